Context: an optimization exercise on an open-source flow, tuned for small area and a short achievable clock period. The choices shown serve that exercise and are no tape-out recipe. Only simulation tests tie the RTL to the original design; equivalence was not proved. Runs are listed by start time; runs that overlapped did not see each other's results, and the first one shown may already differ from the original design. Some runs may be left out. An edit can pass the tests and still lose a function that they never use. Power and IR drop assume default switching activity.

$ cat flow/design.v
`timescale 1ns / 1ps
module gg_deblock_filter
   #(
     parameter int BIT_LEN               = 17,
     parameter int WORD_LEN              = 16
    )
    (
    input  logic clk,  
    input  logic [0:3][0:15][7:0]  blki,   
    output logic [0:3][0:15][7:0]  blko,  
    input  logic [0:2][0:1][2:0] bs,  
    input  logic [0:3][5:0] qpz,  
    input  logic [4:0] FilterOffsetA,  
    input  logic [4:0] FilterOffsetB,  
    input  logic ch_flag  
    );     
    logic [0:15][7:0] cur_blk;
    logic [0:15][7:0] lef_blk;
    logic [0:2][7:0] alpha;
    logic [0:2][7:0] beta;
    logic [0:2][0:1][4:0] tc0;
    logic [0:2][0:1][1:0] bsidx;
    logic [5:0] qpavg[2:0];
    logic [6:0] qpofsA[2:0];
    logic [6:0] qpofsB[2:0];
    logic [5:0] indexA[2:0];
    logic [5:0] indexB[2:0];
    logic xx0, xx1, xx2;  
    logic [0:51][5:0] qpc_table;
    logic [0:51][7:0] alpha_table;
    logic [0:51][7:0] beta_table;
    logic [0:2][0:51][4:0] tc0_table;
    assign qpc_table =  { 6'd0,  6'd1,  6'd2,  6'd3,  6'd4,  6'd5,  6'd6,  6'd7,  6'd8,  6'd9,  6'd10, 6'd11, 
                          6'd12, 6'd13, 6'd14, 6'd15, 6'd16, 6'd17, 6'd18, 6'd19, 6'd20, 6'd21, 6'd22, 6'd23, 
                          6'd24, 6'd25, 6'd26, 6'd27, 6'd28, 6'd29, 6'd29, 6'd30, 6'd31, 6'd32, 6'd32, 6'd33, 
                          6'd34, 6'd34, 6'd35, 6'd35, 6'd36, 6'd36, 6'd37, 6'd37, 6'd37, 6'd38, 6'd38, 6'd38, 
                          6'd39, 6'd39, 6'd39, 6'd39 };
    assign alpha_table = { 8'd0, 8'd0, 8'd0, 8'd0, 8'd0, 8'd0, 8'd0, 8'd0, 8'd0, 8'd0, 8'd0, 8'd0, 
                           8'd0, 8'd0, 8'd0, 8'd0, 8'd4, 8'd4, 8'd5, 8'd6, 8'd7, 8'd8, 8'd9, 8'd10, 
                           8'd12, 8'd13, 8'd15, 8'd17, 8'd20, 8'd22, 8'd25, 8'd28, 8'd32, 8'd36, 8'd40, 8'd45, 
                           8'd50, 8'd56, 8'd63, 8'd71, 8'd80, 8'd90, 8'd101, 8'd113, 8'd127, 8'd144, 8'd162, 8'd182, 
                           8'd203, 8'd226, 8'd255, 8'd255 };
    assign beta_table  = { 8'd0, 8'd0, 8'd0, 8'd0, 8'd0, 8'd0, 8'd0, 8'd0, 8'd0, 8'd0, 8'd0, 8'd0, 
                           8'd0, 8'd0, 8'd0, 8'd0, 8'd2, 8'd2, 8'd2, 8'd3, 8'd3, 8'd3, 8'd3, 8'd4, 
                           8'd4, 8'd4, 8'd6, 8'd6, 8'd7, 8'd7, 8'd8, 8'd8, 8'd9, 8'd9, 8'd10, 8'd10, 
                           8'd11, 8'd11, 8'd12, 8'd12, 8'd13, 8'd13, 8'd14, 8'd14, 8'd15, 8'd15, 8'd16, 8'd16, 
                           8'd17, 8'd17, 8'd18, 8'd18 };
    assign tc0_table =  {{ 5'd0, 5'd0, 5'd0, 5'd0, 5'd0, 5'd0, 5'd0, 5'd0, 5'd0, 5'd0, 5'd0, 5'd0, 
                           5'd0, 5'd0, 5'd0, 5'd0, 5'd0, 5'd0, 5'd0, 5'd0, 5'd0, 5'd0, 5'd0, 5'd1, 
                           5'd1, 5'd1, 5'd1, 5'd1, 5'd1, 5'd1, 5'd1, 5'd1, 5'd1, 5'd2, 5'd2, 5'd2, 
                           5'd2, 5'd3, 5'd3, 5'd3, 5'd4, 5'd4, 5'd4, 5'd5, 5'd6, 5'd6, 5'd7, 5'd8, 
                           5'd9, 5'd10, 5'd11, 5'd13  },
                         { 5'd0, 5'd0, 5'd0, 5'd0, 5'd0, 5'd0, 5'd0, 5'd0, 5'd0, 5'd0, 5'd0, 5'd0, 
                           5'd0, 5'd0, 5'd0, 5'd0, 5'd0, 5'd0, 5'd0, 5'd0, 5'd0, 5'd1, 5'd1, 5'd1, 
                           5'd1, 5'd1, 5'd1, 5'd1, 5'd1, 5'd1, 5'd1, 5'd2, 5'd2, 5'd2, 5'd2, 5'd3, 
                           5'd3, 5'd3, 5'd4, 5'd4, 5'd5, 5'd5, 5'd6, 5'd7, 5'd8, 5'd8, 5'd10, 5'd11, 
                           5'd12, 5'd13, 5'd15, 5'd17 },
                         { 5'd0, 5'd0, 5'd0, 5'd0, 5'd0, 5'd0, 5'd0, 5'd0, 5'd0, 5'd0, 5'd0, 5'd0, 
                           5'd0, 5'd0, 5'd0, 5'd0, 5'd0, 5'd1, 5'd1, 5'd1, 5'd1, 5'd1, 5'd1, 5'd1, 
                           5'd1, 5'd1, 5'd1, 5'd2, 5'd2, 5'd2, 5'd2, 5'd3, 5'd3, 5'd3, 5'd4, 5'd4, 
                           5'd4, 5'd5, 5'd6, 5'd6, 5'd7, 5'd8, 5'd9, 5'd10, 5'd11, 5'd13, 5'd14, 5'd16, 
                           5'd18, 5'd20, 5'd23, 5'd25 } };
    always_comb begin
        { qpavg[0][5:0], xx0 } = ch_flag ? (qpc_table[qpz[2]] + qpc_table[qpz[3]] + 1) : ( qpz[2] + qpz[3] + 1);  
        { qpavg[1][5:0], xx1 } = ch_flag ? (qpc_table[qpz[0]] + qpc_table[qpz[2]] + 1) : ( qpz[0] + qpz[2] + 1);  
        { qpavg[2][5:0], xx2 } = ch_flag ? (qpc_table[qpz[1]] + qpc_table[qpz[3]] + 1) : ( qpz[1] + qpz[3] + 1);  
        for( int ii = 0; ii < 3; ii++ ) begin
            qpofsA[ii][6:0] = { 1'b0, qpavg[ii][5:0] } + { {2{FilterOffsetA[4]}}, FilterOffsetA[4:0] };
            qpofsB[ii][6:0] = { 1'b0, qpavg[ii][5:0] } + { {2{FilterOffsetB[4]}}, FilterOffsetB[4:0] };
            indexA[ii][5:0] = ( qpofsA[ii][6] ) ? 6'd0 : ( qpofsA[ii][5:0] > 6'd51 ) ? 6'd51 : qpofsA[ii][5:0];
            indexB[ii][5:0] = ( qpofsB[ii][6] ) ? 6'd0 : ( qpofsB[ii][5:0] > 6'd51 ) ? 6'd51 : qpofsB[ii][5:0];
            alpha[ii][7:0] = alpha_table[indexA[ii]];
            beta[ii][7:0]  = beta_table[indexB[ii]];
            bsidx[ii][0][1:0] = (bs[ii]==2)?2'd1:(bs[ii][0]==3)?2'd2:2'd0;
            bsidx[ii][1][1:0] = (bs[ii]==2)?2'd1:(bs[ii][1]==3)?2'd2:2'd0;  
            tc0[ii][0][4:0]   = tc0_table[bsidx[ii][0]][indexA[ii]];
            tc0[ii][1][4:0]   = tc0_table[bsidx[ii][1]][indexA[ii]];
         end
    end
    genvar ii;
    generate
        for (ii=0; ii<4; ii=ii+1) begin
            gg_deblock_filter_1x8 _filt0 ( 
                .clk        ( clk      ),
                .ch_flag    ( ch_flag  ),
                .bs         ( ( ii < 2 ) ? bs[0][0] : bs[0][1] ),
                .alpha      ( alpha[0] ),
                .beta       ( beta[0]  ),
                .tc0        ( ( ii < 2 ) ? tc0[0][0] : tc0[0][1] ),
                .qi         ( { blki[3][0+4*ii], blki[3][1+4*ii], blki[3][2+4*ii], blki[3][3+4*ii] } ),
                .pi         ( { blki[2][3+4*ii], blki[2][2+4*ii], blki[2][1+4*ii], blki[2][0+4*ii] } ),
                .qo         ( { cur_blk[0+4*ii], cur_blk[1+4*ii], cur_blk[2+4*ii], cur_blk[3+4*ii] } ),
                .po         ( { lef_blk[3+4*ii], lef_blk[2+4*ii], lef_blk[1+4*ii], lef_blk[0+4*ii] } )
            );
        end
        for (ii=0; ii<4; ii=ii+1) begin
            gg_deblock_filter_1x8 _filt1 ( 
                .clk        ( clk      ),
                .ch_flag    ( ch_flag  ),
                .bs         ( ( ii < 2 ) ? bs[1][0] : bs[1][1] ),
                .alpha      ( alpha[1] ),
                .beta       ( beta[1]  ),
                .tc0        ( ( ii < 2 ) ? tc0[1][0] : tc0[1][1] ),
                .qi         ( { lef_blk[0*4+ii], lef_blk[1*4+ii], lef_blk[2*4+ii], lef_blk[3*4+ii] } ),
                .pi         ( { blki[0][3*4+ii], blki[0][2*4+ii], blki[0][1*4+ii], blki[0][0*4+ii] } ),
                .qo         ( { blko[2][0*4+ii], blko[2][1*4+ii], blko[2][2*4+ii], blko[2][3*4+ii] } ),
                .po         ( { blko[0][3*4+ii], blko[0][2*4+ii], blko[0][1*4+ii], blko[0][0*4+ii] } )
            );
        end
        for (ii=0; ii<4; ii=ii+1) begin
            gg_deblock_filter_1x8 _filt2 ( 
                .clk        ( clk      ),
                .ch_flag    ( ch_flag  ),
                .bs         ( ( ii < 2 ) ? bs[2][0] : bs[2][1] ),
                .alpha      ( alpha[2] ),
                .beta       ( beta[2]  ),
                .tc0        ( ( ii < 2 ) ? tc0[2][0] : tc0[2][1] ),
                .qi         ( { cur_blk[0*4+ii], cur_blk[1*4+ii], cur_blk[2*4+ii], cur_blk[3*4+ii] } ),
                .pi         ( { blki[1][3*4+ii], blki[1][2*4+ii], blki[1][1*4+ii], blki[1][0*4+ii] } ),
                .qo         ( { blko[3][0*4+ii], blko[3][1*4+ii], blko[3][2*4+ii], blko[3][3*4+ii] } ),
                .po         ( { blko[1][3*4+ii], blko[1][2*4+ii], blko[1][1*4+ii], blko[1][0*4+ii] } )
            );
        end
    endgenerate    
endmodule
module gg_deblock_filter_1x8
(
    input logic clk,
    input logic ch_flag,
    input logic [2:0] bs,
    input logic [7:0] alpha,
    input logic [7:0] beta,
    input logic [4:0] tc0,
    input logic [0:3][7:0] pi,
    input logic [0:3][7:0] qi,
    output logic [0:3][7:0] po,
    output logic [0:3][7:0] qo
 );
    logic filterSamplesFlag;
    logic aq1_lt_beta, ap1_lt_beta, aq2_lt_beta, ap2_lt_beta, pq_lt_alpha, pq_lt_alpha_d4;
    logic [4:0]  tc;
    logic [2:0]  dummy1;
    logic [5:0]  delta_clip;
    logic [11:0] delta;
    logic [9:0]  p0pd, q0md;
    logic [7:0]  p0pd_clip, q0md_clip;
    logic [10:0] p1d, q1d;
    logic [5:0]  p1d_clip, q1d_clip;
    logic [7:0]  p1pd, q1pd;
    logic [7:0]  alpha_d4;
    logic [10:0] p0f, p1f, p2f, p0cf;
    logic [10:0] q0f, q1f, q2f, q0cf;
    always_comb begin
        aq2_lt_beta =   ( { 1'b0, qi[2] } - { 1'b0, qi[0] } < { 1'b0, beta  } || 
                         { 1'b0, qi[0] } - { 1'b0, qi[2] } < { 1'b0, beta  } ) ? 1'b1 : 1'b0;
        ap2_lt_beta =   ( { 1'b0, pi[2] } - { 1'b0, pi[0] } < { 1'b0, beta  } || 
                         { 1'b0, pi[0] } - { 1'b0, pi[2] } < { 1'b0, beta  } ) ? 1'b1 : 1'b0;
        aq1_lt_beta =   ( { 1'b0, qi[1] } - { 1'b0, qi[0] } < { 1'b0, beta  } || 
                         { 1'b0, qi[0] } - { 1'b0, qi[1] } < { 1'b0, beta  } ) ? 1'b1 : 1'b0;
        ap1_lt_beta =   ( { 1'b0, pi[1] } - { 1'b0, pi[0] } < { 1'b0, beta  } || 
                         { 1'b0, pi[0] } - { 1'b0, pi[1] } < { 1'b0, beta  } ) ? 1'b1 : 1'b0;
        pq_lt_alpha =  ( { 1'b0, pi[0] } - { 1'b0, qi[0] } < { 1'b0, alpha } || 
                         { 1'b0, qi[0] } - { 1'b0, pi[0] } < { 1'b0, alpha } ) ? 1'b1 : 1'b0 ;
        alpha_d4      = alpha[7:2] + 2;
        pq_lt_alpha_d4 =  ( { 1'b0, pi[0] } - { 1'b0, qi[0] } < { 1'b0, alpha_d4 } || 
                          { 1'b0, qi[0] } - { 1'b0, pi[0] } < { 1'b0, alpha_d4 } ) ? 1'b1 : 1'b0 ;
        filterSamplesFlag = pq_lt_alpha & ap1_lt_beta & aq1_lt_beta;
        tc = tc0 + (( ch_flag ) ? 5'd1 : ({ 4'b0, ap2_lt_beta } + { 4'b0, aq2_lt_beta }));
        delta[11:0] = ( { 2'b00  , qi[0], 2'b00 } - { 2'b00  , pi[0], 2'b00 } ) +
                      ( { 4'b0000, pi[1]        } - { 4'b0000, qi[1]        } ) + 12'd4;
        delta_clip[5:0] = ( !delta[11] && delta[11:3] >  { 4'b0000,  tc[4:0] } ) ? { 1'b0,  tc[4:0] } :
                          (  delta[11] && delta[11:3] <= { 4'b1111, ~tc[4:0] } ) ? { 1'b1, ~tc[4:0] } + 6'd1 : delta[8:3];
        p0pd[9:0] = { 2'b00, pi[0][7:0] } + { {4{delta_clip[5]}}, delta_clip[5:0] } ;
        q0md[9:0] = { 2'b00, qi[0][7:0] } - { {4{delta_clip[5]}}, delta_clip[5:0] } ;
        p0pd_clip[7:0] = ( p0pd[9] ) ? 8'h00 : ( p0pd[8] ) ? 8'hFF : p0pd[7:0];  
        q0md_clip[7:0] = ( q0md[9] ) ? 8'h00 : ( q0md[8] ) ? 8'hFF : q0md[7:0];  
        p1d[10:0] = { 2'b00, pi[2], 1'b1 } + { 3'b000, pi[0] } + { 3'b000, qi[0] } - { 1'b0, pi[1], 2'b00 };
        q1d[10:0] = { 2'b00, qi[2], 1'b1 } + { 3'b000, pi[0] } + { 3'b000, qi[0] } - { 1'b0, qi[1], 2'b00 };
        p1d_clip = ( !p1d[10] && p1d[10:2] >  {5'b00000,  tc0[4:0]} ) ? { 1'b0,  tc0[4:0] } :
                   (  p1d[10] && p1d[10:2] <= {5'b11111, ~tc0[4:0]} ) ? { 1'b1, ~tc0[4:0] } + 6'd1 : p1d[7:2];
        q1d_clip = ( !q1d[10] && q1d[10:2] >  {5'b00000,  tc0[4:0]} ) ? { 1'b0,  tc0[4:0] } :
                   (  q1d[10] && q1d[10:2] <= {5'b11111, ~tc0[4:0]} ) ? { 1'b1, ~tc0[4:0] } + 6'd1 : q1d[7:2];
        p1pd = pi[1] + { {2{p1d_clip[5]}}, p1d_clip };
        q1pd = qi[1] + { {2{q1d_clip[5]}}, q1d_clip };
        p0f  = (pi[2] + {pi[1], 1'b0}) + ({pi[0],1'b0} + {qi[0],1'b0}) + (qi[1] + 4);
        p1f  = (pi[2] + pi[1]) + (pi[0] + qi[0]) + 2;
        p2f  = (({pi[3],1'b0} + {pi[2],1'b0}) + (pi[2] + pi[1])) + ((pi[0] + qi[0]) + 4);
        p0cf = ({pi[1],1'b0} + pi[0]) + (qi[1] + 2);      
        q0f  = (qi[2] + {qi[1], 1'b0}) + ({qi[0],1'b0} + {pi[0],1'b0}) + (pi[1] + 4);
        q1f  = (qi[2] + qi[1]) + (qi[0] + pi[0]) + 2;
        q2f  = (({qi[3],1'b0} + {qi[2],1'b0}) + (qi[2] + qi[1])) + ((qi[0] + pi[0]) + 4);
        q0cf = ({qi[1],1'b0} + qi[0]) + (pi[1] + 2);      
        po = pi;
        qo = qi;
        if( filterSamplesFlag && bs[2:0] == 3'd4 ) begin
            if( ap2_lt_beta && pq_lt_alpha_d4 && !ch_flag ) begin
                po[0] = p0f[10:3];
                po[1] = p1f[9:2];
                po[2] = p2f[10:3];
            end else begin
                po[0] = p0cf[9:2];
            end
            if( aq2_lt_beta && pq_lt_alpha_d4 && !ch_flag ) begin
                qo[0] = q0f[10:3];
                qo[1] = q1f[9:2];
                qo[2] = q2f[10:3];
            end else begin
                qo[0] = q0cf[9:2]; 
            end       
        end
        else if( filterSamplesFlag && bs[2:0] != 3'd0 ) begin
            po[0] = p0pd;
            qo[0] = q0md;
            if( ap2_lt_beta && !ch_flag )
                po[1] = p1pd;
            if( aq2_lt_beta && !ch_flag )
                qo[1] = q1pd;
        end
    end   
endmodule
`timescale 1ns / 1ps
module gg_deblock_filter_top (
    input  logic         clk,
    input  logic [511:0] blki_d,
    input  logic [17:0]  bs_d,
    input  logic [23:0]  qpz_d,
    input  logic [4:0]   FilterOffsetA_d,
    input  logic [4:0]   FilterOffsetB_d,
    input  logic         ch_flag_d,
    output logic [511:0] blko_q
);
    logic [0:3][0:15][7:0] blki;
    logic [0:3][0:15][7:0] blko;
    logic [0:2][0:1][2:0]  bs;
    logic [0:3][5:0]       qpz;
    logic [4:0]            FilterOffsetA;
    logic [4:0]            FilterOffsetB;
    logic                  ch_flag;
    always_ff @(posedge clk) begin
        blki          <= blki_d;
        bs            <= bs_d;
        qpz           <= qpz_d;
        FilterOffsetA <= FilterOffsetA_d;
        FilterOffsetB <= FilterOffsetB_d;
        ch_flag       <= ch_flag_d;
    end
    gg_deblock_filter _core_filter
    (
        .clk           ( clk           ),
        .blki          ( blki          ),
        .blko          ( blko          ),
        .bs            ( bs            ),
        .qpz           ( qpz           ),
        .FilterOffsetA ( FilterOffsetA ),
        .FilterOffsetB ( FilterOffsetB ),
        .ch_flag       ( ch_flag       )
    );
    always_ff @(posedge clk) begin
        blko_q <= blko;
    end
endmodule
$ cat flow/run.sh
#!/bin/bash
# synth_recipe.tcl (not shown) runs the flow's synth.tcl, then flattens the netlist and writes it again
# the make line also repeats each setting of config.mk as NAME=value (left out here)
make -C /OpenROAD-flow-scripts/flow DESIGN_CONFIG=/design/flow/config.mk WORK_HOME=/design/flow/orfs CLKGATE_MAP_FILE= SYNTH_SCRIPT=/design/flow/synth_recipe.tcl finish
$ cat flow/config.mk
export PLATFORM = sky130hd
export DESIGN_NAME = gg_deblock_filter_top
export DESIGN_NICKNAME = gg_deblock_filter_top
export VERILOG_FILES = /design/flow/design.v
export SDC_FILE = /design/flow/constraint.sdc
export NUM_CORES = 4
export LEC_CHECK = 0
export CAP_MARGIN = 20
export CORE_MARGIN = 2
export CORE_UTILIZATION = 30
export PLACE_DENSITY = 0.35
export SLEW_MARGIN = 20
$ cat flow/constraint.sdc
create_clock -name core_clock -period 27.0 [get_ports {clk}]
set_input_delay 5.4000 -clock core_clock [delete_from_list [all_inputs] [get_ports {clk}]]
set_output_delay 5.4000 -clock core_clock [all_outputs]
set_load 0.01 [all_outputs]
==> results of run 1 <==
repair_timing:
action                                  in CTS  in global routing
setup buffers                                0                  9
endpoints found under the setup margin      18                 56
gates cloned                                 0                  0
pin swaps                                    0                  4
gates resized for setup                     10                 42
registers in the layout (all words and copies together), names as in the netlist:
signal         count
blki             512
qpz               24
FilterOffsetA      5
blko_q           512
FilterOffsetB      5
ch_flag            1
bs                18
worst reg2reg max path, delay by kind of cell (launching register included):
family                   cells  cell delay, ns
AO/OA/AOI/OAI               39            8.55
AND/OR/NAND/NOR             26            6.42
adder cells (fa/ha/maj)     17            5.87
buffers and inverters       14            2.19
XOR/XNOR                     4            1.17
multiplexers                 3            0.70
flip-flops                   1            0.42
layer usage:
metal | share of wire, % | up-vias | track usage (%)
met5 | 0.015 | - | 0
met4 | 5.2 | 34 | 14.23
met3 | 5.6 | 1672 | 4.402
met2 | 45 | 7646 | 52.99
met1 | 44 | 112500 | 43.28
li1 | - | 104900 | -
final cells by class:
type	instances	area (um2)
antenna	131	327.8
clock buffer	196	4240
clock inverter	76	1051
fill	81710	504500
inverter	2993	11250
multi-input combinational	23680	197700
sequential	1077	21580
tap	10240	12810
timing repair buffer	2193	19220
worst max-delay path by stage:
stage / slack [ns] / startpoint / cells past startpoint / endpoint
6_report: 1.60 / qpz[2]$_DFF_P_ / 103 / blko_q[391]$_DFF_P_
5_1_grt: -0.04 / qpz[1]$_DFF_P_ / 115 / blko_q[127]$_DFF_P_
4_1_cts: 0.04 / qpz[2]$_DFF_P_ / 106 / blko_q[127]$_DFF_P_
3_5_place_dp: -0.88 / qpz[2]$_DFF_P_ / 99 / blko_q[127]$_DFF_P_
3_3_place_gp: -1.28 / qpz[8]$_DFF_P_ / 96 / blko_q[127]$_DFF_P_
2_1_floorplan: 1.99 / qpz[0]$_DFF_P_ / 107 / blko_q[391]$_DFF_P_
synthesized netlist by cell type, drive strengths merged, types with 63 or more instances:
| master | instances |
|---|---|
| nor2b | 463 |
| buf | 165 |
| and2 | 94 |
| fa | 1423 |
| o22ai | 198 |
| nor4 | 103 |
| o221ai | 101 |
| o21ai | 1657 |
| mux2 | 89 |
| nor3 | 583 |
| xor2 | 762 |
| o211ai | 227 |
| o2111ai | 65 |
| nor2 | 2197 |
| a211o | 69 |
| a31oi | 308 |
| o31ai | 124 |
| inv | 2972 |
| dfxtp | 1077 |
| ha | 4637 |
| nand3 | 405 |
| a211oi | 292 |
| o311ai | 63 |
| a21oi | 2530 |
| a311oi | 74 |
| a21o | 1105 |
| a2111oi | 104 |
| or2 | 110 |
| clkbuf | 790 |
| nand4 | 230 |
| or3 | 101 |
| nand2 | 1459 |
| a221oi | 125 |
| o21bai | 496 |
| mux2i | 252 |
| o21a | 303 |
| a22oi | 145 |
| and3 | 145 |
| nand2b | 358 |
| xnor2 | 1372 |
| a21boi | 83 |
stage by stage:
step                      setup TNS [ns]  setup slack [ns]  cell area (um2)  hold WS (ns)  util (%)
after floorplan                        0             1.987           232400        0.3308         -
after global placement            -13.71            -1.281           262100        0.3420     33.92
after detailed placement          -6.031           -0.8797           262200        0.3430     33.93
after CTS                              0           0.03977           267500        0.3523     34.62
after global routing            -0.05088          -0.04351           268100        0.3574     34.69
final                                  0             1.601           268200        0.3530     34.70
kinds of logic after synthesis:
family	Yosys count	share of synthesized area, %
multiplexers	348	1.587
flip-flops	1077	9.282
XOR/XNOR	2137	8.089
AND/OR/NAND/NOR	6440	13.08
AO/OA/AOI/OAI	8663	24.17
other	1	0.001614
buffers and inverters	3948	6.526
adder cells (fa/ha/maj)	6064	37.26
placed cells by master (no fill, tap or decap), types with 744 or more instances in the layout:
cell type,n
ha_1,4632
nor2_1,2176
inv_1,2959
nand2_1,1450
fa_1,1417
o21ai_0,1578
dfxtp_1,1066
xnor2_1,1329
buf_4,1110
a21oi_1,2479
xor2_1,744
clkdlybuf4s50_1,1077
a21o_1,1105
==> impl_metrics.csv, run 1 <==
group,metric,value,unit
run_status,status,"finished clean",
die,initial_core_util,30.06,%
routing,wl,1326000,um
sta,finalHoldViolations,0,
cells_and_area,drive_gt1_share,6.692,%
critical_path,worstPathRequired,27.85,ns
placement,place_congestion,0.9680,
synth,synth.ff_latch_count,1077,
critical_path,crit_fanout,24,
routing,viasPerCell,5.587,
synth,synth_edf_count,0,
cts,ctsHtreeMaxLevel,4,
sta,setup_viol,0,
critical_path,endpoint_kind,"flip-flop",
synth,synthFlopType,"dfxtp_1",
critical_path,r2r-start,"qpz[2]$_DFF_P_",
sta,maxSlewHeadroom,15.78,%
synth,synth_top_area_share,24.98,%
worst_hold_path,whs_path_depth,0,
cts,cts_tree,"yes",
cts,clk_pin_slew_worst_paths,0.07,ns
routing,dr.pass1.iters,7,
synth,synth_top_cells_by_area,"ha_1 (25%), fa_1 (12%), dfxtp_1 (9.3%)",
critical_path,cpLargestDelayFamily,"compound AO/OA/AOI/OAI gates",
cells_and_area,area_growth,15.45,%
die,rows,323,
critical_path,critical-path-slowest-cell,"a2111oi_0",
worst_hold_path,hp-class,"reg2reg",
synth,yosys.area.top_type,"ha_1",
routing,avgRoutedWirePerCell,32.68,um
die,die_w,883.9,um
global_route,grt_pass1_vias,223700,
synth,netlist_instances,28680,
critical_path,r2r-end,"blko_q[391]$_DFF_P_",
routing,drt_iter0_markers,19260,
critical_path,critPathBufInv,14,
job,drv_cap,0,
sta,fin_crit,25.40,ns
routing,drc_errors,0,
critical_path,crit_type,"reg2reg",
global_route,grt_max_degree,65,
synth,seq_area_frac_synth,9.282,%
critical_path,reg2reg_depth,103,
synth,syn_area,0.2323,mm2
synth,yosysUniqueCellTypes,136,
critical_path,slowest_delay,0.90,ns
sta,fmax,39.37,MHz
synth,synthArstFlopShare,0,%
die,die_area,0.7813,mm2
synth,synth-warning-count,8,
die,core,0.7727,mm2
worst_hold_path,hold-path-endpoint,"blko_q[1]$_DFF_P_",
die,fp.dieH,883.9,um
sta,worst_slew_pin_slew,1.250,ns
global_route,overflow,0,
cts,cts_buffer_depth,4,
global_route,grt_pass1_wl,1825000,um
worst_hold_path,hold_start,"blki[1]$_DFF_P_",
global_route,antenna_found_initial,152,
critical_path,crit_arrival,26.25,ns
cells_and_area,fin_nets,36730,
cells_and_area,fin_cells,40590,
cts,clk_latency,1.01,ns
sta,fin_skew,0.1498,ns
placement,detailed_place_hpwl,1098000,um
critical_path,critPathLaunchType,"flip-flop",
cts,root_buffer,"clkbuf_16",
cts,clkSinkCount,1077,
cts,cts_buffers,153,
synth,avgSynthCellArea,8.100,um2
sta,fin_crit_sh,94.07,%
critical_path,r2r_slack,1.60,ns
die,ioPinCount,1078,
sta,maxSlewViolCount,0,
routing,dr_total_vias,226700,
cts,holdBufCountCts,0,
global_route,grt.total_usage,32.64,%
routing,ant_nets,0,
placement,portBuffers,1077,
placement,dp_cells,40170,
Power of run 1 is not shown: default switching activity piles up to over one toggle a cycle in this logic, so the estimate is an artifact.
==> run 2: changes to the inputs <==
==> flow/design.v (replaced) <==
`timescale 1ns / 1ps
module gg_deblock_filter
(
    input  logic [0:3][0:15][7:0] blki,
    output logic [0:3][0:15][7:0] blko,
    input  logic [1:2][7:0]       alpha,
    input  logic [1:2][4:0]       beta,
    input  logic [0:2][0:1][4:0]  tc0,
    input  logic [1:2][0:1]       is4,
    input  logic [1:2][0:1]       is13,
    input  logic [0:3][4:0]       vflg,
    input  logic                  ch_flag
);
    logic [0:15][7:0] cur_blk;
    logic [0:15][7:0] lef_blk;
    logic [0:7][4:0]  hflg;
    genvar ii;
    generate
        for (ii = 0; ii < 4; ii++) begin : g_v
            gg_deblock_dp _dp (
                .ch_flag ( ch_flag ), .tc0 ( tc0[0][ii/2] ), .flags ( vflg[ii] ),
                .pi ( { blki[2][3+4*ii], blki[2][2+4*ii], blki[2][1+4*ii], blki[2][0+4*ii] } ),
                .qi ( { blki[3][0+4*ii], blki[3][1+4*ii], blki[3][2+4*ii], blki[3][3+4*ii] } ),
                .po ( { lef_blk[3+4*ii], lef_blk[2+4*ii], lef_blk[1+4*ii], lef_blk[0+4*ii] } ),
                .qo ( { cur_blk[0+4*ii], cur_blk[1+4*ii], cur_blk[2+4*ii], cur_blk[3+4*ii] } )
            );
        end
        for (ii = 0; ii < 4; ii++) begin : g_h1
            gg_deblock_dec _dec (
                .alpha ( alpha[1] ), .beta ( beta[1] ),
                .is4 ( is4[1][ii/2] ), .is13 ( is13[1][ii/2] ),
                .pi ( { blki[0][3*4+ii], blki[0][2*4+ii], blki[0][1*4+ii], blki[0][0*4+ii] } ),
                .qi ( { lef_blk[0*4+ii], lef_blk[1*4+ii], lef_blk[2*4+ii], lef_blk[3*4+ii] } ),
                .flags ( hflg[ii] )
            );
            gg_deblock_dp _dp (
                .ch_flag ( ch_flag ), .tc0 ( tc0[1][ii/2] ), .flags ( hflg[ii] ),
                .pi ( { blki[0][3*4+ii], blki[0][2*4+ii], blki[0][1*4+ii], blki[0][0*4+ii] } ),
                .qi ( { lef_blk[0*4+ii], lef_blk[1*4+ii], lef_blk[2*4+ii], lef_blk[3*4+ii] } ),
                .po ( { blko[0][3*4+ii], blko[0][2*4+ii], blko[0][1*4+ii], blko[0][0*4+ii] } ),
                .qo ( { blko[2][0*4+ii], blko[2][1*4+ii], blko[2][2*4+ii], blko[2][3*4+ii] } )
            );
        end
        for (ii = 0; ii < 4; ii++) begin : g_h2
            gg_deblock_dec _dec (
                .alpha ( alpha[2] ), .beta ( beta[2] ),
                .is4 ( is4[2][ii/2] ), .is13 ( is13[2][ii/2] ),
                .pi ( { blki[1][3*4+ii], blki[1][2*4+ii], blki[1][1*4+ii], blki[1][0*4+ii] } ),
                .qi ( { cur_blk[0*4+ii], cur_blk[1*4+ii], cur_blk[2*4+ii], cur_blk[3*4+ii] } ),
                .flags ( hflg[4+ii] )
            );
            gg_deblock_dp _dp (
                .ch_flag ( ch_flag ), .tc0 ( tc0[2][ii/2] ), .flags ( hflg[4+ii] ),
                .pi ( { blki[1][3*4+ii], blki[1][2*4+ii], blki[1][1*4+ii], blki[1][0*4+ii] } ),
                .qi ( { cur_blk[0*4+ii], cur_blk[1*4+ii], cur_blk[2*4+ii], cur_blk[3*4+ii] } ),
                .po ( { blko[1][3*4+ii], blko[1][2*4+ii], blko[1][1*4+ii], blko[1][0*4+ii] } ),
                .qo ( { blko[3][0*4+ii], blko[3][1*4+ii], blko[3][2*4+ii], blko[3][3*4+ii] } )
            );
        end
    endgenerate
endmodule
module gg_deblock_params
(
    input  logic [0:3][5:0] qpz,
    input  logic [4:0] FilterOffsetA,
    input  logic [4:0] FilterOffsetB,
    input  logic ch_flag,
    input  logic [0:2][0:1][2:0] bs,
    output logic [0:2][7:0]      alpha,
    output logic [0:2][4:0]      beta,
    output logic [0:2][0:1][4:0] tc0,
    output logic [0:2][0:1]      is4,
    output logic [0:2][0:1]      is13
);
    function automatic logic [5:0] qpc(input logic [5:0] q);
        case (q)
            6'd30: qpc = 6'd29; 6'd31: qpc = 6'd30; 6'd32: qpc = 6'd31; 6'd33: qpc = 6'd32;
            6'd34: qpc = 6'd32; 6'd35: qpc = 6'd33; 6'd36: qpc = 6'd34; 6'd37: qpc = 6'd34;
            6'd38: qpc = 6'd35; 6'd39: qpc = 6'd35; 6'd40: qpc = 6'd36; 6'd41: qpc = 6'd36;
            6'd42: qpc = 6'd37; 6'd43: qpc = 6'd37; 6'd44: qpc = 6'd37; 6'd45: qpc = 6'd38;
            6'd46: qpc = 6'd38; 6'd47: qpc = 6'd38; 6'd48: qpc = 6'd39; 6'd49: qpc = 6'd39;
            6'd50: qpc = 6'd39; 6'd51: qpc = 6'd39;
            default: qpc = q;
        endcase
    endfunction
    function automatic logic [7:0] alpha_f(input logic [5:0] i);
        case (i)
            16: alpha_f = 4;   17: alpha_f = 4;   18: alpha_f = 5;   19: alpha_f = 6;
            20: alpha_f = 7;   21: alpha_f = 8;   22: alpha_f = 9;   23: alpha_f = 10;
            24: alpha_f = 12;  25: alpha_f = 13;  26: alpha_f = 15;  27: alpha_f = 17;
            28: alpha_f = 20;  29: alpha_f = 22;  30: alpha_f = 25;  31: alpha_f = 28;
            32: alpha_f = 32;  33: alpha_f = 36;  34: alpha_f = 40;  35: alpha_f = 45;
            36: alpha_f = 50;  37: alpha_f = 56;  38: alpha_f = 63;  39: alpha_f = 71;
            40: alpha_f = 80;  41: alpha_f = 90;  42: alpha_f = 101; 43: alpha_f = 113;
            44: alpha_f = 127; 45: alpha_f = 144; 46: alpha_f = 162; 47: alpha_f = 182;
            48: alpha_f = 203; 49: alpha_f = 226; 50: alpha_f = 255; 51: alpha_f = 255;
            default: alpha_f = 0;
        endcase
    endfunction
    function automatic logic [4:0] beta_f(input logic [5:0] i);
        case (i)
            16: beta_f = 2;  17: beta_f = 2;  18: beta_f = 2;  19: beta_f = 3;
            20: beta_f = 3;  21: beta_f = 3;  22: beta_f = 3;  23: beta_f = 4;
            24: beta_f = 4;  25: beta_f = 4;  26: beta_f = 6;  27: beta_f = 6;
            28: beta_f = 7;  29: beta_f = 7;  30: beta_f = 8;  31: beta_f = 8;
            32: beta_f = 9;  33: beta_f = 9;  34: beta_f = 10; 35: beta_f = 10;
            36: beta_f = 11; 37: beta_f = 11; 38: beta_f = 12; 39: beta_f = 12;
            40: beta_f = 13; 41: beta_f = 13; 42: beta_f = 14; 43: beta_f = 14;
            44: beta_f = 15; 45: beta_f = 15; 46: beta_f = 16; 47: beta_f = 16;
            48: beta_f = 17; 49: beta_f = 17; 50: beta_f = 18; 51: beta_f = 18;
            default: beta_f = 0;
        endcase
    endfunction
    function automatic logic [4:0] tc0_f(input logic [1:0] r, input logic [5:0] i);
        logic [4:0] v0, v1, v2;
        case (i)
            23: begin v0 = 1;  v1 = 1;  v2 = 1;  end
            24: begin v0 = 1;  v1 = 1;  v2 = 1;  end
            25: begin v0 = 1;  v1 = 1;  v2 = 1;  end
            26: begin v0 = 1;  v1 = 1;  v2 = 1;  end
            27: begin v0 = 1;  v1 = 1;  v2 = 2;  end
            28: begin v0 = 1;  v1 = 1;  v2 = 2;  end
            29: begin v0 = 1;  v1 = 1;  v2 = 2;  end
            30: begin v0 = 1;  v1 = 1;  v2 = 2;  end
            31: begin v0 = 1;  v1 = 2;  v2 = 3;  end
            32: begin v0 = 1;  v1 = 2;  v2 = 3;  end
            33: begin v0 = 2;  v1 = 2;  v2 = 3;  end
            34: begin v0 = 2;  v1 = 2;  v2 = 4;  end
            35: begin v0 = 2;  v1 = 3;  v2 = 4;  end
            36: begin v0 = 2;  v1 = 3;  v2 = 4;  end
            37: begin v0 = 3;  v1 = 3;  v2 = 5;  end
            38: begin v0 = 3;  v1 = 4;  v2 = 6;  end
            39: begin v0 = 3;  v1 = 4;  v2 = 6;  end
            40: begin v0 = 4;  v1 = 5;  v2 = 7;  end
            41: begin v0 = 4;  v1 = 5;  v2 = 8;  end
            42: begin v0 = 4;  v1 = 6;  v2 = 9;  end
            43: begin v0 = 5;  v1 = 7;  v2 = 10; end
            44: begin v0 = 6;  v1 = 8;  v2 = 11; end
            45: begin v0 = 6;  v1 = 8;  v2 = 13; end
            46: begin v0 = 7;  v1 = 10; v2 = 14; end
            47: begin v0 = 8;  v1 = 11; v2 = 16; end
            48: begin v0 = 9;  v1 = 12; v2 = 18; end
            49: begin v0 = 10; v1 = 13; v2 = 20; end
            50: begin v0 = 11; v1 = 15; v2 = 23; end
            51: begin v0 = 13; v1 = 17; v2 = 25; end
            default: begin
                v0 = 0;
                v1 = (i >= 21) ? 5'd1 : 5'd0;
                v2 = (i >= 17) ? 5'd1 : 5'd0;
            end
        endcase
        tc0_f = (r == 2'd1) ? v1 : (r == 2'd2) ? v2 : v0;
    endfunction
    logic [5:0] qa [0:3];
    logic [6:0] qsum [0:2];
    logic [5:0] qavg [0:2];
    logic [6:0] ofsA, ofsB;
    logic [5:0] idxA, idxB;
    logic [1:0] r0, r1;
    always_comb begin
        for (int b = 0; b < 4; b++) qa[b] = ch_flag ? qpc(qpz[b]) : qpz[b];
        qsum[0] = qa[2] + qa[3] + 7'd1;
        qsum[1] = qa[0] + qa[2] + 7'd1;
        qsum[2] = qa[1] + qa[3] + 7'd1;
        for (int e = 0; e < 3; e++) begin
            qavg[e] = qsum[e][6:1];
            ofsA = { 1'b0, qavg[e] } + { {2{FilterOffsetA[4]}}, FilterOffsetA };
            ofsB = { 1'b0, qavg[e] } + { {2{FilterOffsetB[4]}}, FilterOffsetB };
            idxA = ofsA[6] ? 6'd0 : (ofsA[5:0] > 6'd51) ? 6'd51 : ofsA[5:0];
            idxB = ofsB[6] ? 6'd0 : (ofsB[5:0] > 6'd51) ? 6'd51 : ofsB[5:0];
            alpha[e] = alpha_f(idxA);
            beta[e]  = beta_f(idxB);
            r0 = (bs[e][0] == 3'd3) ? 2'd2 : 2'd0;
            r1 = (bs[e][0] == 3'd0 && bs[e][1] == 3'd2) ? 2'd1 : (bs[e][1] == 3'd3) ? 2'd2 : 2'd0;
            tc0[e][0] = tc0_f(r0, idxA);
            tc0[e][1] = tc0_f(r1, idxA);
            for (int h = 0; h < 2; h++) begin
                is4[e][h]  = bs[e][h] == 3'd4;
                is13[e][h] = bs[e][h] != 3'd4 && bs[e][h] != 3'd0;
            end
        end
    end
endmodule
module gg_deblock_dec
(
    input  logic [7:0] alpha,
    input  logic [4:0] beta,
    input  logic is4,
    input  logic is13,
    input  logic [0:3][7:0] pi,
    input  logic [0:3][7:0] qi,
    output logic [4:0] flags
);
    function automatic logic absd_lt(input logic [7:0] a, input logic [7:0] b, input logic [7:0] thr);
        logic [8:0] d;
        logic [7:0] m;
        d = {1'b0, a} - {1'b0, b};
        m = d[7:0] ^ {8{d[8]}};           
        absd_lt = d[8] ? ((thr != 8'd0) && (m < thr - 8'd1)) : (m < thr);
    endfunction
    logic [7:0] alpha4;
    logic f, ap1, aq1, ap2, aq2, pq_a, pq_a4;
    always_comb begin
        alpha4 = {2'b0, alpha[7:2]} + 8'd2;
        pq_a  = absd_lt(pi[0], qi[0], alpha);
        pq_a4 = absd_lt(pi[0], qi[0], alpha4);
        ap1   = absd_lt(pi[1], pi[0], {3'd0, beta});
        aq1   = absd_lt(qi[1], qi[0], {3'd0, beta});
        ap2   = absd_lt(pi[2], pi[0], {3'd0, beta});
        aq2   = absd_lt(qi[2], qi[0], {3'd0, beta});
        f = pq_a & ap1 & aq1;
        flags = { f & is4, f & is13, ap2, aq2, pq_a4 };
    end
endmodule
module gg_deblock_dp
(
    input  logic ch_flag,
    input  logic [4:0] tc0,
    input  logic [4:0] flags,
    input  logic [0:3][7:0] pi,
    input  logic [0:3][7:0] qi,
    output logic [0:3][7:0] po,
    output logic [0:3][7:0] qo
);
    logic [7:0] p0, p1, p2, p3, q0, q1, q2, q3;
    assign { p0, p1, p2, p3 } = pi;
    assign { q0, q1, q2, q3 } = qi;
    logic str_en, nrm_en, ap2, aq2, sm, pstr, qstr;
    logic [4:0] tc;
    logic [8:0] d0, e;
    logic [9:0] dl;
    logic [8:0] dsh;
    logic [5:0] dclip;
    logic [8:0] S1;
    logic [9:0] X, Xq, A1, Aq1, B1, C2, Cq2, p0cf, q0cf;
    logic [8:0] T, Tq, D1, D1q;
    logic [10:0] p0f, q0f, p2f, q2f;
    logic [5:0] c1, c1q;
    logic [7:0] p0n, q0n, p1n, q1n;
    always_comb begin
        { str_en, nrm_en, ap2, aq2, sm } = flags;
        pstr = ap2 & sm & !ch_flag;
        qstr = aq2 & sm & !ch_flag;
        tc = tc0 + (ch_flag ? 5'd1 : ({4'd0, ap2} + {4'd0, aq2}));
        d0 = {1'b0, q0} - {1'b0, p0};
        e  = {1'b0, p1} - {1'b0, q1};
        dl = {d0[8], d0} + {{3{e[8]}}, e[8:2]} + 10'd1;      
        dsh = dl[9:1];
        dclip = (!dsh[8] && dsh[7:0] > {3'd0, tc}) ? {1'b0, tc} :
                ( dsh[8] && ~dsh[7:0] >= {3'd0, tc}) ? (6'd0 - {1'b0, tc}) : dsh[5:0];
        p0n = p0 + {{2{dclip[5]}}, dclip};
        q0n = q0 - {{2{dclip[5]}}, dclip};
        S1 = {1'b0, p0} + {1'b0, q0} + 9'd1;
        X  = {1'b0, p2, 1'b0} + {1'b0, S1};                 
        Xq = {1'b0, q2, 1'b0} + {1'b0, S1};
        D1  = {1'b0, X[9:2]}  - {1'b0, p1};
        D1q = {1'b0, Xq[9:2]} - {1'b0, q1};
        c1  = D1[8]  ? (6'd0 - {1'b0, tc0}) : (D1[7:0]  > {3'd0, tc0}) ? {1'b0, tc0} : D1[5:0];
        c1q = D1q[8] ? (6'd0 - {1'b0, tc0}) : (D1q[7:0] > {3'd0, tc0}) ? {1'b0, tc0} : D1q[5:0];
        p1n = p1 + {{2{c1[5]}}, c1};
        q1n = q1 + {{2{c1q[5]}}, c1q};
        A1  = {1'b0, S1} + {2'd0, p1};                      
        Aq1 = {1'b0, S1} + {2'd0, q1};
        B1  = A1 + {2'd0, q1};                              
        C2  = A1 + {2'd0, p2} + 10'd1;                      
        Cq2 = Aq1 + {2'd0, q2} + 10'd1;
        T   = {1'b0, p3} + {1'b0, p2};
        Tq  = {1'b0, q3} + {1'b0, q2};
        p0f = {1'b0, C2} + {1'b0, B1} + 11'd1;              
        q0f = {1'b0, Cq2} + {1'b0, B1} + 11'd1;
        p2f = {1'b0, T, 1'b0} + {1'b0, C2} + 11'd2;         
        q2f = {1'b0, Tq, 1'b0} + {1'b0, Cq2} + 11'd2;
        p0cf = {1'b0, p1, 1'b0} + {2'd0, p0} + {2'd0, q1} + 10'd2;
        q0cf = {1'b0, q1, 1'b0} + {2'd0, q0} + {2'd0, p1} + 10'd2;
        po = pi;
        qo = qi;
        if (str_en) begin
            if (pstr) begin
                po[0] = p0f[10:3]; po[1] = C2[9:2]; po[2] = p2f[10:3];
            end else
                po[0] = p0cf[9:2];
            if (qstr) begin
                qo[0] = q0f[10:3]; qo[1] = Cq2[9:2]; qo[2] = q2f[10:3];
            end else
                qo[0] = q0cf[9:2];
        end else if (nrm_en) begin
            po[0] = p0n;
            qo[0] = q0n;
            if (ap2 && !ch_flag) po[1] = p1n;
            if (aq2 && !ch_flag) qo[1] = q1n;
        end
    end
endmodule
`timescale 1ns / 1ps
module gg_deblock_filter_top (
    input  logic         clk,
    input  logic [511:0] blki_d,
    input  logic [17:0]  bs_d,
    input  logic [23:0]  qpz_d,
    input  logic [4:0]   FilterOffsetA_d,
    input  logic [4:0]   FilterOffsetB_d,
    input  logic         ch_flag_d,
    output logic [511:0] blko_q
);
    logic [0:3][0:15][7:0] blki_w;
    logic [0:2][0:1][2:0]  bs_w;
    logic [0:3][5:0]       qpz_w;
    assign blki_w = blki_d;
    assign bs_w   = bs_d;
    assign qpz_w  = qpz_d;
    logic [0:2][7:0]      alpha_w;
    logic [0:2][4:0]      beta_w;
    logic [0:2][0:1][4:0] tc0_w;
    logic [0:2][0:1]      is4_w, is13_w;
    logic [0:3][4:0]      vflg_w;    
    gg_deblock_params _par (
        .qpz(qpz_w), .FilterOffsetA(FilterOffsetA_d), .FilterOffsetB(FilterOffsetB_d),
        .ch_flag(ch_flag_d), .bs(bs_w),
        .alpha(alpha_w), .beta(beta_w), .tc0(tc0_w), .is4(is4_w), .is13(is13_w)
    );
    genvar ii;
    generate
        for (ii = 0; ii < 4; ii++) begin : g_vdec
            gg_deblock_dec _dec (
                .alpha ( alpha_w[0] ), .beta ( beta_w[0] ),
                .is4   ( is4_w[0][ii/2] ), .is13 ( is13_w[0][ii/2] ),
                .pi    ( { blki_w[2][3+4*ii], blki_w[2][2+4*ii], blki_w[2][1+4*ii], blki_w[2][0+4*ii] } ),
                .qi    ( { blki_w[3][0+4*ii], blki_w[3][1+4*ii], blki_w[3][2+4*ii], blki_w[3][3+4*ii] } ),
                .flags ( vflg_w[ii] )
            );
        end
    endgenerate
    logic [0:3][0:15][7:0] blki;
    logic [1:2][7:0]       alpha;
    logic [1:2][4:0]       beta;
    logic [0:2][0:1][4:0]  tc0;
    logic [1:2][0:1]       is4, is13;
    logic [0:3][4:0]       vflg;
    logic                  ch_flag;
    always_ff @(posedge clk) begin
        blki    <= blki_w;
        alpha   <= alpha_w[1:2];
        beta    <= beta_w[1:2];
        tc0     <= tc0_w;
        is4     <= is4_w[1:2];
        is13    <= is13_w[1:2];
        vflg    <= vflg_w;
        ch_flag <= ch_flag_d;
    end
    logic [0:3][0:15][7:0] blko;
    gg_deblock_filter _core_filter (
        .blki ( blki ), .blko ( blko ),
        .alpha ( alpha ), .beta ( beta ), .tc0 ( tc0 ),
        .is4 ( is4 ), .is13 ( is13 ), .vflg ( vflg ), .ch_flag ( ch_flag )
    );
    always_ff @(posedge clk) begin
        blko_q <= blko;
    end
endmodule
==> impl_metrics.csv, run 2 <==
group,metric,value,unit
synth,synthXorXnorAreaFrac,11.35,%
synth,synth_fa_ha_area_share,34.16,%
critical_path,critical-path-slowest-cell,"a211oi_2",
synth,synth_compound_area_share,22.74,%
global_route,grt_pass1_wl,1257000,um
cts,clk_latency,0.95,ns
sta,fmax,56.67,MHz
cells_and_area,drive_gt1_share,5.015,%
routing,dr.pass1.iters,6,
synth,synthFlopType,"dfxtp_1",
critical_path,crit_fanout,12,
sta,setup_viol,0,
synth,synthMuxAreaShare,1.851,%
synth,synthArstFlopShare,0,%
placement,detailed_place_hpwl,761000,um
die,ioPinCount,1078,
synth,synth.most_common_cell,"ha_1",
synth,synth_top_family_by_area,"adder cells",
sta,rsz0062_at_grt,"false",
cts,clkSinkCount,1109,
critical_path,critPathLaunchType,"flip-flop",
cells_and_area,top_regs,"blki x512, blko_q x512, tc0 x30",
routing,avgRoutedWirePerCell,27.99,um
critical_path,endpoint_kind,"flip-flop",
synth,synth_top_area_share,28.36,%
sta,worst_slew_pin_slew,1.219,ns
critical_path,worst_path_most_repeated_cell,"ha_1",
die,initial_core_util,30.14,%
routing,dr_total_vias,170100,
global_route,overflow,0,
cells_and_area,final_cell_mix,"ha_1 (4,208), inv_1 (2,251), a21oi_1 (1,887)",
sta,finalHoldViolations,0,
sta,fin_crit_sh,65.35,%
critical_path,slowest_delay,0.74,ns
cts,ctsHtreeMaxLevel,4,
worst_hold_path,hp-class,"reg2reg",
cts,root_buffer,"clkbuf_16",
run_status,status,"finished clean",
synth,ys_top_cells_by_count,"ha_1 (4,208), inv_1 (2,254), a21oi_1 (1,906)",
synth,synth.ff_latch_count,1109,
synth,seq_area_frac_synth,11.96,%
routing,drt_iter0_markers,12920,
sta,maxSlewViolCount,0,
synth,yosys.area.top_type,"ha_1",
placement,portBuffers,1077,
cts,cts_buffers,159,
synth,synth_edf_count,0,
critical_path,crit_arrival,18.50,ns
placement,place_congestion,0.9246,
sta,tns,0,ns
synth,avgSynthCellArea,8.209,um2
cts,holdBufCountCts,0,
routing,wl,904500,um
sta,fin_skew,0.05484,ns
cts,cts_tree,"yes",
synth,netlist_instances,22610,
synth,yosysUniqueCellTypes,103,
sta,maxSlewHeadroom,18.13,%
cts,cts_buffer_depth,4,
cts,cts_resized,0,
cells_and_area,fin_nets,29320,
synth,synth_top_cells_by_area,"ha_1 (28%), dfxtp_1 (12%), xnor2_1 (7.9%)",
job,drv_cap,0,
critical_path,worstPathRequired,27.86,ns
cts,postCtsSetupBuffers,0,
global_route,antenna_found_initial,221,
synth,synth-warning-count,7,
cts,clk_pin_slew_worst_paths,0.06,ns
cells_and_area,layout_commonest_cell,"ha_1",
synth,yosys.area_share.simple,12.59,%
cells_and_area,area_growth,15.90,%
global_route,grt.total_usage,27.93,%
routing,ant_nets,0,
global_route,grt_max_degree,49,
global_route,grt_pass1_vias,164900,
die,die_w,790.6,um
die,core,0.6158,mm2
die,die_area,0.6251,mm2
die,fp.dieH,790.6,um
sta,fin_crit,17.65,ns
synth,syn_area,0.1856,mm2
critical_path,crit_type,"reg2reg",
routing,viasPerCell,5.265,
die,rows,288,
routing,drc_errors,0,
## run 2: cell types whose count changed in the layout (fill, tap and decap cells not counted), moves of 108 or more
cell / before / now
inv_1: 2959 / 2251
xnor2_1: 1329 / 1665
a211oi_1: 275 / 163
a21oi_1: 2479 / 1887
o21a_1: 302 / 440
a31oi_1: 295 / 115
nor2_1: 2176 / 1407
o21ai_0: 1578 / 1231
ha_1: 4632 / 4208
fa_1: 1417 / 537
o211ai_1: 227 / 119
nand3_1: 402 / 240
buf_4: 1110 / 526
nand2_1: 1450 / 1072
## run 2: routing by layer
layer	wire [um]	vias to the layer above	GRT usage, %	share of wire (%)
met3	46660	714	3.308	5.2
met5	405	-	0	0.045
met4	23000	60	6.485	2.5
li1	-	83330	-	-
met2	388200	4236	43.49	43
met1	446200	81800	40.82	49
## run 2: path summary, 6_finish.rpt
path	start	endpoint	slack (ns)	cells past startpoint
setup / recovery	blki[113]$_DFF_P_	blko_q[231]$_DFF_P_	9.35	74
hold / removal	blki[354]$_DFF_P_	blko_q[354]$_DFF_P_	0.36	0
hold reg to reg	blki[354]$_DFF_P_	blko_q[354]$_DFF_P_	0.36	0
setup reg to reg	blki[113]$_DFF_P_	blko_q[231]$_DFF_P_	9.35	74
## run 2: layout make-up
class / count / area, um2
fill: 64470 / 400700
multi-input combinational: 18870 / 154100
sequential: 1109 / 22210
timing repair buffer: 1604 / 14760
tap: 8120 / 10160
inverter: 2258 / 8476
clock buffer: 210 / 4433
clock inverter: 74 / 814.5
antenna: 67 / 167.7
## run 2: stage by stage
| stage | utilization, % | std cells | hold slack [ns] | setup slack, ns | area [um2] |
|---|---|---|---|---|---|
| floorplan | - | 22610 | 0.3345 | 12.12 | 185600 |
| global placement | 34.04 | 31960 | 0.3488 | 9.292 | 209700 |
| detailed placement | 34.05 | 31960 | 0.3542 | 9.336 | 209700 |
| CTS | 34.90 | 32250 | 0.3632 | 9.242 | 214900 |
| global route | 34.92 | 32280 | 0.3668 | 7.732 | 215100 |
| finish | 34.94 | 32310 | 0.3592 | 9.355 | 215200 |
## run 2: cells by family after synthesis
kind of cell    after synthesis
compound gates             6603
xor+xnor                   2405
fa+ha+maj                  4747
buf+inv                    2633
flops                      1109
mux                         326
simple gates               4791
## run 2: critical path: cells and delay by family, from the launching register on
| family | cells | cell delay (ns) |
|---|---|---|
| compound gates | 30 | 7.29 |
| fa+ha+maj | 11 | 3.34 |
| simple gates | 20 | 3.19 |
| xor+xnor | 7 | 1.51 |
| buf+inv | 4 | 0.82 |
| mux | 2 | 0.77 |
| flops | 1 | 0.62 |
Power of run 2 is not shown: the default activity estimate is doubtful for this run.
==> run 3: changes to the inputs <==
==> flow/design.v (replaced) <==
`timescale 1ns / 1ps
module gg_deblock_stage2
(
    input  logic [0:3][0:15][7:0] blki,
    output logic [0:3][0:15][7:0] blkm,    
    input  logic [0:2][41:0]      thr,
    input  logic [0:2][0:1][14:0] tcs,
    input  logic [0:2][0:1]       is4,
    input  logic [0:2][0:1]       is13,
    input  logic                  ch_flag,
    output logic [0:7][4:0]       hflg
);
    logic [0:15][7:0] cur_blk;
    logic [0:15][7:0] lef_blk;
    logic [0:3][4:0]  vflg;
    assign blkm[0] = blki[0];
    assign blkm[1] = blki[1];
    assign blkm[2] = lef_blk;
    assign blkm[3] = cur_blk;
    genvar ii;
    generate
        for (ii = 0; ii < 4; ii++) begin : g_v
            gg_deblock_dec _dec (
                .thr ( thr[0] ), .is4 ( is4[0][ii/2] ), .is13 ( is13[0][ii/2] ),
                .pi ( { blki[2][3+4*ii], blki[2][2+4*ii], blki[2][1+4*ii], blki[2][0+4*ii] } ),
                .qi ( { blki[3][0+4*ii], blki[3][1+4*ii], blki[3][2+4*ii], blki[3][3+4*ii] } ),
                .flags ( vflg[ii] )
            );
            gg_deblock_dp #(.PAR(0)) _dp (
                .ch_flag ( ch_flag ), .tcs ( tcs[0][ii/2] ), .flags ( vflg[ii] ),
                .pi ( { blki[2][3+4*ii], blki[2][2+4*ii], blki[2][1+4*ii], blki[2][0+4*ii] } ),
                .qi ( { blki[3][0+4*ii], blki[3][1+4*ii], blki[3][2+4*ii], blki[3][3+4*ii] } ),
                .po ( { lef_blk[3+4*ii], lef_blk[2+4*ii], lef_blk[1+4*ii], lef_blk[0+4*ii] } ),
                .qo ( { cur_blk[0+4*ii], cur_blk[1+4*ii], cur_blk[2+4*ii], cur_blk[3+4*ii] } )
            );
        end
        for (ii = 0; ii < 4; ii++) begin : g_h
            gg_deblock_dec _dec1 (
                .thr ( thr[1] ), .is4 ( is4[1][ii/2] ), .is13 ( is13[1][ii/2] ),
                .pi ( { blki[0][3*4+ii], blki[0][2*4+ii], blki[0][1*4+ii], blki[0][0*4+ii] } ),
                .qi ( { lef_blk[0*4+ii], lef_blk[1*4+ii], lef_blk[2*4+ii], lef_blk[3*4+ii] } ),
                .flags ( hflg[ii] )
            );
            gg_deblock_dec _dec2 (
                .thr ( thr[2] ), .is4 ( is4[2][ii/2] ), .is13 ( is13[2][ii/2] ),
                .pi ( { blki[1][3*4+ii], blki[1][2*4+ii], blki[1][1*4+ii], blki[1][0*4+ii] } ),
                .qi ( { cur_blk[0*4+ii], cur_blk[1*4+ii], cur_blk[2*4+ii], cur_blk[3*4+ii] } ),
                .flags ( hflg[4+ii] )
            );
        end
    endgenerate
endmodule
module gg_deblock_stage3
(
    input  logic [0:3][0:15][7:0] blkm,
    output logic [0:3][0:15][7:0] blko,
    input  logic [1:2][0:1][14:0] tcs,
    input  logic                  ch_flag,
    input  logic [0:7][4:0]       hflg
);
    genvar ii;
    generate
        for (ii = 0; ii < 4; ii++) begin : g_h
            gg_deblock_dp #(.PAR(1)) _dp1 (
                .ch_flag ( ch_flag ), .tcs ( tcs[1][ii/2] ), .flags ( hflg[ii] ),
                .pi ( { blkm[0][3*4+ii], blkm[0][2*4+ii], blkm[0][1*4+ii], blkm[0][0*4+ii] } ),
                .qi ( { blkm[2][0*4+ii], blkm[2][1*4+ii], blkm[2][2*4+ii], blkm[2][3*4+ii] } ),
                .po ( { blko[0][3*4+ii], blko[0][2*4+ii], blko[0][1*4+ii], blko[0][0*4+ii] } ),
                .qo ( { blko[2][0*4+ii], blko[2][1*4+ii], blko[2][2*4+ii], blko[2][3*4+ii] } )
            );
            gg_deblock_dp #(.PAR(1)) _dp2 (
                .ch_flag ( ch_flag ), .tcs ( tcs[2][ii/2] ), .flags ( hflg[4+ii] ),
                .pi ( { blkm[1][3*4+ii], blkm[1][2*4+ii], blkm[1][1*4+ii], blkm[1][0*4+ii] } ),
                .qi ( { blkm[3][0*4+ii], blkm[3][1*4+ii], blkm[3][2*4+ii], blkm[3][3*4+ii] } ),
                .po ( { blko[1][3*4+ii], blko[1][2*4+ii], blko[1][1*4+ii], blko[1][0*4+ii] } ),
                .qo ( { blko[3][0*4+ii], blko[3][1*4+ii], blko[3][2*4+ii], blko[3][3*4+ii] } )
            );
        end
    endgenerate
endmodule
module gg_deblock_index
(
    input  logic [0:3][5:0] qpz,
    input  logic [4:0] FilterOffsetA,
    input  logic [4:0] FilterOffsetB,
    input  logic ch_flag,
    output logic [0:2][6:0] tA,      
    output logic [0:2][6:0] tB
);
    function automatic logic [5:0] qpc(input logic [5:0] i);
        case (i)
            6'd0: qpc = 6'd0;
            6'd1: qpc = 6'd1;
            6'd2: qpc = 6'd2;
            6'd3: qpc = 6'd3;
            6'd4: qpc = 6'd4;
            6'd5: qpc = 6'd5;
            6'd6: qpc = 6'd6;
            6'd7: qpc = 6'd7;
            6'd8: qpc = 6'd8;
            6'd9: qpc = 6'd9;
            6'd10: qpc = 6'd10;
            6'd11: qpc = 6'd11;
            6'd12: qpc = 6'd12;
            6'd13: qpc = 6'd13;
            6'd14: qpc = 6'd14;
            6'd15: qpc = 6'd15;
            6'd16: qpc = 6'd16;
            6'd17: qpc = 6'd17;
            6'd18: qpc = 6'd18;
            6'd19: qpc = 6'd19;
            6'd20: qpc = 6'd20;
            6'd21: qpc = 6'd21;
            6'd22: qpc = 6'd22;
            6'd23: qpc = 6'd23;
            6'd24: qpc = 6'd24;
            6'd25: qpc = 6'd25;
            6'd26: qpc = 6'd26;
            6'd27: qpc = 6'd27;
            6'd28: qpc = 6'd28;
            6'd29: qpc = 6'd29;
            6'd30: qpc = 6'd29;
            6'd31: qpc = 6'd30;
            6'd32: qpc = 6'd31;
            6'd33: qpc = 6'd32;
            6'd34: qpc = 6'd32;
            6'd35: qpc = 6'd33;
            6'd36: qpc = 6'd34;
            6'd37: qpc = 6'd34;
            6'd38: qpc = 6'd35;
            6'd39: qpc = 6'd35;
            6'd40: qpc = 6'd36;
            6'd41: qpc = 6'd36;
            6'd42: qpc = 6'd37;
            6'd43: qpc = 6'd37;
            6'd44: qpc = 6'd37;
            6'd45: qpc = 6'd38;
            6'd46: qpc = 6'd38;
            6'd47: qpc = 6'd38;
            6'd48: qpc = 6'd39;
            6'd49: qpc = 6'd39;
            6'd50: qpc = 6'd39;
            6'd51: qpc = 6'd39;
            default: qpc = 6'd39;
        endcase
    endfunction
    function automatic logic [6:0] qsum(input logic [5:0] qa, input logic [5:0] qb, input logic [4:0] ofs);
        logic [7:0] a, b, c, s, cy, t;
        a = {2'b00, qa};
        b = {2'b00, qb};
        c = {ofs[4], ofs[4], ofs[4:0], 1'b1};         
        s  = a ^ b ^ c;
        cy = {(a[6:0] & b[6:0]) | (a[6:0] & c[6:0]) | (b[6:0] & c[6:0]), 1'b0};
        t = s + cy;
        qsum = t[7:1];
    endfunction
    logic [5:0] qa [0:3];
    always_comb begin
        for (int b = 0; b < 4; b++) qa[b] = ch_flag ? qpc(qpz[b]) : qpz[b];
        tA[0] = qsum(qa[2], qa[3], FilterOffsetA);  tB[0] = qsum(qa[2], qa[3], FilterOffsetB);
        tA[1] = qsum(qa[0], qa[2], FilterOffsetA);  tB[1] = qsum(qa[0], qa[2], FilterOffsetB);
        tA[2] = qsum(qa[1], qa[3], FilterOffsetA);  tB[2] = qsum(qa[1], qa[3], FilterOffsetB);
    end
endmodule
module gg_deblock_params
(
    input  logic [0:2][6:0] tA,
    input  logic [0:2][6:0] tB,
    input  logic [0:2][0:1][2:0] bs,
    output logic [0:2][41:0]      thr,
    output logic [0:2][0:1][14:0] tcs,
    output logic [0:2][0:1]       is4,
    output logic [0:2][0:1]       is13
);
    function automatic logic [7:0] alpha_f(input logic [5:0] i);
        case (i)
            6'd0: alpha_f = 8'd0;
            6'd1: alpha_f = 8'd0;
            6'd2: alpha_f = 8'd0;
            6'd3: alpha_f = 8'd0;
            6'd4: alpha_f = 8'd0;
            6'd5: alpha_f = 8'd0;
            6'd6: alpha_f = 8'd0;
            6'd7: alpha_f = 8'd0;
            6'd8: alpha_f = 8'd0;
            6'd9: alpha_f = 8'd0;
            6'd10: alpha_f = 8'd0;
            6'd11: alpha_f = 8'd0;
            6'd12: alpha_f = 8'd0;
            6'd13: alpha_f = 8'd0;
            6'd14: alpha_f = 8'd0;
            6'd15: alpha_f = 8'd0;
            6'd16: alpha_f = 8'd4;
            6'd17: alpha_f = 8'd4;
            6'd18: alpha_f = 8'd5;
            6'd19: alpha_f = 8'd6;
            6'd20: alpha_f = 8'd7;
            6'd21: alpha_f = 8'd8;
            6'd22: alpha_f = 8'd9;
            6'd23: alpha_f = 8'd10;
            6'd24: alpha_f = 8'd12;
            6'd25: alpha_f = 8'd13;
            6'd26: alpha_f = 8'd15;
            6'd27: alpha_f = 8'd17;
            6'd28: alpha_f = 8'd20;
            6'd29: alpha_f = 8'd22;
            6'd30: alpha_f = 8'd25;
            6'd31: alpha_f = 8'd28;
            6'd32: alpha_f = 8'd32;
            6'd33: alpha_f = 8'd36;
            6'd34: alpha_f = 8'd40;
            6'd35: alpha_f = 8'd45;
            6'd36: alpha_f = 8'd50;
            6'd37: alpha_f = 8'd56;
            6'd38: alpha_f = 8'd63;
            6'd39: alpha_f = 8'd71;
            6'd40: alpha_f = 8'd80;
            6'd41: alpha_f = 8'd90;
            6'd42: alpha_f = 8'd101;
            6'd43: alpha_f = 8'd113;
            6'd44: alpha_f = 8'd127;
            6'd45: alpha_f = 8'd144;
            6'd46: alpha_f = 8'd162;
            6'd47: alpha_f = 8'd182;
            6'd48: alpha_f = 8'd203;
            6'd49: alpha_f = 8'd226;
            6'd50: alpha_f = 8'd255;
            6'd51: alpha_f = 8'd255;
            default: alpha_f = 8'd255;
        endcase
    endfunction
    function automatic logic [7:0] alpha_m1_f(input logic [5:0] i);
        case (i)
            6'd0: alpha_m1_f = 8'd0;
            6'd1: alpha_m1_f = 8'd0;
            6'd2: alpha_m1_f = 8'd0;
            6'd3: alpha_m1_f = 8'd0;
            6'd4: alpha_m1_f = 8'd0;
            6'd5: alpha_m1_f = 8'd0;
            6'd6: alpha_m1_f = 8'd0;
            6'd7: alpha_m1_f = 8'd0;
            6'd8: alpha_m1_f = 8'd0;
            6'd9: alpha_m1_f = 8'd0;
            6'd10: alpha_m1_f = 8'd0;
            6'd11: alpha_m1_f = 8'd0;
            6'd12: alpha_m1_f = 8'd0;
            6'd13: alpha_m1_f = 8'd0;
            6'd14: alpha_m1_f = 8'd0;
            6'd15: alpha_m1_f = 8'd0;
            6'd16: alpha_m1_f = 8'd3;
            6'd17: alpha_m1_f = 8'd3;
            6'd18: alpha_m1_f = 8'd4;
            6'd19: alpha_m1_f = 8'd5;
            6'd20: alpha_m1_f = 8'd6;
            6'd21: alpha_m1_f = 8'd7;
            6'd22: alpha_m1_f = 8'd8;
            6'd23: alpha_m1_f = 8'd9;
            6'd24: alpha_m1_f = 8'd11;
            6'd25: alpha_m1_f = 8'd12;
            6'd26: alpha_m1_f = 8'd14;
            6'd27: alpha_m1_f = 8'd16;
            6'd28: alpha_m1_f = 8'd19;
            6'd29: alpha_m1_f = 8'd21;
            6'd30: alpha_m1_f = 8'd24;
            6'd31: alpha_m1_f = 8'd27;
            6'd32: alpha_m1_f = 8'd31;
            6'd33: alpha_m1_f = 8'd35;
            6'd34: alpha_m1_f = 8'd39;
            6'd35: alpha_m1_f = 8'd44;
            6'd36: alpha_m1_f = 8'd49;
            6'd37: alpha_m1_f = 8'd55;
            6'd38: alpha_m1_f = 8'd62;
            6'd39: alpha_m1_f = 8'd70;
            6'd40: alpha_m1_f = 8'd79;
            6'd41: alpha_m1_f = 8'd89;
            6'd42: alpha_m1_f = 8'd100;
            6'd43: alpha_m1_f = 8'd112;
            6'd44: alpha_m1_f = 8'd126;
            6'd45: alpha_m1_f = 8'd143;
            6'd46: alpha_m1_f = 8'd161;
            6'd47: alpha_m1_f = 8'd181;
            6'd48: alpha_m1_f = 8'd202;
            6'd49: alpha_m1_f = 8'd225;
            6'd50: alpha_m1_f = 8'd254;
            6'd51: alpha_m1_f = 8'd254;
            default: alpha_m1_f = 8'd254;
        endcase
    endfunction
    function automatic logic [6:0] alpha4_f(input logic [5:0] i);
        case (i)
            6'd0: alpha4_f = 7'd2;
            6'd1: alpha4_f = 7'd2;
            6'd2: alpha4_f = 7'd2;
            6'd3: alpha4_f = 7'd2;
            6'd4: alpha4_f = 7'd2;
            6'd5: alpha4_f = 7'd2;
            6'd6: alpha4_f = 7'd2;
            6'd7: alpha4_f = 7'd2;
            6'd8: alpha4_f = 7'd2;
            6'd9: alpha4_f = 7'd2;
            6'd10: alpha4_f = 7'd2;
            6'd11: alpha4_f = 7'd2;
            6'd12: alpha4_f = 7'd2;
            6'd13: alpha4_f = 7'd2;
            6'd14: alpha4_f = 7'd2;
            6'd15: alpha4_f = 7'd2;
            6'd16: alpha4_f = 7'd3;
            6'd17: alpha4_f = 7'd3;
            6'd18: alpha4_f = 7'd3;
            6'd19: alpha4_f = 7'd3;
            6'd20: alpha4_f = 7'd3;
            6'd21: alpha4_f = 7'd4;
            6'd22: alpha4_f = 7'd4;
            6'd23: alpha4_f = 7'd4;
            6'd24: alpha4_f = 7'd5;
            6'd25: alpha4_f = 7'd5;
            6'd26: alpha4_f = 7'd5;
            6'd27: alpha4_f = 7'd6;
            6'd28: alpha4_f = 7'd7;
            6'd29: alpha4_f = 7'd7;
            6'd30: alpha4_f = 7'd8;
            6'd31: alpha4_f = 7'd9;
            6'd32: alpha4_f = 7'd10;
            6'd33: alpha4_f = 7'd11;
            6'd34: alpha4_f = 7'd12;
            6'd35: alpha4_f = 7'd13;
            6'd36: alpha4_f = 7'd14;
            6'd37: alpha4_f = 7'd16;
            6'd38: alpha4_f = 7'd17;
            6'd39: alpha4_f = 7'd19;
            6'd40: alpha4_f = 7'd22;
            6'd41: alpha4_f = 7'd24;
            6'd42: alpha4_f = 7'd27;
            6'd43: alpha4_f = 7'd30;
            6'd44: alpha4_f = 7'd33;
            6'd45: alpha4_f = 7'd38;
            6'd46: alpha4_f = 7'd42;
            6'd47: alpha4_f = 7'd47;
            6'd48: alpha4_f = 7'd52;
            6'd49: alpha4_f = 7'd58;
            6'd50: alpha4_f = 7'd65;
            6'd51: alpha4_f = 7'd65;
            default: alpha4_f = 7'd65;
        endcase
    endfunction
    function automatic logic [6:0] alpha4_m1_f(input logic [5:0] i);
        case (i)
            6'd0: alpha4_m1_f = 7'd1;
            6'd1: alpha4_m1_f = 7'd1;
            6'd2: alpha4_m1_f = 7'd1;
            6'd3: alpha4_m1_f = 7'd1;
            6'd4: alpha4_m1_f = 7'd1;
            6'd5: alpha4_m1_f = 7'd1;
            6'd6: alpha4_m1_f = 7'd1;
            6'd7: alpha4_m1_f = 7'd1;
            6'd8: alpha4_m1_f = 7'd1;
            6'd9: alpha4_m1_f = 7'd1;
            6'd10: alpha4_m1_f = 7'd1;
            6'd11: alpha4_m1_f = 7'd1;
            6'd12: alpha4_m1_f = 7'd1;
            6'd13: alpha4_m1_f = 7'd1;
            6'd14: alpha4_m1_f = 7'd1;
            6'd15: alpha4_m1_f = 7'd1;
            6'd16: alpha4_m1_f = 7'd2;
            6'd17: alpha4_m1_f = 7'd2;
            6'd18: alpha4_m1_f = 7'd2;
            6'd19: alpha4_m1_f = 7'd2;
            6'd20: alpha4_m1_f = 7'd2;
            6'd21: alpha4_m1_f = 7'd3;
            6'd22: alpha4_m1_f = 7'd3;
            6'd23: alpha4_m1_f = 7'd3;
            6'd24: alpha4_m1_f = 7'd4;
            6'd25: alpha4_m1_f = 7'd4;
            6'd26: alpha4_m1_f = 7'd4;
            6'd27: alpha4_m1_f = 7'd5;
            6'd28: alpha4_m1_f = 7'd6;
            6'd29: alpha4_m1_f = 7'd6;
            6'd30: alpha4_m1_f = 7'd7;
            6'd31: alpha4_m1_f = 7'd8;
            6'd32: alpha4_m1_f = 7'd9;
            6'd33: alpha4_m1_f = 7'd10;
            6'd34: alpha4_m1_f = 7'd11;
            6'd35: alpha4_m1_f = 7'd12;
            6'd36: alpha4_m1_f = 7'd13;
            6'd37: alpha4_m1_f = 7'd15;
            6'd38: alpha4_m1_f = 7'd16;
            6'd39: alpha4_m1_f = 7'd18;
            6'd40: alpha4_m1_f = 7'd21;
            6'd41: alpha4_m1_f = 7'd23;
            6'd42: alpha4_m1_f = 7'd26;
            6'd43: alpha4_m1_f = 7'd29;
            6'd44: alpha4_m1_f = 7'd32;
            6'd45: alpha4_m1_f = 7'd37;
            6'd46: alpha4_m1_f = 7'd41;
            6'd47: alpha4_m1_f = 7'd46;
            6'd48: alpha4_m1_f = 7'd51;
            6'd49: alpha4_m1_f = 7'd57;
            6'd50: alpha4_m1_f = 7'd64;
            6'd51: alpha4_m1_f = 7'd64;
            default: alpha4_m1_f = 7'd64;
        endcase
    endfunction
    function automatic logic [4:0] beta_f(input logic [5:0] i);
        case (i)
            6'd0: beta_f = 5'd0;
            6'd1: beta_f = 5'd0;
            6'd2: beta_f = 5'd0;
            6'd3: beta_f = 5'd0;
            6'd4: beta_f = 5'd0;
            6'd5: beta_f = 5'd0;
            6'd6: beta_f = 5'd0;
            6'd7: beta_f = 5'd0;
            6'd8: beta_f = 5'd0;
            6'd9: beta_f = 5'd0;
            6'd10: beta_f = 5'd0;
            6'd11: beta_f = 5'd0;
            6'd12: beta_f = 5'd0;
            6'd13: beta_f = 5'd0;
            6'd14: beta_f = 5'd0;
            6'd15: beta_f = 5'd0;
            6'd16: beta_f = 5'd2;
            6'd17: beta_f = 5'd2;
            6'd18: beta_f = 5'd2;
            6'd19: beta_f = 5'd3;
            6'd20: beta_f = 5'd3;
            6'd21: beta_f = 5'd3;
            6'd22: beta_f = 5'd3;
            6'd23: beta_f = 5'd4;
            6'd24: beta_f = 5'd4;
            6'd25: beta_f = 5'd4;
            6'd26: beta_f = 5'd6;
            6'd27: beta_f = 5'd6;
            6'd28: beta_f = 5'd7;
            6'd29: beta_f = 5'd7;
            6'd30: beta_f = 5'd8;
            6'd31: beta_f = 5'd8;
            6'd32: beta_f = 5'd9;
            6'd33: beta_f = 5'd9;
            6'd34: beta_f = 5'd10;
            6'd35: beta_f = 5'd10;
            6'd36: beta_f = 5'd11;
            6'd37: beta_f = 5'd11;
            6'd38: beta_f = 5'd12;
            6'd39: beta_f = 5'd12;
            6'd40: beta_f = 5'd13;
            6'd41: beta_f = 5'd13;
            6'd42: beta_f = 5'd14;
            6'd43: beta_f = 5'd14;
            6'd44: beta_f = 5'd15;
            6'd45: beta_f = 5'd15;
            6'd46: beta_f = 5'd16;
            6'd47: beta_f = 5'd16;
            6'd48: beta_f = 5'd17;
            6'd49: beta_f = 5'd17;
            6'd50: beta_f = 5'd18;
            6'd51: beta_f = 5'd18;
            default: beta_f = 5'd18;
        endcase
    endfunction
    function automatic logic [4:0] beta_m1_f(input logic [5:0] i);
        case (i)
            6'd0: beta_m1_f = 5'd0;
            6'd1: beta_m1_f = 5'd0;
            6'd2: beta_m1_f = 5'd0;
            6'd3: beta_m1_f = 5'd0;
            6'd4: beta_m1_f = 5'd0;
            6'd5: beta_m1_f = 5'd0;
            6'd6: beta_m1_f = 5'd0;
            6'd7: beta_m1_f = 5'd0;
            6'd8: beta_m1_f = 5'd0;
            6'd9: beta_m1_f = 5'd0;
            6'd10: beta_m1_f = 5'd0;
            6'd11: beta_m1_f = 5'd0;
            6'd12: beta_m1_f = 5'd0;
            6'd13: beta_m1_f = 5'd0;
            6'd14: beta_m1_f = 5'd0;
            6'd15: beta_m1_f = 5'd0;
            6'd16: beta_m1_f = 5'd1;
            6'd17: beta_m1_f = 5'd1;
            6'd18: beta_m1_f = 5'd1;
            6'd19: beta_m1_f = 5'd2;
            6'd20: beta_m1_f = 5'd2;
            6'd21: beta_m1_f = 5'd2;
            6'd22: beta_m1_f = 5'd2;
            6'd23: beta_m1_f = 5'd3;
            6'd24: beta_m1_f = 5'd3;
            6'd25: beta_m1_f = 5'd3;
            6'd26: beta_m1_f = 5'd5;
            6'd27: beta_m1_f = 5'd5;
            6'd28: beta_m1_f = 5'd6;
            6'd29: beta_m1_f = 5'd6;
            6'd30: beta_m1_f = 5'd7;
            6'd31: beta_m1_f = 5'd7;
            6'd32: beta_m1_f = 5'd8;
            6'd33: beta_m1_f = 5'd8;
            6'd34: beta_m1_f = 5'd9;
            6'd35: beta_m1_f = 5'd9;
            6'd36: beta_m1_f = 5'd10;
            6'd37: beta_m1_f = 5'd10;
            6'd38: beta_m1_f = 5'd11;
            6'd39: beta_m1_f = 5'd11;
            6'd40: beta_m1_f = 5'd12;
            6'd41: beta_m1_f = 5'd12;
            6'd42: beta_m1_f = 5'd13;
            6'd43: beta_m1_f = 5'd13;
            6'd44: beta_m1_f = 5'd14;
            6'd45: beta_m1_f = 5'd14;
            6'd46: beta_m1_f = 5'd15;
            6'd47: beta_m1_f = 5'd15;
            6'd48: beta_m1_f = 5'd16;
            6'd49: beta_m1_f = 5'd16;
            6'd50: beta_m1_f = 5'd17;
            6'd51: beta_m1_f = 5'd17;
            default: beta_m1_f = 5'd17;
        endcase
    endfunction
    function automatic logic [4:0] tc0_r0_f(input logic [5:0] i);
        case (i)
            6'd0: tc0_r0_f = 5'd0;
            6'd1: tc0_r0_f = 5'd0;
            6'd2: tc0_r0_f = 5'd0;
            6'd3: tc0_r0_f = 5'd0;
            6'd4: tc0_r0_f = 5'd0;
            6'd5: tc0_r0_f = 5'd0;
            6'd6: tc0_r0_f = 5'd0;
            6'd7: tc0_r0_f = 5'd0;
            6'd8: tc0_r0_f = 5'd0;
            6'd9: tc0_r0_f = 5'd0;
            6'd10: tc0_r0_f = 5'd0;
            6'd11: tc0_r0_f = 5'd0;
            6'd12: tc0_r0_f = 5'd0;
            6'd13: tc0_r0_f = 5'd0;
            6'd14: tc0_r0_f = 5'd0;
            6'd15: tc0_r0_f = 5'd0;
            6'd16: tc0_r0_f = 5'd0;
            6'd17: tc0_r0_f = 5'd0;
            6'd18: tc0_r0_f = 5'd0;
            6'd19: tc0_r0_f = 5'd0;
            6'd20: tc0_r0_f = 5'd0;
            6'd21: tc0_r0_f = 5'd0;
            6'd22: tc0_r0_f = 5'd0;
            6'd23: tc0_r0_f = 5'd1;
            6'd24: tc0_r0_f = 5'd1;
            6'd25: tc0_r0_f = 5'd1;
            6'd26: tc0_r0_f = 5'd1;
            6'd27: tc0_r0_f = 5'd1;
            6'd28: tc0_r0_f = 5'd1;
            6'd29: tc0_r0_f = 5'd1;
            6'd30: tc0_r0_f = 5'd1;
            6'd31: tc0_r0_f = 5'd1;
            6'd32: tc0_r0_f = 5'd1;
            6'd33: tc0_r0_f = 5'd2;
            6'd34: tc0_r0_f = 5'd2;
            6'd35: tc0_r0_f = 5'd2;
            6'd36: tc0_r0_f = 5'd2;
            6'd37: tc0_r0_f = 5'd3;
            6'd38: tc0_r0_f = 5'd3;
            6'd39: tc0_r0_f = 5'd3;
            6'd40: tc0_r0_f = 5'd4;
            6'd41: tc0_r0_f = 5'd4;
            6'd42: tc0_r0_f = 5'd4;
            6'd43: tc0_r0_f = 5'd5;
            6'd44: tc0_r0_f = 5'd6;
            6'd45: tc0_r0_f = 5'd6;
            6'd46: tc0_r0_f = 5'd7;
            6'd47: tc0_r0_f = 5'd8;
            6'd48: tc0_r0_f = 5'd9;
            6'd49: tc0_r0_f = 5'd10;
            6'd50: tc0_r0_f = 5'd11;
            6'd51: tc0_r0_f = 5'd13;
            default: tc0_r0_f = 5'd13;
        endcase
    endfunction
    function automatic logic [4:0] tc0_r1_f(input logic [5:0] i);
        case (i)
            6'd0: tc0_r1_f = 5'd0;
            6'd1: tc0_r1_f = 5'd0;
            6'd2: tc0_r1_f = 5'd0;
            6'd3: tc0_r1_f = 5'd0;
            6'd4: tc0_r1_f = 5'd0;
            6'd5: tc0_r1_f = 5'd0;
            6'd6: tc0_r1_f = 5'd0;
            6'd7: tc0_r1_f = 5'd0;
            6'd8: tc0_r1_f = 5'd0;
            6'd9: tc0_r1_f = 5'd0;
            6'd10: tc0_r1_f = 5'd0;
            6'd11: tc0_r1_f = 5'd0;
            6'd12: tc0_r1_f = 5'd0;
            6'd13: tc0_r1_f = 5'd0;
            6'd14: tc0_r1_f = 5'd0;
            6'd15: tc0_r1_f = 5'd0;
            6'd16: tc0_r1_f = 5'd0;
            6'd17: tc0_r1_f = 5'd0;
            6'd18: tc0_r1_f = 5'd0;
            6'd19: tc0_r1_f = 5'd0;
            6'd20: tc0_r1_f = 5'd0;
            6'd21: tc0_r1_f = 5'd1;
            6'd22: tc0_r1_f = 5'd1;
            6'd23: tc0_r1_f = 5'd1;
            6'd24: tc0_r1_f = 5'd1;
            6'd25: tc0_r1_f = 5'd1;
            6'd26: tc0_r1_f = 5'd1;
            6'd27: tc0_r1_f = 5'd1;
            6'd28: tc0_r1_f = 5'd1;
            6'd29: tc0_r1_f = 5'd1;
            6'd30: tc0_r1_f = 5'd1;
            6'd31: tc0_r1_f = 5'd2;
            6'd32: tc0_r1_f = 5'd2;
            6'd33: tc0_r1_f = 5'd2;
            6'd34: tc0_r1_f = 5'd2;
            6'd35: tc0_r1_f = 5'd3;
            6'd36: tc0_r1_f = 5'd3;
            6'd37: tc0_r1_f = 5'd3;
            6'd38: tc0_r1_f = 5'd4;
            6'd39: tc0_r1_f = 5'd4;
            6'd40: tc0_r1_f = 5'd5;
            6'd41: tc0_r1_f = 5'd5;
            6'd42: tc0_r1_f = 5'd6;
            6'd43: tc0_r1_f = 5'd7;
            6'd44: tc0_r1_f = 5'd8;
            6'd45: tc0_r1_f = 5'd8;
            6'd46: tc0_r1_f = 5'd10;
            6'd47: tc0_r1_f = 5'd11;
            6'd48: tc0_r1_f = 5'd12;
            6'd49: tc0_r1_f = 5'd13;
            6'd50: tc0_r1_f = 5'd15;
            6'd51: tc0_r1_f = 5'd17;
            default: tc0_r1_f = 5'd17;
        endcase
    endfunction
    function automatic logic [4:0] tc0_r2_f(input logic [5:0] i);
        case (i)
            6'd0: tc0_r2_f = 5'd0;
            6'd1: tc0_r2_f = 5'd0;
            6'd2: tc0_r2_f = 5'd0;
            6'd3: tc0_r2_f = 5'd0;
            6'd4: tc0_r2_f = 5'd0;
            6'd5: tc0_r2_f = 5'd0;
            6'd6: tc0_r2_f = 5'd0;
            6'd7: tc0_r2_f = 5'd0;
            6'd8: tc0_r2_f = 5'd0;
            6'd9: tc0_r2_f = 5'd0;
            6'd10: tc0_r2_f = 5'd0;
            6'd11: tc0_r2_f = 5'd0;
            6'd12: tc0_r2_f = 5'd0;
            6'd13: tc0_r2_f = 5'd0;
            6'd14: tc0_r2_f = 5'd0;
            6'd15: tc0_r2_f = 5'd0;
            6'd16: tc0_r2_f = 5'd0;
            6'd17: tc0_r2_f = 5'd1;
            6'd18: tc0_r2_f = 5'd1;
            6'd19: tc0_r2_f = 5'd1;
            6'd20: tc0_r2_f = 5'd1;
            6'd21: tc0_r2_f = 5'd1;
            6'd22: tc0_r2_f = 5'd1;
            6'd23: tc0_r2_f = 5'd1;
            6'd24: tc0_r2_f = 5'd1;
            6'd25: tc0_r2_f = 5'd1;
            6'd26: tc0_r2_f = 5'd1;
            6'd27: tc0_r2_f = 5'd2;
            6'd28: tc0_r2_f = 5'd2;
            6'd29: tc0_r2_f = 5'd2;
            6'd30: tc0_r2_f = 5'd2;
            6'd31: tc0_r2_f = 5'd3;
            6'd32: tc0_r2_f = 5'd3;
            6'd33: tc0_r2_f = 5'd3;
            6'd34: tc0_r2_f = 5'd4;
            6'd35: tc0_r2_f = 5'd4;
            6'd36: tc0_r2_f = 5'd4;
            6'd37: tc0_r2_f = 5'd5;
            6'd38: tc0_r2_f = 5'd6;
            6'd39: tc0_r2_f = 5'd6;
            6'd40: tc0_r2_f = 5'd7;
            6'd41: tc0_r2_f = 5'd8;
            6'd42: tc0_r2_f = 5'd9;
            6'd43: tc0_r2_f = 5'd10;
            6'd44: tc0_r2_f = 5'd11;
            6'd45: tc0_r2_f = 5'd13;
            6'd46: tc0_r2_f = 5'd14;
            6'd47: tc0_r2_f = 5'd16;
            6'd48: tc0_r2_f = 5'd18;
            6'd49: tc0_r2_f = 5'd20;
            6'd50: tc0_r2_f = 5'd23;
            6'd51: tc0_r2_f = 5'd25;
            default: tc0_r2_f = 5'd25;
        endcase
    endfunction
    function automatic logic [5:0] clip_idx(input logic [6:0] t);
        clip_idx = t[6] ? 6'd0 : (t[5:0] > 6'd51) ? 6'd51 : t[5:0];
    endfunction
    function automatic logic [14:0] tcs_f(input logic [1:0] r, input logic [5:0] i);
        logic [4:0] v;
        v = (r == 2'd1) ? tc0_r1_f(i) : (r == 2'd2) ? tc0_r2_f(i) : tc0_r0_f(i);
        tcs_f = { v, v + 5'd1, v + 5'd2 };
    endfunction
    logic [5:0] idxA, idxB;
    logic [1:0] r0, r1;
    always_comb begin
        for (int e = 0; e < 3; e++) begin
            idxA = clip_idx(tA[e]);
            idxB = clip_idx(tB[e]);
            thr[e] = { alpha_f(idxA), alpha_m1_f(idxA), 1'b0, alpha4_f(idxA), 1'b0, alpha4_m1_f(idxA),
                       beta_f(idxB), beta_m1_f(idxB) };
            r0 = (bs[e][0] == 3'd3) ? 2'd2 : 2'd0;
            r1 = (bs[e][0] == 3'd0 && bs[e][1] == 3'd2) ? 2'd1 : (bs[e][1] == 3'd3) ? 2'd2 : 2'd0;
            tcs[e][0] = tcs_f(r0, idxA);
            tcs[e][1] = tcs_f(r1, idxA);
            for (int h = 0; h < 2; h++) begin
                is4[e][h]  = bs[e][h] == 3'd4;
                is13[e][h] = bs[e][h] != 3'd4 && bs[e][h] != 3'd0;
            end
        end
    end
endmodule
module gg_deblock_dec
(
    input  logic [41:0] thr,
    input  logic is4,
    input  logic is13,
    input  logic [0:3][7:0] pi,
    input  logic [0:3][7:0] qi,
    output logic [4:0] flags
);
    function automatic logic absd_lt5(input logic [7:0] a, input logic [7:0] b,
                                      input logic [4:0] t, input logic [4:0] t_m1);
        logic [8:0] d;
        logic [4:0] m;
        d = {1'b0, a} - {1'b0, b};
        m = d[4:0] ^ {5{d[8]}};
        absd_lt5 = (d[8:5] == {4{d[8]}}) && (d[8] ? (m < t_m1) : (m < t));
    endfunction
    logic [7:0] alpha, alpha_m1;
    logic [6:0] alpha4, alpha4_m1;
    logic [4:0] beta, beta_m1;
    logic [8:0] d0;
    logic [7:0] m8;
    logic [6:0] m7;
    logic f, ap1, aq1, ap2, aq2, pq_a, pq_a4;
    always_comb begin
        alpha     = thr[41:34];
        alpha_m1  = thr[33:26];
        alpha4    = thr[24:18];
        alpha4_m1 = thr[16:10];
        beta      = thr[9:5];
        beta_m1   = thr[4:0];
        d0  = {1'b0, qi[0]} - {1'b0, pi[0]};
        m8  = d0[7:0] ^ {8{d0[8]}};
        m7  = m8[6:0];
        pq_a  = d0[8] ? (m8 < alpha_m1) : (m8 < alpha);
        pq_a4 = (d0[8:7] == {2{d0[8]}}) && (d0[8] ? (m7 < alpha4_m1) : (m7 < alpha4));
        ap1   = absd_lt5(pi[1], pi[0], beta, beta_m1);
        aq1   = absd_lt5(qi[1], qi[0], beta, beta_m1);
        ap2   = absd_lt5(pi[2], pi[0], beta, beta_m1);
        aq2   = absd_lt5(qi[2], qi[0], beta, beta_m1);
        f = pq_a & ap1 & aq1;
        flags = { f & is4, f & is13, ap2, aq2, pq_a4 };
    end
endmodule
module gg_deblock_dp
#(
    parameter int PAR = 0
)
(
    input  logic ch_flag,
    input  logic [14:0] tcs,         
    input  logic [4:0] flags,
    input  logic [0:3][7:0] pi,
    input  logic [0:3][7:0] qi,
    output logic [0:3][7:0] po,
    output logic [0:3][7:0] qo
);
    function automatic logic [11:0] csa_s(input logic [11:0] a, input logic [11:0] b, input logic [11:0] c);
        csa_s = a ^ b ^ c;
    endfunction
    function automatic logic [11:0] csa_c(input logic [11:0] a, input logic [11:0] b, input logic [11:0] c);
        csa_c = ((a & b) | (a & c) | (b & c)) << 1;
    endfunction
    logic [11:0] p0, p1, p2, p3, q0, q1, q2, q3;
    assign p0 = {4'd0, pi[0]};  assign p1 = {4'd0, pi[1]};  assign p2 = {4'd0, pi[2]};  assign p3 = {4'd0, pi[3]};
    assign q0 = {4'd0, qi[0]};  assign q1 = {4'd0, qi[1]};  assign q2 = {4'd0, qi[2]};  assign q3 = {4'd0, qi[3]};
    logic str_en, nrm_en, ap2, aq2, sm, pstr, qstr;
    logic [4:0] tc0, tc;
    logic [11:0] d0, e, dl, S, X, Xq, D1, D1q, Y, Yq;
    logic [11:0] s1, c1, s2, c2, s3, c3;
    logic [11:0] C2, Cq2, p0f, q0f, p2f, q2f, p0cf, q0cf;
    logic [8:0] dsh;
    logic hi, lo;
    logic [5:0] dclip, k1, k1q;
    logic [7:0] p0n, q0n, p1n, q1n;
    always_comb begin
        { str_en, nrm_en, ap2, aq2, sm } = flags;
        pstr = ap2 & sm & !ch_flag;
        qstr = aq2 & sm & !ch_flag;
        tc0 = tcs[14:10];
        tc  = ch_flag ? tcs[9:5] : (ap2 & aq2) ? tcs[4:0] : (ap2 | aq2) ? tcs[9:5] : tcs[14:10];
        d0 = q0 - p0;
        e  = p1 - q1;
        S  = p0 + q0;
        dl = d0 + {{2{e[11]}}, e[11:2]} + 12'd1;           
        dsh = dl[9:1];
        hi = !dsh[8] && (dsh[7:0] > {3'd0, tc});
        lo =  dsh[8] && (~dsh[7:0] >= {3'd0, tc});
        if (PAR) begin
            Y  = S + {{2{e[11]}}, e[11:2]} + 12'd1;         
            Yq = S + {{2{~e[11]}}, ~e[11:2]} + 12'd1;       
            p0n = hi ? pi[0] + {3'd0, tc} : lo ? pi[0] - {3'd0, tc} : Y[8:1];
            q0n = hi ? qi[0] - {3'd0, tc} : lo ? qi[0] + {3'd0, tc} : Yq[8:1];
        end else begin
            dclip = hi ? {1'b0, tc} : lo ? (6'd0 - {1'b0, tc}) : dsh[5:0];
            p0n = pi[0] + {{2{dclip[5]}}, dclip};
            q0n = qi[0] - {{2{dclip[5]}}, dclip};
        end
        X   = {p2[10:0], 1'b1} + S;
        Xq  = {q2[10:0], 1'b1} + S;
        D1  = {2'd0, X[11:2]}  - p1;
        D1q = {2'd0, Xq[11:2]} - q1;
        if (PAR) begin
            p1n = D1[11]  ? pi[1] - {3'd0, tc0} : (D1[7:0]  > {3'd0, tc0}) ? pi[1] + {3'd0, tc0} : X[9:2];
            q1n = D1q[11] ? qi[1] - {3'd0, tc0} : (D1q[7:0] > {3'd0, tc0}) ? qi[1] + {3'd0, tc0} : Xq[9:2];
        end else begin
            k1  = D1[11]  ? (6'd0 - {1'b0, tc0}) : (D1[7:0]  > {3'd0, tc0}) ? {1'b0, tc0} : D1[5:0];
            k1q = D1q[11] ? (6'd0 - {1'b0, tc0}) : (D1q[7:0] > {3'd0, tc0}) ? {1'b0, tc0} : D1q[5:0];
            p1n = pi[1] + {{2{k1[5]}}, k1};
            q1n = qi[1] + {{2{k1q[5]}}, k1q};
        end
        s1 = csa_s(p2, p1, S);  c1 = csa_c(p2, p1, S);
        s2 = csa_s(s1, c1, 12'd2);  c2 = csa_c(s1, c1, 12'd2);
        C2 = s2 + c2;
        s1 = csa_s(q2, q1, S);  c1 = csa_c(q2, q1, S);
        s2 = csa_s(s1, c1, 12'd2);  c2 = csa_c(s1, c1, 12'd2);
        Cq2 = s2 + c2;
        s1 = csa_s(p2, p1 << 1, S << 1);  c1 = csa_c(p2, p1 << 1, S << 1);
        s2 = csa_s(s1, c1, q1);  c2 = csa_c(s1, c1, q1);
        s3 = csa_s(s2, c2, 12'd4);  c3 = csa_c(s2, c2, 12'd4);
        p0f = s3 + c3;
        s1 = csa_s(q2, q1 << 1, S << 1);  c1 = csa_c(q2, q1 << 1, S << 1);
        s2 = csa_s(s1, c1, p1);  c2 = csa_c(s1, c1, p1);
        s3 = csa_s(s2, c2, 12'd4);  c3 = csa_c(s2, c2, 12'd4);
        q0f = s3 + c3;
        s1 = csa_s(p3 << 1, p2 << 1, C2);  c1 = csa_c(p3 << 1, p2 << 1, C2);
        s2 = csa_s(s1, c1, 12'd2);  c2 = csa_c(s1, c1, 12'd2);
        p2f = s2 + c2;
        s1 = csa_s(q3 << 1, q2 << 1, Cq2);  c1 = csa_c(q3 << 1, q2 << 1, Cq2);
        s2 = csa_s(s1, c1, 12'd2);  c2 = csa_c(s1, c1, 12'd2);
        q2f = s2 + c2;
        s1 = csa_s(p1 << 1, p0, q1);  c1 = csa_c(p1 << 1, p0, q1);
        s2 = csa_s(s1, c1, 12'd2);  c2 = csa_c(s1, c1, 12'd2);
        p0cf = s2 + c2;
        s1 = csa_s(q1 << 1, q0, p1);  c1 = csa_c(q1 << 1, q0, p1);
        s2 = csa_s(s1, c1, 12'd2);  c2 = csa_c(s1, c1, 12'd2);
        q0cf = s2 + c2;
        po = pi;
        qo = qi;
        if (str_en) begin
            if (pstr) begin
                po[0] = p0f[10:3]; po[1] = C2[9:2]; po[2] = p2f[10:3];
            end else
                po[0] = p0cf[9:2];
            if (qstr) begin
                qo[0] = q0f[10:3]; qo[1] = Cq2[9:2]; qo[2] = q2f[10:3];
            end else
                qo[0] = q0cf[9:2];
        end else if (nrm_en) begin
            po[0] = p0n;
            qo[0] = q0n;
            if (ap2 && !ch_flag) po[1] = p1n;
            if (aq2 && !ch_flag) qo[1] = q1n;
        end
    end
endmodule
`timescale 1ns / 1ps
module gg_deblock_filter_top (
    input  logic         clk,
    input  logic [511:0] blki_d,
    input  logic [17:0]  bs_d,
    input  logic [23:0]  qpz_d,
    input  logic [4:0]   FilterOffsetA_d,
    input  logic [4:0]   FilterOffsetB_d,
    input  logic         ch_flag_d,
    output logic [511:0] blko_q
);
    logic [0:3][5:0]       qpz_w;
    logic [0:2][6:0]       tA_w, tB_w;
    assign qpz_w = qpz_d;
    gg_deblock_index _idx (
        .qpz(qpz_w), .FilterOffsetA(FilterOffsetA_d), .FilterOffsetB(FilterOffsetB_d),
        .ch_flag(ch_flag_d), .tA(tA_w), .tB(tB_w)
    );
    logic [0:3][0:15][7:0] blki;
    logic [0:2][6:0]       tA, tB;
    logic [0:2][0:1][2:0]  bs;
    logic                  ch_flag;
    always_ff @(posedge clk) begin
        blki    <= blki_d;
        tA      <= tA_w;
        tB      <= tB_w;
        bs      <= bs_d;
        ch_flag <= ch_flag_d;
    end
    logic [0:3][0:15][7:0] blkm_w;
    logic [0:7][4:0]       hflg_w;
    logic [0:2][41:0]      thr;
    logic [0:2][0:1][14:0] tcs;
    logic [0:2][0:1]       is4, is13;
    gg_deblock_params _par (
        .tA(tA), .tB(tB), .bs(bs),
        .thr(thr), .tcs(tcs), .is4(is4), .is13(is13)
    );
    gg_deblock_stage2 _st2 (
        .blki ( blki ), .blkm ( blkm_w ),
        .thr ( thr ), .tcs ( tcs ), .is4 ( is4 ), .is13 ( is13 ),
        .ch_flag ( ch_flag ), .hflg ( hflg_w )
    );
    logic [0:3][0:15][7:0] blkm;
    logic [0:7][4:0]       hflg;
    logic [1:2][0:1][14:0] tcs_h;
    logic                  ch_flag_h;
    always_ff @(posedge clk) begin
        blkm      <= blkm_w;
        hflg      <= hflg_w;
        tcs_h     <= tcs[1:2];
        ch_flag_h <= ch_flag;
    end
    logic [0:3][0:15][7:0] blko;
    gg_deblock_stage3 _st3 (
        .blkm ( blkm ), .blko ( blko ), .tcs ( tcs_h ), .ch_flag ( ch_flag_h ), .hflg ( hflg )
    );
    assign blko_q = blko;
endmodule
==> impl_metrics.csv, run 3 <==
group,metric,value,unit
die,ioPinCount,1078,
synth,avgSynthCellArea,8.275,um2
cells_and_area,drive_gt1_share,4.491,%
sta,fin_crit_sh,53.46,%
cells_and_area,utilization,34.73,%
cts,clkSinkCount,1182,
cts,holdBufCountCts,0,
cts,clk_pin_slew_worst_paths,0.06,ns
sta,fin_skew,0.07655,ns
routing,wl,962200,um
global_route,grt_pass1_wl,1333000,um
placement,place_ws,13.11,ns
synth,yosysUniqueCellTypes,110,
synth,synthArstFlopShare,0,%
sta,maxSlewHeadroom,9.919,%
global_route,antenna_found_initial,176,
synth,synth_edf_count,0,
cts,postCtsSetupBuffers,0,
routing,avgRoutedWirePerCell,27.82,um
critical_path,crit_fanout,24,
sta,finalHoldViolations,0,
synth,synth_top_area_share,26.58,%
cts,cts_tree,"yes",
job,drv_cap,0,
synth,syn_area,0.1998,mm2
cts,clk_latency,1.02,ns
routing,dr_total_vias,175900,
power_and_ir_drop,power,24.12,mW
power_and_ir_drop,powerDensity,104.7,mW/mm2
worst_hold_path,hp-class,"reg2reg",
synth,synth-warning-count,7,
critical_path,endpoint_kind,"primary output",
critical_path,crit_type,"reg2out",
run_status,status,"finished clean",
die,die_area,0.6726,mm2
global_route,grt.total_usage,27.70,%
global_route,grt_pass1_vias,174200,
die,die_w,820.1,um
critical_path,critPathLaunchType,"flip-flop",
critical_path,crit_arrival,9.03,ns
synth,ys_top_cells_by_count,"ha_1 (4,245), inv_1 (3,491), a21oi_1 (1,966)",
synth,yosys.area.top_type,"ha_1",
power_and_ir_drop,ir_drop,110.8,uV
cts,cts_buffer_depth,4,
placement,place_congestion,0.9333,
die,initial_core_util,30.13,%
sta,worst_hold_slack,0.3235,ns
sta,fin_crit,14.43,ns
global_route,grt_max_degree,47,
synth,synth.ff_latch_count,1182,
routing,drt_iter0_markers,12410,
synth,synth.most_common_cell,"ha_1",
cells_and_area,final_cell_mix,"ha_1 (4,245), inv_1 (3,491), a21oi_1 (1,952)",
synth,netlist_instances,24150,
placement,detailed_place_hpwl,821000,um
critical_path,worstPathRequired,21.60,ns
cts,ctsHtreeMaxLevel,4,
sta,worst_slew_pin_slew,1.351,ns
cells_and_area,fin_nets,31390,
die,fp.dieH,820.1,um
sta,maxSlewViolCount,0,
cells_and_area,layout_commonest_cell,"ha_1",
cells_and_area,area_growth,15.28,%
sta,fmax,69.28,MHz
cells_and_area,top_regs,"blki x512, blkm x512, tcs_h x56",
cts,cts_resized,0,
sta,tns,0,ns
routing,viasPerCell,5.085,
worst_hold_path,hold_start,"blki[357]$_DFF_P_",
cts,cts_buffers,179,
synth,seq_area_frac_synth,11.84,%
global_route,overflow,0,
placement,portBuffers,1077,
critical_path,critPathLaunch,"blkm[217]$_DFF_P_",
synth,synthFlopType,"dfxtp_1",
die,core,0.6633,mm2
power_and_ir_drop,leakage,110.4,nW
routing,dr.pass1.iters,6,
synth,synth_top_cells_by_area,"ha_1 (27%), fa_1 (12%), dfxtp_1 (12%)",
routing,drc_errors,0,
sta,setup_viol,0,
die,rows,299,
sta,fin_ws,12.57,ns
sta,rsz0062_at_grt,"false",
routing,ant_nets,0,
critical_path,r2r-start,"tA[19]$_DFF_P_",
cts,root_buffer,"clkbuf_16",
## run 3: changes by cell type after synthesis, sizes merged, moves of 73 or more
cell / previous run / this run
o21a: 440 / 322
buf: 68 / 178
dfxtp: 1109 / 1182
o21ai: 1309 / 1396
xor2: 727 / 569
clkbuf: 307 / 383
nor3: 507 / 341
fa: 537 / 1208
inv: 2257 / 3497
a21o: 1024 / 743
xnor2: 1678 / 1451
nor2: 1412 / 1585
nand2: 1074 / 1188
## run 3: worst paths after layout
check / to / slack [ns] / cells after the start
min: blkm[357]$_DFF_P_ / 0.32 / 0
max reg2reg: hflg[19]$_DFF_P_ / 12.84 / 48
max: blko_q[251] / 12.57 / 25
min reg2reg: blkm[357]$_DFF_P_ / 0.32 / 0
## run 3: final cells by class
class | instances | area, um2
inverter | 3505 | 13160
multi-input combinational | 18900 | 160800
fill | 69980 | 432900
clock buffer | 221 | 4898
tap | 8879 | 11110
sequential | 1182 | 23680
clock inverter | 106 | 1460
timing repair buffer | 1602 | 14720
antenna | 197 | 493.0
## run 3: cell families after synthesis
logic type | synth area share, %
AO/OA/AOI/OAI | 20.13
adder cells (fa/ha/maj) | 38.73
AND/OR/NAND/NOR | 11.35
buffers and inverters | 7.902
XOR/XNOR | 8.858
flip-flops | 11.84
multiplexers | 1.185
## run 3: where the power goes
group / total, mW / switching, mW / internal (mW)
Combinational: 19.3 / 11.3 / 7.99
Sequential: 2.21 / 0.309 / 1.90
Clock: 2.65 / 1.12 / 1.53
## run 3: routing by layer
metal	global-route usage (%)	share of wire [%]
met1	40.04	49
met5	0	0.012
met3	2.725	4.5
met4	6.974	2.8
met2	43.99	44
## run 3: worst max-delay path: stages, from the launching register on
cell and delay (ns):
dfxtp_1 0.52, inv_1 0.36, ha_1 0.40, a21oi_1 0.23, nor2b_1 0.10, o21a_1 0.19
nor2_1 0.16, o21bai_1 0.12, a21oi_1 0.23, nor2b_1 0.09, o21ai_0 0.12, nor2b_1 0.67
ha_1 0.40, or3_1 0.35, o21ai_0 0.08, a21oi_1 0.07, xor2_1 0.18, o2111ai_1 0.18
o21ai_0 0.20, a211o_1 0.71, inv_1 0.29, a22o_1 0.27, a2111oi_0 0.71, mux2i_1 0.31
o21ai_0 0.46, clkdlybuf4s50_1 0.63
## run 3: through the flow
| step | cells | instance area [um2] |
|---|---|---|
| after floorplan | 24150 | 199800 |
| after global placement | 34070 | 223400 |
| after detailed placement | 34070 | 223500 |
| after CTS | 34390 | 229800 |
| after global routing | 34530 | 230200 |
| final | 34590 | 230300 |
==> run 4: changes to the inputs <==
--- a/flow/design.v
+++ b/flow/design.v
@@ -1,4 +1,24 @@
 `timescale 1ns / 1ps
+module gg_deblock_stage1
+(
+    input  logic [0:3][0:15][7:0] blki,
+    input  logic [0:2][41:0]      thr,
+    input  logic [0:2][0:1]       is4,
+    input  logic [0:2][0:1]       is13,
+    output logic [0:3][4:0]       vflg
+);
+    genvar ii;
+    generate
+        for (ii = 0; ii < 4; ii++) begin : g_v
+            gg_deblock_dec _dec (
+                .thr ( thr[0] ), .is4 ( is4[0][ii/2] ), .is13 ( is13[0][ii/2] ),
+                .pi ( { blki[2][3+4*ii], blki[2][2+4*ii], blki[2][1+4*ii], blki[2][0+4*ii] } ),
+                .qi ( { blki[3][0+4*ii], blki[3][1+4*ii], blki[3][2+4*ii], blki[3][3+4*ii] } ),
+                .flags ( vflg[ii] )
+            );
+        end
+    endgenerate
+endmodule
 module gg_deblock_stage2
 (
     input  logic [0:3][0:15][7:0] blki,
@@ -8,11 +28,12 @@
     input  logic [0:2][0:1]       is4,
     input  logic [0:2][0:1]       is13,
     input  logic                  ch_flag,
-    output logic [0:7][4:0]       hflg
+    input  logic [0:3][4:0]       vflg,
+    output logic [0:7][4:0]       hflg,
+    output logic [0:7][17:0]      hclp
 );
     logic [0:15][7:0] cur_blk;
     logic [0:15][7:0] lef_blk;
-    logic [0:3][4:0]  vflg;
     assign blkm[0] = blki[0];
     assign blkm[1] = blki[1];
     assign blkm[2] = lef_blk;
@@ -20,14 +41,8 @@
     genvar ii;
     generate
         for (ii = 0; ii < 4; ii++) begin : g_v
-            gg_deblock_dec _dec (
-                .thr ( thr[0] ), .is4 ( is4[0][ii/2] ), .is13 ( is13[0][ii/2] ),
-                .pi ( { blki[2][3+4*ii], blki[2][2+4*ii], blki[2][1+4*ii], blki[2][0+4*ii] } ),
-                .qi ( { blki[3][0+4*ii], blki[3][1+4*ii], blki[3][2+4*ii], blki[3][3+4*ii] } ),
-                .flags ( vflg[ii] )
-            );
-            gg_deblock_dp #(.PAR(0)) _dp (
-                .ch_flag ( ch_flag ), .tcs ( tcs[0][ii/2] ), .flags ( vflg[ii] ),
+            gg_deblock_dp #(.MODE(0)) _dp (
+                .ch_flag ( ch_flag ), .tcs ( tcs[0][ii/2] ), .flags ( vflg[ii] ), .clp ( 18'd0 ),
                 .pi ( { blki[2][3+4*ii], blki[2][2+4*ii], blki[2][1+4*ii], blki[2][0+4*ii] } ),
                 .qi ( { blki[3][0+4*ii], blki[3][1+4*ii], blki[3][2+4*ii], blki[3][3+4*ii] } ),
                 .po ( { lef_blk[3+4*ii], lef_blk[2+4*ii], lef_blk[1+4*ii], lef_blk[0+4*ii] } ),
@@ -41,12 +56,24 @@
                 .qi ( { lef_blk[0*4+ii], lef_blk[1*4+ii], lef_blk[2*4+ii], lef_blk[3*4+ii] } ),
                 .flags ( hflg[ii] )
             );
+            gg_deblock_clip _clp1 (
+                .ch_flag ( ch_flag ), .tcs ( tcs[1][ii/2] ), .flags ( hflg[ii] ),
+                .pi ( { blki[0][3*4+ii], blki[0][2*4+ii], blki[0][1*4+ii], blki[0][0*4+ii] } ),
+                .qi ( { lef_blk[0*4+ii], lef_blk[1*4+ii], lef_blk[2*4+ii], lef_blk[3*4+ii] } ),
+                .clp ( hclp[ii] )
+            );
             gg_deblock_dec _dec2 (
                 .thr ( thr[2] ), .is4 ( is4[2][ii/2] ), .is13 ( is13[2][ii/2] ),
                 .pi ( { blki[1][3*4+ii], blki[1][2*4+ii], blki[1][1*4+ii], blki[1][0*4+ii] } ),
                 .qi ( { cur_blk[0*4+ii], cur_blk[1*4+ii], cur_blk[2*4+ii], cur_blk[3*4+ii] } ),
                 .flags ( hflg[4+ii] )
             );
+            gg_deblock_clip _clp2 (
+                .ch_flag ( ch_flag ), .tcs ( tcs[2][ii/2] ), .flags ( hflg[4+ii] ),
+                .pi ( { blki[1][3*4+ii], blki[1][2*4+ii], blki[1][1*4+ii], blki[1][0*4+ii] } ),
+                .qi ( { cur_blk[0*4+ii], cur_blk[1*4+ii], cur_blk[2*4+ii], cur_blk[3*4+ii] } ),
+                .clp ( hclp[4+ii] )
+            );
         end
     endgenerate
 endmodule
@@ -56,20 +83,21 @@
     output logic [0:3][0:15][7:0] blko,
     input  logic [1:2][0:1][14:0] tcs,
     input  logic                  ch_flag,
-    input  logic [0:7][4:0]       hflg
+    input  logic [0:7][4:0]       hflg,
+    input  logic [0:7][17:0]      hclp
 );
     genvar ii;
     generate
         for (ii = 0; ii < 4; ii++) begin : g_h
-            gg_deblock_dp #(.PAR(1)) _dp1 (
-                .ch_flag ( ch_flag ), .tcs ( tcs[1][ii/2] ), .flags ( hflg[ii] ),
+            gg_deblock_dp #(.MODE(2)) _dp1 (
+                .ch_flag ( ch_flag ), .tcs ( tcs[1][ii/2] ), .flags ( hflg[ii] ), .clp ( hclp[ii] ),
                 .pi ( { blkm[0][3*4+ii], blkm[0][2*4+ii], blkm[0][1*4+ii], blkm[0][0*4+ii] } ),
                 .qi ( { blkm[2][0*4+ii], blkm[2][1*4+ii], blkm[2][2*4+ii], blkm[2][3*4+ii] } ),
                 .po ( { blko[0][3*4+ii], blko[0][2*4+ii], blko[0][1*4+ii], blko[0][0*4+ii] } ),
                 .qo ( { blko[2][0*4+ii], blko[2][1*4+ii], blko[2][2*4+ii], blko[2][3*4+ii] } )
             );
-            gg_deblock_dp #(.PAR(1)) _dp2 (
-                .ch_flag ( ch_flag ), .tcs ( tcs[2][ii/2] ), .flags ( hflg[4+ii] ),
+            gg_deblock_dp #(.MODE(2)) _dp2 (
+                .ch_flag ( ch_flag ), .tcs ( tcs[2][ii/2] ), .flags ( hflg[4+ii] ), .clp ( hclp[4+ii] ),
                 .pi ( { blkm[1][3*4+ii], blkm[1][2*4+ii], blkm[1][1*4+ii], blkm[1][0*4+ii] } ),
                 .qi ( { blkm[3][0*4+ii], blkm[3][1*4+ii], blkm[3][2*4+ii], blkm[3][3*4+ii] } ),
                 .po ( { blko[1][3*4+ii], blko[1][2*4+ii], blko[1][1*4+ii], blko[1][0*4+ii] } ),
@@ -758,12 +786,13 @@
 endmodule
 module gg_deblock_dp
 #(
-    parameter int PAR = 0
+    parameter int MODE = 0
 )
 (
     input  logic ch_flag,
     input  logic [14:0] tcs,         
     input  logic [4:0] flags,
+    input  logic [17:0] clp,         
     input  logic [0:3][7:0] pi,
     input  logic [0:3][7:0] qi,
     output logic [0:3][7:0] po,
@@ -780,11 +809,12 @@
     assign q0 = {4'd0, qi[0]};  assign q1 = {4'd0, qi[1]};  assign q2 = {4'd0, qi[2]};  assign q3 = {4'd0, qi[3]};
     logic str_en, nrm_en, ap2, aq2, sm, pstr, qstr;
     logic [4:0] tc0, tc;
-    logic [11:0] d0, e, dl, S, X, Xq, D1, D1q, Y, Yq;
-    logic [11:0] s1, c1, s2, c2, s3, c3;
+    logic [11:0] ts, tcy, tqs, tqcy;                  
+    logic [11:0] a1, b1, a2, b2, a3, b3;
+    logic [11:0] dnum, ynum, yqnum, X, Xq, p1d, q1d;
     logic [11:0] C2, Cq2, p0f, q0f, p2f, q2f, p0cf, q0cf;
     logic [8:0] dsh;
-    logic hi, lo;
+    logic hi, lo, p1neg, q1neg, p1big, q1big;
     logic [5:0] dclip, k1, k1q;
     logic [7:0] p0n, q0n, p1n, q1n;
     always_comb begin
@@ -793,62 +823,69 @@
         qstr = aq2 & sm & !ch_flag;
         tc0 = tcs[14:10];
         tc  = ch_flag ? tcs[9:5] : (ap2 & aq2) ? tcs[4:0] : (ap2 | aq2) ? tcs[9:5] : tcs[14:10];
-        d0 = q0 - p0;
-        e  = p1 - q1;
-        S  = p0 + q0;
-        dl = d0 + {{2{e[11]}}, e[11:2]} + 12'd1;           
-        dsh = dl[9:1];
+        a1 = csa_s((q0 << 2) | 12'd3, (~p0 << 2) | 12'd3, p1);  b1 = csa_c((q0 << 2) | 12'd3, (~p0 << 2) | 12'd3, p1);
+        a2 = csa_s(a1, b1 | 12'd1, ~q1);  b2 = csa_c(a1, b1 | 12'd1, ~q1);
+        dnum = a2 + (b2 | 12'd1) + 12'd1;
+        dsh = dnum[11:3];
         hi = !dsh[8] && (dsh[7:0] > {3'd0, tc});
         lo =  dsh[8] && (~dsh[7:0] >= {3'd0, tc});
-        if (PAR) begin
-            Y  = S + {{2{e[11]}}, e[11:2]} + 12'd1;         
-            Yq = S + {{2{~e[11]}}, ~e[11:2]} + 12'd1;       
-            p0n = hi ? pi[0] + {3'd0, tc} : lo ? pi[0] - {3'd0, tc} : Y[8:1];
-            q0n = hi ? qi[0] - {3'd0, tc} : lo ? qi[0] + {3'd0, tc} : Yq[8:1];
+        if (MODE == 1) begin
+            a1 = csa_s((p0 << 2) | 12'd3, (q0 << 2) | 12'd1, p1);  b1 = csa_c((p0 << 2) | 12'd3, (q0 << 2) | 12'd1, p1);
+            a2 = csa_s(a1, b1 | 12'd1, ~q1);  b2 = csa_c(a1, b1 | 12'd1, ~q1);
+            ynum = a2 + b2;
+            a1 = csa_s((p0 << 2) | 12'd3, q0 << 2, q1);  b1 = csa_c((p0 << 2) | 12'd3, q0 << 2, q1);
+            a2 = csa_s(a1, b1 | 12'd1, ~p1);  b2 = csa_c(a1, b1 | 12'd1, ~p1);
+            yqnum = a2 + b2;
+            p0n = hi ? pi[0] + {3'd0, tc} : lo ? pi[0] - {3'd0, tc} : ynum[10:3];
+            q0n = hi ? qi[0] - {3'd0, tc} : lo ? qi[0] + {3'd0, tc} : yqnum[10:3];
         end else begin
-            dclip = hi ? {1'b0, tc} : lo ? (6'd0 - {1'b0, tc}) : dsh[5:0];
+            ynum = 12'd0;
+            yqnum = 12'd0;
+            dclip = (MODE == 2) ? clp[17:12] : hi ? {1'b0, tc} : lo ? (6'd0 - {1'b0, tc}) : dsh[5:0];
             p0n = pi[0] + {{2{dclip[5]}}, dclip};
             q0n = qi[0] - {{2{dclip[5]}}, dclip};
         end
-        X   = {p2[10:0], 1'b1} + S;
-        Xq  = {q2[10:0], 1'b1} + S;
-        D1  = {2'd0, X[11:2]}  - p1;
-        D1q = {2'd0, Xq[11:2]} - q1;
-        if (PAR) begin
-            p1n = D1[11]  ? pi[1] - {3'd0, tc0} : (D1[7:0]  > {3'd0, tc0}) ? pi[1] + {3'd0, tc0} : X[9:2];
-            q1n = D1q[11] ? qi[1] - {3'd0, tc0} : (D1q[7:0] > {3'd0, tc0}) ? qi[1] + {3'd0, tc0} : Xq[9:2];
+        X   = csa_s((p2 << 1) | 12'd1, p0, q0) + csa_c((p2 << 1) | 12'd1, p0, q0);
+        Xq  = csa_s((q2 << 1) | 12'd1, p0, q0) + csa_c((q2 << 1) | 12'd1, p0, q0);
+        a1 = csa_s((p2 << 1) | 12'd1, p0, q0);  b1 = csa_c((p2 << 1) | 12'd1, p0, q0);
+        a2 = csa_s(a1, b1 | 12'd1, (~p1 << 2) | 12'd3);  b2 = csa_c(a1, b1 | 12'd1, (~p1 << 2) | 12'd3);
+        p1d = a2 + b2;
+        a1 = csa_s((q2 << 1) | 12'd1, p0, q0);  b1 = csa_c((q2 << 1) | 12'd1, p0, q0);
+        a2 = csa_s(a1, b1 | 12'd1, (~q1 << 2) | 12'd3);  b2 = csa_c(a1, b1 | 12'd1, (~q1 << 2) | 12'd3);
+        q1d = a2 + b2;
+        p1neg = p1d[11];
+        q1neg = q1d[11];
+        p1big = p1d[10:2] > {4'd0, tc0};
+        q1big = q1d[10:2] > {4'd0, tc0};
+        if (MODE == 1) begin
+            p1n = p1neg ? pi[1] - {3'd0, tc0} : p1big ? pi[1] + {3'd0, tc0} : X[9:2];
+            q1n = q1neg ? qi[1] - {3'd0, tc0} : q1big ? qi[1] + {3'd0, tc0} : Xq[9:2];
         end else begin
-            k1  = D1[11]  ? (6'd0 - {1'b0, tc0}) : (D1[7:0]  > {3'd0, tc0}) ? {1'b0, tc0} : D1[5:0];
-            k1q = D1q[11] ? (6'd0 - {1'b0, tc0}) : (D1q[7:0] > {3'd0, tc0}) ? {1'b0, tc0} : D1q[5:0];
+            k1  = (MODE == 2) ? clp[11:6] : p1neg ? (6'd0 - {1'b0, tc0}) : p1big ? {1'b0, tc0} : p1d[7:2];
+            k1q = (MODE == 2) ? clp[5:0]  : q1neg ? (6'd0 - {1'b0, tc0}) : q1big ? {1'b0, tc0} : q1d[7:2];
             p1n = pi[1] + {{2{k1[5]}}, k1};
             q1n = qi[1] + {{2{k1q[5]}}, k1q};
         end
-        s1 = csa_s(p2, p1, S);  c1 = csa_c(p2, p1, S);
-        s2 = csa_s(s1, c1, 12'd2);  c2 = csa_c(s1, c1, 12'd2);
-        C2 = s2 + c2;
-        s1 = csa_s(q2, q1, S);  c1 = csa_c(q2, q1, S);
-        s2 = csa_s(s1, c1, 12'd2);  c2 = csa_c(s1, c1, 12'd2);
-        Cq2 = s2 + c2;
-        s1 = csa_s(p2, p1 << 1, S << 1);  c1 = csa_c(p2, p1 << 1, S << 1);
-        s2 = csa_s(s1, c1, q1);  c2 = csa_c(s1, c1, q1);
-        s3 = csa_s(s2, c2, 12'd4);  c3 = csa_c(s2, c2, 12'd4);
-        p0f = s3 + c3;
-        s1 = csa_s(q2, q1 << 1, S << 1);  c1 = csa_c(q2, q1 << 1, S << 1);
-        s2 = csa_s(s1, c1, p1);  c2 = csa_c(s1, c1, p1);
-        s3 = csa_s(s2, c2, 12'd4);  c3 = csa_c(s2, c2, 12'd4);
-        q0f = s3 + c3;
-        s1 = csa_s(p3 << 1, p2 << 1, C2);  c1 = csa_c(p3 << 1, p2 << 1, C2);
-        s2 = csa_s(s1, c1, 12'd2);  c2 = csa_c(s1, c1, 12'd2);
-        p2f = s2 + c2;
-        s1 = csa_s(q3 << 1, q2 << 1, Cq2);  c1 = csa_c(q3 << 1, q2 << 1, Cq2);
-        s2 = csa_s(s1, c1, 12'd2);  c2 = csa_c(s1, c1, 12'd2);
-        q2f = s2 + c2;
-        s1 = csa_s(p1 << 1, p0, q1);  c1 = csa_c(p1 << 1, p0, q1);
-        s2 = csa_s(s1, c1, 12'd2);  c2 = csa_c(s1, c1, 12'd2);
-        p0cf = s2 + c2;
-        s1 = csa_s(q1 << 1, q0, p1);  c1 = csa_c(q1 << 1, q0, p1);
-        s2 = csa_s(s1, c1, 12'd2);  c2 = csa_c(s1, c1, 12'd2);
-        q0cf = s2 + c2;
+        ts   = csa_s(p1, p0, q0);  tcy  = csa_c(p1, p0, q0);
+        tqs  = csa_s(q1, p0, q0);  tqcy = csa_c(q1, p0, q0);
+        C2  = csa_s(ts, tcy | 12'd1, p2) + (csa_c(ts, tcy | 12'd1, p2) | 12'd1);
+        Cq2 = csa_s(tqs, tqcy | 12'd1, q2) + (csa_c(tqs, tqcy | 12'd1, q2) | 12'd1);
+        a1 = csa_s(p2, q1, (ts << 1) | 12'd1);  b1 = csa_c(p2, q1, (ts << 1) | 12'd1);
+        a2 = csa_s(a1, b1 | 12'd1, (tcy << 1) | 12'd2);  b2 = csa_c(a1, b1 | 12'd1, (tcy << 1) | 12'd2);
+        p0f = a2 + b2;
+        a1 = csa_s(q2, p1, (tqs << 1) | 12'd1);  b1 = csa_c(q2, p1, (tqs << 1) | 12'd1);
+        a2 = csa_s(a1, b1 | 12'd1, (tqcy << 1) | 12'd2);  b2 = csa_c(a1, b1 | 12'd1, (tqcy << 1) | 12'd2);
+        q0f = a2 + b2;
+        a1 = csa_s((p3 << 1) | 12'd1, (p2 << 1) | 12'd1, p2);  b1 = csa_c((p3 << 1) | 12'd1, (p2 << 1) | 12'd1, p2);
+        a2 = csa_s(a1, b1 | 12'd1, ts);  b2 = csa_c(a1, b1 | 12'd1, ts);
+        a3 = csa_s(a2, b2 | 12'd1, tcy);  b3 = csa_c(a2, b2 | 12'd1, tcy);
+        p2f = a3 + b3;
+        a1 = csa_s((q3 << 1) | 12'd1, (q2 << 1) | 12'd1, q2);  b1 = csa_c((q3 << 1) | 12'd1, (q2 << 1) | 12'd1, q2);
+        a2 = csa_s(a1, b1 | 12'd1, tqs);  b2 = csa_c(a1, b1 | 12'd1, tqs);
+        a3 = csa_s(a2, b2 | 12'd1, tqcy);  b3 = csa_c(a2, b2 | 12'd1, tqcy);
+        q2f = a3 + b3;
+        p0cf = csa_s((p1 << 1) | 12'd1, p0, q1) + (csa_c((p1 << 1) | 12'd1, p0, q1) | 12'd1);
+        q0cf = csa_s((q1 << 1) | 12'd1, q0, p1) + (csa_c((q1 << 1) | 12'd1, q0, p1) | 12'd1);
         po = pi;
         qo = qi;
         if (str_en) begin
@@ -868,6 +905,51 @@
         end
     end
 endmodule
+module gg_deblock_clip
+(
+    input  logic ch_flag,
+    input  logic [14:0] tcs,         
+    input  logic [4:0] flags,
+    input  logic [0:3][7:0] pi,
+    input  logic [0:3][7:0] qi,
+    output logic [17:0] clp
+);
+    function automatic logic [11:0] csa_s(input logic [11:0] a, input logic [11:0] b, input logic [11:0] c);
+        csa_s = a ^ b ^ c;
+    endfunction
+    function automatic logic [11:0] csa_c(input logic [11:0] a, input logic [11:0] b, input logic [11:0] c);
+        csa_c = ((a & b) | (a & c) | (b & c)) << 1;
+    endfunction
+    logic [11:0] p0, p1, p2, q0, q1, q2;
+    assign p0 = {4'd0, pi[0]};  assign p1 = {4'd0, pi[1]};  assign p2 = {4'd0, pi[2]};
+    assign q0 = {4'd0, qi[0]};  assign q1 = {4'd0, qi[1]};  assign q2 = {4'd0, qi[2]};
+    logic ap2, aq2;
+    logic [4:0] tc0, tc;
+    logic [11:0] a1, b1, a2, b2, dnum, p1d, q1d;
+    logic [8:0] dsh;
+    logic hi, lo;
+    always_comb begin
+        ap2 = flags[2];
+        aq2 = flags[1];
+        tc0 = tcs[14:10];
+        tc  = ch_flag ? tcs[9:5] : (ap2 & aq2) ? tcs[4:0] : (ap2 | aq2) ? tcs[9:5] : tcs[14:10];
+        a1 = csa_s((q0 << 2) | 12'd3, (~p0 << 2) | 12'd3, p1);  b1 = csa_c((q0 << 2) | 12'd3, (~p0 << 2) | 12'd3, p1);
+        a2 = csa_s(a1, b1 | 12'd1, ~q1);  b2 = csa_c(a1, b1 | 12'd1, ~q1);
+        dnum = a2 + (b2 | 12'd1) + 12'd1;
+        dsh = dnum[11:3];
+        a1 = csa_s((p2 << 1) | 12'd1, p0, q0);  b1 = csa_c((p2 << 1) | 12'd1, p0, q0);
+        a2 = csa_s(a1, b1 | 12'd1, (~p1 << 2) | 12'd3);  b2 = csa_c(a1, b1 | 12'd1, (~p1 << 2) | 12'd3);
+        p1d = a2 + b2;
+        a1 = csa_s((q2 << 1) | 12'd1, p0, q0);  b1 = csa_c((q2 << 1) | 12'd1, p0, q0);
+        a2 = csa_s(a1, b1 | 12'd1, (~q1 << 2) | 12'd3);  b2 = csa_c(a1, b1 | 12'd1, (~q1 << 2) | 12'd3);
+        q1d = a2 + b2;
+        hi = !dsh[8] && (dsh[7:0] > {3'd0, tc});
+        lo =  dsh[8] && (~dsh[7:0] >= {3'd0, tc});
+        clp[17:12] = hi ? {1'b0, tc} : lo ? (6'd0 - {1'b0, tc}) : dsh[5:0];
+        clp[11:6]  = p1d[11] ? (6'd0 - {1'b0, tc0}) : (p1d[10:2] > {4'd0, tc0}) ? {1'b0, tc0} : p1d[7:2];
+        clp[5:0]   = q1d[11] ? (6'd0 - {1'b0, tc0}) : (q1d[10:2] > {4'd0, tc0}) ? {1'b0, tc0} : q1d[7:2];
+    end
+endmodule
 `timescale 1ns / 1ps
 module gg_deblock_filter_top (
     input  logic         clk,
@@ -879,51 +961,72 @@
     input  logic         ch_flag_d,
     output logic [511:0] blko_q
 );
+    logic [0:3][0:15][7:0] blki_w;
     logic [0:3][5:0]       qpz_w;
+    logic [0:2][0:1][2:0]  bs_w;
     logic [0:2][6:0]       tA_w, tB_w;
-    assign qpz_w = qpz_d;
+    logic [0:2][41:0]      thr_w;
+    logic [0:2][0:1][14:0] tcs_w;
+    logic [0:2][0:1]       is4_w, is13_w;
+    logic [0:3][4:0]       vflg_w;
+    assign blki_w = blki_d;
+    assign qpz_w  = qpz_d;
+    assign bs_w   = bs_d;
     gg_deblock_index _idx (
         .qpz(qpz_w), .FilterOffsetA(FilterOffsetA_d), .FilterOffsetB(FilterOffsetB_d),
         .ch_flag(ch_flag_d), .tA(tA_w), .tB(tB_w)
     );
+    gg_deblock_params _par1 (
+        .tA(tA_w), .tB(tB_w), .bs(bs_w),
+        .thr(thr_w), .tcs(tcs_w), .is4(is4_w), .is13(is13_w)
+    );
+    gg_deblock_stage1 _st1 (
+        .blki ( blki_w ), .thr ( thr_w ), .is4 ( is4_w ), .is13 ( is13_w ), .vflg ( vflg_w )
+    );
     logic [0:3][0:15][7:0] blki;
     logic [0:2][6:0]       tA, tB;
     logic [0:2][0:1][2:0]  bs;
     logic                  ch_flag;
+    logic [0:3][4:0]       vflg;
     always_ff @(posedge clk) begin
         blki    <= blki_d;
         tA      <= tA_w;
         tB      <= tB_w;
         bs      <= bs_d;
         ch_flag <= ch_flag_d;
+        vflg    <= vflg_w;
     end
-    logic [0:3][0:15][7:0] blkm_w;
-    logic [0:7][4:0]       hflg_w;
     logic [0:2][41:0]      thr;
     logic [0:2][0:1][14:0] tcs;
     logic [0:2][0:1]       is4, is13;
-    gg_deblock_params _par (
+    logic [0:3][0:15][7:0] blkm_w;
+    logic [0:7][4:0]       hflg_w;
+    logic [0:7][17:0]      hclp_w;
+    gg_deblock_params _par2 (
         .tA(tA), .tB(tB), .bs(bs),
         .thr(thr), .tcs(tcs), .is4(is4), .is13(is13)
     );
     gg_deblock_stage2 _st2 (
         .blki ( blki ), .blkm ( blkm_w ),
         .thr ( thr ), .tcs ( tcs ), .is4 ( is4 ), .is13 ( is13 ),
-        .ch_flag ( ch_flag ), .hflg ( hflg_w )
+        .ch_flag ( ch_flag ), .vflg ( vflg ), .hflg ( hflg_w ), .hclp ( hclp_w )
     );
     logic [0:3][0:15][7:0] blkm;
     logic [0:7][4:0]       hflg;
+    logic [0:7][17:0]      hclp;
     logic [1:2][0:1][14:0] tcs_h;
     logic                  ch_flag_h;
     always_ff @(posedge clk) begin
         blkm      <= blkm_w;
         hflg      <= hflg_w;
+        hclp      <= hclp_w;
         tcs_h     <= tcs[1:2];
         ch_flag_h <= ch_flag;
     end
     logic [0:3][0:15][7:0] blko;
     gg_deblock_stage3 _st3 (
-        .blkm ( blkm ), .blko ( blko ), .tcs ( tcs_h ), .ch_flag ( ch_flag_h ), .hflg ( hflg )
+        .blkm ( blkm ), .blko ( blko ), .tcs ( tcs_h ), .ch_flag ( ch_flag_h ),
+        .hflg ( hflg ), .hclp ( hclp )
     );
     assign blko_q = blko;
 endmodule
--- a/flow/config.mk
+++ b/flow/config.mk
@@ -5,6 +5,7 @@
 export SDC_FILE = /design/flow/constraint.sdc
 export NUM_CORES = 4
 export LEC_CHECK = 0
+export ABC_AREA = 1
 export CAP_MARGIN = 20
 export CORE_MARGIN = 2
 export CORE_UTILIZATION = 30
==> impl_metrics.csv, run 4 <==
group,metric,value,unit
run_status,status,"finished clean",
sta,fin_crit,13.25,ns
synth,yosys.area.top_type,"fa_1",
synth,netlist_instances,24300,
power_and_ir_drop,pwr-share-comb,70.2,%
routing,dr.pass1.iters,5,
sta,finalHoldViolations,0,
synth,ys_top_cells_by_count,"inv_1 (4,886), nand2_1 (3,248), ha_1 (3,216)",
synth,synth_top_area_share,21.21,%
sta,tns,0,ns
sta,maxSlewHeadroom,17.68,%
cells_and_area,seq_area,0.02570,mm2
cells_and_area,fillers,67560,
synth,syn_area,0.1919,mm2
synth,synth-warning-count,8,
cts,cts_resized,0,
routing,avgRoutedWirePerCell,26.04,um
cts,clk_pin_slew_worst_paths,0.06,ns
cts,root_buffer,"clkbuf_16",
critical_path,crit_arrival,14.08,ns
cts,ctsHtreeMaxLevel,4,
worst_hold_path,hp-class,"reg2reg",
die,initial_core_util,30.13,%
cts,cts_buffers,198,
cells_and_area,layout_commonest_cell,"inv_1",
sta,worst_slew_pin_slew,1.226,ns
synth,seq_area_frac_synth,13.38,%
die,rows,293,
power_and_ir_drop,intPower,8.503,mW
critical_path,worstPathRequired,27.83,ns
placement,detailed_place_hpwl,763700,um
critical_path,crit_type,"reg2reg",
routing,ant_nets,0,
die,die_w,803.9,um
power_and_ir_drop,power,18.16,mW
synth,synth_edf_count,0,
critical_path,slowest_delay,0.48,ns
routing,viasPerCell,4.849,
power_and_ir_drop,switchingPower,9.653,mW
cells_and_area,fin_cells,34190,
placement,dp_cells,33770,
global_route,overflow,0,
cells_and_area,final_cell_mix,"inv_1 (4,885), nand2_1 (3,248), ha_1 (3,216)",
power_and_ir_drop,powerDensity,81.98,mW/mm2
global_route,grt_pass1_vias,164900,
cells_and_area,drive_gt1_share,4.125,%
synth,synth.ff_latch_count,1283,
sta,fmax,75.48,MHz
critical_path,critPathBufInv,9,
die,die_area,0.6462,mm2
placement,portBuffers,1077,
synth,yosysUniqueCellTypes,98,
global_route,grt_max_degree,55,
power_and_ir_drop,power.share.clock,15.8,%
global_route,grt.total_usage,26.94,%
placement,place_area,0.2144,mm2
critical_path,critPathLaunchType,"flip-flop",
cells_and_area,top_regs,"blki x512, blkm x512, hclp x144",
critical_path,endpoint_kind,"flip-flop",
global_route,grt_pass1_wl,1246000,um
synth,avgSynthCellArea,7.900,um2
cts,holdBufCountCts,0,
cells_and_area,fin_nets,31380,
cells_and_area,finish.instance_area,0.2215,mm2
die,ioPinCount,1078,
cells_and_area,multiInputGateArea,0.1462,mm2
global_route,antenna_found_initial,212,
cts,cts_buffer_depth,4,
critical_path,crit_fanout,11,
synth,synthFlopType,"dfxtp_1",
sta,rsz0062_at_grt,"false",
routing,drt_iter0_markers,11550,
critical_path,critical-path-slowest-cell,"inv_1",
placement,place_congestion,0.9053,
cts,clkSinkCount,1283,
synth,synthArstFlopShare,0,%
sta,setup_viol,0,
power_and_ir_drop,ir_drop,58.05,uV
critical_path,cpLargestDelayFamily,"simple AND/OR/NAND/NOR gates",
synth,synth_top_cells_by_area,"fa_1 (21%), ha_1 (21%), dfxtp_1 (13%)",
cts,clk_latency,1.02,ns
cts,cts_tree,"yes",
routing,wl,890200,um
sta,fin_skew,0.07018,ns
die,fp.dieH,803.9,um
sta,fin_crit_sh,49.07,%
critical_path,worst_path_most_repeated_cell,"nand2_1",
power_and_ir_drop,leakage,109.9,nW
cells_and_area,area_growth,15.39,%
power_and_ir_drop,seqPwrFrac,14.0,%
job,drv_cap,0,
routing,drc_errors,0,
cts,postCtsSetupBuffers,0,
synth,synth.most_common_cell,"inv_1",
routing,dr_total_vias,165800,
die,core,0.6372,mm2
power_and_ir_drop,swShare,53.17,%
sta,maxSlewViolCount,0,
## run 4: routing by layer
metal / share of wire, % / GRT usage, % / vias to the layer above
li1: - / - / 80980
met1: 50 / 40.31 / 80230
met2: 43 / 41.85 / 3838
met4: 1.9 / 4.963 / 30
met5: 0.022 / 0 / -
met3: 4.5 / 2.995 / 684
## run 4: path summary, 6_finish.rpt
check / from / endpoint / slack (ns) / depth (start not counted)
worst max-delay path: tA[18]$_DFF_P_ / hclp[68]$_DFF_P_ / 13.75 / 78
worst min-delay path: blki[379]$_DFF_P_ / blkm[379]$_DFF_P_ / 0.30 / 0
worst min register to register: blki[379]$_DFF_P_ / blkm[379]$_DFF_P_ / 0.30 / 0
worst max register to register: tA[18]$_DFF_P_ / hclp[68]$_DFF_P_ / 13.75 / 78
## run 4: cell families (layout without fill, tap and decap cells)
group | after synthesis | after routing | share of synthesized area, %
XOR/XNOR | 1210 | 1210 | 5.537
other | 0 | 58 | 0
flip-flops | 1283 | 1283 | 13.38
AND/OR/NAND/NOR | 6471 | 6471 | 13.78
adder cells (fa/ha/maj) | 5250 | 5250 | 42.18
multiplexers | 19 | 19 | 0.09973
AO/OA/AOI/OAI | 4736 | 4736 | 14.31
buffers and inverters | 5327 | 6752 | 10.71
## run 4: cell type report
cell class | instances | share of cell area [%]
antenna | 58 | 0.06553
clock buffer | 254 | 2.514
clock inverter | 106 | 0.6000
inverter | 4968 | 8.423
multi-input combinational | 17690 | 66.00
sequential | 1283 | 11.60
tap | 8407 | 4.749
timing repair buffer | 1424 | 6.044
## run 4: power by group through the flow
stage | Combinational [mW] | Sequential [mW] | Clock (mW)
global placement | 12.6 | 2.60 | 0
detailed placement | 12.6 | 2.60 | 0
global route | 14.6 | 2.58 | 3.02
finish | 12.7 | 2.55 | 2.87
CTS | 12.7 | 2.56 | 2.97
floorplan | 8.91 | 2.36 | 0
## run 4: per-stage QoR
step           util (%)  hold WS (ns)  setup WS [ns]
2_1_floorplan         -        0.3096          15.79
6_report          34.76        0.2981          13.75
3_5_place_dp      33.65        0.3121          13.95
4_1_cts           34.74        0.3022          13.88
3_3_place_gp      33.65        0.3100          14.03
5_1_grt           34.75        0.3205          12.39
==> run 5: changes to the inputs <==
--- a/flow/design.v
+++ b/flow/design.v
@@ -988,6 +988,7 @@
     logic [0:2][0:1][2:0]  bs;
     logic                  ch_flag;
     logic [0:3][4:0]       vflg;
+    logic [0:1][14:0]      tcs0;
     always_ff @(posedge clk) begin
         blki    <= blki_d;
         tA      <= tA_w;
@@ -995,9 +996,10 @@
         bs      <= bs_d;
         ch_flag <= ch_flag_d;
         vflg    <= vflg_w;
+        tcs0    <= tcs_w[0];
     end
     logic [0:2][41:0]      thr;
-    logic [0:2][0:1][14:0] tcs;
+    logic [0:2][0:1][14:0] tcs, tcs_s2;
     logic [0:2][0:1]       is4, is13;
     logic [0:3][0:15][7:0] blkm_w;
     logic [0:7][4:0]       hflg_w;
@@ -1006,9 +1008,10 @@
         .tA(tA), .tB(tB), .bs(bs),
         .thr(thr), .tcs(tcs), .is4(is4), .is13(is13)
     );
+    assign tcs_s2 = { tcs0, tcs[1], tcs[2] };
     gg_deblock_stage2 _st2 (
         .blki ( blki ), .blkm ( blkm_w ),
-        .thr ( thr ), .tcs ( tcs ), .is4 ( is4 ), .is13 ( is13 ),
+        .thr ( thr ), .tcs ( tcs_s2 ), .is4 ( is4 ), .is13 ( is13 ),
         .ch_flag ( ch_flag ), .vflg ( vflg ), .hflg ( hflg_w ), .hclp ( hclp_w )
     );
     logic [0:3][0:15][7:0] blkm;
==> impl_metrics.csv, run 5 <==
group,metric,value,unit
run_status,status,"finished clean",
cts,clk_pin_slew_worst_paths,0.07,ns
die,die_area,0.6458,mm2
cts,postCtsSetupBuffers,0,
cts,clk_latency,1.00,ns
critical_path,worstPathRequired,27.83,ns
synth,synth_top_area_share,21.23,%
sta,rsz0062_at_grt,"false",
cells_and_area,fin_nets,31270,
synth,yosysUniqueCellTypes,95,
critical_path,crit_type,"reg2reg",
synth,ys_top_cells_by_count,"inv_1 (4,827), nand2_1 (3,274), ha_1 (3,217)",
critical_path,crit_fanout,8,
routing,dr_total_vias,164800,
routing,avgRoutedWirePerCell,26.15,um
routing,viasPerCell,4.827,
global_route,grt_max_degree,52,
cts,cts_buffers,193,
worst_hold_path,hp-class,"reg2reg",
global_route,grt.total_usage,27.03,%
routing,drc_errors,0,
sta,finalHoldViolations,0,
cells_and_area,area_growth,15.37,%
die,ioPinCount,1078,
cells_and_area,utilization,34.75,%
placement,place_congestion,0.9314,
synth,yosys.area.top_type,"fa_1",
synth,synth_edf_count,0,
cts,ctsHtreeMaxLevel,4,
synth,synth_compound_area_share,14.26,%
synth,syn_area,0.1918,mm2
sta,fmax,81.22,MHz
placement,detailed_place_hpwl,768200,um
synth,synth.ff_latch_count,1298,
global_route,grt_pass1_wl,1248000,um
cts,root_buffer,"clkbuf_16",
die,core,0.6368,mm2
cts,cts_resized,0,
sta,fin_crit,12.31,ns
synth,yosys.area_share.simple,13.68,%
sta,tns,0,ns
cts,holdBufCountCts,0,
cts,clkSinkCount,1298,
job,drv_cap,0,
sta,maxSlewHeadroom,17.18,%
critical_path,critPathLaunchType,"flip-flop",
power_and_ir_drop,ir_drop,48.40,uV
critical_path,crit_arrival,13.14,ns
critical_path,critical-path-slowest-cell,"o21ai_2",
placement,portBuffers,1077,
global_route,grt_pass1_vias,163500,
routing,wl,892700,um
die,rows,293,
sta,fin_crit_sh,45.60,%
synth,avgSynthCellArea,7.925,um2
synth,netlist_instances,24200,
synth,synth_top_cells_by_area,"fa_1 (21%), ha_1 (21%), dfxtp_1 (14%)",
synth,seq_area_frac_synth,13.55,%
synth,synth.most_common_cell,"inv_1",
die,fp.dieH,803.6,um
cells_and_area,drive_gt1_share,4.234,%
cells_and_area,final_cell_mix,"inv_1 (4,826), nand2_1 (3,273), ha_1 (3,217)",
die,die_w,803.6,um
synth,synth_top_family_by_area,"adder cells",
routing,ant_nets,0,
cells_and_area,layout_commonest_cell,"inv_1",
synth,synthFlopType,"dfxtp_1",
synth,synthXorXnorAreaFrac,5.541,%
global_route,overflow,0,
synth,synthArstFlopShare,0,%
sta,fin_skew,0.06497,ns
power_and_ir_drop,leakage,109.7,nW
power_and_ir_drop,powerDensity,80.84,mW/mm2
global_route,antenna_found_initial,194,
sta,maxSlewViolCount,0,
routing,drt_iter0_markers,11020,
synth,synth_fa_ha_area_share,42.21,%
cells_and_area,top_regs,"blki x512, blkm x512, hclp x144",
cts,cts_buffer_depth,4,
synth,synth-warning-count,8,
critical_path,endpoint_kind,"flip-flop",
critical_path,slowest_delay,0.75,ns
critical_path,worst_path_most_repeated_cell,"nand2_1",
die,initial_core_util,30.12,%
synth,synthMuxAreaShare,0.1213,%
sta,setup_viol,0,
sta,worst_slew_pin_slew,1.238,ns
cts,cts_tree,"yes",
routing,dr.pass1.iters,9,
-- run 5: cell types whose count changed after synthesis, sizes merged, moves of 10 or more --
cell	delta
a211oi	+11
a21boi	-14
a21oi	-16
dfxtp	+15
inv	-35
nand2	+40
nand3	-11
nor2	-68
o2111ai	-13
o21ai	+47
o22ai	-11
xnor2	-10
-- run 5: path summary, 6_finish.rpt --
path	from	endpoint	slack (ns)	depth (start not counted)
min	blki[358]$_DFF_P_	blkm[358]$_DFF_P_	0.31	0
min reg2reg	blki[358]$_DFF_P_	blkm[358]$_DFF_P_	0.31	0
max	blki[57]$_DFF_P_	hclp[86]$_DFF_P_	14.69	61
max reg2reg	blki[57]$_DFF_P_	hclp[86]$_DFF_P_	14.69	61
-- run 5: metrics by stage --
stage / setup WS (ns) / hold WS, ns / power (mW) / instances / area [um2]
6_report: 14.69 / 0.3138 / 17.89 / 34140 / 221300
5_1_grt: 13.55 / 0.3157 / 19.86 / 34100 / 221200
4_1_cts: 14.61 / 0.3040 / 18.02 / 34010 / 221000
3_5_place_dp: 13.96 / 0.3121 / 14.99 / 33660 / 214200
3_3_place_gp: 13.96 / 0.3104 / 14.99 / 33660 / 214200
2_1_floorplan: 15.85 / 0.3096 / 11.05 / 24200 / 191800
-- run 5: cells by family after synthesis --
kind of cell | after synthesis
compound gates | 4723
flops | 1298
xor+xnor | 1207
fa+ha+maj | 5251
simple gates | 6411
mux | 23
buf+inv | 5289
-- run 5: worst max-delay path: cells and delay by family, from the launching register on --
kind                       cells  cell delay (ns)
adders and majority gates      9             3.43
AOI/OAI and AO/OA             20             4.05
DFF                            1             0.55
buffers and inverters          8             1.07
and+or+nand+nor               22             2.60
xor gates and xnor gates       2             0.38
-- run 5: cell type report --
type                            instances  area, um2
Fill cell                           67290     415500
Multi-Input combinational cell      17620     145800
Sequential cell                      1298      26000
Inverter                             4926      18500
Timing Repair Buffer                 1415      13320
Tap cell                             8407      10520
Clock buffer                          232       5220
Clock inverter                        116       1568
Antenna cell                          131      327.8
-- run 5: power by group --
| group | internal [mW] | switching [mW] | total [mW] |
|---|---|---|---|
| logic | 4.58 | 7.86 | 12.4 |
| registers | 2.17 | 0.421 | 2.59 |
| clock network | 1.67 | 1.19 | 2.86 |
| total | 8.42 | 9.47 | 17.9 |
-- run 5: layer usage --
| layer | GRT usage (%) | part of all wire [%] |
|---|---|---|
| met5 | 0 | 0.028 |
| met4 | 6.253 | 2.5 |
| met3 | 2.891 | 4.3 |
| met2 | 42.53 | 44 |
| met1 | 39.59 | 49 |
==> run 6: changes to the inputs <==
--- a/flow/design.v
+++ b/flow/design.v
@@ -751,11 +751,15 @@
 );
     function automatic logic absd_lt5(input logic [7:0] a, input logic [7:0] b,
                                       input logic [4:0] t, input logic [4:0] t_m1);
-        logic [8:0] d;
-        logic [4:0] m;
-        d = {1'b0, a} - {1'b0, b};
-        m = d[4:0] ^ {5{d[8]}};
-        absd_lt5 = (d[8:5] == {4{d[8]}}) && (d[8] ? (m < t_m1) : (m < t));
+        logic [5:0] d;
+        logic eq, up, dn, pos, neg;
+        d  = {1'b0, a[4:0]} - {1'b0, b[4:0]};           
+        eq = a[7:5] == b[7:5];
+        up = {1'b0, a[7:5]} == {1'b0, b[7:5]} + 4'd1;
+        dn = {1'b0, a[7:5]} + 4'd1 == {1'b0, b[7:5]};
+        pos = d[5] ? up : eq;                           
+        neg = d[5] ? eq : dn;                           
+        absd_lt5 = (pos && (d[4:0] < t)) || (neg && (~d[4:0] < t_m1));
     endfunction
     logic [7:0] alpha, alpha_m1;
     logic [6:0] alpha4, alpha4_m1;
==> impl_metrics.csv, run 6 <==
group,metric,value,unit
die,die_area,0.6460,mm2
sta,maxSlewHeadroom,13.40,%
run_status,status,"finished clean",
synth,yosys.area.top_type,"fa_1",
critical_path,crit_fanout,13,
placement,detailed_place_hpwl,773000,um
synth,ys_top_cells_by_count,"inv_1 (5,087), nand2_1 (3,360), ha_1 (3,134)",
job,drv_cap,0,
synth,synth_top_cells_by_area,"fa_1 (21%), ha_1 (20%), dfxtp_1 (14%)",
synth,synth_top_area_share,21.24,%
synth,synth.ff_latch_count,1298,
cts,ctsHtreeMaxLevel,4,
cells_and_area,fin_nets,31550,
cells_and_area,final_cell_mix,"inv_1 (5,085), nand2_1 (3,359), ha_1 (3,134)",
synth,yosysUniqueCellTypes,83,
sta,maxSlewViolCount,0,
synth,seq_area_frac_synth,13.54,%
critical_path,crit_arrival,13.34,ns
critical_path,worstPathRequired,27.93,ns
power_and_ir_drop,power,18.50,mW
die,fp.dieH,803.7,um
global_route,overflow,0,
cts,clkSinkCount,1298,
sta,rsz0062_at_grt,"false",
die,rows,293,
global_route,grt_max_degree,54,
sta,finalHoldViolations,0,
routing,drc_errors,0,
cells_and_area,layout_commonest_cell,"inv_1",
worst_hold_path,hp-class,"reg2reg",
cells_and_area,top_regs,"blki x512, blkm x512, hclp x144",
power_and_ir_drop,powerDensity,83.56,mW/mm2
routing,viasPerCell,4.834,
synth,synth.most_common_cell,"inv_1",
critical_path,worst_path_most_repeated_cell,"inv_1",
synth,synthFlopType,"dfxtp_1",
critical_path,critical-path-slowest-cell,"clkdlybuf4s50_1",
routing,dr.pass1.iters,6,
cts,cts_tree,"yes",
global_route,grt_pass1_wl,1258000,um
critical_path,crit_type,"in2reg",
sta,fin_skew,0.04342,ns
die,die_w,803.7,um
sta,worst_slew_pin_slew,1.299,ns
cts,cts_buffers,197,
placement,place_area,0.2145,mm2
power_and_ir_drop,ir_drop,56.02,uV
cts,clk_latency,1.00,ns
global_route,antenna_found_initial,204,
cts,clk_pin_slew_worst_paths,0.07,ns
cells_and_area,area_growth,15.41,%
placement,portBuffers,1077,
sta,fin_crit,12.41,ns
synth,synth_edf_count,0,
die,core,0.6368,mm2
synth,avgSynthCellArea,7.815,um2
cells_and_area,fillers,67470,
routing,wl,898500,um
cts,cts_resized,0,
global_route,grt_pass1_vias,164800,
routing,drt_iter0_markers,11250,
die,initial_core_util,30.13,%
critical_path,slowest_delay,0.78,ns
sta,setup_viol,0,
cells_and_area,drive_gt1_share,4.158,%
routing,ant_nets,0,
synth,netlist_instances,24550,
placement,place_congestion,0.9131,
cts,holdBufCountCts,0,
cts,cts_buffer_depth,4,
cells_and_area,finish.instance_area,0.2214,mm2
synth,synthArstFlopShare,0,%
cells_and_area,utilization,34.77,%
power_and_ir_drop,leakage,110.1,nW
cts,root_buffer,"clkbuf_16",
routing,avgRoutedWirePerCell,26.07,um
routing,dr_total_vias,166600,
synth,syn_area,0.1919,mm2
global_route,grt.total_usage,27.20,%
die,ioPinCount,1078,
critical_path,endpoint_kind,"flip-flop",
critical_path,critPathLaunchType,"primary input",
sta,fmax,80.59,MHz
sta,tns,0,ns
sta,fin_crit_sh,45.96,%
synth,synth-warning-count,8,
cts,postCtsSetupBuffers,0,
run 6: cell types whose count changed after synthesis, sizes merged, moves of 51 or more:
| cell | before | now |
|---|---|---|
| nor2 | 2057 | 2296 |
| inv | 4898 | 5129 |
| a21oi | 1747 | 1598 |
| o21ai | 1718 | 1597 |
| nand2 | 3332 | 3417 |
| ha | 3217 | 3134 |
| xor2 | 795 | 734 |
| xnor2 | 412 | 359 |
| a211oi | 138 | 189 |
run 6: worst max-delay path: cells and delay by family:
kind	cells	cell delay, ns
and+or+nand+nor	5	0.70
AOI/OAI and AO/OA	11	3.36
buffers and inverters	7	1.59
xor gates and xnor gates	1	0.24
adders and majority gates	6	2.05
run 6: stage by stage:
step	setup slack, ns	instances	hold slack (ns)
after floorplan	16.08	24550	0.3096
after global placement	13.58	34020	0.3103
after detailed placement	13.55	34020	0.3121
after CTS	14.64	34380	0.3196
after global routing	13.98	34410	0.3268
final	14.59	34460	0.3166
run 6: layout make-up:
type	instances	area (um2)	area share, %
clock buffers	250	5369	2.425
multi-input cells	17700	144900	65.45
diodes	79	197.7	0.08928
flip-flops and latches	1298	26000	11.74
repair buffers	1457	13660	6.168
clock inverters	108	1378	0.6221
well taps	8407	10520	4.750
inverters	5162	19380	8.753
run 6: report_power, final:
| part | leakage, nW | internal [mW] | switching, mW |
|---|---|---|---|
| combinational | 96.0 | 4.79 | 8.26 |
| sequential | 10.9 | 2.18 | 0.429 |
| clock | 3.24 | 1.63 | 1.22 |
run 6: final timing paths:
check                    start                end  slack, ns  depth (start not counted)
min          blki[352]$_DFF_P_  blkm[352]$_DFF_P_       0.32                          0
max                  ch_flag_d   vflg[18]$_DFF_P_      14.59                         30
min reg2reg  blki[352]$_DFF_P_  blkm[352]$_DFF_P_       0.32                          0
max reg2reg  blki[171]$_DFF_P_   hclp[70]$_DFF_P_      15.24                         63
run 6: per-layer routing:
metal | GRT usage [%] | share of wire (%) | vias up
met4 | 4.541 | 1.8 | 58
met1 | 40.97 | 50 | 80590
met3 | 3.787 | 5.3 | 613
li1 | - | - | 81540
met2 | 41.55 | 43 | 3757
met5 | 0 | 0.042 | -
run 6: cell families (layout without fill, tap and decap cells):
| logic type | after synthesis | in the layout | synth area share, % |
|---|---|---|---|
| XOR/XNOR | 1093 | 1093 | 5.001 |
| buffers and inverters | 5557 | 6977 | 11.15 |
| flip-flops | 1298 | 1298 | 13.54 |
| AO/OA/AOI/OAI | 4555 | 4555 | 13.85 |
| other | 0 | 79 | 0 |
| AND/OR/NAND/NOR | 6860 | 6860 | 14.67 |
| multiplexers | 19 | 19 | 0.1069 |
| adder cells (fa/ha/maj) | 5170 | 5170 | 41.68 |
==> run 7: changes to the inputs <==
--- a/flow/design.v
+++ b/flow/design.v
@@ -5,7 +5,8 @@
     input  logic [0:2][41:0]      thr,
     input  logic [0:2][0:1]       is4,
     input  logic [0:2][0:1]       is13,
-    output logic [0:3][4:0]       vflg
+    output logic [0:3][4:0]       vflg,
+    output logic [0:3][28:0]      vunc
 );
     genvar ii;
     generate
@@ -16,33 +17,36 @@
                 .qi ( { blki[3][0+4*ii], blki[3][1+4*ii], blki[3][2+4*ii], blki[3][3+4*ii] } ),
                 .flags ( vflg[ii] )
             );
+            gg_deblock_unc _unc (
+                .pi ( { blki[2][3+4*ii], blki[2][2+4*ii], blki[2][1+4*ii], blki[2][0+4*ii] } ),
+                .qi ( { blki[3][0+4*ii], blki[3][1+4*ii], blki[3][2+4*ii], blki[3][3+4*ii] } ),
+                .unc ( vunc[ii] )
+            );
         end
     endgenerate
 endmodule
 module gg_deblock_stage2
 (
     input  logic [0:3][0:15][7:0] blki,
-    output logic [0:3][0:15][7:0] blkm,    
+    output logic [0:3][0:15][7:0] blkb,    
     input  logic [0:2][41:0]      thr,
     input  logic [0:2][0:1][14:0] tcs,
     input  logic [0:2][0:1]       is4,
     input  logic [0:2][0:1]       is13,
     input  logic                  ch_flag,
     input  logic [0:3][4:0]       vflg,
-    output logic [0:7][4:0]       hflg,
-    output logic [0:7][17:0]      hclp
+    input  logic [0:3][28:0]      vunc,
+    output logic [0:7][17:0]      hadd     
 );
     logic [0:15][7:0] cur_blk;
     logic [0:15][7:0] lef_blk;
-    assign blkm[0] = blki[0];
-    assign blkm[1] = blki[1];
-    assign blkm[2] = lef_blk;
-    assign blkm[3] = cur_blk;
+    logic [0:7][4:0]  hflg;
+    logic [0:7][17:0] hclp;
     genvar ii;
     generate
         for (ii = 0; ii < 4; ii++) begin : g_v
-            gg_deblock_dp #(.MODE(0)) _dp (
-                .ch_flag ( ch_flag ), .tcs ( tcs[0][ii/2] ), .flags ( vflg[ii] ), .clp ( 18'd0 ),
+            gg_deblock_dp #(.MODE(3)) _dp (
+                .ch_flag ( ch_flag ), .tcs ( tcs[0][ii/2] ), .flags ( vflg[ii] ), .clp ( 18'd0 ), .unc ( vunc[ii] ),
                 .pi ( { blki[2][3+4*ii], blki[2][2+4*ii], blki[2][1+4*ii], blki[2][0+4*ii] } ),
                 .qi ( { blki[3][0+4*ii], blki[3][1+4*ii], blki[3][2+4*ii], blki[3][3+4*ii] } ),
                 .po ( { lef_blk[3+4*ii], lef_blk[2+4*ii], lef_blk[1+4*ii], lef_blk[0+4*ii] } ),
@@ -74,37 +78,49 @@
                 .qi ( { cur_blk[0*4+ii], cur_blk[1*4+ii], cur_blk[2*4+ii], cur_blk[3*4+ii] } ),
                 .clp ( hclp[4+ii] )
             );
+            gg_deblock_dp #(.MODE(2)) _bas1 (
+                .ch_flag ( ch_flag ), .tcs ( 15'd0 ), .flags ( hflg[ii] & 5'b10111 ), .clp ( 18'd0 ), .unc ( 29'd0 ),
+                .pi ( { blki[0][3*4+ii], blki[0][2*4+ii], blki[0][1*4+ii], blki[0][0*4+ii] } ),
+                .qi ( { lef_blk[0*4+ii], lef_blk[1*4+ii], lef_blk[2*4+ii], lef_blk[3*4+ii] } ),
+                .po ( { blkb[0][3*4+ii], blkb[0][2*4+ii], blkb[0][1*4+ii], blkb[0][0*4+ii] } ),
+                .qo ( { blkb[2][0*4+ii], blkb[2][1*4+ii], blkb[2][2*4+ii], blkb[2][3*4+ii] } )
+            );
+            gg_deblock_dp #(.MODE(2)) _bas2 (
+                .ch_flag ( ch_flag ), .tcs ( 15'd0 ), .flags ( hflg[4+ii] & 5'b10111 ), .clp ( 18'd0 ), .unc ( 29'd0 ),
+                .pi ( { blki[1][3*4+ii], blki[1][2*4+ii], blki[1][1*4+ii], blki[1][0*4+ii] } ),
+                .qi ( { cur_blk[0*4+ii], cur_blk[1*4+ii], cur_blk[2*4+ii], cur_blk[3*4+ii] } ),
+                .po ( { blkb[1][3*4+ii], blkb[1][2*4+ii], blkb[1][1*4+ii], blkb[1][0*4+ii] } ),
+                .qo ( { blkb[3][0*4+ii], blkb[3][1*4+ii], blkb[3][2*4+ii], blkb[3][3*4+ii] } )
+            );
+        end
+        for (ii = 0; ii < 8; ii++) begin : g_add
+            assign hadd[ii][17:12] = hflg[ii][3] ? hclp[ii][17:12] : 6'd0;
+            assign hadd[ii][11:6]  = (hflg[ii][3] && hflg[ii][2] && !ch_flag) ? hclp[ii][11:6] : 6'd0;
+            assign hadd[ii][5:0]   = (hflg[ii][3] && hflg[ii][1] && !ch_flag) ? hclp[ii][5:0]  : 6'd0;
         end
     endgenerate
 endmodule
 module gg_deblock_stage3
 (
-    input  logic [0:3][0:15][7:0] blkm,
+    input  logic [0:3][0:15][7:0] blkb,
     output logic [0:3][0:15][7:0] blko,
-    input  logic [1:2][0:1][14:0] tcs,
-    input  logic                  ch_flag,
-    input  logic [0:7][4:0]       hflg,
-    input  logic [0:7][17:0]      hclp
+    input  logic [0:7][17:0]      hadd
 );
-    genvar ii;
-    generate
-        for (ii = 0; ii < 4; ii++) begin : g_h
-            gg_deblock_dp #(.MODE(2)) _dp1 (
-                .ch_flag ( ch_flag ), .tcs ( tcs[1][ii/2] ), .flags ( hflg[ii] ), .clp ( hclp[ii] ),
-                .pi ( { blkm[0][3*4+ii], blkm[0][2*4+ii], blkm[0][1*4+ii], blkm[0][0*4+ii] } ),
-                .qi ( { blkm[2][0*4+ii], blkm[2][1*4+ii], blkm[2][2*4+ii], blkm[2][3*4+ii] } ),
-                .po ( { blko[0][3*4+ii], blko[0][2*4+ii], blko[0][1*4+ii], blko[0][0*4+ii] } ),
-                .qo ( { blko[2][0*4+ii], blko[2][1*4+ii], blko[2][2*4+ii], blko[2][3*4+ii] } )
-            );
-            gg_deblock_dp #(.MODE(2)) _dp2 (
-                .ch_flag ( ch_flag ), .tcs ( tcs[2][ii/2] ), .flags ( hflg[4+ii] ), .clp ( hclp[4+ii] ),
-                .pi ( { blkm[1][3*4+ii], blkm[1][2*4+ii], blkm[1][1*4+ii], blkm[1][0*4+ii] } ),
-                .qi ( { blkm[3][0*4+ii], blkm[3][1*4+ii], blkm[3][2*4+ii], blkm[3][3*4+ii] } ),
-                .po ( { blko[1][3*4+ii], blko[1][2*4+ii], blko[1][1*4+ii], blko[1][0*4+ii] } ),
-                .qo ( { blko[3][0*4+ii], blko[3][1*4+ii], blko[3][2*4+ii], blko[3][3*4+ii] } )
-            );
+    function automatic logic [31:0] addc(input logic [31:0] pq, input logic [17:0] c);
+        logic [7:0] p0, p1, q0, q1;
+        { p1, p0, q0, q1 } = pq;
+        addc = { p1 + {{2{c[11]}}, c[11:6]}, p0 + {{2{c[17]}}, c[17:12]},
+                 q0 - {{2{c[17]}}, c[17:12]}, q1 + {{2{c[5]}}, c[5:0]} };
+    endfunction
+    always_comb begin
+        blko = blkb;
+        for (int ii = 0; ii < 4; ii++) begin
+            { blko[0][2*4+ii], blko[0][3*4+ii], blko[2][0*4+ii], blko[2][1*4+ii] } =
+                addc({ blkb[0][2*4+ii], blkb[0][3*4+ii], blkb[2][0*4+ii], blkb[2][1*4+ii] }, hadd[ii]);
+            { blko[1][2*4+ii], blko[1][3*4+ii], blko[3][0*4+ii], blko[3][1*4+ii] } =
+                addc({ blkb[1][2*4+ii], blkb[1][3*4+ii], blkb[3][0*4+ii], blkb[3][1*4+ii] }, hadd[4+ii]);
         end
-    endgenerate
+    end
 endmodule
 module gg_deblock_index
 (
@@ -797,6 +813,7 @@
     input  logic [14:0] tcs,         
     input  logic [4:0] flags,
     input  logic [17:0] clp,         
+    input  logic [28:0] unc,         
     input  logic [0:3][7:0] pi,
     input  logic [0:3][7:0] qi,
     output logic [0:3][7:0] po,
@@ -830,7 +847,7 @@
         a1 = csa_s((q0 << 2) | 12'd3, (~p0 << 2) | 12'd3, p1);  b1 = csa_c((q0 << 2) | 12'd3, (~p0 << 2) | 12'd3, p1);
         a2 = csa_s(a1, b1 | 12'd1, ~q1);  b2 = csa_c(a1, b1 | 12'd1, ~q1);
         dnum = a2 + (b2 | 12'd1) + 12'd1;
-        dsh = dnum[11:3];
+        dsh = (MODE == 3) ? unc[28:20] : dnum[11:3];
         hi = !dsh[8] && (dsh[7:0] > {3'd0, tc});
         lo =  dsh[8] && (~dsh[7:0] >= {3'd0, tc});
         if (MODE == 1) begin
@@ -857,6 +874,10 @@
         a1 = csa_s((q2 << 1) | 12'd1, p0, q0);  b1 = csa_c((q2 << 1) | 12'd1, p0, q0);
         a2 = csa_s(a1, b1 | 12'd1, (~q1 << 2) | 12'd3);  b2 = csa_c(a1, b1 | 12'd1, (~q1 << 2) | 12'd3);
         q1d = a2 + b2;
+        if (MODE == 3) begin
+            p1d = {unc[19:10], 2'b00};
+            q1d = {unc[9:0], 2'b00};
+        end
         p1neg = p1d[11];
         q1neg = q1d[11];
         p1big = p1d[10:2] > {4'd0, tc0};
@@ -954,6 +975,35 @@
         clp[5:0]   = q1d[11] ? (6'd0 - {1'b0, tc0}) : (q1d[10:2] > {4'd0, tc0}) ? {1'b0, tc0} : q1d[7:2];
     end
 endmodule
+module gg_deblock_unc
+(
+    input  logic [0:3][7:0] pi,
+    input  logic [0:3][7:0] qi,
+    output logic [28:0] unc
+);
+    function automatic logic [11:0] csa_s(input logic [11:0] a, input logic [11:0] b, input logic [11:0] c);
+        csa_s = a ^ b ^ c;
+    endfunction
+    function automatic logic [11:0] csa_c(input logic [11:0] a, input logic [11:0] b, input logic [11:0] c);
+        csa_c = ((a & b) | (a & c) | (b & c)) << 1;
+    endfunction
+    logic [11:0] p0, p1, p2, q0, q1, q2;
+    assign p0 = {4'd0, pi[0]};  assign p1 = {4'd0, pi[1]};  assign p2 = {4'd0, pi[2]};
+    assign q0 = {4'd0, qi[0]};  assign q1 = {4'd0, qi[1]};  assign q2 = {4'd0, qi[2]};
+    logic [11:0] a1, b1, a2, b2, dnum, p1d, q1d;
+    always_comb begin
+        a1 = csa_s((q0 << 2) | 12'd3, (~p0 << 2) | 12'd3, p1);  b1 = csa_c((q0 << 2) | 12'd3, (~p0 << 2) | 12'd3, p1);
+        a2 = csa_s(a1, b1 | 12'd1, ~q1);  b2 = csa_c(a1, b1 | 12'd1, ~q1);
+        dnum = a2 + (b2 | 12'd1) + 12'd1;
+        a1 = csa_s((p2 << 1) | 12'd1, p0, q0);  b1 = csa_c((p2 << 1) | 12'd1, p0, q0);
+        a2 = csa_s(a1, b1 | 12'd1, (~p1 << 2) | 12'd3);  b2 = csa_c(a1, b1 | 12'd1, (~p1 << 2) | 12'd3);
+        p1d = a2 + b2;
+        a1 = csa_s((q2 << 1) | 12'd1, p0, q0);  b1 = csa_c((q2 << 1) | 12'd1, p0, q0);
+        a2 = csa_s(a1, b1 | 12'd1, (~q1 << 2) | 12'd3);  b2 = csa_c(a1, b1 | 12'd1, (~q1 << 2) | 12'd3);
+        q1d = a2 + b2;
+        unc = { dnum[11:3], p1d[11:2], q1d[11:2] };
+    end
+endmodule
 `timescale 1ns / 1ps
 module gg_deblock_filter_top (
     input  logic         clk,
@@ -973,6 +1023,7 @@
     logic [0:2][0:1][14:0] tcs_w;
     logic [0:2][0:1]       is4_w, is13_w;
     logic [0:3][4:0]       vflg_w;
+    logic [0:3][28:0]      vunc_w;
     assign blki_w = blki_d;
     assign qpz_w  = qpz_d;
     assign bs_w   = bs_d;
@@ -985,7 +1036,7 @@
         .thr(thr_w), .tcs(tcs_w), .is4(is4_w), .is13(is13_w)
     );
     gg_deblock_stage1 _st1 (
-        .blki ( blki_w ), .thr ( thr_w ), .is4 ( is4_w ), .is13 ( is13_w ), .vflg ( vflg_w )
+        .blki ( blki_w ), .thr ( thr_w ), .is4 ( is4_w ), .is13 ( is13_w ), .vflg ( vflg_w ), .vunc ( vunc_w )
     );
     logic [0:3][0:15][7:0] blki;
     logic [0:2][6:0]       tA, tB;
@@ -993,6 +1044,7 @@
     logic                  ch_flag;
     logic [0:3][4:0]       vflg;
     logic [0:1][14:0]      tcs0;
+    logic [0:3][28:0]      vunc;
     always_ff @(posedge clk) begin
         blki    <= blki_d;
         tA      <= tA_w;
@@ -1001,39 +1053,32 @@
         ch_flag <= ch_flag_d;
         vflg    <= vflg_w;
         tcs0    <= tcs_w[0];
+        vunc    <= vunc_w;
     end
     logic [0:2][41:0]      thr;
     logic [0:2][0:1][14:0] tcs, tcs_s2;
     logic [0:2][0:1]       is4, is13;
-    logic [0:3][0:15][7:0] blkm_w;
-    logic [0:7][4:0]       hflg_w;
-    logic [0:7][17:0]      hclp_w;
+    logic [0:3][0:15][7:0] blkb_w;
+    logic [0:7][17:0]      hadd_w;
     gg_deblock_params _par2 (
         .tA(tA), .tB(tB), .bs(bs),
         .thr(thr), .tcs(tcs), .is4(is4), .is13(is13)
     );
     assign tcs_s2 = { tcs0, tcs[1], tcs[2] };
     gg_deblock_stage2 _st2 (
-        .blki ( blki ), .blkm ( blkm_w ),
+        .blki ( blki ), .blkb ( blkb_w ),
         .thr ( thr ), .tcs ( tcs_s2 ), .is4 ( is4 ), .is13 ( is13 ),
-        .ch_flag ( ch_flag ), .vflg ( vflg ), .hflg ( hflg_w ), .hclp ( hclp_w )
+        .ch_flag ( ch_flag ), .vflg ( vflg ), .vunc ( vunc ), .hadd ( hadd_w )
     );
-    logic [0:3][0:15][7:0] blkm;
-    logic [0:7][4:0]       hflg;
-    logic [0:7][17:0]      hclp;
-    logic [1:2][0:1][14:0] tcs_h;
-    logic                  ch_flag_h;
+    logic [0:3][0:15][7:0] blkb;
+    logic [0:7][17:0]      hadd;
     always_ff @(posedge clk) begin
-        blkm      <= blkm_w;
-        hflg      <= hflg_w;
-        hclp      <= hclp_w;
-        tcs_h     <= tcs[1:2];
-        ch_flag_h <= ch_flag;
+        blkb <= blkb_w;
+        hadd <= hadd_w;
     end
     logic [0:3][0:15][7:0] blko;
     gg_deblock_stage3 _st3 (
-        .blkm ( blkm ), .blko ( blko ), .tcs ( tcs_h ), .ch_flag ( ch_flag_h ),
-        .hflg ( hflg ), .hclp ( hclp )
+        .blkb ( blkb ), .blko ( blko ), .hadd ( hadd )
     );
     assign blko_q = blko;
 endmodule
==> impl_metrics.csv, run 7 <==
group,metric,value,unit
run_status,status,"finished clean",
cts,clk_latency,1.02,ns
synth,seq_area_frac_synth,14.29,%
cts,cts_buffers,194,
global_route,gr-usage-met2,42.46,%
global_route,top_usage_layer,"met2",
sta,fin_crit,13.18,ns
cts,holdBufCountCts,0,
die,rows,294,
die,die_area,0.6476,mm2
synth,yosys.area.top_type,"fa_1",
critical_path,crit_type,"in2reg",
global_route,overflow,0,
routing,dr.pass1.iters,6,
sta,fin_skew,0.08282,ns
critical_path,cpLargestDelayFamily,"compound AO/OA/AOI/OAI gates",
cells_and_area,top_regs,"blkb x512, blki x512, hadd x144",
sta,maxSlewViolCount,0,
global_route,grtUsageMet1,39.63,%
critical_path,critical-path-slowest-cell,"clkdlybuf4s50_1",
die,fp.dieH,804.7,um
worst_hold_path,hp-class,"reg2reg",
synth,synth-warning-count,10,
global_route,grt_pass1_vias,161400,
power_and_ir_drop,powerDensity,79.24,mW/mm2
synth,synth_top_area_share,21.23,%
die,initial_core_util,30.05,%
power_and_ir_drop,ir_drop,60.15,uV
cells_and_area,multiInputGateArea,0.1424,mm2
synth,yosysUniqueCellTypes,90,
power_and_ir_drop,power.share.clock,16.1,%
global_route,grt_pass1_wl,1241000,um
global_route,use_met3,3.334,%
cells_and_area,seq_area,0.02750,mm2
synth,synth.most_common_cell,"inv_1",
sta,worst_slew_pin_slew,1.234,ns
cts,clk_pin_slew_worst_paths,0.06,ns
global_route,grt_max_degree,41,
sta,setup_viol,0,
cts,postCtsSetupBuffers,0,
critical_path,critPathLaunchType,"primary input",
power_and_ir_drop,switchingPower,9.164,mW
sta,tns,0,ns
cells_and_area,final_cell_mix,"inv_1 (5,276), ha_1 (3,195), nand2_1 (3,112)",
synth,avgSynthCellArea,8.041,um2
power_and_ir_drop,seqPwrFrac,14.5,%
routing,wl,889600,um
synth,ys_top_cells_by_count,"inv_1 (5,277), ha_1 (3,195), nand2_1 (3,115)",
routing,drt_iter0_markers,10800,
cts,clkSinkCount,1373,
cts,cts_resized,0,
die,ioPinCount,1078,
die,core,0.6401,mm2
power_and_ir_drop,leakage,111.7,nW
critical_path,cp.depth,25,
sta,worst_hold_slack,0.3505,ns
global_route,antenna_found_initial,216,
synth,syn_area,0.1923,mm2
placement,detailed_place_hpwl,760800,um
cells_and_area,drive_gt1_share,4.488,%
critical_path,endpoint_kind,"flip-flop",
sta,finalHoldViolations,0,
critical_path,worstPathRequired,27.91,ns
synth,netlist_instances,23920,
sta,fmax,75.88,MHz
routing,viasPerCell,4.770,
routing,dr_total_vias,161400,
sta,fin_crit_sh,48.81,%
synth,synthFlopType,"dfxtp_1",
cells_and_area,layout_commonest_cell,"inv_1",
cells_and_area,area_growth,15.08,%
cells_and_area,fin_nets,30940,
global_route,grt.total_usage,26.95,%
critical_path,crit_fanout,18,
power_and_ir_drop,pwr-share-comb,69.4,%
worst_hold_path,whs_path_depth,0,
synth,synth.ff_latch_count,1373,
cts,ctsHtreeMaxLevel,4,
synth,synthArstFlopShare,0,%
placement,place_congestion,0.9037,
routing,ant_nets,0,
critical_path,worst_path_most_repeated_cell,"a21oi_1",
power_and_ir_drop,intPower,8.375,mW
die,die_w,804.7,um
routing,avgRoutedWirePerCell,26.29,um
critical_path,reg2reg_depth,41,
sta,maxSlewHeadroom,17.43,%
synth,synth_edf_count,0,
cells_and_area,fillers,67860,
job,drv_cap,0,
synth,synth_top_cells_by_area,"fa_1 (21%), ha_1 (21%), dfxtp_1 (14%)",
critical_path,slowest_delay,0.90,ns
critical_path,crit_arrival,14.09,ns
placement,portBuffers,1077,
power_and_ir_drop,swShare,52.25,%
cts,cts_buffer_depth,4,
sta,rsz0062_at_grt,"false",
cts,cts_tree,"yes",
critical_path,critPathBufInv,4,
cts,root_buffer,"clkbuf_16",
routing,drc_errors,0,
run 7: cell types whose count changed in the layout (fill, tap and decap cells not counted), moves of 63 or more:
cell | before | now
nand2_1 | 3359 | 3112
inv_1 | 5085 | 5276
o22ai_1 | 150 | 87
xor2_1 | 729 | 904
o21a_1 | 122 | 41
o21ai_0 | 1493 | 1158
nor2_1 | 2268 | 1689
dfxtp_1 | 1288 | 1368
a21oi_1 | 1575 | 1672
xnor2_1 | 357 | 488
run 7: worst paths after layout:
check | from | slack (ns) | endpoint
setup / recovery | ch_flag_d | 13.82 | vflg[18]$_DFF_P_
hold / removal | blki[486]$_DFF_P_ | 0.35 | blkb[486]$_DFF_P_
setup reg to reg | ch_flag$_DFF_P_ | 15.88 | blkb[416]$_DFF_P_
hold reg to reg | blki[486]$_DFF_P_ | 0.35 | blkb[486]$_DFF_P_
run 7: metal layers:
metal	share of wire [%]	vias to the layer above	wire length (um)
met1	49	78370	438500
met4	2.0	40	18200
met5	0.028	-	250
li1	-	78500	-
met3	4.9	670	43540
met2	44	3832	389100
run 7: through the flow:
stage / setup WS (ns) / cells / instance area, um2 / power [mW] / util [%]
6_report: 13.82 / 33840 / 221300 / 17.54 / 34.58
5_1_grt: 12.97 / 33800 / 221200 / 19.42 / 34.57
4_1_cts: 13.86 / 33730 / 221000 / 17.65 / 34.53
3_5_place_dp: 12.82 / 33380 / 214300 / 14.69 / 33.48
3_3_place_gp: 12.76 / 33380 / 214300 / 14.68 / 33.48
2_1_floorplan: 15.73 / 23920 / 192300 / 10.76 / -
run 7: logic make-up after synthesis:
group	Yosys count	share of synthesized area [%]
flops	1373	14.29
buf+inv	5814	11.95
mux	25	0.1314
compound gates	4118	12.38
xor+xnor	1396	6.361
simple gates	5960	12.87
fa+ha+maj	5235	42.02
run 7: power by group through the flow:
stage	clock network (mW)	logic [mW]	registers (mW)
finish	2.82	12.2	2.54
global route	2.97	13.9	2.56
floorplan	0	8.33	2.43
CTS	2.92	12.2	2.55
detailed placement	0	12.1	2.59
global placement	0	12.1	2.60
run 7: area by class of cell:
cell class / instances / share of cell area, %
clock buffer: 244 / 2.419
inverter: 5355 / 9.083
sequential: 1373 / 12.42
tap: 8436 / 4.769
timing repair buffer: 1482 / 6.249
antenna: 110 / 0.1244
multi-input combinational: 16730 / 64.31
clock inverter: 104 / 0.6195
==> run 8: changes to the inputs <==
--- a/flow/design.v
+++ b/flow/design.v
@@ -28,7 +28,7 @@
 module gg_deblock_stage2
 (
     input  logic [0:3][0:15][7:0] blki,
-    output logic [0:3][0:15][7:0] blkb,    
+    output logic [0:3][0:15][7:0] blkm,    
     input  logic [0:2][41:0]      thr,
     input  logic [0:2][0:1][14:0] tcs,
     input  logic [0:2][0:1]       is4,
@@ -36,12 +36,15 @@
     input  logic                  ch_flag,
     input  logic [0:3][4:0]       vflg,
     input  logic [0:3][28:0]      vunc,
-    output logic [0:7][17:0]      hadd     
+    output logic [0:7][4:0]       hflg,
+    output logic [0:7][17:0]      hclp
 );
     logic [0:15][7:0] cur_blk;
     logic [0:15][7:0] lef_blk;
-    logic [0:7][4:0]  hflg;
-    logic [0:7][17:0] hclp;
+    assign blkm[0] = blki[0];
+    assign blkm[1] = blki[1];
+    assign blkm[2] = lef_blk;
+    assign blkm[3] = cur_blk;
     genvar ii;
     generate
         for (ii = 0; ii < 4; ii++) begin : g_v
@@ -78,49 +81,37 @@
                 .qi ( { cur_blk[0*4+ii], cur_blk[1*4+ii], cur_blk[2*4+ii], cur_blk[3*4+ii] } ),
                 .clp ( hclp[4+ii] )
             );
-            gg_deblock_dp #(.MODE(2)) _bas1 (
-                .ch_flag ( ch_flag ), .tcs ( 15'd0 ), .flags ( hflg[ii] & 5'b10111 ), .clp ( 18'd0 ), .unc ( 29'd0 ),
-                .pi ( { blki[0][3*4+ii], blki[0][2*4+ii], blki[0][1*4+ii], blki[0][0*4+ii] } ),
-                .qi ( { lef_blk[0*4+ii], lef_blk[1*4+ii], lef_blk[2*4+ii], lef_blk[3*4+ii] } ),
-                .po ( { blkb[0][3*4+ii], blkb[0][2*4+ii], blkb[0][1*4+ii], blkb[0][0*4+ii] } ),
-                .qo ( { blkb[2][0*4+ii], blkb[2][1*4+ii], blkb[2][2*4+ii], blkb[2][3*4+ii] } )
-            );
-            gg_deblock_dp #(.MODE(2)) _bas2 (
-                .ch_flag ( ch_flag ), .tcs ( 15'd0 ), .flags ( hflg[4+ii] & 5'b10111 ), .clp ( 18'd0 ), .unc ( 29'd0 ),
-                .pi ( { blki[1][3*4+ii], blki[1][2*4+ii], blki[1][1*4+ii], blki[1][0*4+ii] } ),
-                .qi ( { cur_blk[0*4+ii], cur_blk[1*4+ii], cur_blk[2*4+ii], cur_blk[3*4+ii] } ),
-                .po ( { blkb[1][3*4+ii], blkb[1][2*4+ii], blkb[1][1*4+ii], blkb[1][0*4+ii] } ),
-                .qo ( { blkb[3][0*4+ii], blkb[3][1*4+ii], blkb[3][2*4+ii], blkb[3][3*4+ii] } )
-            );
-        end
-        for (ii = 0; ii < 8; ii++) begin : g_add
-            assign hadd[ii][17:12] = hflg[ii][3] ? hclp[ii][17:12] : 6'd0;
-            assign hadd[ii][11:6]  = (hflg[ii][3] && hflg[ii][2] && !ch_flag) ? hclp[ii][11:6] : 6'd0;
-            assign hadd[ii][5:0]   = (hflg[ii][3] && hflg[ii][1] && !ch_flag) ? hclp[ii][5:0]  : 6'd0;
         end
     endgenerate
 endmodule
 module gg_deblock_stage3
 (
-    input  logic [0:3][0:15][7:0] blkb,
+    input  logic [0:3][0:15][7:0] blkm,
     output logic [0:3][0:15][7:0] blko,
-    input  logic [0:7][17:0]      hadd
+    input  logic [1:2][0:1][14:0] tcs,
+    input  logic                  ch_flag,
+    input  logic [0:7][4:0]       hflg,
+    input  logic [0:7][17:0]      hclp
 );
-    function automatic logic [31:0] addc(input logic [31:0] pq, input logic [17:0] c);
-        logic [7:0] p0, p1, q0, q1;
-        { p1, p0, q0, q1 } = pq;
-        addc = { p1 + {{2{c[11]}}, c[11:6]}, p0 + {{2{c[17]}}, c[17:12]},
-                 q0 - {{2{c[17]}}, c[17:12]}, q1 + {{2{c[5]}}, c[5:0]} };
-    endfunction
-    always_comb begin
-        blko = blkb;
-        for (int ii = 0; ii < 4; ii++) begin
-            { blko[0][2*4+ii], blko[0][3*4+ii], blko[2][0*4+ii], blko[2][1*4+ii] } =
-                addc({ blkb[0][2*4+ii], blkb[0][3*4+ii], blkb[2][0*4+ii], blkb[2][1*4+ii] }, hadd[ii]);
-            { blko[1][2*4+ii], blko[1][3*4+ii], blko[3][0*4+ii], blko[3][1*4+ii] } =
-                addc({ blkb[1][2*4+ii], blkb[1][3*4+ii], blkb[3][0*4+ii], blkb[3][1*4+ii] }, hadd[4+ii]);
+    genvar ii;
+    generate
+        for (ii = 0; ii < 4; ii++) begin : g_h
+            gg_deblock_dp #(.MODE(2)) _dp1 (
+                .ch_flag ( ch_flag ), .tcs ( tcs[1][ii/2] ), .flags ( hflg[ii] ), .clp ( hclp[ii] ), .unc ( 29'd0 ),
+                .pi ( { blkm[0][3*4+ii], blkm[0][2*4+ii], blkm[0][1*4+ii], blkm[0][0*4+ii] } ),
+                .qi ( { blkm[2][0*4+ii], blkm[2][1*4+ii], blkm[2][2*4+ii], blkm[2][3*4+ii] } ),
+                .po ( { blko[0][3*4+ii], blko[0][2*4+ii], blko[0][1*4+ii], blko[0][0*4+ii] } ),
+                .qo ( { blko[2][0*4+ii], blko[2][1*4+ii], blko[2][2*4+ii], blko[2][3*4+ii] } )
+            );
+            gg_deblock_dp #(.MODE(2)) _dp2 (
+                .ch_flag ( ch_flag ), .tcs ( tcs[2][ii/2] ), .flags ( hflg[4+ii] ), .clp ( hclp[4+ii] ), .unc ( 29'd0 ),
+                .pi ( { blkm[1][3*4+ii], blkm[1][2*4+ii], blkm[1][1*4+ii], blkm[1][0*4+ii] } ),
+                .qi ( { blkm[3][0*4+ii], blkm[3][1*4+ii], blkm[3][2*4+ii], blkm[3][3*4+ii] } ),
+                .po ( { blko[1][3*4+ii], blko[1][2*4+ii], blko[1][1*4+ii], blko[1][0*4+ii] } ),
+                .qo ( { blko[3][0*4+ii], blko[3][1*4+ii], blko[3][2*4+ii], blko[3][3*4+ii] } )
+            );
         end
-    end
+    endgenerate
 endmodule
 module gg_deblock_index
 (
@@ -1058,27 +1049,35 @@
     logic [0:2][41:0]      thr;
     logic [0:2][0:1][14:0] tcs, tcs_s2;
     logic [0:2][0:1]       is4, is13;
-    logic [0:3][0:15][7:0] blkb_w;
-    logic [0:7][17:0]      hadd_w;
+    logic [0:3][0:15][7:0] blkm_w;
+    logic [0:7][4:0]       hflg_w;
+    logic [0:7][17:0]      hclp_w;
     gg_deblock_params _par2 (
         .tA(tA), .tB(tB), .bs(bs),
         .thr(thr), .tcs(tcs), .is4(is4), .is13(is13)
     );
     assign tcs_s2 = { tcs0, tcs[1], tcs[2] };
     gg_deblock_stage2 _st2 (
-        .blki ( blki ), .blkb ( blkb_w ),
+        .blki ( blki ), .blkm ( blkm_w ),
         .thr ( thr ), .tcs ( tcs_s2 ), .is4 ( is4 ), .is13 ( is13 ),
-        .ch_flag ( ch_flag ), .vflg ( vflg ), .vunc ( vunc ), .hadd ( hadd_w )
+        .ch_flag ( ch_flag ), .vflg ( vflg ), .vunc ( vunc ), .hflg ( hflg_w ), .hclp ( hclp_w )
     );
-    logic [0:3][0:15][7:0] blkb;
-    logic [0:7][17:0]      hadd;
+    logic [0:3][0:15][7:0] blkm;
+    logic [0:7][4:0]       hflg;
+    logic [0:7][17:0]      hclp;
+    logic [1:2][0:1][14:0] tcs_h;
+    logic                  ch_flag_h;
     always_ff @(posedge clk) begin
-        blkb <= blkb_w;
-        hadd <= hadd_w;
+        blkm      <= blkm_w;
+        hflg      <= hflg_w;
+        hclp      <= hclp_w;
+        tcs_h     <= tcs[1:2];
+        ch_flag_h <= ch_flag;
     end
     logic [0:3][0:15][7:0] blko;
     gg_deblock_stage3 _st3 (
-        .blkb ( blkb ), .blko ( blko ), .hadd ( hadd )
+        .blkm ( blkm ), .blko ( blko ), .tcs ( tcs_h ), .ch_flag ( ch_flag_h ),
+        .hflg ( hflg ), .hclp ( hclp )
     );
     assign blko_q = blko;
 endmodule
==> impl_metrics.csv, run 8 <==
group,metric,value,unit
run_status,status,"finished clean",
cts,cts_buffer_depth,4,
global_route,antenna_found_initial,249,
synth,avgSynthCellArea,7.908,um2
routing,viasPerCell,4.787,
cts,holdBufCountCts,0,
critical_path,endpoint_kind,"flip-flop",
cts,clkSinkCount,1414,
power_and_ir_drop,power.share.clock,17.0,%
critical_path,cp.depth,32,
synth,yosys.area.top_type,"fa_1",
die,rows,294,
sta,fin_skew,0.09008,ns
sta,worst_slew_pin_slew,1.317,ns
power_and_ir_drop,switchingPower,9.490,mW
cells_and_area,utilization,34.86,%
global_route,grt_pass1_wl,1246000,um
cells_and_area,seq_area,0.02832,mm2
die,die_w,806.5,um
critical_path,worst_path_most_repeated_cell,"a21oi_1",
power_and_ir_drop,seqPwrFrac,16.2,%
critical_path,cpLargestDelayFamily,"compound AO/OA/AOI/OAI gates",
critical_path,slowest_delay,0.81,ns
critical_path,critPathBufInv,4,
job,drv_cap,0,
sta,setup_viol,0,
die,fp.dieH,806.5,um
power_and_ir_drop,pwr-share-comb,66.8,%
cells_and_area,layout_commonest_cell,"inv_1",
critical_path,r2r-end,"hclp[69]$_DFF_P_",
cts,cts_resized,0,
placement,place_congestion,0.9092,
routing,ant_nets,0,
sta,worst_hold_slack,0.2939,ns
power_and_ir_drop,ir_drop,62.30,uV
synth,synth-warning-count,9,
routing,avgRoutedWirePerCell,25.80,um
cells_and_area,finish.instance_area,0.2235,mm2
cts,cts_tree,"yes",
cells_and_area,fillers,67780,
synth,synthFlopType,"dfxtp_1",
cells_and_area,fin_cells,34580,
die,die_area,0.6504,mm2
die,initial_core_util,30.13,%
cells_and_area,fin_nets,31390,
synth,netlist_instances,24430,
power_and_ir_drop,powerDensity,81.68,mW/mm2
synth,synth.ff_latch_count,1414,
cells_and_area,drive_gt1_share,4.229,%
sta,fin_crit_sh,46.85,%
critical_path,endpoint,"vflg[14]$_DFF_P_",
synth,synth_top_area_share,21.14,%
die,ioPinCount,1078,
global_route,grt_pass1_vias,164000,
cts,clk_pin_slew_worst_paths,0.06,ns
cells_and_area,final_cell_mix,"inv_1 (5,030), nand2_1 (3,214), ha_1 (3,118)",
critical_path,r2r-start,"ch_flag$_DFF_P_",
sta,maxSlewViolCount,0,
cts,root_buffer,"clkbuf_16",
critical_path,reg2reg_depth,49,
critical_path,crit_type,"in2reg",
placement,detailed_place_hpwl,766300,um
sta,finalHoldViolations,0,
critical_path,critPathLaunchType,"primary input",
routing,wl,892200,um
cells_and_area,area_growth,15.68,%
critical_path,r2r_slack,16.48,ns
routing,drc_errors,0,
synth,synth_edf_count,0,
synth,ys_top_cells_by_count,"inv_1 (5,032), nand2_1 (3,214), ha_1 (3,118)",
synth,seq_area_frac_synth,14.65,%
placement,place_area,0.2156,mm2
routing,dr_total_vias,165500,
worst_hold_path,hp-class,"reg2reg",
synth,yosysUniqueCellTypes,97,
placement,portBuffers,1077,
routing,dr.pass1.iters,5,
synth,synthArstFlopShare,0,%
synth,syn_area,0.1932,mm2
routing,drt_iter0_markers,11620,
placement,dp_cells,34040,
power_and_ir_drop,swShare,51.99,%
sta,fin_crit,12.65,ns
sta,tns,0,ns
global_route,grt_max_degree,61,
power_and_ir_drop,leakage,110.5,nW
cts,ctsHtreeMaxLevel,4,
global_route,grt.total_usage,26.87,%
power_and_ir_drop,intPower,8.764,mW
sta,rsz0062_at_grt,"false",
global_route,overflow,0,
sta,maxSlewHeadroom,11.25,%
cts,postCtsSetupBuffers,0,
synth,synth_top_cells_by_area,"fa_1 (21%), ha_1 (20%), dfxtp_1 (15%)",
cells_and_area,multiInputGateArea,0.1441,mm2
cts,cts_buffers,211,
die,core,0.6412,mm2
critical_path,crit_arrival,13.56,ns
critical_path,crit_fanout,14,
critical_path,critical-path-slowest-cell,"clkdlybuf4s50_1",
cells_and_area,top_regs,"blki x512, blkm x512, hclp x144",
synth,synth.most_common_cell,"inv_1",
cts,clk_latency,1.05,ns
sta,fmax,79.06,MHz
critical_path,worstPathRequired,27.91,ns
critical_path,critPathLaunch,"ch_flag_d",
## run 8: kinds of logic (layout without fill, tap and decap cells)
| kind of cell | after synthesis | after routing | share of synthesized area, % |
|---|---|---|---|
| fa+ha+maj | 5158 | 5158 | 41.33 |
| flops | 1414 | 1414 | 14.65 |
| simple gates | 6698 | 6698 | 14.24 |
| compound gates | 4556 | 4556 | 13.73 |
| xor+xnor | 1095 | 1095 | 4.968 |
| mux | 19 | 19 | 0.1114 |
| other cells | 0 | 154 | 0 |
| buf+inv | 5490 | 6903 | 10.97 |
## run 8: worst min path at each step
stage                            startpoint                end  slack [ns]  depth (start not counted)
after floorplan           blki[352]$_DFF_P_  blkm[352]$_DFF_P_        0.31                          0
after global placement    blki[480]$_DFF_P_  blkm[480]$_DFF_P_        0.31                          0
after detailed placement  blki[355]$_DFF_P_  blkm[355]$_DFF_P_        0.31                          0
after CTS                 blki[353]$_DFF_P_  blkm[353]$_DFF_P_        0.31                          0
after global routing      blki[353]$_DFF_P_  blkm[353]$_DFF_P_        0.31                          0
final                     blki[353]$_DFF_P_  blkm[353]$_DFF_P_        0.29                          0
## run 8: layout make-up
| class | count | share of cell area (%) |
|---|---|---|
| clock buffers | 269 | 2.628 |
| well taps | 8584 | 4.806 |
| diodes | 154 | 0.1724 |
| flip-flops and latches | 1414 | 12.67 |
| clock inverters | 117 | 0.7217 |
| multi-input cells | 17530 | 64.48 |
| inverters | 5109 | 8.588 |
| repair buffers | 1408 | 5.935 |
## run 8: through the flow
step / worst slack (ns) / power, mW
after global placement: 13.48 / 15.11
after floorplan: 15.98 / 11.18
after global routing: 13.89 / 20.25
after CTS: 14.59 / 18.39
final: 14.35 / 18.25
after detailed placement: 13.51 / 15.12
## run 8: worst register-to-register path, delay by kind of cell (launching register included)
kind	cells	cell delay [ns]
buffers and inverters	7	0.96
and+or+nand+nor	22	3.09
xor gates and xnor gates	1	0.19
adders and majority gates	5	2.00
DFF	1	0.72
AOI/OAI and AO/OA	14	3.43
## run 8: per-layer routing
metal  GRT usage (%)  vias up  wire, um  share of wire, %
met4           6.090       68     21610               2.4
met1           39.42    79740    436300                49
met2           41.61     3872    384600                43
met3           3.744      726     49190               5.5
met5               0        -       408             0.046
li1                -    81140         -                 -
## run 8: power groups by stage
| stage | combinational [mW] | sequential [mW] | clock (mW) |
|---|---|---|---|
| 2_1_floorplan | 8.48 | 2.70 | 0 |
| 3_3_place_gp | 12.1 | 3.01 | 0 |
| 3_5_place_dp | 12.1 | 3.00 | 0 |
| 4_1_cts | 12.2 | 2.96 | 3.22 |
| 5_1_grt | 14.0 | 2.99 | 3.27 |
| 6_report | 12.2 | 2.95 | 3.11 |

## re-timing with driven ports
No port has a modelled driver above. Below, the same layouts with a new extraction and two added sets of constraints.
Step 1: set_driving_cell puts a clkbuf_16 on clk and a buf_2 on each other input, an assumption about the parent block.
Step 2 moves the port delays by t, midway between the first and last clock arrival at a register: inputs arrive t later, outputs are due t later. That takes back most of the time a late clock gives input paths.
a / b / c = ideal ports / drivers / drivers and shift; a / b = the first two.
| run | shift t [ns] | slack for setup (ns) | worst hold slack (ns) | worst setup path after step 2 |
|---|---|---|---|---|
| run 1 | 1.095 | 1.601 / 1.601 / 1.601 | 0.353 / 0.353 / 0.353 | register to register |
| run 2 | 1.065 | 9.355 / 9.355 / 9.355 | 0.359 / 0.359 / 0.359 | register to register |
| run 3 | 1.115 | 12.566 / 12.429 / 12.838 | 0.324 / 0.324 / 0.324 | register to register |
| run 4 | 1.110 | 13.752 / 13.752 / 13.752 | 0.298 / 0.298 / 0.298 | register to register |
| run 5 | 1.111 | 14.688 / 14.688 / 13.970 | 0.314 / 0.314 / 0.314 | input to register |
| run 6 | 1.123 | 14.592 / 14.706 / 13.583 | 0.317 / 0.317 / 0.317 | input to register |
| run 7 | 1.131 | 13.821 / 13.954 / 12.823 | 0.350 / 0.350 / 0.350 | input to register |
| run 8 | 1.133 | 14.351 / 14.459 / 13.326 | 0.294 / 0.294 / 0.294 | input to register |
After both steps setup and hold are still met in every run listed. The setup slack of run 8, which loses most, moves by +0.108 ns with the drivers and by -1.025 ns with both steps.
